From an optimization exercise on the open Yosys and OpenROAD flow, aimed at small area; shortcuts taken in it are not production practice. At most, simulation tests tie the RTL to the original design; equivalence was not proved. Runs are listed by start time; runs that overlapped did not see each other's results, and the first one shown may already differ from the original design. Some runs may be left out. An edit can pass the tests and still lose a function that they never use. Only the layout flow was run in runs 13 and 15; the RTL was not checked for function there. No driver is modelled on the clock port, so clocking that relies on it looks cheaper here than on a real chip. No activity file was given, so power comes from the tool's default toggle rates.

<file path="flow/design.v">
module ula (
    input signed [15:0] A, B,
    input [2:0] param,
    output reg signed [15:0] S
);
    always @(*) begin
        case (param)
				3'b000: S = B;
            3'b001: S = A + B;  
            3'b010: S = A + B;  
            3'b011: S = A - B;  
            3'b100: S = A - B;  
            3'b101: S = A * B;  
				3'b110: S = 16'b0;
				3'b111: S = A;
            default: S = 16'b0;
        endcase
    end
endmodule
module memoria(input clk, input enable, input ativar_clear,
	input [3:0] endereco_reg1, input [3:0] endereco_reg2, 
	input [3:0] endereco_escrita, input [15:0] conteudo_escrita, 
	output [15:0] conteudo_reg1, output [15:0] conteudo_reg2);
	reg [15:0] banco_mem [15:0];
	integer i;  
	assign conteudo_reg1 = banco_mem[endereco_reg1];
	assign conteudo_reg2 = banco_mem[endereco_reg2];
	always@(posedge clk) begin  
		 if(ativar_clear) begin  
			 for (i = 0; i < 16; i = i + 1) begin
					banco_mem[i] <= 16'd0;
			 end
		 end
		 else if (enable) begin
			 banco_mem[endereco_escrita] <= conteudo_escrita; 
		 end
	end
endmodule
module binarioParaBCD (
    input [15:0] binario,
    output reg [3:0] dezenaDeMilhar, milhar, centena, dezena, unidade
);
    integer i;
    reg [19:0] bcd; 
    always @(binario) begin
        bcd = 20'b0;
        for (i = 15; i >= 0; i = i - 1) begin
            if (bcd[3:0] >= 5) bcd[3:0] = bcd[3:0] + 3;
            if (bcd[7:4] >= 5) bcd[7:4] = bcd[7:4] + 3;
            if (bcd[11:8] >= 5) bcd[11:8] = bcd[11:8] + 3;
            if (bcd[15:12] >= 5) bcd[15:12] = bcd[15:12] + 3;
            if (bcd[19:16] >= 5) bcd[19:16] = bcd[19:16] + 3;
            bcd = bcd << 1;
            bcd[0] = binario[i];
        end
        unidade = bcd[3:0];
        dezena = bcd[7:4];
        centena = bcd[11:8];
        milhar = bcd[15:12];
        dezenaDeMilhar = bcd[19:16];
    end
endmodule
module debounce_Botao(
    input clk, rst, botaoAgora,
    output reg botaoPressionado
);
    reg [19:0] contador;
    reg botaoAnterior;
    reg botaoEstavel;
    always @(posedge clk) begin
    if (rst) begin
        contador <= 20'b0;
        botaoAnterior <= 1'b0;
        botaoEstavel <= 1'b0;
        botaoPressionado <= 1'b0;
    end else begin
        if (botaoAgora != botaoAnterior) begin
            if (contador < 20'd50) begin
                contador <= contador + 1;
            end else begin
                botaoEstavel <= botaoAgora;
                contador <= 20'b0;
            end
        end else begin
            contador <= 20'b0;
    end
    botaoAnterior <= botaoEstavel;
    if (botaoEstavel && !botaoAnterior) begin
        botaoPressionado <= 1'b1;
    end else begin
        botaoPressionado <= 1'b0;
    end
    end
    end
endmodule
module lcd(
    input wire clk,
    input wire reset,       
    input wire sinal_start,
    input wire [2:0] entrada_op,
    input wire [3:0] entrada_end,  
    input wire signed [15:0] entrada_valor,
    output reg [7:0] saida_dados,  
    output reg lcd_rs,        
    output reg lcd_rw,  
    output reg lcd_e  
);
    reg [2:0] op_salva;
    reg [3:0] end_salvo;
    reg signed [15:0] val_salvo;  
    localparam [7:0] CMD_SET_FUNC = 8'h38;  
    localparam [7:0] CMD_LIGAR    = 8'h0C;  
    localparam [7:0] CMD_LIMPAR   = 8'h01;  
    localparam [7:0] CMD_MODO     = 8'h06;  
    localparam [31:0] T_INI_LONGO  = 32'd1_000;  
    localparam [31:0] T_CMD_CURTO  = 32'd20;  
    localparam [31:0] T_CMD_LENTO  = 32'd200;  
    localparam [31:0] T_PULSO      = 32'd6;  
    function [7:0] lista_cmds;
        input [1:0] i;
        case (i)
            2'd0: lista_cmds = CMD_SET_FUNC;
            2'd1: lista_cmds = CMD_LIGAR;
            2'd2: lista_cmds = CMD_LIMPAR;
            default: lista_cmds = CMD_MODO;
        endcase
    endfunction
    wire [15:0] val_absoluto = (val_salvo < 0) ? -val_salvo : val_salvo;  
    wire [3:0] dig_4, dig_3, dig_2, dig_1, dig_0;
    binarioParaBCD conversor (  
        .binario(val_absoluto),
        .dezenaDeMilhar(dig_4), .milhar(dig_3), .centena(dig_2), .dezena(dig_1), .unidade(dig_0)
    );
    reg [7:0] texto_tela [0:31];
    integer k;
    always @(*) begin  
        for(k=0; k<32; k=k+1) texto_tela[k] = " ";  
        case (op_salva)  
            3'b000: begin texto_tela[0]="L"; texto_tela[1]="O"; texto_tela[2]="A"; texto_tela[3]="D"; end
            3'b001: begin texto_tela[0]="A"; texto_tela[1]="D"; texto_tela[2]="D"; texto_tela[3]=" "; end
            3'b010: begin texto_tela[0]="A"; texto_tela[1]="D"; texto_tela[2]="D"; texto_tela[3]="I"; end
            3'b011: begin texto_tela[0]="S"; texto_tela[1]="U"; texto_tela[2]="B"; texto_tela[3]=" "; end
            3'b100: begin texto_tela[0]="S"; texto_tela[1]="U"; texto_tela[2]="B"; texto_tela[3]="I"; end
            3'b101: begin texto_tela[0]="M"; texto_tela[1]="U"; texto_tela[2]="L"; texto_tela[3]="T"; end
            3'b110: begin texto_tela[0]="C"; texto_tela[1]="L"; texto_tela[2]="R"; texto_tela[3]=" "; end
            3'b111: begin texto_tela[0]="D"; texto_tela[1]="P"; texto_tela[2]="L"; texto_tela[3]=" "; end
            default:begin texto_tela[0]="E"; texto_tela[1]="R"; texto_tela[2]="R"; texto_tela[3]="O"; end
        endcase
        texto_tela[10] = "[";
        texto_tela[11] = (end_salvo[3]) ? "1" : "0";  
        texto_tela[12] = (end_salvo[2]) ? "1" : "0";
        texto_tela[13] = (end_salvo[1]) ? "1" : "0";
        texto_tela[14] = (end_salvo[0]) ? "1" : "0";
        texto_tela[15] = "]";
        texto_tela[26] = (val_salvo < 0) ? "-" : "+";  
        texto_tela[27] = 8'h30 + dig_4;  
        texto_tela[28] = 8'h30 + dig_3;
        texto_tela[29] = 8'h30 + dig_2;
        texto_tela[30] = 8'h30 + dig_1;
        texto_tela[31] = 8'h30 + dig_0;
    end
    localparam [3:0]
		 EST_RESET        = 4'b0000, 
		 EST_AGUARDA_BOOT = 4'b0001, 
		 EST_OCIOSO       = 4'b0010,  
		 EST_SYNC_CPU     = 4'b0011,  
		 EST_PREPARA_BYTE = 4'b0100,  
		 EST_PULSO_E      = 4'b0101,  
		 EST_DELAY_GEN    = 4'b0110,  
		 EST_PROXIMO      = 4'b0111,  
		 EST_TRAVA_FIM    = 4'b1000;  
    localparam FASE_INIT = 1'b0;  
    localparam FASE_MSG  = 1'b1;
    reg [3:0] est_atual, est_prox;  
    reg [31:0] cnt, prox_cnt;
    reg fase_atual, prox_fase;       
    reg [5:0] index, prox_index;     
    reg [31:0] delay_alvo, prox_delay_alvo;  
    reg travar_entradas;
    reg [7:0] temp_dados, prox_temp_dados;  
    reg temp_rs, prox_temp_rs; 
    always @(posedge clk) begin  
        if(reset) begin
            est_atual  <= EST_RESET;
            cnt        <= 0;
            fase_atual <= FASE_INIT;
            index      <= 0;
            op_salva   <= 0;
            end_salvo  <= 0;
            val_salvo  <= 0;
            delay_alvo <= 0;
            temp_dados <= 0;
            temp_rs    <= 0;
        end
        else begin
            est_atual       <= est_prox;
            cnt             <= prox_cnt;
            fase_atual      <= prox_fase;
            index           <= prox_index;
            delay_alvo      <= prox_delay_alvo;
            temp_dados      <= prox_temp_dados;
            temp_rs         <= prox_temp_rs;
            if (travar_entradas) begin
                op_salva  <= entrada_op;
                end_salvo <= entrada_end;
                val_salvo <= entrada_valor;
            end
        end
    end
    always @(*) begin
        est_prox        = est_atual;
        prox_cnt        = cnt;
        prox_fase       = fase_atual;
        prox_index      = index;
        prox_delay_alvo = delay_alvo;
        prox_temp_dados = temp_dados;
        prox_temp_rs    = temp_rs;
        travar_entradas = 0;
        case(est_atual)
            EST_RESET: begin
                prox_cnt = 0;
                est_prox = EST_AGUARDA_BOOT;
            end
            EST_AGUARDA_BOOT: begin
                if (cnt < T_INI_LONGO)
                    prox_cnt = cnt + 1;
                else begin
                    prox_cnt   = 0;
                    prox_fase  = FASE_INIT;
                    prox_index = 0; 
                    est_prox   = EST_PREPARA_BYTE;  
                end
            end
            EST_OCIOSO: begin
                if (sinal_start) begin
                    prox_cnt = 0;
                    est_prox = EST_SYNC_CPU;
                end
            end
            EST_SYNC_CPU: begin
                if (cnt < 32'd40)
                    prox_cnt = cnt + 1;
                else begin
                    travar_entradas = 1;  
                    prox_fase       = FASE_MSG;
                    prox_index      = 0;
                    est_prox        = EST_PREPARA_BYTE;
                end
            end
            EST_PREPARA_BYTE: begin
                prox_cnt = 0;  
                if (fase_atual == FASE_INIT) begin
                    prox_temp_rs    = 0;
                    prox_temp_dados = lista_cmds(index[1:0]);
                    prox_delay_alvo = (index == 2) ? T_CMD_LENTO : T_CMD_CURTO;
                    est_prox        = EST_PULSO_E;
                end
                else begin
                    if (index == 0) begin  
                        prox_temp_rs = 0; 
                        prox_temp_dados = 8'h80; 
                        prox_delay_alvo = T_CMD_CURTO;
                        est_prox = EST_PULSO_E;
                    end
                    else if (index == 17) begin  
                        prox_temp_rs = 0; 
                        prox_temp_dados = 8'hC0;
                        prox_delay_alvo = T_CMD_CURTO;
                        est_prox = EST_PULSO_E;
                    end
                    else begin  
                        prox_temp_rs = 1;
                        if (index < 17)
                            prox_temp_dados = texto_tela[index - 1];
                        else
                            prox_temp_dados = texto_tela[index - 2];
                        prox_delay_alvo = T_CMD_CURTO;
                        est_prox = EST_PULSO_E;
                    end
                end
            end
            EST_PULSO_E: begin
                if (cnt < T_PULSO)
                    prox_cnt = cnt + 1;
                else begin
                    prox_cnt = 0;
                    est_prox = EST_DELAY_GEN;
                end
            end
            EST_DELAY_GEN: begin
                if (cnt < delay_alvo)
                    prox_cnt = cnt + 1;
                else
                    est_prox = EST_PROXIMO;
            end
            EST_PROXIMO: begin
                if (fase_atual == FASE_INIT) begin
                    if (index < 3) begin
                        prox_index = index + 1;
                        est_prox   = EST_PREPARA_BYTE;
                    end else begin
                        est_prox   = EST_OCIOSO;
                    end
                end
                else begin  
                    if (index < 33) begin
                        prox_index = index + 1;
                        est_prox   = EST_PREPARA_BYTE;
                    end else begin
                        est_prox   = EST_TRAVA_FIM;  
                    end
                end
            end
            EST_TRAVA_FIM: begin
                if (!sinal_start)
                    est_prox = EST_OCIOSO;
            end
            default: est_prox = EST_RESET;
        endcase
    end
    always @(*) begin  
        lcd_e       = 0;
        lcd_rw      = 0;
        lcd_rs      = temp_rs;      
        saida_dados = temp_dados;  
        if (est_atual == EST_PULSO_E)  
            lcd_e = 1;
    end
endmodule
module CPU (
    input clk,
    input rst,
    input botao_ligar_agora,
    input botao_enviar_agora,
    input [17:0] instrucao_completa,
    output reg flag_clear_memoria,  
    output reg flag_escrever,  
    output [7:0] lcd_data,
    output lcd_rs,
    output lcd_rw,
    output lcd_e,
    output lcd_on,
    output lcd_blon
);
    assign lcd_on = 1'b1;
    assign lcd_blon = 1'b1;
    localparam OP_LOAD = 3'b000;
    localparam OP_ADD = 3'b001;
    localparam OP_ADDI = 3'b010;
    localparam OP_SUB = 3'b011;
    localparam OP_SUBI = 3'b100;
    localparam OP_MUL = 3'b101;
    localparam OP_CLEAR = 3'b110;
    localparam OP_DISPLAY = 3'b111;
    localparam S_DESLIGADO = 2'd0,
               S_AGUARDANDO = 2'd1,
               S_EXECUTANDO = 2'd2;
    reg [1:0] estado;
    reg sistema_ligado;
    wire flag_ligar, flag_enviar;
    reg [2:0] lcd_opcode_latched;
    reg [3:0] lcd_logger_latched;
    reg [15:0] lcd_result_latched;
    reg [3:0] reg_1_endereco, reg_2_endereco, escrita_endereco;
    wire [15:0] reg_1_conteudo, reg_2_conteudo;
    reg [15:0] operador_1, operador_2;
    wire [15:0] conteudo_resultado;
    wire [2:0] opcode_chaves = instrucao_completa[17:15];
    wire sinal = instrucao_completa[6];
    wire [5:0] modulo_imediato_curto = instrucao_completa[5:0];
    wire [15:0] imediato_estendido;
    assign imediato_estendido =
        (sinal) ? -{10'd0, modulo_imediato_curto} :
                  {10'd0, modulo_imediato_curto};
		 memoria banco_memoria (
		 .clk(clk),
		 .enable(flag_escrever),
		 .ativar_clear(flag_clear_memoria || ~sistema_ligado),  
		 .endereco_reg1(reg_1_endereco),
		 .endereco_reg2(reg_2_endereco),
		 .endereco_escrita(escrita_endereco),
		 .conteudo_escrita(conteudo_resultado),
		 .conteudo_reg1   (reg_1_conteudo),
		 .conteudo_reg2   (reg_2_conteudo)
	);
    ula ula(
        .A(operador_1),
        .B(operador_2),
        .param(opcode_chaves),
        .S(conteudo_resultado)
    );
    lcd displayLCD(
			 .clk(clk),
			 .reset(~sistema_ligado),            
			 .sinal_start(flag_enviar),                
			 .entrada_op(lcd_opcode_latched),         
			 .entrada_end(lcd_logger_latched),         
			 .entrada_valor(lcd_result_latched),         
			 .saida_dados(lcd_data),                   
			 .lcd_rs(lcd_rs),
			 .lcd_rw(lcd_rw),
			 .lcd_e(lcd_e)
		);
    debounce_Botao detector_ligar (
        .clk(clk),
        .rst(rst),
        .botaoAgora(botao_ligar_agora),
        .botaoPressionado(flag_ligar)
    );
    debounce_Botao detector_enviar(
        .clk(clk),
        .rst(rst),
        .botaoAgora(botao_enviar_agora),
        .botaoPressionado(flag_enviar)
    );
    always@(posedge clk) begin
        if(rst)
            sistema_ligado <= 1'b0;
        else if(flag_ligar)
            sistema_ligado <= ~sistema_ligado;
    end
    always@(posedge clk) begin
        if(~sistema_ligado) begin
            estado <= S_DESLIGADO;
            lcd_opcode_latched <= 0;
            lcd_logger_latched <= 0;
            lcd_result_latched <= 0;
        end
        else begin
            case(estado)
                S_DESLIGADO: begin
                    estado <= S_AGUARDANDO;
                end
                S_AGUARDANDO: begin
                    if (flag_enviar) begin
                        lcd_opcode_latched <= opcode_chaves;
                        lcd_logger_latched <= escrita_endereco;  
                        if (opcode_chaves == OP_DISPLAY)
                            lcd_result_latched <= operador_1;  
                        else
                            lcd_result_latched <= conteudo_resultado;  
                        estado <= S_EXECUTANDO;
                    end
                end
                S_EXECUTANDO: begin
                    estado <= S_AGUARDANDO;
                end
            endcase
        end
    end
    always@(*) begin
        flag_escrever = 0;
        flag_clear_memoria = 0;
        reg_1_endereco = 0;
        reg_2_endereco = 0;
        escrita_endereco = 0;
        operador_1 = 0;
        operador_2 = 0;
        if (estado == S_AGUARDANDO || estado == S_EXECUTANDO) begin
            if (estado == S_EXECUTANDO) begin
                if (opcode_chaves == OP_CLEAR)
                    flag_clear_memoria = 1;
                else if (opcode_chaves != OP_DISPLAY)
                    flag_escrever = 1;
            end
            case (opcode_chaves)
                OP_LOAD: begin
                    escrita_endereco = instrucao_completa[14:11];
                    operador_1 = 16'd0;
                    operador_2 = imediato_estendido;
                end
                OP_ADD,
                OP_SUB: begin
                    escrita_endereco = instrucao_completa[14:11];
                    reg_1_endereco = instrucao_completa[10:7];
                    reg_2_endereco = instrucao_completa[3:0];
                    operador_1 = reg_1_conteudo;
                    operador_2 = reg_2_conteudo;
                end
                OP_ADDI,
                OP_SUBI,
                OP_MUL: begin
                    escrita_endereco = instrucao_completa[14:11];
                    reg_1_endereco = instrucao_completa[10:7];
                    operador_1 = reg_1_conteudo;
                    operador_2 = imediato_estendido;
                end
                OP_DISPLAY: begin
                    reg_1_endereco = instrucao_completa[14:11];
                    escrita_endereco = instrucao_completa[14:11];  
                    operador_1 = reg_1_conteudo;
                end
                default: begin
                end
            endcase
        end
    end
endmodule
</file>
<file path="flow/run.sh">
#!/bin/bash
# synth_recipe.tcl (not shown) runs the flow's synth.tcl, then flattens the netlist and writes it again
# the make line also repeats each setting of config.mk as NAME=value (left out here)
make -C /OpenROAD-flow-scripts/flow DESIGN_CONFIG=/design/flow/config.mk WORK_HOME=/design/flow/orfs CLKGATE_MAP_FILE= SYNTH_SCRIPT=/design/flow/synth_recipe.tcl finish
</file>
<file path="flow/config.mk">
export PLATFORM = sky130hd
export DESIGN_NAME = CPU
export DESIGN_NICKNAME = CPU
export VERILOG_FILES = /design/flow/design.v
export SDC_FILE = /design/flow/constraint.sdc
export NUM_CORES = 4
export LEC_CHECK = 0
export CAP_MARGIN = 20
export CORE_MARGIN = 2
export CORE_UTILIZATION = 40
export PLACE_DENSITY = 0.6
export SLEW_MARGIN = 20
</file>
<file path="flow/constraint.sdc">
create_clock -name core_clock -period 18.0 [get_ports {clk}]
set_input_delay 3.6000 -clock core_clock [delete_from_list [all_inputs] [get_ports {clk}]]
set_output_delay 3.6000 -clock core_clock [all_outputs]
set_load 0.01 [all_outputs]
</file>
==> results of run 1 <==
-- cell families (layout without fill, tap and decap cells) --
group	count (synthesis)	after routing	synth area share (%)
simple gates	1261	1261	18.2
compound gates	740	740	16.6
flops	422	422	34.2
buf+inv	409	359	4.88
fa+ha+maj	235	235	11.0
mux	206	206	10.9
xor+xnor	145	145	4.14
other cells	2	31	0.0234
-- final cells by class --
| cell class | instances | area, sq um | share of cell area [%] |
|---|---|---|---|
| flip-flops and latches | 422 | 11000 | 31.5 |
| repair buffers | 77 | 673 | 1.92 |
| clock buffers | 56 | 1190 | 3.39 |
| clock inverters | 24 | 287 | 0.819 |
| well taps | 1050 | 1310 | 3.75 |
| inverters | 202 | 759 | 2.17 |
| multi-input cells | 2618 | 19800 | 56.5 |
-- worst register-to-register path, delay by kind of cell, from the launching register on --
family / cells / cell delay [ns]
flip-flops: 1 / 0.34
XOR/XNOR: 9 / 2.54
multiplexers: 3 / 0.54
adder cells (fa/ha/maj): 11 / 3.09
AO/OA/AOI/OAI: 18 / 4.63
buffers and inverters: 6 / 0.59
AND/OR/NAND/NOR: 20 / 4.04
-- state kept, by name (all words and copies together), names as in the netlist, 2 cells and up --
register                  flops
displayLCD.end_salvo          4
lcd_opcode_latched            3
detector_ligar.contador      20
lcd_logger_latched            4
displayLCD.op_salva           3
displayLCD.est_atual          4
lcd_result_latched           16
displayLCD.texto_tela        17
displayLCD.delay_alvo         2
banco_memoria.banco_mem     256
displayLCD.index              6
detector_enviar.contador     20
displayLCD.temp_dados         8
displayLCD.val_salvo         16
displayLCD.cnt               32
estado                        2
-- synth_stat cells (35+ instances only) --
cell,n
a21boi_0,41
a21o_1,37
a21oi_1,140
a221oi_1,46
a22oi_1,53
a31oi_1,35
and2_1,43
and3_1,37
clkbuf_1,178
dfxtp_1,166
edfxtp_1,256
fa_1,80
ha_1,151
inv_1,192
mux2i_1,70
mux4_2,112
nand2_1,364
nand3_1,67
nor2_1,465
nor2b_1,87
nor3_1,43
o21ai_0,114
xnor2_1,91
xor2_1,47
-- through the flow --
stage	worst slack (ns)	power, mW
after global placement	2.75	1.46
after CTS	2.22	2.40
after detailed placement	2.25	1.46
final	2.15	2.40
after floorplan	4.23	1.33
after global routing	0.445	2.47
-- layer usage --
metal | global-route usage, % | share of wire (%) | vias to the layer above
met1 | 30.3 | 43 | 12700
met5 | 0 | 0.055 | -
met4 | 6.52 | 2.5 | 8
met2 | 35.8 | 46 | 1023
met3 | 3.88 | 8.6 | 175
li1 | - | - | 12200
-- power breakdown --
| group | leakage, nW | total, mW | switching [mW] | internal [mW] |
|---|---|---|---|---|
| Clock | 0.707 | 0.947 | 0.404 | 0.542 |
| Sequential | 4.37 | 1.09 | 0.0225 | 1.07 |
| Combinational | 8.46 | 0.355 | 0.227 | 0.128 |
| Total | 13.5 | 2.40 | 0.654 | 1.74 |
-- worst min-delay path by stage --
stage / start / to / slack, ns / cells after the start
6_report: detector_ligar.contador[0] / detector_ligar.contador[0] / 0.44 / 1
5_1_grt: detector_ligar.contador[0] / detector_ligar.contador[0] / 0.46 / 1
4_1_cts: detector_ligar.contador[0] / detector_ligar.contador[0] / 0.44 / 1
3_5_place_dp: detector_ligar.contador[0] / detector_ligar.contador[0] / 0.43 / 1
3_3_place_gp: detector_ligar.contador[0] / detector_ligar.contador[0] / 0.43 / 1
2_1_floorplan: detector_enviar.contador[0] / detector_enviar.contador[0] / 0.41 / 1
==> metrics.md, run 1 <==
| Metric | Value |
|---|---|
| DRT Pass-1 Iters | `8` |
| Via count | `26100` |
| Share of cells above drive strength 1 | `approximately a tenth` |
| Synth unique cells | `126` |
| Placed inst area | `33500 sq um` |
| Clock sink count | `422` |
| Core box area | `79300 sq um` |
| Min-delay worst type | `register to register` |
| Global-route wire length before repair | `145000 microns` |
| Antenna Cells | `0` |
| WL/cell | `20.7 microns` |
| Setup TNS | `0 ns` |
| Clock skew | `0.0383 ns` |
| Leak | `13.5 nW` |
| Top post-synthesis cells by area | `edfxtp_1 (24%), dfxtp_1 (10%), mux4_2 (7.8%)` |
| Clock Tree Buf Depth | `3` |
| Worst hold slack | `between 0.4 and 0.5 ns` |
| RSZ-0062 raised after global routing | `false` |
| Async SR Flop Fraction | `0%` |
| R2r endpoint | `displayLCD.temp_dados[1]` |
| Post-layout instance area | `~35000 sq um` |
| Worst reg2reg setup slack | `2.15 ns` |
| Die X | `approximately 290 microns` |
| Critical Path Sink | `displayLCD.temp_dados[1]` |
| Max cap viols | `0` |
| H-Tree Depth | `2` |
| Worst rel slew slack | `24.1%` |
| Post-synth EDFFs | `approximately 260` |
| GR Util All Layers | `22.1%` |
| Clk Latency, worst-skew pair | `0.58 ns` |
| Synthesis warning total | `7` |
| Cell taking the most area after synthesis | `edfxtp_1` |
| Initial Utilization | `between 40 and 50%` |
| Post-synthesis cell area | `32200 sq um` |
| Die height | `288 microns` |
| Slew Viols, Final | `0` |
| Crit path max fanout | `12` |
| Commonest non-fill, non-tap cell in the layout | `nor2_1` |
| Synth Register Bits | `422` |
| Util after Layout | `44.1%` |
| Ratio of final minimum period to clock period | `88.1%` |
| Port Buffer Count | `33` |
| # fillers | `7584` |
| Placed insts | `4369` |
| Setup crit end kind | `register` |
| DIE AREA | `82700 sq um` |
| Vias per cell | `~6` |
| Pin count of the biggest net entering global routing | `77` |
| Crit start category | `register` |
| Worst setup startpoint | `displayLCD.val_salvo[0]` |
| Initial antenna violation count | `4` |
| Hold buffer count at CTS | `0` |
| Layout net count | `3618` |
| P&R area growth vs syn | `8.80%` |
| Min cycle time layout | `roughly 16 ns` |
| Gpl congestion | `0.887` |
| Cells after Synth | `3420` |
| Status | `no timing/DRC/antenna violations` |
| Clock Pin Slew Worst Setup and Hold Paths | `about 0.07 ns` |
| Most frequent CP cell | `ha_1` |
| Crit-path slowest cell | `or3b_2` |
| Worst path arrival time | `16.31 ns` |
| Final Hold Fails | `0` |
| Total Wirelength | `92200 microns` |
| Pwr dens | `a little under 70 nW/um^2` |
| Setup CP Type | `register to register` |
| Reg-to-Reg Start | `displayLCD.val_salvo[0]` |
| Max Clock Freq | `63.1 MHz` |
| Num ports | `37` |
| Post-route ant nets | `0` |
| Number of global-route vias before repair | `25400` |
| Total congestion overflow | `0` |
| Root Driver | `clkbuf_16` |
| CTS tree | `yes` |
| WP buf/inv | `6` |
| Slew @ Worst Pin | `1.14 ns` |
| Most frequent cells in the layout | `nor2_1 (465), nand2_1 (363), edfxtp_1 (256)` |
| DRC violations left | `0` |
| Synth Area per Inst | `9.40 sq um` |
| CTS Buf Count | `44` |
| Ys flop type | `edfxtp_1` |
| Setup Viol. Count Final | `0` |
| Post-CTS resize count | `0` |
| Highest cell delay on the worst timing path | `0.53 ns` |
| Critical Path Stages | `67` |
| Synth top area share | `23.9%` |
| HPWL Detailed | `63900 microns` |
| Initial DRC Count | `2508` |
| Part of the Yosys area used for sequential elements | `34.2%` |
| Setup bufs post-CTS | `0` |
| Post-Layout Cell Count | `4449` |
| FP Rows | `103` |
| Delay-heaviest family, CP | `compound AO/OA/AOI/OAI gates` |
| Worst path required time | `18.46 ns` |
| Peak VDD IR | `0.0000688 V` |
| Reg2reg path depth | `67` |
==> inputs of run 2 (changes only) <==
==> flow/design.v (replaced) <==
module ula (
    input clk,
    input ativo,           
    input carga_carry,     
    input x,               
    input y,               
    input inv,             
    input [5:0] mag,       
    input a_mul,           
    output s,              
    output p               
);
    reg c;
    reg [4:0] atraso;      
    reg [2:0] c_mul;
    wire yi = y ^ inv;
    assign s = x ^ yi ^ c;
    wire [3:0] soma = (mag[0] & a_mul) + (mag[1] & atraso[0]) + (mag[2] & atraso[1]) +
                      (mag[3] & atraso[2]) + (mag[4] & atraso[3]) + (mag[5] & atraso[4]) +
                      c_mul;
    assign p = soma[0];
    always @(posedge clk) begin
        if (ativo) begin
            c <= (x & yi) | (x & c) | (yi & c);
            atraso <= {atraso[3:0], a_mul};
            c_mul <= soma[3:1];
        end else begin
            c <= carga_carry;
            atraso <= 5'd0;
            c_mul <= 3'd0;
        end
    end
endmodule
module memoria(
    input clk,
    input clear,               
    input escreve,             
    input [3:0] endereco_escrita,
    input bit_escrita,
    input [3:0] endereco_a,
    input [3:0] endereco_b,
    output bit_a,
    output bit_b
);
    reg [15:0] banco [0:15];
    wire [15:0] pos0;
    genvar r;
    generate
        for (r = 0; r < 16; r = r + 1) begin : g_reg
            assign pos0[r] = banco[r][0];
            always @(posedge clk)
                banco[r] <= {clear ? 1'b0 :
                             (escreve && endereco_escrita == r) ? bit_escrita :
                             banco[r][0], banco[r][15:1]};
        end
    endgenerate
    assign bit_a = pos0[endereco_a];
    assign bit_b = pos0[endereco_b];
endmodule
module binarioParaBCD (
    input [15:0] valor,
    input [1:0] sel,           
    output maior_igual,
    output [15:0] diferenca
);
    reg [15:0] k;
    always @(*) begin
        case (sel)
            2'd0: k = 16'd10000;
            2'd1: k = 16'd1000;
            2'd2: k = 16'd100;
            default: k = 16'd10;
        endcase
    end
    wire [16:0] d = {1'b0, valor} - {1'b0, k};
    assign maior_igual = ~d[16];
    assign diferenca = d[15:0];
endmodule
module debounce_Botao(
    input clk, rst, botaoAgora,
    output reg botaoPressionado
);
    reg [5:0] contador;
    reg botaoAnterior;
    reg botaoEstavel;
    always @(posedge clk) begin
        if (rst) begin
            contador <= 6'd0;
            botaoAnterior <= 1'b0;
            botaoEstavel <= 1'b0;
            botaoPressionado <= 1'b0;
        end else begin
            if (botaoAgora != botaoAnterior) begin
                if (contador < 6'd50)
                    contador <= contador + 6'd1;
                else begin
                    botaoEstavel <= botaoAgora;
                    contador <= 6'd0;
                end
            end else
                contador <= 6'd0;
            botaoAnterior <= botaoEstavel;
            botaoPressionado <= botaoEstavel & ~botaoAnterior;
        end
    end
endmodule
module lcd(
    input wire clk,
    input wire reset,
    input wire sinal_start,
    input wire [2:0] entrada_op,
    input wire [3:0] entrada_end,
    input wire captura,           
    input wire bit_valor,         
    input wire le_sinal,          
    input wire bit_sinal,
    output wire quer_captura,     
    output wire [3:0] end_atual,
    output reg [7:0] saida_dados,
    output reg lcd_rs,
    output wire lcd_rw,
    output wire lcd_e
);
    localparam [3:0]
        EST_RESET        = 4'd0,
        EST_AGUARDA_BOOT = 4'd1,
        EST_OCIOSO       = 4'd2,
        EST_SYNC_CPU     = 4'd3,
        EST_PREPARA_BYTE = 4'd4,
        EST_PULSO_E      = 4'd5,
        EST_DELAY_GEN    = 4'd6,
        EST_PROXIMO      = 4'd7,
        EST_TRAVA_FIM    = 4'd8;
    localparam FASE_INIT = 1'b0;
    localparam FASE_MSG  = 1'b1;
    reg [3:0] est;
    reg [9:0] cnt;
    reg fase;
    reg [5:0] index;
    reg [2:0] op_salva;
    reg [3:0] end_salvo;
    reg sinal;
    reg [15:0] val;               
    reg [3:0] digito;             
    wire em_char = (est == EST_PULSO_E) || (est == EST_DELAY_GEN) || (est == EST_PROXIMO);
    wire extrai_janela = (fase == FASE_MSG) && em_char && (index >= 6'd28) && (index <= 6'd31);
    wire ge;
    wire [15:0] dif;
    binarioParaBCD conversor (.valor(val), .sel(index[1:0]), .maior_igual(ge), .diferenca(dif));
    assign quer_captura = (fase == FASE_MSG) && (index == 6'd0) &&
                          (em_char || est == EST_PREPARA_BYTE);
    always @(posedge clk) begin
        if (captura)
            val <= {bit_valor, val[15:1]};
        else if (extrai_janela && ge)
            val <= dif;
        if (le_sinal)
            sinal <= bit_sinal;
        if (est == EST_PREPARA_BYTE)
            digito <= 4'd0;
        else if (extrai_janela && ge)
            digito <= digito + 4'd1;
    end
    function [7:0] nome_op;
        input [2:0] op;
        input [1:0] i;
        reg [31:0] s;
        begin
            case (op)
                3'b000: s = "LOAD";
                3'b001: s = "ADD ";
                3'b010: s = "ADDI";
                3'b011: s = "SUB ";
                3'b100: s = "SUBI";
                3'b101: s = "MULT";
                3'b110: s = "CLR ";
                default: s = "DPL ";
            endcase
            case (i)
                2'd0: nome_op = s[31:24];
                2'd1: nome_op = s[23:16];
                2'd2: nome_op = s[15:8];
                default: nome_op = s[7:0];
            endcase
        end
    endfunction
    reg [7:0] prox_dados;
    reg prox_rs;
    always @(*) begin
        prox_rs = 1'b1;
        prox_dados = " ";
        if (fase == FASE_INIT) begin
            prox_rs = 1'b0;
            case (index[1:0])
                2'd0: prox_dados = 8'h38;
                2'd1: prox_dados = 8'h0C;
                2'd2: prox_dados = 8'h01;
                default: prox_dados = 8'h06;
            endcase
        end else begin
            case (index)
                6'd0: begin prox_rs = 1'b0; prox_dados = 8'h80; end
                6'd17: begin prox_rs = 1'b0; prox_dados = 8'hC0; end
                6'd1, 6'd2, 6'd3, 6'd4: prox_dados = nome_op(op_salva, index[1:0] - 2'd1);
                6'd11: prox_dados = "[";
                6'd12: prox_dados = end_salvo[3] ? "1" : "0";
                6'd13: prox_dados = end_salvo[2] ? "1" : "0";
                6'd14: prox_dados = end_salvo[1] ? "1" : "0";
                6'd15: prox_dados = end_salvo[0] ? "1" : "0";
                6'd16: prox_dados = "]";
                6'd28: prox_dados = sinal ? "-" : "+";
                6'd29, 6'd30, 6'd31, 6'd32: prox_dados = {4'h3, digito};
                6'd33: prox_dados = {4'h3, val[3:0]};
                default: prox_dados = " ";
            endcase
        end
    end
    wire [7:0] alvo = (fase == FASE_INIT && index[1:0] == 2'd2) ? 8'd200 : 8'd20;
    always @(posedge clk) begin
        if (reset) begin
            est <= EST_RESET;
            saida_dados <= 8'd0;
            lcd_rs <= 1'b0;
        end else begin
            case (est)
                EST_RESET: begin
                    cnt <= 10'd0;
                    est <= EST_AGUARDA_BOOT;
                end
                EST_AGUARDA_BOOT: begin
                    if (cnt < 10'd1000)
                        cnt <= cnt + 10'd1;
                    else begin
                        cnt <= 10'd0;
                        fase <= FASE_INIT;
                        index <= 6'd0;
                        est <= EST_PREPARA_BYTE;
                    end
                end
                EST_OCIOSO: begin
                    if (sinal_start) begin
                        cnt <= 10'd0;
                        est <= EST_SYNC_CPU;
                    end
                end
                EST_SYNC_CPU: begin
                    if (cnt < 10'd40)
                        cnt <= cnt + 10'd1;
                    else begin
                        op_salva <= entrada_op;
                        end_salvo <= entrada_end;
                        fase <= FASE_MSG;
                        index <= 6'd0;
                        est <= EST_PREPARA_BYTE;
                    end
                end
                EST_PREPARA_BYTE: begin
                    cnt <= 10'd0;
                    saida_dados <= prox_dados;
                    lcd_rs <= prox_rs;
                    est <= EST_PULSO_E;
                end
                EST_PULSO_E: begin
                    if (cnt < 10'd6)
                        cnt <= cnt + 10'd1;
                    else begin
                        cnt <= 10'd0;
                        est <= EST_DELAY_GEN;
                    end
                end
                EST_DELAY_GEN: begin
                    if (cnt < {2'b00, alvo})
                        cnt <= cnt + 10'd1;
                    else
                        est <= EST_PROXIMO;
                end
                EST_PROXIMO: begin
                    if (fase == FASE_INIT) begin
                        if (index < 6'd3) begin
                            index <= index + 6'd1;
                            est <= EST_PREPARA_BYTE;
                        end else
                            est <= EST_OCIOSO;
                    end else begin
                        if (index < 6'd33) begin
                            index <= index + 6'd1;
                            est <= EST_PREPARA_BYTE;
                        end else
                            est <= EST_TRAVA_FIM;
                    end
                end
                EST_TRAVA_FIM: begin
                    if (!sinal_start)
                        est <= EST_OCIOSO;
                end
                default: est <= EST_RESET;
            endcase
        end
    end
    assign end_atual = end_salvo;
    assign lcd_rw = 1'b0;
    assign lcd_e = (est == EST_PULSO_E);
endmodule
module CPU (
    input clk,
    input rst,
    input botao_ligar_agora,
    input botao_enviar_agora,
    input [17:0] instrucao_completa,
    output reg flag_clear_memoria,
    output reg flag_escrever,
    output [7:0] lcd_data,
    output lcd_rs,
    output lcd_rw,
    output lcd_e,
    output lcd_on,
    output lcd_blon
);
    assign lcd_on = 1'b1;
    assign lcd_blon = 1'b1;
    localparam OP_LOAD = 3'b000;
    localparam OP_ADD = 3'b001;
    localparam OP_ADDI = 3'b010;
    localparam OP_SUB = 3'b011;
    localparam OP_SUBI = 3'b100;
    localparam OP_MUL = 3'b101;
    localparam OP_CLEAR = 3'b110;
    localparam OP_DISPLAY = 3'b111;
    localparam S_DESLIGADO = 2'd0,
               S_AGUARDANDO = 2'd1,
               S_EXECUTANDO = 2'd2;
    reg [1:0] estado;
    reg sistema_ligado;
    wire flag_ligar, flag_enviar;
    debounce_Botao detector_ligar (
        .clk(clk), .rst(rst),
        .botaoAgora(botao_ligar_agora), .botaoPressionado(flag_ligar)
    );
    debounce_Botao detector_enviar (
        .clk(clk), .rst(rst),
        .botaoAgora(botao_enviar_agora), .botaoPressionado(flag_enviar)
    );
    always @(posedge clk) begin
        if (rst)
            sistema_ligado <= 1'b0;
        else if (flag_ligar)
            sistema_ligado <= ~sistema_ligado;
    end
    always @(posedge clk) begin
        if (~sistema_ligado)
            estado <= S_DESLIGADO;
        else begin
            case (estado)
                S_DESLIGADO: estado <= S_AGUARDANDO;
                S_AGUARDANDO: if (flag_enviar) estado <= S_EXECUTANDO;
                S_EXECUTANDO: estado <= S_AGUARDANDO;
                default: estado <= estado;
            endcase
        end
    end
    wire [2:0] opcode_chaves = instrucao_completa[17:15];
    always @(*) begin
        flag_clear_memoria = (estado == S_EXECUTANDO) && (opcode_chaves == OP_CLEAR);
        flag_escrever = (estado == S_EXECUTANDO) && !(opcode_chaves[2] && opcode_chaves[1]);
    end
    wire inicia = sistema_ligado && (estado == S_AGUARDANDO) && flag_enviar;
    reg [17:0] ir;
    always @(posedge clk)
        if (inicia) ir <= instrucao_completa;
    wire [2:0] op = ir[17:15];
    wire [3:0] rd = ir[14:11];
    wire [3:0] ra = ir[10:7];
    wire [3:0] rb = ir[3:0];
    wire sgn = ir[6];
    wire [5:0] mag = ir[5:0];
    reg [3:0] fase;         
    reg pendente, rodando;
    always @(posedge clk) begin
        if (~sistema_ligado) begin
            fase <= 4'd0;
            pendente <= 1'b0;
            rodando <= 1'b0;
        end else begin
            fase <= fase + 4'd1;
            if (fase == 4'd15) begin
                rodando <= pendente;
                pendente <= inicia;
            end else if (inicia)
                pendente <= 1'b1;
        end
    end
    wire quer_captura;
    reg captura;
    wire le_sinal = quer_captura && (fase == 4'd15) && !captura;
    always @(posedge clk) begin
        if (~sistema_ligado)
            captura <= 1'b0;
        else if (fase == 4'd15)
            captura <= le_sinal;
    end
    wire [3:0] end_lcd;
    wire bit_a, bit_b;
    wire soma, prod;
    wire leitura_lcd = quer_captura | captura;
    wire limpa = ~sistema_ligado | (rodando && op == OP_CLEAR);
    wire escreve = rodando && (op[2] == 1'b0 || op[1] == 1'b0);
    wire m_k = (fase < 4'd6) ? mag[fase[2:0]] : 1'b0;
    reg x, y, inv;
    reg sinal_lcd;
    always @(*) begin
        x = bit_a; y = m_k; inv = sgn;
        case (op)
            OP_LOAD: begin x = 1'b0; y = m_k; inv = sgn; end
            OP_ADD:  begin x = bit_a; y = bit_b; inv = 1'b0; end
            OP_ADDI: begin x = bit_a; y = m_k; inv = sgn; end
            OP_SUB:  begin x = bit_a; y = bit_b; inv = 1'b1; end
            OP_SUBI: begin x = bit_a; y = m_k; inv = ~sgn; end
            default: begin x = 1'b0; y = prod; inv = sgn; end
        endcase
        if (captura) begin
            x = 1'b0; y = bit_a; inv = sinal_lcd;
        end
    end
    always @(posedge clk)
        if (le_sinal) sinal_lcd <= bit_a;
    ula ula (
        .clk(clk),
        .ativo(rodando | captura),
        .carga_carry(le_sinal ? bit_a : inv),
        .x(x), .y(y), .inv(inv),
        .mag(mag), .a_mul(bit_a),
        .s(soma), .p(prod)
    );
    memoria banco_memoria (
        .clk(clk),
        .clear(limpa),
        .escreve(escreve),
        .endereco_escrita(rd),
        .bit_escrita(soma),
        .endereco_a(leitura_lcd ? end_lcd : ra),
        .endereco_b(rb),
        .bit_a(bit_a),
        .bit_b(bit_b)
    );
    lcd displayLCD (
        .clk(clk),
        .reset(~sistema_ligado),
        .sinal_start(flag_enviar),
        .entrada_op(op),
        .entrada_end(op == OP_CLEAR ? 4'd0 : rd),
        .captura(captura),
        .bit_valor(soma),
        .le_sinal(le_sinal),
        .bit_sinal(bit_a),
        .quer_captura(quer_captura),
        .end_atual(end_lcd),
        .saida_dados(lcd_data),
        .lcd_rs(lcd_rs),
        .lcd_rw(lcd_rw),
        .lcd_e(lcd_e)
    );
endmodule
==> run 2 against run 1 <==
Net effect: worst hold slack lost 0.12 ns; die area shrank 62%; utilization grew 2.8 points; sequential cell count shrank 53; non-clock buffer count shrank 40; synthesized cell count shrank 70%; global-route usage shrank 8.4 points; sequential share of layout area grew 26 points.
==> metrics.md, run 2 <==
| Metric | Value |
|---|---|
| Synth top cells by count | `dfxtp_1 (310), nor2_1 (85), nand2_1 (67), edfxtp_1 (59), o21ai_0 (45)` |
| CTS tree | `yes` |
| Die height | `178 microns` |
| Synth unique cells | `65` |
| Post-route ant nets | `0` |
| RSZ-0062 raised after global routing | `false` |
| Total congestion overflow | `0` |
| Setup Viol. Count Final | `0` |
| Num ports | `37` |
| DRT Pass-1 Iters | `5` |
| Post-synthesis cell area | `around 12000 sq um` |
| Clock sink count | `369` |
| Via count | `7191` |
| H-Tree Depth | `2` |
| Crit path max fanout | `3` |
| Cell taking the most area after synthesis | `dfxtp_1` |
| Hold Crit Start | `banco_memoria.banco[1][4]` |
| Top post-synthesis cells by area | `dfxtp_1 (51%), edfxtp_1 (15%), ha_1 (3.0%)` |
| Reg with most FFs | `banco_memoria.banco` |
| Antenna Cells | `0` |
| Vias per cell | `4.90` |
| Regs by FF count | `banco_memoria.banco x256, ir x18, displayLCD.val x16` |
| DIE AREA | `~32000 sq um` |
| Setup crit end kind | `primary output` |
| Min-delay worst type | `register to register` |
| Max reg flops | `around 260` |
| Part of the Yosys area used for sequential elements | `66.0%` |
| Port Buffer Count | `33` |
| GR Util All Layers | `a little over an eighth` |
| Min cycle time layout | `8.44 ns` |
| Reg-to-Reg Start | `displayLCD.index[0]` |
| Synth Register Bits | `369` |
| Setup bufs post-CTS | `0` |
| Crit start category | `input port` |
| Reg2reg path depth | `18` |
| Final Hold Fails | `0` |
| Synthesis warning total | `7` |
| Pin count of the biggest net entering global routing | `36` |
| Status | `no timing/DRC/antenna violations` |
| Synth Area per Inst | `11.9 sq um` |
| Worst path arrival time | `4.84 ns` |
| HPWL Detailed | `14100 microns` |
| Slew Viols, Final | `0` |
| Max Clock Freq | `118 MHz` |
| P&R area growth vs syn | `15.4%` |
| Setup CP Type | `input port to primary output` |
| Initial Utilization | `40.7%` |
| Util after Layout | `46.9%` |
| Core box area | `29700 sq um` |
| Synth top area share | `51.3%` |
| Commonest non-fill, non-tap cell in the layout | `dfxtp_1` |
| Clock skew | `0.0171 ns` |
| CTS Buf Count | `36` |
| Most frequent cells in the layout | `dfxtp_1 (310), nor2_1 (84), nand2_1 (67)` |
| Ys flop type | `dfxtp_1` |
| Hold path cells | `0` |
| Initial antenna violation count | `0` |
| Gpl congestion | `0.853` |
| Share of cells above drive strength 1 | `7.43%` |
| Worst hold path endpoint | `banco_memoria.banco[1][3]` |
| Clock Pin Slew Worst Setup and Hold Paths | `0.06 ns` |
| Root Driver | `clkbuf_16` |
| Die X | `around 180 microns` |
| Layout net count | `1107` |
| Setup TNS | `0 ns` |
| FP Rows | `63` |
| Clk Latency, worst-skew pair | `~0.53 ns` |
| DRC violations left | `0` |
| Number of global-route vias before repair | `6738` |
| R2r endpoint | `displayLCD.val[15]` |
| Async SR Flop Fraction | `0%` |
| Most numerous cell in the Yosys netlist | `dfxtp_1` |
| Post-synth EDFFs | `59` |
| Post-CTS resize count | `0` |
| Cells after Synth | `slightly above 1000` |
| Hold buffer count at CTS | `0` |
| Worst path required time | `14.40 ns` |
| Ratio of final minimum period to clock period | `46.9%` |
| Slew @ Worst Pin | `0.941 ns` |
| Total Wirelength | `21200 microns` |
| Max cap viols | `0` |
| Worst reg2reg setup slack | `approximately 12 ns` |
| Worst rel slew slack | `36.8%` |
| WL/cell | `14.4 microns` |
| Global-route wire length before repair | `34600 microns` |
| Clock Tree Buf Depth | `3` |
| Initial DRC Count | `404` |
## run 2: worst max path at each step
stage | from | endpoint | slack [ns]
floorplan | instrucao_completa[15] | flag_clear_memoria | 10.50
global placement | instrucao_completa[17] | flag_clear_memoria | 9.54
detailed placement | instrucao_completa[17] | flag_clear_memoria | 9.55
CTS | instrucao_completa[17] | flag_clear_memoria | 9.55
global route | instrucao_completa[16] | flag_clear_memoria | 9.50
finish | instrucao_completa[17] | flag_clear_memoria | 9.56
## run 2: layout make-up
class / instances / area [sq um]
repair buffers: 37 / 360
inverters: 32 / 120
well taps: 390 / 488
flip-flops and latches: 369 / 7980
clock inverters: 15 / 128
multi-input cells: 574 / 3850
clock buffers: 50 / 1020
fillers: 2660 / 15800
## run 2: routing by layer
layer  global-route usage (%)  part of all wire (%)  up-vias
met2                     19.8                    40      164
met4                     4.71                   2.3        0
met3                     3.36                   6.0       36
met5                        0                     0        -
li1                         -                     -     3623
met1                     20.0                    51     3368
## run 2: through the flow
step                hold WS (ns)  std cells  setup slack (ns)  area (sq um)
floorplan                  0.310       1014             10.50         12100
global placement           0.310       1401              9.54         12800
detailed placement         0.312       1401              9.55         12800
CTS                        0.320       1466              9.55         13900
global route               0.325       1467              9.50         14000
finish                     0.321       1467              9.56         14000
## run 2: kinds of logic after synthesis
group	share of synthesized area, %
compound gates	9.17
xor+xnor	3.04
fa+ha+maj	3.99
buf+inv	2.30
flops	66.0
mux	4.12
other cells	0.0621
simple gates	11.4
## run 2: worst max-delay path, stage by stage
cell	delay [ns]
clkdlybuf4s50_1	0.50
nand2_1	0.06
nor3_1	0.13
clkdlybuf4s50_1	0.56
Power of run 2 is not shown: the default activity estimate is doubtful for this run.
==> inputs of run 3 (changes only) <==
--- a/flow/design.v
+++ b/flow/design.v
@@ -82,2 +82,3 @@
 );
+    localparam [5:0] CONTA_50 = 6'b010011;
     reg [5:0] contador;
@@ -85,2 +86,4 @@
     reg botaoEstavel;
+    wire diferente = botaoAgora != botaoAnterior;
+    wire fim = contador == CONTA_50;
     always @(posedge clk) begin
@@ -92,11 +95,8 @@
         end else begin
-            if (botaoAgora != botaoAnterior) begin
-                if (contador < 6'd50)
-                    contador <= contador + 6'd1;
-                else begin
-                    botaoEstavel <= botaoAgora;
-                    contador <= 6'd0;
-                end
-            end else
+            if (diferente && !fim)
+                contador <= {contador[4:0], ~(contador[5] ^ contador[4])};
+            else
                 contador <= 6'd0;
+            if (diferente && fim)
+                botaoEstavel <= botaoAgora;
             botaoAnterior <= botaoEstavel;
@@ -123,18 +123,12 @@
 );
-    localparam [3:0]
-        EST_RESET        = 4'd0,
-        EST_AGUARDA_BOOT = 4'd1,
-        EST_OCIOSO       = 4'd2,
-        EST_SYNC_CPU     = 4'd3,
-        EST_PREPARA_BYTE = 4'd4,
-        EST_PULSO_E      = 4'd5,
-        EST_DELAY_GEN    = 4'd6,
-        EST_PROXIMO      = 4'd7,
-        EST_TRAVA_FIM    = 4'd8;
+    localparam [1:0]
+        EST_ESPERA = 2'd0,        
+        EST_OCIOSO = 2'd1,
+        EST_SLOT   = 2'd2;
     localparam FASE_INIT = 1'b0;
     localparam FASE_MSG  = 1'b1;
-    reg [3:0] est;
-    reg [9:0] cnt;
+    reg [1:0] est;
+    reg [9:0] c;
     reg fase;
-    reg [5:0] index;
+    reg [5:0] index;              
     reg [2:0] op_salva;
@@ -143,5 +137,7 @@
     reg [15:0] val;               
+    reg [3:0] conta;              
     reg [3:0] digito;             
-    wire em_char = (est == EST_PULSO_E) || (est == EST_DELAY_GEN) || (est == EST_PROXIMO);
-    wire extrai_janela = (fase == FASE_MSG) && em_char && (index >= 6'd28) && (index <= 6'd31);
+    wire boot = index[2];         
+    wire extrai_janela = (est == EST_SLOT) && (fase == FASE_MSG) &&
+                         (index[5:2] == 4'd7);       
     wire ge;
@@ -149,4 +145,9 @@
     binarioParaBCD conversor (.valor(val), .sel(index[1:0]), .maior_igual(ge), .diferenca(dif));
-    assign quer_captura = (fase == FASE_MSG) && (index == 6'd0) &&
-                          (em_char || est == EST_PREPARA_BYTE);
+    wire extrai = extrai_janela && ge;
+    assign quer_captura = (est == EST_SLOT) && (fase == FASE_MSG) && (index == 6'd0);
+    wire longo = (fase == FASE_INIT) && (index[1:0] == 2'd2);
+    wire fim_init = (fase == FASE_INIT) && (index[1:0] == 2'd3) && (c[7:0] == 8'd28);
+    wire fim_slot = longo ? (c[7:0] == 8'd209) : (c[7:0] == 8'd29);
+    wire fim_msg = (fase == FASE_MSG) && (index == 6'd33);
+    wire fim_espera = boot ? (c == 10'd1002) : (c == 10'd41);
     always @(posedge clk) begin
@@ -154,3 +155,3 @@
             val <= {bit_valor, val[15:1]};
-        else if (extrai_janela && ge)
+        else if (extrai)
             val <= dif;
@@ -158,6 +159,52 @@
             sinal <= bit_sinal;
-        if (est == EST_PREPARA_BYTE)
-            digito <= 4'd0;
-        else if (extrai_janela && ge)
-            digito <= digito + 4'd1;
+    end
+    always @(posedge clk) begin
+        if (reset) begin
+            est <= EST_ESPERA;
+            c <= 10'd0;
+            fase <= FASE_INIT;
+            index <= 6'd4;
+        end else begin
+            c <= c + 10'd1;
+            case (est)
+                EST_ESPERA: begin
+                    if (fim_espera) begin
+                        c <= 10'd0;
+                        index <= 6'd0;
+                        est <= EST_SLOT;
+                        if (!boot) begin
+                            fase <= FASE_MSG;
+                            op_salva <= entrada_op;
+                            end_salvo <= entrada_end;
+                        end else
+                            fase <= FASE_INIT;
+                    end
+                end
+                EST_OCIOSO: begin
+                    if (sinal_start) begin
+                        c <= 10'd0;
+                        est <= EST_ESPERA;
+                    end
+                end
+                default: begin  
+                    if (fim_init)
+                        est <= EST_OCIOSO;
+                    else if (fim_slot) begin
+                        if (fim_msg)
+                            est <= EST_OCIOSO;
+                        else begin
+                            c <= 10'd0;
+                            index <= index + 6'd1;
+                        end
+                    end
+                end
+            endcase
+        end
+    end
+    always @(posedge clk) begin
+        if (est == EST_SLOT && fim_slot) begin
+            conta <= 4'd0;
+            digito <= conta;
+        end else if (extrai)
+            conta <= conta + 4'd1;
     end
@@ -186,14 +233,13 @@
     endfunction
-    reg [7:0] prox_dados;
-    reg prox_rs;
     always @(*) begin
-        prox_rs = 1'b1;
-        prox_dados = " ";
+        lcd_rs = 1'b1;
+        saida_dados = " ";
         if (fase == FASE_INIT) begin
-            prox_rs = 1'b0;
-            case (index[1:0])
-                2'd0: prox_dados = 8'h38;
-                2'd1: prox_dados = 8'h0C;
-                2'd2: prox_dados = 8'h01;
-                default: prox_dados = 8'h06;
+            lcd_rs = 1'b0;
+            case (index[2:0])
+                3'd0: saida_dados = 8'h38;
+                3'd1: saida_dados = 8'h0C;
+                3'd2: saida_dados = 8'h01;
+                3'd3: saida_dados = 8'h06;
+                default: saida_dados = 8'h00;
             endcase
@@ -201,97 +247,15 @@
             case (index)
-                6'd0: begin prox_rs = 1'b0; prox_dados = 8'h80; end
-                6'd17: begin prox_rs = 1'b0; prox_dados = 8'hC0; end
-                6'd1, 6'd2, 6'd3, 6'd4: prox_dados = nome_op(op_salva, index[1:0] - 2'd1);
-                6'd11: prox_dados = "[";
-                6'd12: prox_dados = end_salvo[3] ? "1" : "0";
-                6'd13: prox_dados = end_salvo[2] ? "1" : "0";
-                6'd14: prox_dados = end_salvo[1] ? "1" : "0";
-                6'd15: prox_dados = end_salvo[0] ? "1" : "0";
-                6'd16: prox_dados = "]";
-                6'd28: prox_dados = sinal ? "-" : "+";
-                6'd29, 6'd30, 6'd31, 6'd32: prox_dados = {4'h3, digito};
-                6'd33: prox_dados = {4'h3, val[3:0]};
-                default: prox_dados = " ";
-            endcase
-        end
-    end
-    wire [7:0] alvo = (fase == FASE_INIT && index[1:0] == 2'd2) ? 8'd200 : 8'd20;
-    always @(posedge clk) begin
-        if (reset) begin
-            est <= EST_RESET;
-            saida_dados <= 8'd0;
-            lcd_rs <= 1'b0;
-        end else begin
-            case (est)
-                EST_RESET: begin
-                    cnt <= 10'd0;
-                    est <= EST_AGUARDA_BOOT;
-                end
-                EST_AGUARDA_BOOT: begin
-                    if (cnt < 10'd1000)
-                        cnt <= cnt + 10'd1;
-                    else begin
-                        cnt <= 10'd0;
-                        fase <= FASE_INIT;
-                        index <= 6'd0;
-                        est <= EST_PREPARA_BYTE;
-                    end
-                end
-                EST_OCIOSO: begin
-                    if (sinal_start) begin
-                        cnt <= 10'd0;
-                        est <= EST_SYNC_CPU;
-                    end
-                end
-                EST_SYNC_CPU: begin
-                    if (cnt < 10'd40)
-                        cnt <= cnt + 10'd1;
-                    else begin
-                        op_salva <= entrada_op;
-                        end_salvo <= entrada_end;
-                        fase <= FASE_MSG;
-                        index <= 6'd0;
-                        est <= EST_PREPARA_BYTE;
-                    end
-                end
-                EST_PREPARA_BYTE: begin
-                    cnt <= 10'd0;
-                    saida_dados <= prox_dados;
-                    lcd_rs <= prox_rs;
-                    est <= EST_PULSO_E;
-                end
-                EST_PULSO_E: begin
-                    if (cnt < 10'd6)
-                        cnt <= cnt + 10'd1;
-                    else begin
-                        cnt <= 10'd0;
-                        est <= EST_DELAY_GEN;
-                    end
-                end
-                EST_DELAY_GEN: begin
-                    if (cnt < {2'b00, alvo})
-                        cnt <= cnt + 10'd1;
-                    else
-                        est <= EST_PROXIMO;
-                end
-                EST_PROXIMO: begin
-                    if (fase == FASE_INIT) begin
-                        if (index < 6'd3) begin
-                            index <= index + 6'd1;
-                            est <= EST_PREPARA_BYTE;
-                        end else
-                            est <= EST_OCIOSO;
-                    end else begin
-                        if (index < 6'd33) begin
-                            index <= index + 6'd1;
-                            est <= EST_PREPARA_BYTE;
-                        end else
-                            est <= EST_TRAVA_FIM;
-                    end
-                end
-                EST_TRAVA_FIM: begin
-                    if (!sinal_start)
-                        est <= EST_OCIOSO;
-                end
-                default: est <= EST_RESET;
+                6'd0: begin lcd_rs = 1'b0; saida_dados = 8'h80; end
+                6'd17: begin lcd_rs = 1'b0; saida_dados = 8'hC0; end
+                6'd1, 6'd2, 6'd3, 6'd4: saida_dados = nome_op(op_salva, index[1:0] - 2'd1);
+                6'd11: saida_dados = "[";
+                6'd12: saida_dados = end_salvo[3] ? "1" : "0";
+                6'd13: saida_dados = end_salvo[2] ? "1" : "0";
+                6'd14: saida_dados = end_salvo[1] ? "1" : "0";
+                6'd15: saida_dados = end_salvo[0] ? "1" : "0";
+                6'd16: saida_dados = "]";
+                6'd28: saida_dados = sinal ? "-" : "+";
+                6'd29, 6'd30, 6'd31, 6'd32: saida_dados = {4'h3, digito};
+                6'd33: saida_dados = {4'h3, val[3:0]};
+                default: saida_dados = " ";
             endcase
@@ -301,3 +265,3 @@
     assign lcd_rw = 1'b0;
-    assign lcd_e = (est == EST_PULSO_E);
+    assign lcd_e = (est == EST_SLOT) && (c[9:3] == 7'd0) && (c[2:0] != 3'd7);
 endmodule
==> run 3 against run 2 <==
Net effect: still clean; cell area decreased by 3.2%; worst hold slack worse by 0.012 ns; cell count down 3.1%; critical path depth unchanged; first-iteration DRC count up 9.2%; setup slack lost 0.022 ns; global-route usage fell by 0.21 points; maximum frequency shrank 0.26%; sequential share of layout area shrank 0.14 points; count of clock-buffer cells in the layout decreased by 4; register-to-register slack worse by 0.34 ns; synthesized area is 4.2% lower; critical path type unchanged; critical endpoint unchanged.
==> metrics.md, run 3 <==
| Metric | Value |
|---|---|
| GR Util All Layers | `13.5%` |
| Clk Latency, worst-skew pair | `0.54 ns` |
| Clock skew | `0.0342 ns` |
| Num ports | `37` |
| Async SR Flop Fraction | `0%` |
| Ratio of final minimum period to clock period | `47.0%` |
| Crit path max fanout | `3` |
| Slew @ Worst Pin | `0.766 ns` |
| Post-CTS resize count | `0` |
| Clock sink count | `362` |
| Share of cells above drive strength 1 | `8.09%` |
| Number of global-route vias before repair | `6513` |
| Min-delay worst type | `register to register` |
| Max Clock Freq | `118 MHz` |
| Global-route wire length before repair | `33400 microns` |
| FP Rows | `62` |
| Cell taking the most area after synthesis | `dfxtp_1` |
| WL/cell | `14.0 microns` |
| Setup crit end kind | `primary output` |
| Initial DRC Count | `441` |
| Worst path required time | `approximately 14 ns` |
| Largest family of logic cells by synthesized area | `simple AND/OR/NAND/NOR gates` |
| Setup slack at placement | `9.53 ns` |
| Total Wirelength | `20000 microns` |
| CTS Buf Count | `36` |
| Hold buffer count at CTS | `0` |
| Worst rel slew slack | `48.9%` |
| DRT Pass-1 Iters | `5` |
| Post-synth EDFFs | `46` |
| Commonest non-fill, non-tap cell in the layout | `dfxtp_1` |
| Synth unique cells | `67` |
| Layout net count | `1073` |
| Clock Tree Buf Depth | `3` |
| Crit start category | `input port` |
| Core box area | `28600 sq um` |
| P&R area growth vs syn | `16.6%` |
| Synthesis warning total | `7` |
| Setup Viol. Count Final | `0` |
| Antenna Cells | `0` |
| HPWL Detailed | `roughly 14000 microns` |
| Synth Area in XOR/XNOR | `under 10%` |
| Reg with most FFs | `banco_memoria.banco` |
| CTS tree | `yes` |
| Clock Pin Slew Worst Setup and Hold Paths | `~0.07 ns` |
| Part of the Yosys area used for sequential elements | `66.5%` |
| Ys flop type | `dfxtp_1` |
| Initial antenna violation count | `0` |
| WP buf/inv | `2` |
| Final Hold Fails | `0` |
| Highest cell delay on the worst timing path | `0.55 ns` |
| Delay-heaviest family, CP | `buffers and inverters` |
| DIE AREA | `30300 sq um` |
| Synth Area per Inst | `approximately 12 sq um` |
| Synth Area in Adders | `4.28%` |
| Setup CP Type | `input port to primary output` |
| Most frequent cells in the layout | `dfxtp_1 (316), nor2_1 (85), nand2_1 (67)` |
| Pin count of the biggest net entering global routing | `38` |
| Gpl congestion | `0.816` |
| H-Tree Depth | `2` |
| Synth top area share | `54.6%` |
| Multiplexer share of the synthesized area | `about 4.4%` |
| Die height | `174 microns` |
| Slew Viols, Final | `0` |
| Crit-path slowest cell | `clkdlybuf4s50_1` |
| Compound-Gate Fraction of Synth Area | `7.92%` |
| Post-synthesis cell area | `between 10000 and 15000 sq um` |
| Cells after Synth | `972` |
| Most numerous cell in the Yosys netlist | `dfxtp_1` |
| Setup TNS | `0 ns` |
| Worst-path cell chain | `clkdlybuf4s50_1 > nand2_1 > nor3_1 > clkdlybuf4s50_1` |
| Post-route ant nets | `0` |
| Min cycle time layout | `~8.5 ns` |
| Initial Utilization | `40.5%` |
| Setup WS post-layout | `9.54 ns` |
| Max reg flops | `256` |
| Total congestion overflow | `0` |
| Via count | `6726` |
| RSZ-0062 raised after global routing | `false` |
| Most frequent CP cell | `clkdlybuf4s50_1` |
| Max cap viols | `0` |
| # fillers | `2557` |
| Synth top cells by count | `dfxtp_1 (316), nor2_1 (86), nand2_1 (67), edfxtp_1 (46), a21oi_1 (44)` |
| Worst path arrival time | `4.86 ns` |
| Synth Register Bits | `362` |
| Vias per cell | `between 4 and 5` |
| DRC violations left | `0` |
| Status | `no timing/DRC/antenna violations` |
| Regs by FF count | `banco_memoria.banco x256, ir x18, displayLCD.val x16` |
| Setup bufs post-CTS | `0` |
| Port Buffer Count | `33` |
| Top post-synthesis cells by area | `dfxtp_1 (55%), edfxtp_1 (12%), ha_1 (3.2%)` |
| Root Driver | `clkbuf_16` |
| Synth Area in Simple Gates | `11.9%` |
| Die X | `174 microns` |
run 3: changes by cell type in the layout (fill, tap and decap cells not counted), moves of 4 or more:
cell,change
a311oi_1,-11
edfxtp_1,-13
inv_1,+5
nor3_1,-5
and2_1,+14
a21oi_1,+6
xnor2_1,-4
clkbuf_8,-5
xor2_1,-6
bufinv_16,+4
dfxtp_1,+6
nand3_1,-4
o21ai_0,-4
o211ai_1,-6
run 3: area by class of cell:
type / count / area, sq um / share of cell area, %
inverters: 38 / 143 / 1.06
clock buffers: 46 / 980 / 7.25
flip-flops and latches: 362 / 7710 / 57.0
repair buffers: 36 / 353 / 2.61
well taps: 384 / 480 / 3.56
multi-input cells: 541 / 3600 / 26.6
clock inverters: 15 / 248 / 1.83
run 3: worst reg2reg max path, cell delays in order (launching register included):
cell and delay (ns):
dfxtp_1 0.40, inv_1 0.21, ha_1 0.56, a31o_1 0.46, mux2i_4 0.51, mux2i_1 0.30, mux2i_1 0.12, mux2i_1 0.17
mux2_4 0.20, inv_1 0.06, and2_1 0.17, fa_1 0.46, fa_1 0.51, nor3b_1 0.20, nor2_1 0.07, a22oi_2 0.18
xor2_1 0.10, fa_1 0.83, inv_1 0.21, mux2i_1 0.19, nor2_1 0.09
run 3: worst paths after layout:
kind                                                  from                     endpoint  slack [ns]  depth (start not counted)
worst max-delay path                instrucao_completa[17]           flag_clear_memoria        9.54                          4
worst min-delay path            banco_memoria.banco[12][1]   banco_memoria.banco[12][0]        0.31                          0
worst max register to register         displayLCD.index[0]  banco_memoria.banco[13][15]       11.88                         20
worst min register to register  banco_memoria.banco[12][1]   banco_memoria.banco[12][0]        0.31                          0
run 3: per-layer routing:
layer  wire length, microns  vias up  GRT usage (%)
li1                       -     3405              -
met1                  10100     3169           19.7
met2                   8600      117           20.0
met3                    835       35           2.80
met4                    407        0           4.73
met5                      0        -              0
run 3: cell families (layout without fill, tap and decap cells):
| logic type | after synthesis | in the layout |
|---|---|---|
| buffers and inverters | 70 | 135 |
| muxes | 41 | 41 |
| xor gates and xnor gates | 32 | 32 |
| other | 2 | 3 |
| DFF | 362 | 362 |
| and+or+nand+nor | 284 | 284 |
| adders and majority gates | 36 | 36 |
| AOI/OAI and AO/OA | 145 | 145 |
run 3: stage by stage:
| step | std cells | hold WS [ns] | utilization (%) | area [sq um] |
|---|---|---|---|---|
| 2_1_floorplan | 973 | 0.310 | - | 11600 |
| 6_report | 1422 | 0.309 | 47.2 | 13500 |
| 4_1_cts | 1422 | 0.311 | 47.2 | 13500 |
| 5_1_grt | 1422 | 0.316 | 47.2 | 13500 |
| 3_3_place_gp | 1361 | 0.310 | 42.9 | 12300 |
| 3_5_place_dp | 1361 | 0.312 | 42.9 | 12300 |
Power of run 3 is not shown: the default activity estimate is doubtful for this run.
==> inputs of run 4 (changes only) <==
--- a/flow/design.v
+++ b/flow/design.v
@@ -127,8 +127,5 @@
         EST_SLOT   = 2'd2;
-    localparam FASE_INIT = 1'b0;
-    localparam FASE_MSG  = 1'b1;
     reg [1:0] est;
     reg [9:0] c;
-    reg fase;
-    reg [5:0] index;              
+    reg [5:0] index;
     reg [2:0] op_salva;
@@ -137,7 +134,6 @@
     reg [15:0] val;               
-    reg [3:0] conta;              
     reg [3:0] digito;             
+    wire init = index[5:3] == 3'b111;
     wire boot = index[2];         
-    wire extrai_janela = (est == EST_SLOT) && (fase == FASE_MSG) &&
-                         (index[5:2] == 4'd7);       
+    wire extrai_janela = (est == EST_SLOT) && (index[5:2] == 4'd7);   
     wire ge;
@@ -146,7 +142,8 @@
     wire extrai = extrai_janela && ge;
-    assign quer_captura = (est == EST_SLOT) && (fase == FASE_MSG) && (index == 6'd0);
-    wire longo = (fase == FASE_INIT) && (index[1:0] == 2'd2);
-    wire fim_init = (fase == FASE_INIT) && (index[1:0] == 2'd3) && (c[7:0] == 8'd28);
-    wire fim_slot = longo ? (c[7:0] == 8'd209) : (c[7:0] == 8'd29);
-    wire fim_msg = (fase == FASE_MSG) && (index == 6'd33);
+    assign quer_captura = (est == EST_SLOT) && (index == 6'd0);
+    wire longo = index == 6'd58;
+    wire fim_init = (index == 6'd59) && (c[7:0] == 8'd28);
+    wire fim_slot = !init ? (c[5:0] == 6'd29) :
+                    longo ? (c[7:0] == 8'd209) : (c[7:0] == 8'd29);
+    wire fim_msg = index == 6'd33;
     wire fim_espera = boot ? (c == 10'd1002) : (c == 10'd41);
@@ -164,6 +161,6 @@
             c <= 10'd0;
-            fase <= FASE_INIT;
-            index <= 6'd4;
+            index <= 6'd60;
         end else begin
-            c <= c + 10'd1;
+            c[5:0] <= c[5:0] + 6'd1;
+            c[9:6] <= c[9:6] + {3'd0, (&c[5:0]) | extrai};
             case (est)
@@ -172,6 +169,5 @@
                         c <= 10'd0;
-                        index <= 6'd0;
                         est <= EST_SLOT;
                         if (!boot) begin
-                            fase <= FASE_MSG;
+                            index <= 6'd0;
                             op_salva <= entrada_op;
@@ -179,3 +175,3 @@
                         end else
-                            fase <= FASE_INIT;
+                            index <= 6'd56;
                     end
@@ -203,9 +199,5 @@
     end
-    always @(posedge clk) begin
-        if (est == EST_SLOT && fim_slot) begin
-            conta <= 4'd0;
-            digito <= conta;
-        end else if (extrai)
-            conta <= conta + 4'd1;
-    end
+    always @(posedge clk)
+        if (est == EST_SLOT && fim_slot)
+            digito <= c[9:6];
     function [7:0] nome_op;
@@ -236,13 +228,9 @@
         saida_dados = " ";
-        if (fase == FASE_INIT) begin
-            lcd_rs = 1'b0;
-            case (index[2:0])
-                3'd0: saida_dados = 8'h38;
-                3'd1: saida_dados = 8'h0C;
-                3'd2: saida_dados = 8'h01;
-                3'd3: saida_dados = 8'h06;
-                default: saida_dados = 8'h00;
-            endcase
-        end else begin
+        begin
             case (index)
+                6'd56: begin lcd_rs = 1'b0; saida_dados = 8'h38; end
+                6'd57: begin lcd_rs = 1'b0; saida_dados = 8'h0C; end
+                6'd58: begin lcd_rs = 1'b0; saida_dados = 8'h01; end
+                6'd59: begin lcd_rs = 1'b0; saida_dados = 8'h06; end
+                6'd60: begin lcd_rs = 1'b0; saida_dados = 8'h00; end
                 6'd0: begin lcd_rs = 1'b0; saida_dados = 8'h80; end
@@ -265,3 +253,4 @@
     assign lcd_rw = 1'b0;
-    assign lcd_e = (est == EST_SLOT) && (c[9:3] == 7'd0) && (c[2:0] != 3'd7);
+    assign lcd_e = (est == EST_SLOT) && (c[5:3] == 3'd0) && (c[2:0] != 3'd7) &&
+                   (!init || c[7:6] == 2'd0);
 endmodule
--- a/flow/config.mk
+++ b/flow/config.mk
@@ -7,6 +7,8 @@
 export LEC_CHECK = 0
-export CAP_MARGIN = 20
+export CAP_MARGIN = 0
 export CORE_MARGIN = 2
 export CORE_UTILIZATION = 40
+export CTS_CLUSTER_DIAMETER = 60
+export CTS_CLUSTER_SIZE = 20
 export PLACE_DENSITY = 0.6
-export SLEW_MARGIN = 20
+export SLEW_MARGIN = 0
==> run 4 against run 3 <==
Net effect: setup slack better by 0.0033 ns; count of clock-buffer cells in the layout down 15; synthesized area down 2.9%; non-clock buffer count down 2; cell count down 6.3%; die area down 2.8%; first-iteration DRC count up 3.4%; largest cell class unchanged; global-route usage down 0.090 points; maximum frequency about the same; critical path depth unchanged; utilization down 1.3 points; routed wire length down 4.1%.
==> metrics.md, run 4 <==
| Metric | Value |
|---|---|
| Core box area | `27700 sq um` |
| Setup slack at placement | `9.54 ns` |
| Cell taking the most area after synthesis | `dfxtp_1` |
| Post-layout instance area | `approximately 13000 sq um` |
| Reg-to-Reg Start | `displayLCD.index[0]` |
| Clock Pin Slew Worst Setup and Hold Paths | `0.08 ns` |
| Worst setup startpoint | `instrucao_completa[16]` |
| DRT Pass-1 Iters | `5` |
| Crit path max fanout | `3` |
| Antenna Cells | `0` |
| Pin count of the biggest net entering global routing | `35` |
| Post-synth EDFFs | `between 40 and 50` |
| Top post-synthesis cells by area | `dfxtp_1 (55%), edfxtp_1 (12%), ha_1 (3.2%)` |
| Root Driver | `clkbuf_16` |
| Initial DRC Count | `between 400 and 500` |
| RSZ-0062 raised after global routing | `false` |
| R2r endpoint | `banco_memoria.banco[14][15]` |
| Share of cells above drive strength 1 | `6.18%` |
| Status | `no timing/DRC/antenna violations` |
| Max Clock Freq | `118 MHz` |
| Placed insts | `1293` |
| Worst path arrival time | `4.86 ns` |
| Post-route ant nets | `0` |
| Ratio of final minimum period to clock period | `47.0%` |
| H-Tree Depth | `1` |
| Number of global-route vias before repair | `~6100` |
| Synth top cells by count | `dfxtp_1 (311), nand2_1 (60), nor2_1 (55), a21oi_1 (53), edfxtp_1 (46)` |
| Clock skew | `0.0169 ns` |
| Commonest non-fill, non-tap cell in the layout | `dfxtp_1` |
| Max reg flops | `256` |
| Initial antenna violation count | `0` |
| WL/cell | `between 10 and 15 microns` |
| Gpl congestion | `0.816` |
| Setup bufs post-CTS | `0` |
| Worst path required time | `14.40 ns` |
| Synth unique cells | `68` |
| Synthesis warning total | `7` |
| Placed inst area | `around 12000 sq um` |
| Num ports | `37` |
| Slew Viols, Final | `0` |
| Clock Tree Buf Depth | `3` |
| Clk Latency, worst-skew pair | `between 0.5 and 0.6 ns` |
| Via count | `6396` |
| Reg with most FFs | `banco_memoria.banco` |
| Global-route wire length before repair | `31300 microns` |
| FP Rows | `just over 60` |
| Critical Path Sink | `flag_clear_memoria` |
| Synth Area per Inst | `about 12 sq um` |
| DIE AREA | `29500 sq um` |
| Hold buffer count at CTS | `0` |
| Max cap viols | `0` |
| Synth Register Bits | `roughly 360` |
| Vias per cell | `4.80` |
| Ys flop type | `dfxtp_1` |
| Part of the Yosys area used for sequential elements | `67.6%` |
| Clock sink count | `about 360` |
| Regs by FF count | `banco_memoria.banco x256, ir x18, displayLCD.val x16` |
| Port Buffer Count | `33` |
| Worst reg2reg setup slack | `roughly 12 ns` |
| CTS Buf Count | `25` |
| Die X | `172 microns` |
| Layout net count | `999` |
| Setup Viol. Count Final | `0` |
| Synth top area share | `55.4%` |
| DRC violations left | `0` |
| Total congestion overflow | `0` |
| P&R area growth vs syn | `13.1%` |
| CTS tree | `yes` |
| Min cycle time layout | `8.46 ns` |
| Slew @ Worst Pin | `1.23 ns` |
| Total Wirelength | `19200 microns` |
| Cells after Synth | `912` |
| Initial Utilization | `40.6%` |
| HPWL Detailed | `13500 microns` |
| Die height | `172 microns` |
| Setup crit end kind | `primary output` |
| Crit start category | `input port` |
| Post-synthesis cell area | `around 11000 sq um` |
| Most frequent cells in the layout | `dfxtp_1 (311), nand2_1 (60), nor2_1 (54)` |
| Final Hold Fails | `0` |
| Async SR Flop Fraction | `0%` |
| Worst rel slew slack | `17.1%` |
| Setup CP Type | `input port to primary output` |
| Min-delay worst type | `register to register` |
| Post-CTS resize count | `0` |
| Setup TNS | `0 ns` |
| Reg2reg path depth | `18` |
| Post-Layout Cell Count | `1333` |
| Setup WS post-layout | `about 9.5 ns` |
| Most numerous cell in the Yosys netlist | `dfxtp_1` |
| GR Util All Layers | `13.4%` |
run 4: cell types whose count changed after synthesis, sizes merged, moves of 8 or more:
cell / previous run / this run
nor2: 86 / 56
mux2i: 31 / 13
o21ai: 43 / 29
a311oi: 0 / 12
a21oi: 44 / 54
a211oi: 10 / 2
run 4: critical path, cell delays in order:
cell and delay (ns):
clkdlybuf4s50_1 0.50, nand2_1 0.06, nor3_1 0.14, clkdlybuf4s50_1 0.56
run 4: routing by layer:
metal | vias to the layer above | share of wire [%] | routed length [microns] | global-route usage, %
li1 | 3234 | - | - | -
met4 | 0 | 1.8 | 352 | 3.87
met1 | 3037 | 47 | 9100 | 18.0
met5 | - | 0 | 0 | 0
met2 | 102 | 47 | 9000 | 22.3
met3 | 23 | 3.7 | 711 | 2.28
run 4: cell type report:
class | count | area, sq um
clock inverters | 9 | 119
multi-input cells | 492 | 3390
flip-flops and latches | 357 | 7610
clock buffers | 31 | 669
well taps | 378 | 473
repair buffers | 34 | 338
fillers | 2492 | 15000
inverters | 32 | 120
run 4: how the worst min path moves through the flow:
stage                                   to                   startpoint  depth (start not counted)  slack, ns
2_1_floorplan    banco_memoria.banco[0][0]    banco_memoria.banco[0][1]                          0       0.31
3_3_place_gp     banco_memoria.banco[5][4]    banco_memoria.banco[5][5]                          0       0.31
3_5_place_dp   banco_memoria.banco[13][12]  banco_memoria.banco[13][13]                          0       0.31
4_1_cts          banco_memoria.banco[9][4]    banco_memoria.banco[9][5]                          0       0.32
5_1_grt          banco_memoria.banco[9][4]    banco_memoria.banco[9][5]                          0       0.33
6_report         banco_memoria.banco[9][4]    banco_memoria.banco[9][5]                          0       0.32
run 4: logic make-up (layout without fill, tap and decap cells):
| kind of cell | Yosys count | after routing | synth area share (%) |
|---|---|---|---|
| and+or+nand+nor | 254 | 254 | 11.6 |
| muxes | 27 | 27 | 3.63 |
| DFF | 357 | 357 | 67.6 |
| AOI/OAI and AO/OA | 151 | 151 | 8.78 |
| other | 2 | 3 | 0.0668 |
| adders and majority gates | 35 | 35 | 4.29 |
| xor gates and xnor gates | 22 | 22 | 1.71 |
| buffers and inverters | 64 | 106 | 2.28 |
run 4: stage by stage:
step / util, % / hold WS [ns]
floorplan: - / 0.310
global placement: 43.1 / 0.310
detailed placement: 43.1 / 0.312
CTS: 45.9 / 0.317
global route: 45.9 / 0.327
finish: 45.9 / 0.316
Power of run 4 is not shown: the default activity estimate is doubtful for this run.
==> inputs of run 5 (changes only) <==
--- a/flow/config.mk
+++ b/flow/config.mk
@@ -7,8 +7,8 @@
 export LEC_CHECK = 0
-export CAP_MARGIN = 0
+export CAP_MARGIN = 20
 export CORE_MARGIN = 2
 export CORE_UTILIZATION = 40
-export CTS_CLUSTER_DIAMETER = 60
-export CTS_CLUSTER_SIZE = 20
+export CTS_CLUSTER_DIAMETER = 90
+export CTS_CLUSTER_SIZE = 32
 export PLACE_DENSITY = 0.6
-export SLEW_MARGIN = 0
+export SLEW_MARGIN = 20
==> run 5 against run 4 <==
Net effect: register-to-register slack worse by 0.02 ns; via count shrank 1.1%; worst hold slack better by 0.0064 ns; utilization fell by 0.93 points; sequential cell count stayed put; clock skew is 0.00058 ns lower; synthesized cell count unchanged; routed wire length decreased by 1.3%; maximum frequency hardly changed; synthesized area did not move; cell count decreased by 1.1%; critical path type unchanged.
==> metrics.md, run 5 <==
| Metric | Value |
|---|---|
| GR Util All Layers | `13.2%` |
| Worst-path cell chain | `clkdlybuf4s50_1 > nand2_1 > nor3_1 > clkdlybuf4s50_1` |
| Highest cell delay on the worst timing path | `0.56 ns` |
| Setup Viol. Count Final | `0` |
| CTS tree | `yes` |
| Port Buffer Count | `33` |
| Vias per cell | `4.80` |
| Post-route ant nets | `0` |
| Compound-Gate Fraction of Synth Area | `between 8 and 9%` |
| Max cap viols | `0` |
| Number of global-route vias before repair | `5968` |
| Post-CTS resize count | `0` |
| Reg-to-Reg Start | `displayLCD.index[0]` |
| Worst path arrival time | `4.86 ns` |
| Cell taking the most area after synthesis | `dfxtp_1` |
| Worst reg2reg setup slack | `12.02 ns` |
| Root Driver | `clkbuf_16` |
| HPWL Detailed | `13400 microns` |
| Reg with most FFs | `banco_memoria.banco` |
| DIE AREA | `29500 sq um` |
| Commonest non-fill, non-tap cell in the layout | `dfxtp_1` |
| Die X | `172 microns` |
| Worst rel slew slack | `approximately 30%` |
| Crit start category | `input port` |
| Top post-synthesis cells by area | `dfxtp_1 (55%), edfxtp_1 (12%), ha_1 (3.2%)` |
| Most numerous cell in the Yosys netlist | `dfxtp_1` |
| Synth Area in Simple Gates | `between 10% and 20%` |
| Clk Latency, worst-skew pair | `0.51 ns` |
| Setup TNS | `0 ns` |
| Regs by FF count | `banco_memoria.banco x256, ir x18, displayLCD.val x16` |
| Slew Viols, Final | `0` |
| Clock skew | `0.0163 ns` |
| Initial Utilization | `40.6%` |
| Status | `no timing/DRC/antenna violations` |
| Worst path required time | `between 10 and 15 ns` |
| Multiplexer share of the synthesized area | `between 3 and 4%` |
| Ys flop type | `dfxtp_1` |
| Num ports | `37` |
| Largest family of logic cells by synthesized area | `simple AND/OR/NAND/NOR gates` |
| Core box area | `~28000 sq um` |
| Total Wirelength | `between 15000 and 20000 microns` |
| Min-delay worst type | `register to register` |
| Crit path max fanout | `3` |
| Hold buffer count at CTS | `0` |
| Total congestion overflow | `0` |
| Synth Area in Adders | `around 4.3%` |
| Setup WS post-layout | `9.54 ns` |
| Critical Path Sink | `flag_clear_memoria` |
| P&R area growth vs syn | `10.8%` |
| Synth unique cells | `68` |
| WL/cell | `14.3 microns` |
| Most frequent cells in the layout | `dfxtp_1 (311), nand2_1 (60), nor2_1 (54)` |
| Slew @ Worst Pin | `1.05 ns` |
| Share of cells above drive strength 1 | `between 5 and 6%` |
| Part of the Yosys area used for sequential elements | `around two thirds` |
| Synthesis warning total | `7` |
| Setup bufs post-CTS | `0` |
| DRC violations left | `0` |
| Post-synth EDFFs | `46` |
| Min cycle time layout | `8.46 ns` |
| Setup CP Type | `input port to primary output` |
| Post-synthesis cell area | `around 11000 sq um` |
| RSZ-0062 raised after global routing | `false` |
| DRT Pass-1 Iters | `8` |
| Gpl congestion | `a little over 0.8` |
| Post-Layout Cell Count | `1319` |
| Placed inst area | `around 12000 sq um` |
| Pin count of the biggest net entering global routing | `35` |
| Setup crit end kind | `primary output` |
| Layout net count | `990` |
| Synth Area in XOR/XNOR | `1.71%` |
| Global-route wire length before repair | `31000 microns` |
| Async SR Flop Fraction | `0%` |
| Die height | `172 microns` |
| Initial antenna violation count | `1` |
| Clock sink count | `about 360` |
| Synth top cells by count | `dfxtp_1 (311), nand2_1 (60), nor2_1 (55), a21oi_1 (53), edfxtp_1 (46)` |
| Placed insts | `1293` |
| Ratio of final minimum period to clock period | `47.0%` |
| Most frequent CP cell | `clkdlybuf4s50_1` |
| Final Hold Fails | `0` |
| R2r endpoint | `banco_memoria.banco[6][15]` |
| Setup slack at placement | `9.54 ns` |
| Antenna Cells | `0` |
| Cells after Synth | `912` |
| Crit-path slowest cell | `clkdlybuf4s50_1` |
| # fillers | `roughly 2500` |
| Clock Pin Slew Worst Setup and Hold Paths | `0.12 ns` |
| Synth top area share | `a little under three fifths` |
| Reg2reg path depth | `18` |
| Post-layout instance area | `roughly 12000 sq um` |
| CTS Buf Count | `16` |
| FP Rows | `61` |
| Synth Area per Inst | `about 12 sq um` |
| Max Clock Freq | `118 MHz` |
| Via count | `6328` |
| Synth Register Bits | `between 300 and 400` |
| Max reg flops | `256` |
| H-Tree Depth | `1` |
| Initial DRC Count | `357` |
| Worst setup startpoint | `instrucao_completa[16]` |
| Clock Tree Buf Depth | `3` |
run 5: cell counts after synthesis:
Identical to the previous run, type by type.
run 5: area by class of cell:
class                           count  area [sq um]  area share [%]
Sequential cell                   357          7610            61.1
Multi-Input combinational cell    492          3400            27.3
Clock buffer                       21           440            3.54
Clock inverter                      5          80.1           0.643
Tap cell                          378           473            3.80
Timing Repair Buffer               34           338            2.71
Inverter                           32           120           0.964
run 5: worst max-delay path, delay by kind of cell:
family        cells  cell delay, ns
simple gates      2            0.20
buf+inv           2            1.06
run 5: how the worst min path moves through the flow:
stage	from	to	slack [ns]	cells after the start
2_1_floorplan	banco_memoria.banco[0][1]	banco_memoria.banco[0][0]	0.31	0
3_3_place_gp	banco_memoria.banco[5][5]	banco_memoria.banco[5][4]	0.31	0
3_5_place_dp	banco_memoria.banco[13][1]	banco_memoria.banco[13][0]	0.31	0
4_1_cts	banco_memoria.banco[14][1]	banco_memoria.banco[14][0]	0.32	0
5_1_grt	banco_memoria.banco[6][5]	banco_memoria.banco[6][4]	0.32	0
6_report	banco_memoria.banco[14][1]	banco_memoria.banco[14][0]	0.32	0
run 5: routing by layer:
metal	vias to the layer above	GRT usage, %	share of wire, %
met1	2994	18.3	48
li1	3215	-	-
met3	25	2.00	4.0
met5	-	0	0
met4	0	3.17	1.7
met2	94	21.6	46
run 5: cells by family (layout without fill, tap and decap cells):
| logic type | after synthesis | count (layout) |
|---|---|---|
| buffers and inverters | 64 | 92 |
| multiplexers | 27 | 27 |
| adder cells (fa/ha/maj) | 35 | 35 |
| XOR/XNOR | 22 | 22 |
| flip-flops | 357 | 357 |
| AO/OA/AOI/OAI | 151 | 151 |
| other | 2 | 3 |
| AND/OR/NAND/NOR | 254 | 254 |
run 5: per-stage QoR:
stage	util [%]	hold WS (ns)
6_report	45.0	0.323
5_1_grt	45.0	0.325
4_1_cts	44.9	0.323
3_5_place_dp	43.1	0.312
3_3_place_gp	43.1	0.310
2_1_floorplan	-	0.310
Power of run 5 is not shown: the default activity estimate is doubtful for this run.
==> inputs of run 6 (changes only) <==
--- a/flow/config.mk
+++ b/flow/config.mk
@@ -10,4 +10,4 @@
 export CORE_UTILIZATION = 40
-export CTS_CLUSTER_DIAMETER = 90
-export CTS_CLUSTER_SIZE = 32
+export CTS_CLUSTER_DIAMETER = 80
+export CTS_CLUSTER_SIZE = 25
 export PLACE_DENSITY = 0.6
==> run 6 against run 5 <==
Net effect: sequential share of layout area down 0.21 points; critical path depth is the same; worst hold slack better by 0.0040 ns; setup slack about the same; utilization grew 0.16 points; critical path type unchanged; largest cell class unchanged.
==> metrics.md, run 6 <==
| Metric | Value |
|---|---|
| Crit path max fanout | `3` |
| Vias per cell | `4.80` |
| Max reg flops | `256` |
| Min cycle time layout | `8.46 ns` |
| Slew Viols, Final | `0` |
| Synth Register Bits | `357` |
| Worst setup startpoint | `instrucao_completa[16]` |
| CTS tree | `yes` |
| Worst rel slew slack | `approximately 30%` |
| Most frequent cells in the layout | `dfxtp_1 (311), nand2_1 (60), nor2_1 (54)` |
| Number of global-route vias before repair | `5999` |
| Initial DRC Count | `380` |
| Clock Tree Buf Depth | `3` |
| Post-synthesis cell area | `approximately 11000 sq um` |
| Cell taking the most area after synthesis | `dfxtp_1` |
| Slew @ Worst Pin | `around 1.1 ns` |
| Synth top area share | `about 55%` |
| DRT Pass-1 Iters | `5` |
| Clock skew | `0.0136 ns` |
| Pin count of the biggest net entering global routing | `35` |
| Layout net count | `993` |
| Async SR Flop Fraction | `0%` |
| Post-synth EDFFs | `between 40 and 50` |
| Worst path required time | `14.40 ns` |
| Port Buffer Count | `33` |
| Ratio of final minimum period to clock period | `approximately 47%` |
| Worst path arrival time | `a little under 5 ns` |
| Setup CP Type | `input port to primary output` |
| Ys flop type | `dfxtp_1` |
| # fillers | `2538` |
| Synth Area per Inst | `12.3 sq um` |
| Reg2reg path depth | `18` |
| Status | `no timing/DRC/antenna violations` |
| Total congestion overflow | `0` |
| Commonest non-fill, non-tap cell in the layout | `dfxtp_1` |
| Global-route wire length before repair | `31100 microns` |
| Reg-to-Reg Start | `displayLCD.index[0]` |
| R2r endpoint | `banco_memoria.banco[12][15]` |
| Reg with most FFs | `banco_memoria.banco` |
| Crit start category | `input port` |
| Hold buffer count at CTS | `0` |
| Post-route ant nets | `0` |
| DRC violations left | `0` |
| Synthesis warning total | `7` |
| Clock sink count | `357` |
| Most numerous cell in the Yosys netlist | `dfxtp_1` |
| WL/cell | `14.3 microns` |
| Top post-synthesis cells by area | `dfxtp_1 (55%), edfxtp_1 (12%), ha_1 (3.2%)` |
| Synth unique cells | `68` |
| Setup bufs post-CTS | `0` |
| Setup TNS | `0 ns` |
| Min-delay worst type | `register to register` |
| P&R area growth vs syn | `11.1%` |
| Post-layout instance area | `12500 sq um` |
| Root Driver | `clkbuf_16` |
| Max cap viols | `0` |
| Core box area | `27700 sq um` |
| FP Rows | `61` |
| H-Tree Depth | `1` |
| Clk Latency, worst-skew pair | `0.51 ns` |
| Total Wirelength | `approximately 19000 microns` |
| Regs by FF count | `banco_memoria.banco x256, ir x18, displayLCD.val x16` |
| Share of cells above drive strength 1 | `5.39%` |
| RSZ-0062 raised after global routing | `false` |
| Worst reg2reg setup slack | `11.99 ns` |
| Part of the Yosys area used for sequential elements | `67.6%` |
| Final Hold Fails | `0` |
| Initial Utilization | `40.6%` |
| Num ports | `37` |
| Die height | `172 microns` |
| Post-CTS resize count | `0` |
| Max Clock Freq | `118 MHz` |
| GR Util All Layers | `13.2%` |
| Gpl congestion | `0.816` |
| Placed inst area | `11900 sq um` |
| DIE AREA | `29500 sq um` |
| Setup Viol. Count Final | `0` |
| CTS Buf Count | `19` |
| Antenna Cells | `0` |
| Critical Path Sink | `flag_clear_memoria` |
| Util after Layout | `roughly 45%` |
| Synth top cells by count | `dfxtp_1 (311), nand2_1 (60), nor2_1 (55), a21oi_1 (53), edfxtp_1 (46)` |
| Initial antenna violation count | `0` |
| Via count | `6357` |
| Clock Pin Slew Worst Setup and Hold Paths | `0.09 ns` |
| HPWL Detailed | `13400 microns` |
| Cells after Synth | `912` |
| Die X | `172 microns` |
| Setup crit end kind | `primary output` |
run 6: cell type report:
type	instances	area, sq um	share of cell area (%)
clock buffer	25	498	3.98
multi-input combinational	492	3400	27.2
clock inverter	6	66.3	0.530
tap	378	473	3.78
inverter	32	120	0.961
timing repair buffer	34	338	2.70
sequential	357	7610	60.9
run 6: through the flow:
step           instances  setup slack, ns  hold slack (ns)
2_1_floorplan        913            10.50            0.310
3_3_place_gp        1293             9.54            0.310
3_5_place_dp        1293             9.54            0.312
4_1_cts             1324             9.53            0.324
5_1_grt             1324             9.47            0.333
6_report            1324             9.54            0.327
run 6: worst min path at each step:
stage	start	end	slack, ns	cells after the start
2_1_floorplan	banco_memoria.banco[0][1]	banco_memoria.banco[0][0]	0.31	0
3_3_place_gp	banco_memoria.banco[5][5]	banco_memoria.banco[5][4]	0.31	0
3_5_place_dp	banco_memoria.banco[13][1]	banco_memoria.banco[13][0]	0.31	0
4_1_cts	banco_memoria.banco[5][9]	banco_memoria.banco[5][8]	0.32	0
5_1_grt	banco_memoria.banco[2][10]	banco_memoria.banco[2][9]	0.33	0
6_report	banco_memoria.banco[5][9]	banco_memoria.banco[5][8]	0.33	0
run 6: worst max-delay path, cell delays in order:
cell             delay [ns]
clkdlybuf4s50_1        0.50
nand2_1                0.06
nor3_1                 0.14
clkdlybuf4s50_1        0.56
run 6: cells by family after synthesis:
family                   share of synthesized area (%)
multiplexers                                      3.63
adder cells (fa/ha/maj)                           4.29
buffers and inverters                             2.28
flip-flops                                        67.6
XOR/XNOR                                          1.71
AO/OA/AOI/OAI                                     8.78
AND/OR/NAND/NOR                                   11.6
other                                           0.0668
run 6: per-layer routing:
layer  vias up  GRT usage (%)  wire length [microns]
met5         -              0                      0
met4         0           3.21                    329
li1       3230              -                      -
met3        31           1.63                    571
met1      2996           18.5                   9340
met2       100           21.6                   8760
Power of run 6 is not shown: the default activity estimate is doubtful for this run.
==> inputs of run 7 (changes only) <==
==> flow/flow/run.sh (new file) <==
#!/bin/bash
# Standard layout, with two changes: ports are buffered with the smallest
# buffer, and clock tree synthesis adds no dummy loads.
cp standard.sh standard_sh_copy.txt
export BUFFER_PORTS_ARGS="-buffer_cell sky130_fd_sc_hd__buf_1"
export CTS_ARGS="-sink_clustering_enable -repair_clock_nets -dont_use_dummy_load -sink_clustering_size 25 -sink_clustering_max_diameter 80"
bash standard.sh > standard.log 2>&1
==> flow/standard.sh (new file) <==
#!/bin/bash
# synth_recipe.tcl (not shown) runs the flow's synth.tcl, then flattens the netlist and writes it again
# the make line also repeats each setting of config.mk as NAME=value (left out here)
make -C /OpenROAD-flow-scripts/flow DESIGN_CONFIG=/design/flow/config.mk WORK_HOME=/design/flow/orfs CLKGATE_MAP_FILE= SYNTH_SCRIPT=/design/flow/synth_recipe.tcl "${@:-finish}"
removed: flow/run.sh
==> run 7 against run 6 <==
Net effect: register-to-register slack gained 0.11 ns; synthesized cell count is the same; first-iteration DRC count grew 7.9%; die area is the same; critical path depth is the same; sequential cell count is the same.
==> metrics.md, run 7 <==
| Metric | Value |
|---|---|
| CTS Buf Count | `19` |
| Clk Latency, worst-skew pair | `between 0.5 and 0.6 ns` |
| Met3 global-route usage | `2.12%` |
| Util after Layout | `44.1%` |
| Status | `no timing/DRC/antenna violations` |
| Post-CTS resize count | `0` |
| Worst path required time | `14.40 ns` |
| Critical Path Sink | `flag_clear_memoria` |
| Worst path arrival time | `4.09 ns` |
| Commonest non-fill, non-tap cell in the layout | `dfxtp_1` |
| Area of the multi-input gates | `3400 sq um` |
| Setup crit end kind | `primary output` |
| Vias per cell | `4.85` |
| Synth top area share | `55.4%` |
| Synth Register Bits | `approximately 360` |
| Core box area | `27700 sq um` |
| Synth top cells by count | `dfxtp_1 (311), nand2_1 (60), nor2_1 (55), a21oi_1 (53), edfxtp_1 (46)` |
| Crit start category | `input port` |
| Most frequent cells in the layout | `dfxtp_1 (311), nand2_1 (60), nor2_1 (54)` |
| Die X | `between 150 and 200 microns` |
| Reg with most FFs | `banco_memoria.banco` |
| Global-route wire length before repair | `30700 microns` |
| Clock skew | `0.0224 ns` |
| Gpl congestion | `0.822` |
| R2r endpoint | `banco_memoria.banco[13][15]` |
| Num ports | `37` |
| FF/Latch Area | `about 7600 sq um` |
| DIE AREA | `29500 sq um` |
| Antenna Cells | `0` |
| Layout net count | `993` |
| WL/cell | `14.5 microns` |
| Post-route ant nets | `0` |
| Post-layout instance area | `about 12000 sq um` |
| Synthesis warning total | `7` |
| Clock Pin Slew Worst Setup and Hold Paths | `0.09 ns` |
| Min cycle time layout | `7.69 ns` |
| Reg-to-Reg Start | `displayLCD.index[0]` |
| Cells after Synth | `912` |
| Setup bufs post-CTS | `0` |
| Part of the Yosys area used for sequential elements | `67.6%` |
| Most used routing layer | `met2` |
| Post-synthesis cell area | `between 10000 and 15000 sq um` |
| GR Util All Layers | `13.1%` |
| Max cap viols | `0` |
| Worst rel slew slack | `29.8%` |
| DRT Pass-1 Iters | `5` |
| Hold path cells | `0` |
| Port Buffer Count | `33` |
| Worst setup startpoint | `instrucao_completa[17]` |
| Pin count of the biggest net entering global routing | `35` |
| Synth unique cells | `68` |
| Most numerous cell in the Yosys netlist | `dfxtp_1` |
| Worst hold slack | `0.311 ns` |
| Min-delay worst type | `register to register` |
| Clock sink count | `357` |
| Max reg flops | `256` |
| HPWL Detailed | `13300 microns` |
| Ys flop type | `dfxtp_1` |
| Top post-synthesis cells by area | `dfxtp_1 (55%), edfxtp_1 (12%), ha_1 (3.2%)` |
| Total Wirelength | `~19000 microns` |
| Clock Tree Buf Depth | `3` |
| Final Hold Fails | `0` |
| Reg2reg path depth | `18` |
| H-Tree Depth | `1` |
| RSZ-0062 raised after global routing | `false` |
| Max Clock Freq | `roughly 130 MHz` |
| Initial Utilization | `40.6%` |
| Initial DRC Count | `410` |
| Met2 Use GR | `21.8%` |
| Regs by FF count | `banco_memoria.banco x256, ir x18, displayLCD.val x16` |
| Post-synth EDFFs | `46` |
| FP Rows | `61` |
| Slew Viols, Final | `0` |
| Synth Area per Inst | `12.3 sq um` |
| Via count | `6369` |
| Initial antenna violation count | `0` |
| Ratio of final minimum period to clock period | `42.7%` |
| # fillers | `2575` |
| Hold buffer count at CTS | `0` |
| Setup CP Type | `input port to primary output` |
| DRC violations left | `0` |
| Setup Viol. Count Final | `0` |
| Die height | `~170 microns` |
| Setup TNS | `0 ns` |
| Crit path max fanout | `3` |
| Share of cells above drive strength 1 | `under 10%` |
| Number of global-route vias before repair | `5886` |
| CTS tree | `yes` |
| Met1 usage | `between 10% and 20%` |
| Async SR Flop Fraction | `0%` |
| Placed inst area | `11700 sq um` |
| Total congestion overflow | `0` |
| Slew @ Worst Pin | `1.03 ns` |
| Cell taking the most area after synthesis | `dfxtp_1` |
| P&R area growth vs syn | `8.52%` |
| Worst reg2reg setup slack | `12.10 ns` |
| Root Driver | `clkbuf_16` |
## run 7: per-stage QoR
step / std cells / setup slack, ns
finish: 1312 / 10.31
global route: 1312 / 10.25
CTS: 1312 / 10.31
floorplan: 913 / 10.50
detailed placement: 1293 / 10.32
global placement: 1293 / 10.33
## run 7: final cells by class
class                           count  area share (%)
Sequential cell                   357            62.3
Tap cell                          378            3.87
Timing Repair Buffer               34            1.08
Clock buffer                       19            3.90
Multi-Input combinational cell    492            27.8
Inverter                           32           0.984
## run 7: metal layers
layer | vias to the layer above | wire, microns | part of all wire (%)
met5 | - | 0 | 0
met4 | 0 | 376 | 2.0
met3 | 31 | 782 | 4.1
met2 | 117 | 8710 | 46
met1 | 3019 | 9180 | 48
li1 | 3202 | - | -
## run 7: worst min-delay path by stage
stage	from	end
detailed placement	banco_memoria.banco[6][12]	banco_memoria.banco[6][11]
global route	banco_memoria.banco[13][8]	banco_memoria.banco[13][7]
CTS	banco_memoria.banco[13][8]	banco_memoria.banco[13][7]
floorplan	banco_memoria.banco[0][1]	banco_memoria.banco[0][0]
global placement	banco_memoria.banco[7][6]	banco_memoria.banco[7][5]
finish	banco_memoria.banco[13][8]	banco_memoria.banco[13][7]
## run 7: kinds of logic (layout without fill, tap and decap cells)
logic type | Yosys count | count (layout) | synth area share [%]
simple gates | 254 | 254 | 11.6
fa+ha+maj | 35 | 35 | 4.29
other cells | 2 | 3 | 0.0668
buf+inv | 64 | 85 | 2.28
xor+xnor | 22 | 22 | 1.71
compound gates | 151 | 151 | 8.78
mux | 27 | 27 | 3.63
flops | 357 | 357 | 67.6
## run 7: worst max-delay path, stage by stage
cell and delay [ns]:
buf_1 0.13, nand2_1 0.07, nor3_1 0.12, buf_1 0.17
Power of run 7 is not shown: the default activity estimate is doubtful for this run.
==> inputs of run 8 (changes only) <==
==> flow/run.sh (new file) <==
#!/bin/bash
# synth_recipe.tcl (not shown) runs the flow's synth.tcl, then flattens the netlist and writes it again
# the make line also repeats each setting of config.mk as NAME=value (left out here)
make -C /OpenROAD-flow-scripts/flow DESIGN_CONFIG=/design/flow/config.mk WORK_HOME=/design/flow/orfs CLKGATE_MAP_FILE= SYNTH_SCRIPT=/design/flow/synth_recipe.tcl finish
--- a/flow/config.mk
+++ b/flow/config.mk
@@ -9,6 +9,6 @@
 export CORE_MARGIN = 2
-export CORE_UTILIZATION = 40
-export CTS_CLUSTER_DIAMETER = 80
+export CORE_UTILIZATION = 65
+export CTS_CLUSTER_DIAMETER = 60
 export CTS_CLUSTER_SIZE = 25
-export PLACE_DENSITY = 0.6
+export PLACE_DENSITY = 0.8
 export SLEW_MARGIN = 20
removed: flow/flow/run.sh
removed: flow/standard.sh
==> run 8 against run 7 <==
Net effect: register-to-register slack got worse by 0.02 ns; highest routed layer is now met5; still clean on timing, DRC and antenna; worst hold slack improved by 0.014 ns; count of clock-buffer cells in the layout rose by 10; via count is 2.1% higher; maximum frequency decreased by 8.9%; sequential cell count did not move; critical path depth did not move; first-iteration DRC count up 24%; die area down 38%.
==> metrics.md, run 8 <==
| Metric | Value |
|---|---|
| Highest cell delay on the worst timing path | `0.56 ns` |
| Post-CTS resize count | `0` |
| Ys flop type | `dfxtp_1` |
| Synth top area share | `55.4%` |
| Worst-path cell chain | `clkdlybuf4s50_1 > nand2_1 > nor3_1 > clkdlybuf4s50_1` |
| WP buf/inv | `2` |
| Worst path arrival time | `4.84 ns` |
| Clock sink count | `~360` |
| Clock Tree Buf Depth | `3` |
| Worst rel slew slack | `~34%` |
| Critical Path Stages | `4` |
| Critical Path Sink | `flag_clear_memoria` |
| Cell taking the most area after synthesis | `dfxtp_1` |
| P&R area growth vs syn | `10.2%` |
| Reg with most FFs | `banco_memoria.banco` |
| Hold Crit Start | `banco_memoria.banco[4][12]` |
| Vias per cell | `5.54` |
| Worst path required time | `14.40 ns` |
| Clock Pin Slew Worst Setup and Hold Paths | `0.09 ns` |
| Share of cells above drive strength 1 | `roughly 5.6%` |
| Max cap viols | `0` |
| Via count | `6502` |
| CTS tree | `yes` |
| Initial antenna violation count | `1` |
| Top post-synthesis cells by area | `dfxtp_1 (55%), edfxtp_1 (12%), ha_1 (3.2%)` |
| Core box area | `17100 sq um` |
| Status | `no timing/DRC/antenna violations` |
| Reg-to-Reg Start | `displayLCD.index[0]` |
| Number of global-route vias before repair | `6152` |
| Crit-path slowest cell | `clkdlybuf4s50_1` |
| Regs by FF count | `banco_memoria.banco x256, ir x18, displayLCD.val x16` |
| DRT Pass-1 Iters | `5` |
| Gpl congestion | `0.874` |
| Global-route wire length before repair | `31500 microns` |
| Clock skew | `0.0176 ns` |
| Placed inst area | `roughly 12000 sq um` |
| Max reg flops | `about 260` |
| WL/cell | `16.7 microns` |
| Clk Latency, worst-skew pair | `0.52 ns` |
| Delay-heaviest family, CP | `buffers and inverters` |
| Synth top cells by count | `dfxtp_1 (311), nand2_1 (60), nor2_1 (55), a21oi_1 (53), edfxtp_1 (46)` |
| Slew @ Worst Pin | `0.967 ns` |
| # fillers | `about 1200` |
| Worst reg2reg setup slack | `12.08 ns` |
| Crit path max fanout | `3` |
| Setup Viol. Count Final | `0` |
| Post-synthesis cell area | `11200 sq um` |
| Most frequent CP cell | `clkdlybuf4s50_1` |
| Min-delay worst type | `register to register` |
| Synth Area per Inst | `between 10 and 15 sq um` |
| Final Hold Fails | `0` |
| Min cycle time layout | `8.44 ns` |
| Hold buffer count at CTS | `0` |
| FP Rows | `48` |
| Post-layout instance area | `~12000 sq um` |
| Die height | `136 microns` |
| Max Clock Freq | `around 120 MHz` |
| Compound-Gate Fraction of Synth Area | `8.78%` |
| Post-synth EDFFs | `46` |
| Most numerous cell in the Yosys netlist | `dfxtp_1` |
| Initial DRC Count | `510` |
| Total Wirelength | `19600 microns` |
| H-Tree Depth | `1` |
| Setup CP Type | `input port to primary output` |
| Setup bufs post-CTS | `0` |
| Commonest non-fill, non-tap cell in the layout | `dfxtp_1` |
| Synth Area in Adders | `4.29%` |
| Worst setup startpoint | `instrucao_completa[16]` |
| DIE AREA | `18400 sq um` |
| HPWL Detailed | `around 13000 microns` |
| Root Driver | `clkbuf_16` |
| Multiplexer share of the synthesized area | `3.63%` |
| Synth Area in Simple Gates | `between 10% and 20%` |
| Layout net count | `between 900 and 1000` |
| Setup TNS | `0 ns` |
| Synthesis warning total | `7` |
| Crit start category | `input port` |
| Reg2reg path depth | `18` |
| Die X | `136 microns` |
| Ratio of final minimum period to clock period | `between 40% and 50%` |
| Largest family of logic cells by synthesized area | `simple AND/OR/NAND/NOR gates` |
| Synth unique cells | `68` |
| CTS Buf Count | `20` |
| Setup crit end kind | `primary output` |
| Port Buffer Count | `33` |
| RSZ-0062 raised after global routing | `false` |
| Most frequent cells in the layout | `dfxtp_1 (311), nand2_1 (60), nor2_1 (54)` |
| R2r endpoint | `banco_memoria.banco[12][15]` |
| Initial Utilization | `65.7%` |
| Pin count of the biggest net entering global routing | `35` |
| Antenna Cells | `0` |
| Synth Area in XOR/XNOR | `1.71%` |
| Part of the Yosys area used for sequential elements | `67.6%` |
| Num ports | `37` |
| Total congestion overflow | `0` |
| Cells after Synth | `between 900 and 1000` |
| Post-route ant nets | `0` |
| DRC violations left | `0` |
| GR Util All Layers | `21.7%` |
| Async SR Flop Fraction | `0%` |
| Slew Viols, Final | `0` |
| Synth Register Bits | `around 360` |
run 8: kinds of logic (layout without fill, tap and decap cells):
kind of cell / after synthesis / count (layout)
AOI/OAI and AO/OA: 151 / 151
xor gates and xnor gates: 22 / 22
adders and majority gates: 35 / 35
buffers and inverters: 64 / 100
DFF: 357 / 357
muxes: 27 / 27
other: 2 / 3
and+or+nand+nor: 254 / 254
run 8: routing by layer:
layer  vias up  GRT usage (%)  routed length (microns)
li1       3230              -                        -
met1      3049           29.8                     8820
met2       180           35.7                     9180
met3        41           3.44                      997
met4         2           7.29                      565
met5         -              0                       13
run 8: worst min path at each step:
| stage | to | slack (ns) | depth (start not counted) |
|---|---|---|---|
| detailed placement | banco_memoria.banco[14][13] | 0.31 | 0 |
| finish | banco_memoria.banco[4][11] | 0.33 | 0 |
| CTS | banco_memoria.banco[1][2] | 0.33 | 0 |
| global route | banco_memoria.banco[1][2] | 0.33 | 0 |
| floorplan | banco_memoria.banco[0][0] | 0.31 | 0 |
| global placement | banco_memoria.banco[13][0] | 0.31 | 0 |
run 8: final cells by class:
type / instances / area (sq um) / share of cell area [%]
flip-flops and latches: 357 / 7610 / 61.4
multi-input cells: 492 / 3400 / 27.5
clock buffers: 29 / 566 / 4.56
repair buffers: 34 / 338 / 2.73
well taps: 225 / 282 / 2.27
inverters: 32 / 120 / 0.969
clock inverters: 5 / 77.6 / 0.626
run 8: metrics by stage:
stage | util [%] | instances | hold slack (ns) | setup WS, ns
4_1_cts | 72.3 | 1174 | 0.327 | 9.55
6_report | 72.4 | 1174 | 0.325 | 9.56
3_3_place_gp | 68.6 | 1140 | 0.310 | 9.55
2_1_floorplan | - | 913 | 0.310 | 10.50
3_5_place_dp | 68.6 | 1140 | 0.312 | 9.57
5_1_grt | 72.4 | 1174 | 0.331 | 9.43
run 8: worst register-to-register path: stages, from the launching register on:
cell and delay [ns]:
dfxtp_1 0.45, inv_1 0.12, ha_1 0.39, a41oi_4 0.32, mux2i_1 0.49, mux4_1 0.42, mux2i_1 0.17, mux2i_1 0.19
and2_1 0.23, fa_1 0.48, inv_1 0.06, fa_1 0.49, nor3b_1 0.22, a21oi_1 0.06, a21oi_1 0.15, a21oi_2 0.06
xor2_1 0.17, fa_1 0.72, a311oi_1 0.59
Power of run 8 is not shown: the default activity estimate is doubtful for this run.
==> inputs of run 9 (changes only) <==
==> flow/flow/run.sh (new file) <==
#!/bin/bash
# Standard layout, with three changes: ports are buffered with the smallest
# buffer, clock tree synthesis adds no dummy loads, and after clock tree
# synthesis cells with slack to spare are downsized.
export BUFFER_PORTS_ARGS="-buffer_cell sky130_fd_sc_hd__buf_1"
export CTS_ARGS="-sink_clustering_enable -repair_clock_nets -dont_use_dummy_load -sink_clustering_size 25 -sink_clustering_max_diameter 80"
export POST_CTS_TCL="$(pwd)/flow/post_cts.tcl"
bash standard.sh > standard.log 2>&1
==> flow/flow/post_cts.tcl (new file) <==
# Area recovery: downsize cells on paths with slack to spare, then
# legalize the placement again.
repair_timing -recover_power 100 -verbose
detailed_placement
check_placement -verbose
==> flow/standard.sh (new file) <==
#!/bin/bash
# synth_recipe.tcl (not shown) runs the flow's synth.tcl, then flattens the netlist and writes it again
# the make line also repeats each setting of config.mk as NAME=value (left out here)
make -C /OpenROAD-flow-scripts/flow DESIGN_CONFIG=/design/flow/config.mk WORK_HOME=/design/flow/orfs CLKGATE_MAP_FILE= SYNTH_SCRIPT=/design/flow/synth_recipe.tcl "${@:-finish}"
--- a/flow/config.mk
+++ b/flow/config.mk
@@ -9,6 +9,6 @@
 export CORE_MARGIN = 2
-export CORE_UTILIZATION = 65
-export CTS_CLUSTER_DIAMETER = 60
+export CORE_UTILIZATION = 40
+export CTS_CLUSTER_DIAMETER = 80
 export CTS_CLUSTER_SIZE = 25
-export PLACE_DENSITY = 0.8
+export PLACE_DENSITY = 0.6
 export SLEW_MARGIN = 20
removed: flow/run.sh
==> run 9 against run 8 <==
Net effect: maximum frequency increased by 9.8%; register-to-register slack got worse by 0.34 ns; sequential cell count stayed put; cell count grew 12%; critical path depth is the same; synthesized cell count unchanged; setup slack improved by 0.75 ns; clock skew up 0.0047 ns; count of clock-buffer cells in the layout fell by 10; routed wire length shrank 2.7%; highest routed layer is now met4; cell area down 1.6%.
==> metrics.md, run 9 <==
| Metric | Value |
|---|---|
| Status | `no timing/DRC/antenna violations` |
| Setup TNS | `0 ns` |
| Cells after Synth | `912` |
| Highest cell delay on the worst timing path | `0.17 ns` |
| Max cap viols | `0` |
| Antenna Cells | `0` |
| WL/cell | `between 10 and 15 microns` |
| Async SR Flop Fraction | `0%` |
| Synth top area share | `55.4%` |
| Clock skew | `0.0223 ns` |
| Area of the multi-input gates | `~3400 sq um` |
| Ys flop type | `dfxtp_1` |
| Synth Area per Inst | `~12 sq um` |
| Layout net count | `994` |
| Global-route wire length before repair | `30800 microns` |
| Synth unique cells | `68` |
| Worst-path cell chain | `buf_1 > nand2_1 > nor3_1 > buf_1` |
| Post-synth EDFFs | `46` |
| Post-route ant nets | `0` |
| CTS tree | `yes` |
| Worst path arrival time | `4.09 ns` |
| Clock Pin Slew Worst Setup and Hold Paths | `0.09 ns` |
| Worst path required time | `14.40 ns` |
| Most numerous cell in the Yosys netlist | `dfxtp_1` |
| FF/Latch Area | `7610 sq um` |
| Ratio of final minimum period to clock period | `42.7%` |
| DRT Pass-1 Iters | `5` |
| Crit start category | `input port` |
| Commonest non-fill, non-tap cell in the layout | `dfxtp_1` |
| Cell taking the most area after synthesis | `dfxtp_1` |
| Max reg flops | `256` |
| Regs by FF count | `banco_memoria.banco x256, ir x18, displayLCD.val x16` |
| Min-delay worst type | `register to register` |
| Delay-heaviest family, CP | `buffers and inverters` |
| Most frequent cells in the layout | `dfxtp_1 (311), nand2_1 (60), nor2_1 (54), a21oi_1 (54), edfxtp_1 (46)` |
| Initial Utilization | `a little over 40%` |
| DIE AREA | `29500 sq um` |
| Clk Latency, worst-skew pair | `around 0.51 ns` |
| P&R area growth vs syn | `8.43%` |
| Total Wirelength | `19000 microns` |
| DRC violations left | `0` |
| Pin count of the biggest net entering global routing | `35` |
| Initial antenna violation count | `0` |
| GR Util All Layers | `13.2%` |
| RSZ-0062 raised after global routing | `false` |
| Top post-synthesis cells by area | `dfxtp_1 (55%), edfxtp_1 (12%), ha_1 (3.2%)` |
| Num ports | `37` |
| Initial DRC Count | `357` |
| Setup Viol. Count Final | `0` |
| Total congestion overflow | `0` |
| Worst rel slew slack | `30.0%` |
| Die height | `between 150 and 200 microns` |
| Vias per cell | `4.85` |
| Slew @ Worst Pin | `1.02 ns` |
| Part of the Yosys area used for sequential elements | `67.6%` |
| Min cycle time layout | `roughly 7.7 ns` |
| Number of global-route vias before repair | `between 5000 and 6000` |
| FP Rows | `a little over 60` |
| Most frequent CP cell | `buf_1` |
| Crit-path slowest cell | `buf_1` |
| Synthesis warning total | `7` |
| Synth Register Bits | `357` |
| Setup CP Type | `input port to primary output` |
| HPWL Detailed | `13300 microns` |
| Setup crit end kind | `primary output` |
| Core box area | `approximately 28000 sq um` |
| Slew Viols, Final | `0` |
| WP buf/inv | `2` |
| Gpl congestion | `just over 0.8` |
| Via count | `6368` |
| Final Hold Fails | `0` |
| Synth top cells by count | `dfxtp_1 (311), nand2_1 (60), nor2_1 (55), a21oi_1 (53), edfxtp_1 (46)` |
| Clock sink count | `357` |
| # fillers | `around 2600` |
| Crit path max fanout | `3` |
| Max Clock Freq | `130 MHz` |
| Reg with most FFs | `banco_memoria.banco` |
| Port Buffer Count | `33` |
| Die X | `approximately 170 microns` |
| Post-synthesis cell area | `11200 sq um` |
| Share of cells above drive strength 1 | `between 4 and 5%` |
run 9: metal layers:
layer,GRT usage [%],vias to the layer above,share of wire [%]
li1,-,3200,-
met1,18.0,3009,48
met2,21.8,128,46
met3,2.12,31,4.0
met4,3.24,0,2.0
met5,0,-,0
run 9: cells by family after synthesis:
| logic type | count (synthesis) | share of synthesized area [%] |
|---|---|---|
| AO/OA/AOI/OAI | 151 | 8.78 |
| XOR/XNOR | 22 | 1.71 |
| adder cells (fa/ha/maj) | 35 | 4.29 |
| buffers and inverters | 64 | 2.28 |
| flip-flops | 357 | 67.6 |
| multiplexers | 27 | 3.63 |
| other | 2 | 0.0668 |
| AND/OR/NAND/NOR | 254 | 11.6 |
run 9: final cells by class:
class	instances	share of cell area (%)
inverter	32	0.985
multi-input combinational	492	27.7
sequential	357	62.4
tap	378	3.88
timing repair buffer	35	1.18
clock buffer	19	3.90
run 9: worst paths after layout:
check	slack, ns	depth (start not counted)	to	startpoint
worst min register to register	0.31	0	banco_memoria.banco[13][7]	banco_memoria.banco[13][8]
worst max register to register	11.74	18	banco_memoria.banco[13][15]	displayLCD.index[0]
worst min-delay path	0.31	0	banco_memoria.banco[13][7]	banco_memoria.banco[13][8]
worst max-delay path	10.31	4	flag_clear_memoria	instrucao_completa[17]
run 9: worst register-to-register path: cells and delay by family (launching register included):
kind	cells	cell delay [ns]
buffers and inverters	2	0.17
AO/OA/AOI/OAI	5	1.62
XOR/XNOR	1	0.20
adder cells (fa/ha/maj)	4	2.11
AND/OR/NAND/NOR	2	0.28
flip-flops	1	0.45
multiplexers	4	1.27
run 9: metrics by stage:
step	instance area, sq um	hold WS [ns]	util (%)	cells	setup slack (ns)
final	12200	0.311	44.0	1313	10.31
after global placement	11700	0.310	42.3	1293	10.33
after global routing	12200	0.318	44.0	1313	10.25
after detailed placement	11700	0.312	42.3	1293	10.32
after floorplan	11300	0.310	-	913	10.50
Power of run 9 is not shown: the default activity estimate is doubtful for this run.
==> inputs of run 10 (changes only) <==
==> flow/flow/run.sh (replaced) <==
#!/bin/bash
# The standard layout (standard.sh), with two changes: the ports are
# buffered with the smallest buffer (buf_1) instead of the default choice,
# and clock tree synthesis inserts no dummy loads. Everything else,
# synthesis included, is the standard flow. Its output goes to
# standard.log in the work folder.
export BUFFER_PORTS_ARGS="-buffer_cell sky130_fd_sc_hd__buf_1"
export CTS_ARGS="-sink_clustering_enable -repair_clock_nets -dont_use_dummy_load -sink_clustering_size 25 -sink_clustering_max_diameter 80"
bash standard.sh > standard.log 2>&1
removed: flow/flow/post_cts.tcl
==> run 10 against run 9 <==
Net effect: critical endpoint unchanged; cell area is essentially flat; still clean on timing, DRC and antenna; synthesized cell count is the same; sequential share of layout area shrank 0.052 points; global-route usage is essentially flat; non-clock buffer count shrank 1.
==> metrics.md, run 10 <==
| Metric | Value |
|---|---|
| Hold path cells | `0` |
| Cell taking the most area after synthesis | `dfxtp_1` |
| DRC violations left | `0` |
| Setup CP Type | `input port to primary output` |
| Synth Area per Inst | `around 12 sq um` |
| Ratio of final minimum period to clock period | `42.7%` |
| CTS Buf Count | `19` |
| Clock skew | `0.0224 ns` |
| Highest cell delay on the worst timing path | `0.17 ns` |
| Gpl congestion | `0.822` |
| Crit-path slowest cell | `buf_1` |
| Num ports | `37` |
| Global-route wire length before repair | `30700 microns` |
| Crit path max fanout | `3` |
| Die height | `172 microns` |
| Pin count of the biggest net entering global routing | `35` |
| Synth unique cells | `68` |
| Reg2reg path depth | `18` |
| Placed inst area | `11700 sq um` |
| Setup Viol. Count Final | `0` |
| Min-delay worst type | `register to register` |
| Number of global-route vias before repair | `5886` |
| Most numerous cell in the Yosys netlist | `dfxtp_1` |
| Top post-synthesis cells by area | `dfxtp_1 (55%), edfxtp_1 (12%), ha_1 (3.2%)` |
| Crit start category | `input port` |
| Async SR Flop Fraction | `0%` |
| Final Hold Fails | `0` |
| Core box area | `27700 sq um` |
| Clock Tree Buf Depth | `3` |
| WL/cell | `14.5 microns` |
| Max Clock Freq | `between 100 and 150 MHz` |
| Total Wirelength | `roughly 19000 microns` |
| Synth top cells by count | `dfxtp_1 (311), nand2_1 (60), nor2_1 (55), a21oi_1 (53), edfxtp_1 (46)` |
| Initial antenna violation count | `0` |
| Post-synth EDFFs | `46` |
| Critical Path Stages | `4` |
| Slew Viols, Final | `0` |
| Worst path arrival time | `4.09 ns` |
| Reg with most FFs | `banco_memoria.banco` |
| DRT Pass-1 Iters | `5` |
| Synthesis warning total | `7` |
| Port Buffer Count | `33` |
| Clock sink count | `357` |
| Post-synthesis cell area | `between 10000 and 15000 sq um` |
| Slew @ Worst Pin | `just over 1 ns` |
| Max cap viols | `0` |
| Min cycle time layout | `7.69 ns` |
| Worst rel slew slack | `29.8%` |
| Post-layout instance area | `12200 sq um` |
| Share of cells above drive strength 1 | `under 10%` |
| RSZ-0062 raised after global routing | `false` |
| Total congestion overflow | `0` |
| Antenna Cells | `0` |
| Post-CTS resize count | `0` |
| Setup slack at placement | `10.32 ns` |
| Root Driver | `clkbuf_16` |
| Status | `no timing/DRC/antenna violations` |
| Post-route ant nets | `0` |
| Setup bufs post-CTS | `0` |
| Initial DRC Count | `410` |
| FP Rows | `61` |
| Synth top area share | `between 50% and 60%` |
| Delay-heaviest family, CP | `buffers and inverters` |
| Max reg flops | `roughly 260` |
| DIE AREA | `29500 sq um` |
| Setup WS post-layout | `10.31 ns` |
| GR Util All Layers | `13.1%` |
| WP buf/inv | `2` |
| Layout net count | `993` |
| Clk Latency, worst-skew pair | `0.51 ns` |
| Initial Utilization | `40.6%` |
| Part of the Yosys area used for sequential elements | `67.6%` |
| Worst path required time | `14.40 ns` |
| Synth Register Bits | `between 300 and 400` |
| Setup TNS | `0 ns` |
| Ys flop type | `dfxtp_1` |
| Die X | `172 microns` |
| Regs by FF count | `banco_memoria.banco x256, ir x18, displayLCD.val x16` |
| Cells after Synth | `912` |
| Via count | `between 6000 and 7000` |
| CTS tree | `yes` |
| Most frequent cells in the layout | `dfxtp_1 (311), nand2_1 (60), nor2_1 (54)` |
| Worst-path cell chain | `buf_1 > nand2_1 > nor3_1 > buf_1` |
| Most frequent CP cell | `buf_1` |
| HPWL Detailed | `13300 microns` |
| Vias per cell | `4.85` |
| Hold buffer count at CTS | `0` |
| Worst hold slack | `0.311 ns` |
| Commonest non-fill, non-tap cell in the layout | `dfxtp_1` |
| P&R area growth vs syn | `8.52%` |
| Setup crit end kind | `primary output` |
| Clock Pin Slew Worst Setup and Hold Paths | `0.09 ns` |
| H-Tree Depth | `1` |
run 10: kinds of logic after synthesis:
kind of cell / synth area share [%]
other: 0.0668
xor gates and xnor gates: 1.71
and+or+nand+nor: 11.6
adders and majority gates: 4.29
DFF: 67.6
muxes: 3.63
AOI/OAI and AO/OA: 8.78
buffers and inverters: 2.28
run 10: layout make-up:
| class | count | area (sq um) |
|---|---|---|
| clock buffer | 19 | 475 |
| fill | 2575 | 15500 |
| inverter | 32 | 120 |
| multi-input combinational | 492 | 3400 |
| sequential | 357 | 7610 |
| tap | 378 | 473 |
| timing repair buffer | 34 | 131 |
run 10: metrics by stage:
stage,util (%),std cells
floorplan,-,913
global placement,42.3,1293
detailed placement,42.3,1293
CTS,44.0,1312
global route,44.1,1312
finish,44.1,1312
run 10: routing by layer:
layer	GRT usage [%]	vias up	share of wire (%)
li1	-	3202	-
met1	18.0	3019	48
met2	21.8	117	46
met3	2.12	31	4.1
met4	3.24	0	2.0
met5	0	-	0
run 10: final timing paths:
check | to | slack (ns) | startpoint
setup reg to reg | banco_memoria.banco[13][15] | 12.10 | displayLCD.index[0]
hold / removal | banco_memoria.banco[13][7] | 0.31 | banco_memoria.banco[13][8]
hold reg to reg | banco_memoria.banco[13][7] | 0.31 | banco_memoria.banco[13][8]
setup / recovery | flag_clear_memoria | 10.31 | instrucao_completa[17]
Power of run 10 is not shown: the default activity estimate is doubtful for this run.
==> inputs of run 11 (changes only) <==
--- a/flow/flow/run.sh
+++ b/flow/flow/run.sh
@@ -7,3 +7,3 @@
 export BUFFER_PORTS_ARGS="-buffer_cell sky130_fd_sc_hd__buf_1"
-export CTS_ARGS="-sink_clustering_enable -repair_clock_nets -dont_use_dummy_load -sink_clustering_size 25 -sink_clustering_max_diameter 80"
+export CTS_ARGS="-sink_clustering_enable -repair_clock_nets -dont_use_dummy_load -sink_clustering_size 36 -sink_clustering_max_diameter 60"
 bash standard.sh > standard.log 2>&1
--- a/flow/config.mk
+++ b/flow/config.mk
@@ -9,6 +9,6 @@
 export CORE_MARGIN = 2
-export CORE_UTILIZATION = 40
+export CORE_UTILIZATION = 65
 export CTS_CLUSTER_DIAMETER = 80
 export CTS_CLUSTER_SIZE = 25
-export PLACE_DENSITY = 0.6
+export PLACE_DENSITY = 0.85
 export SLEW_MARGIN = 20
==> run 11 against run 10 <==
Net effect: non-clock buffer count grew 1; sequential share of layout area rose by 1.4 points; critical endpoint unchanged; still clean on timing, DRC and antenna; setup slack improved by 0.010 ns; critical path depth unchanged; count of clock-buffer cells in the layout down 3; maximum frequency up 0.13%; register-to-register slack improved by 0.05 ns; first-iteration DRC count rose by 22%.
==> metrics.md, run 11 <==
| Metric | Value |
|---|---|
| Synth Area in Adders | `under 10%` |
| Metal2 WL | `around 9400 microns` |
| Initial antenna violation count | `0` |
| Slew @ Worst Pin | `roughly 1 ns` |
| Top post-synthesis cells by area | `dfxtp_1 (55%), edfxtp_1 (12%), ha_1 (3.2%)` |
| CTS Buf Count | `16` |
| Max cap viols | `0` |
| Layout net count | `991` |
| Commonest non-fill, non-tap cell in the layout | `dfxtp_1` |
| Clock skew | `roughly 0.077 ns` |
| Core box area | `17100 sq um` |
| Async SR Flop Fraction | `0%` |
| Synth Area in Simple Gates | `a little under an eighth` |
| Via count | `6461` |
| Setup CP Type | `input port to primary output` |
| Crit-path slowest cell | `buf_1` |
| Highest cell delay on the worst timing path | `between 0.15 and 0.2 ns` |
| Synthesis warning total | `7` |
| Top layer in use | `met4` |
| Setup TNS | `0 ns` |
| Setup crit end kind | `primary output` |
| Die height | `136 microns` |
| Worst rel slew slack | `31.3%` |
| HPWL Detailed | `13400 microns` |
| Final Hold Fails | `0` |
| Vias per cell | `5.58` |
| FP Rows | `48` |
| Largest family of logic cells by synthesized area | `simple AND/OR/NAND/NOR gates` |
| Hold buffer count at CTS | `0` |
| CTS tree | `yes` |
| Max reg flops | `256` |
| Worst hold slack | `0.304 ns` |
| Total congestion overflow | `0` |
| Status | `no timing/DRC/antenna violations` |
| Global-route wire length before repair | `31400 microns` |
| Post-synthesis cell area | `11200 sq um` |
| Num ports | `37` |
| Gpl congestion | `0.887` |
| Reg with most FFs | `banco_memoria.banco` |
| Clock sink count | `approximately 360` |
| GR Util All Layers | `21.8%` |
| Synth Area in XOR/XNOR | `about 1.7%` |
| Root Driver | `clkbuf_16` |
| Post-route ant nets | `0` |
| Delay-heaviest family, CP | `buffers and inverters` |
| Cells after Synth | `~910` |
| Max Clock Freq | `between 100 and 150 MHz` |
| Share of cells above drive strength 1 | `4.51%` |
| Post-synth EDFFs | `46` |
| Slew Viols, Final | `0` |
| Synth top cells by count | `dfxtp_1 (311), nand2_1 (60), nor2_1 (55), a21oi_1 (53), edfxtp_1 (46)` |
| WP buf/inv | `2` |
| Min-delay worst type | `register to register` |
| Initial DRC Count | `500` |
| H-Tree Depth | `1` |
| Synth Area per Inst | `between 10 and 15 sq um` |
| Multiplexer share of the synthesized area | `3.63%` |
| Antenna Cells | `0` |
| Crit start category | `input port` |
| Clk Latency, worst-skew pair | `0.52 ns` |
| Min cycle time layout | `7.68 ns` |
| Die X | `136 microns` |
| Worst path required time | `14.40 ns` |
| Ys flop type | `dfxtp_1` |
| Pin count of the biggest net entering global routing | `37` |
| Worst path arrival time | `4.08 ns` |
| Total Wirelength | `between 15000 and 20000 microns` |
| Most numerous cell in the Yosys netlist | `dfxtp_1` |
| Regs by FF count | `banco_memoria.banco x256, ir x18, displayLCD.val x16` |
| Initial Utilization | `about two thirds` |
| Clock Pin Slew Worst Setup and Hold Paths | `0.12 ns` |
| DRT met1 WL | `8550 microns` |
| DRC violations left | `0` |
| Worst-path cell chain | `buf_1 > nand2_1 > nor3_1 > buf_1` |
| Ratio of final minimum period to clock period | `42.7%` |
| Synth Register Bits | `roughly 360` |
| Met3 WL | `918 microns` |
| Setup bufs post-CTS | `0` |
| Synth top area share | `55.4%` |
| WL/cell | `16.8 microns` |
| Cell taking the most area after synthesis | `dfxtp_1` |
| DRT Pass-1 Iters | `5` |
| Setup Viol. Count Final | `0` |
| Number of global-route vias before repair | `6182` |
| Clock Tree Buf Depth | `3` |
| Most frequent CP cell | `buf_1` |
| Part of the Yosys area used for sequential elements | `67.6%` |
| DIE AREA | `18400 sq um` |
| Port Buffer Count | `33` |
| Crit path max fanout | `3` |
| RSZ-0062 raised after global routing | `false` |
| Post-CTS resize count | `0` |
| P&R area growth vs syn | `6.19%` |
| Most frequent cells in the layout | `dfxtp_1 (311), nand2_1 (60), nor2_1 (54)` |
| Synth unique cells | `68` |
| Compound-Gate Fraction of Synth Area | `8.78%` |
## run 11: worst paths after layout
check             cells past startpoint  slack, ns                 startpoint                         to
setup / recovery                      4      10.32     instrucao_completa[17]         flag_clear_memoria
hold / removal                        0       0.30  banco_memoria.banco[0][2]  banco_memoria.banco[0][1]
setup reg to reg                     19      12.15        displayLCD.index[0]         displayLCD.val[15]
hold reg to reg                       0       0.30  banco_memoria.banco[0][2]  banco_memoria.banco[0][1]
## run 11: cell families (layout without fill, tap and decap cells)
| kind of cell | Yosys count | after routing |
|---|---|---|
| and+or+nand+nor | 254 | 254 |
| AOI/OAI and AO/OA | 151 | 151 |
| DFF | 357 | 357 |
| xor gates and xnor gates | 22 | 22 |
| adders and majority gates | 35 | 35 |
| muxes | 27 | 27 |
| other | 2 | 3 |
| buffers and inverters | 64 | 83 |
## run 11: worst reg2reg max path, cell delays in order (launching register included)
cell     delay (ns)
dfxtp_1        0.47
inv_1          0.13
ha_1           0.40
a41oi_4        0.33
mux2i_1        0.49
mux4_1         0.40
mux2i_1        0.15
mux2i_1        0.17
and2_1         0.22
fa_1           0.49
inv_1          0.06
fa_1           0.47
nor3b_1        0.21
a21oi_1        0.06
a21oi_1        0.15
a21oi_2        0.05
xor2_1         0.17
fa_1           0.91
and2_1         0.22
a31oi_1        0.04
## run 11: layer usage
layer | track usage [%] | vias up
met5 | 0 | -
met1 | 29.0 | 3071
li1 | - | 3194
met2 | 36.8 | 161
met3 | 3.14 | 35
met4 | 7.35 | 0
## run 11: per-stage QoR
| stage | std cells | area, sq um | util (%) | setup WS (ns) |
|---|---|---|---|---|
| 3_3_place_gp | 1140 | 11500 | 67.4 | 10.34 |
| 5_1_grt | 1157 | 11900 | 69.8 | 10.22 |
| 2_1_floorplan | 913 | 11300 | - | 10.50 |
| 3_5_place_dp | 1140 | 11500 | 67.4 | 10.33 |
| 6_report | 1157 | 11900 | 69.8 | 10.32 |
| 4_1_cts | 1156 | 11900 | 69.7 | 10.32 |
## run 11: final cells by class
| cell class | instances | area [sq um] |
|---|---|---|
| multi-input cells | 492 | 3390 |
| flip-flops and latches | 357 | 7610 |
| repair buffers | 35 | 139 |
| fillers | 1204 | 5170 |
| clock buffers | 16 | 400 |
| inverters | 32 | 120 |
| well taps | 225 | 282 |
Power of run 11 is not shown: the default activity estimate is doubtful for this run.
==> inputs of run 12 (changes only) <==
--- a/flow/flow/run.sh
+++ b/flow/flow/run.sh
@@ -7,3 +7,3 @@
 export BUFFER_PORTS_ARGS="-buffer_cell sky130_fd_sc_hd__buf_1"
-export CTS_ARGS="-sink_clustering_enable -repair_clock_nets -dont_use_dummy_load -sink_clustering_size 36 -sink_clustering_max_diameter 60"
+export CTS_ARGS="-sink_clustering_enable -repair_clock_nets -dont_use_dummy_load -sink_clustering_size 30 -sink_clustering_max_diameter 70"
 bash standard.sh > standard.log 2>&1
--- a/flow/config.mk
+++ b/flow/config.mk
@@ -9,6 +9,6 @@
 export CORE_MARGIN = 2
-export CORE_UTILIZATION = 65
+export CORE_UTILIZATION = 40
 export CTS_CLUSTER_DIAMETER = 80
 export CTS_CLUSTER_SIZE = 25
-export PLACE_DENSITY = 0.85
+export PLACE_DENSITY = 0.6
 export SLEW_MARGIN = 20
==> run 12 against run 11 <==
Net effect: cell count is 13% higher; largest cell class unchanged; utilization is 26 points lower; register-to-register slack got worse by 0.03 ns; worst hold slack worse by 0.012 ns; still clean on timing, DRC and antenna.
==> metrics.md, run 12 <==
| Metric | Value |
|---|---|
| Status | `no timing/DRC/antenna violations` |
| Worst-path cell chain | `buf_1 > nand2_1 > nor3_1 > buf_1` |
| Layout net count | `991` |
| Global-route wire length before repair | `30700 microns` |
| Max reg flops | `256` |
| Part of the Yosys area used for sequential elements | `67.6%` |
| Vias per cell | `4.91` |
| Via count | `6431` |
| Ratio of final minimum period to clock period | `42.7%` |
| Antenna Cells | `0` |
| Max Clock Freq | `130 MHz` |
| Ys flop type | `dfxtp_1` |
| Post-CTS resize count | `0` |
| Initial DRC Count | `358` |
| Post-synthesis cell area | `11200 sq um` |
| Most frequent cells in the layout | `dfxtp_1 (311), nand2_1 (60), nor2_1 (54)` |
| Gpl congestion | `just over 0.8` |
| GR Util All Layers | `13.2%` |
| Die height | `172 microns` |
| RSZ-0062 raised after global routing | `false` |
| DRC violations left | `0` |
| Min-delay worst type | `register to register` |
| Core box area | `27700 sq um` |
| Worst rel slew slack | `28.0%` |
| Clock Pin Slew Worst Setup and Hold Paths | `~0.1 ns` |
| DRT Pass-1 Iters | `6` |
| WP buf/inv | `2` |
| Share of cells above drive strength 1 | `4.61%` |
| Commonest non-fill, non-tap cell in the layout | `dfxtp_1` |
| Crit start category | `input port` |
| Synthesis warning total | `7` |
| DIE AREA | `29500 sq um` |
| Most numerous cell in the Yosys netlist | `dfxtp_1` |
| Root Driver | `clkbuf_16` |
| CTS Buf Count | `17` |
| Most frequent CP cell | `buf_1` |
| Highest cell delay on the worst timing path | `0.17 ns` |
| Pin count of the biggest net entering global routing | `35` |
| H-Tree Depth | `1` |
| Crit-path slowest cell | `buf_1` |
| Setup Viol. Count Final | `0` |
| Synth top cells by count | `dfxtp_1 (311), nand2_1 (60), nor2_1 (55), a21oi_1 (53), edfxtp_1 (46)` |
| Total Wirelength | `19100 microns` |
| Number of global-route vias before repair | `5859` |
| Post-route ant nets | `0` |
| Setup CP Type | `input port to primary output` |
| Clk Latency, worst-skew pair | `0.50 ns` |
| Regs by FF count | `banco_memoria.banco x256, ir x18, displayLCD.val x16` |
| Top post-synthesis cells by area | `dfxtp_1 (55%), edfxtp_1 (12%), ha_1 (3.2%)` |
| Slew @ Worst Pin | `1.05 ns` |
| Num ports | `37` |
| Initial antenna violation count | `0` |
| Die X | `172 microns` |
| Synth unique cells | `68` |
| Clock sink count | `approximately 360` |
| FP Rows | `61` |
| Port Buffer Count | `33` |
| Worst path required time | `about 14 ns` |
| Post-synth EDFFs | `46` |
| Max cap viols | `0` |
| Final Hold Fails | `0` |
| Setup bufs post-CTS | `0` |
| HPWL Detailed | `13300 microns` |
| Reg with most FFs | `banco_memoria.banco` |
| Hold buffer count at CTS | `0` |
| Crit path max fanout | `3` |
| Min cycle time layout | `7.69 ns` |
| Synth Register Bits | `357` |
| Total congestion overflow | `0` |
| Synth Area per Inst | `12.3 sq um` |
| Clock Tree Buf Depth | `3` |
| Cell taking the most area after synthesis | `dfxtp_1` |
| Initial Utilization | `40.6%` |
| Placed inst area | `11700 sq um` |
| Cells after Synth | `912` |
| Clock skew | `0.0399 ns` |
| Setup TNS | `0 ns` |
| Delay-heaviest family, CP | `buffers and inverters` |
| CTS tree | `yes` |
| Post-layout instance area | `12200 sq um` |
| Async SR Flop Fraction | `0%` |
| # fillers | `2574` |
| Synth top area share | `55.4%` |
| Slew Viols, Final | `0` |
| P&R area growth vs syn | `8.08%` |
| Worst path arrival time | `4.09 ns` |
| WL/cell | `between 10 and 15 microns` |
| Setup crit end kind | `primary output` |
-- run 12: changes by cell type in the layout (fill, tap and decap cells not counted) --
cell       before  now
buf_4           2    1
clkbuf_16      16   17
o21ai_1         1    0
o21ai_2         0    1
-- run 12: final timing paths --
check | depth (start not counted) | startpoint | end | slack [ns]
setup reg to reg | 18 | displayLCD.index[0] | banco_memoria.banco[13][15] | 12.12
setup / recovery | 4 | instrucao_completa[17] | flag_clear_memoria | 10.31
hold reg to reg | 0 | banco_memoria.banco[8][12] | banco_memoria.banco[8][11] | 0.29
hold / removal | 0 | banco_memoria.banco[8][12] | banco_memoria.banco[8][11] | 0.29
-- run 12: stage by stage --
| step | cells | worst slack (ns) | util (%) | hold WS (ns) |
|---|---|---|---|---|
| floorplan | 913 | 10.50 | - | 0.310 |
| global placement | 1293 | 10.33 | 42.3 | 0.310 |
| detailed placement | 1293 | 10.32 | 42.3 | 0.312 |
| CTS | 1310 | 10.31 | 43.9 | 0.287 |
| global route | 1310 | 10.25 | 43.9 | 0.297 |
| finish | 1310 | 10.31 | 43.9 | 0.292 |
-- run 12: cells by family after synthesis --
logic type	share of synthesized area, %
DFF	67.6
and+or+nand+nor	11.6
AOI/OAI and AO/OA	8.78
buffers and inverters	2.28
adders and majority gates	4.29
muxes	3.63
xor gates and xnor gates	1.71
other	0.0668
-- run 12: cell type report --
cell class                      count  area (sq um)  share of cell area [%]
Sequential cell                   357          7610                    62.6
Multi-Input combinational cell    492          3400                    28.0
Tap cell                          378           473                    3.89
Clock buffer                       17           425                    3.50
Timing Repair Buffer               34           131                    1.08
Inverter                           32           120                   0.988
-- run 12: layer usage --
metal | vias up | GRT usage, % | share of wire, % | routed length, microns
met5 | - | 0 | 0 | 0
met1 | 3056 | 17.9 | 48 | 9050
met3 | 29 | 2.19 | 4.2 | 796
li1 | 3205 | - | - | -
met4 | 0 | 3.54 | 2.1 | 408
met2 | 141 | 21.7 | 46 | 8800
Power of run 12 is not shown: the default activity estimate is doubtful for this run.
==> inputs of run 13 (changes only) <==
--- a/flow/design.v
+++ b/flow/design.v
@@ -135,3 +135,3 @@
     reg [3:0] digito;             
-    wire init = index[5:3] == 3'b111;
+    wire init = index[5] & index[4];
     wire boot = index[2];         
@@ -143,8 +143,10 @@
     assign quer_captura = (est == EST_SLOT) && (index == 6'd0);
-    wire longo = index == 6'd58;
-    wire fim_init = (index == 6'd59) && (c[7:0] == 8'd28);
-    wire fim_slot = !init ? (c[5:0] == 6'd29) :
-                    longo ? (c[7:0] == 8'd209) : (c[7:0] == 8'd29);
-    wire fim_msg = index == 6'd33;
-    wire fim_espera = boot ? (c == 10'd1002) : (c == 10'd41);
+    wire longo = init & index[1] & ~index[0];                  
+    wire fim_init = init & index[1] & index[0] &               
+                    c[4] & c[3] & c[2];
+    wire fim_slot = longo ? (c[7] & c[6] & c[4] & c[0])        
+                          : (c[4] & c[3] & c[2] & c[0]);       
+    wire fim_msg = index[5] & ~index[4] & index[0];            
+    wire fim_espera = boot ? (c[9] & c[8] & c[7] & c[6] & c[5] & c[3] & c[1])   
+                           : (c[5] & c[3] & c[0]);             
     always @(posedge clk) begin
@@ -359,3 +361,4 @@
     wire escreve = rodando && (op[2] == 1'b0 || op[1] == 1'b0);
-    wire m_k = (fase < 4'd6) ? mag[fase[2:0]] : 1'b0;
+    wire impulso = (fase == 4'd0);
+    wire a_mul = (op == OP_MUL) ? bit_a : impulso;
     reg x, y, inv;
@@ -363,9 +366,9 @@
     always @(*) begin
-        x = bit_a; y = m_k; inv = sgn;
+        x = bit_a; y = prod; inv = sgn;
         case (op)
-            OP_LOAD: begin x = 1'b0; y = m_k; inv = sgn; end
+            OP_LOAD: begin x = 1'b0; y = prod; inv = sgn; end
             OP_ADD:  begin x = bit_a; y = bit_b; inv = 1'b0; end
-            OP_ADDI: begin x = bit_a; y = m_k; inv = sgn; end
+            OP_ADDI: begin x = bit_a; y = prod; inv = sgn; end
             OP_SUB:  begin x = bit_a; y = bit_b; inv = 1'b1; end
-            OP_SUBI: begin x = bit_a; y = m_k; inv = ~sgn; end
+            OP_SUBI: begin x = bit_a; y = prod; inv = ~sgn; end
             default: begin x = 1'b0; y = prod; inv = sgn; end
@@ -383,3 +386,3 @@
         .x(x), .y(y), .inv(inv),
-        .mag(mag), .a_mul(bit_a),
+        .mag(mag), .a_mul(a_mul),
         .s(soma), .p(prod)
--- a/flow/flow/run.sh
+++ b/flow/flow/run.sh
@@ -7,3 +7,3 @@
 export BUFFER_PORTS_ARGS="-buffer_cell sky130_fd_sc_hd__buf_1"
-export CTS_ARGS="-sink_clustering_enable -repair_clock_nets -dont_use_dummy_load -sink_clustering_size 30 -sink_clustering_max_diameter 70"
+export CTS_ARGS="-sink_clustering_enable -repair_clock_nets -dont_use_dummy_load -sink_clustering_size 25 -sink_clustering_max_diameter 80"
 bash standard.sh > standard.log 2>&1
==> run 13 against run 12 <==
Net effect: still clean on timing, DRC and antenna; maximum frequency increased by 0.12%; count of clock-buffer cells in the layout increased by 2; synthesized cell count is 0.44% higher; critical path type unchanged; critical endpoint unchanged.
==> metrics.md, run 13 <==
| Metric | Value |
|---|---|
| Setup crit end kind | `primary output` |
| Worst path arrival time | `4.08 ns` |
| Setup TNS | `0 ns` |
| # fillers | `2640` |
| DIE AREA | `29600 sq um` |
| Max Clock Freq | `130 MHz` |
| Most numerous cell in the Yosys netlist | `dfxtp_1` |
| Most frequent cells in the layout | `dfxtp_1 (311), nand2_1 (59), nor2_1 (50)` |
| DRT Pass-1 Iters | `5` |
| Setup CP Type | `input port to primary output` |
| Initial DRC Count | `around 330` |
| Ys flop type | `dfxtp_1` |
| Post-route ant nets | `0` |
| Ratio of final minimum period to clock period | `42.7%` |
| Setup Viol. Count Final | `0` |
| Clock Pin Slew Worst Setup and Hold Paths | `0.09 ns` |
| Top post-synthesis cells by area | `dfxtp_1 (55%), edfxtp_1 (12%), ha_1 (3.2%)` |
| Total Wirelength | `19100 microns` |
| FP Rows | `61` |
| Synth Register Bits | `roughly 360` |
| Total congestion overflow | `0` |
| Synth top area share | `55.1%` |
| Layout net count | `1001` |
| Port Buffer Count | `33` |
| Crit path max fanout | `3` |
| Initial antenna violation count | `0` |
| RSZ-0062 raised after global routing | `false` |
| Post-synthesis cell area | `11300 sq um` |
| Crit start category | `input port` |
| Share of cells above drive strength 1 | `5.20%` |
| CTS Buf Count | `19` |
| Min cycle time layout | `~7.7 ns` |
| Num ports | `37` |
| WL/cell | `14.5 microns` |
| Clock skew | `0.0290 ns` |
| Slew @ Worst Pin | `0.827 ns` |
| Vias per cell | `approximately 4.9` |
| Post-CTS resize count | `0` |
| Slew Viols, Final | `0` |
| Max reg flops | `256` |
| Root Driver | `clkbuf_16` |
| Worst rel slew slack | `approximately 44%` |
| Die X | `172 microns` |
| Cell taking the most area after synthesis | `dfxtp_1` |
| Number of global-route vias before repair | `roughly 6000` |
| Gpl congestion | `0.834` |
| Clock Tree Buf Depth | `3` |
| Max cap viols | `0` |
| Commonest non-fill, non-tap cell in the layout | `dfxtp_1` |
| Die height | `172 microns` |
| DRC violations left | `0` |
| GR Util All Layers | `around an eighth` |
| Clk Latency, worst-skew pair | `0.50 ns` |
| H-Tree Depth | `1` |
| Post-synth EDFFs | `46` |
| Clock sink count | `357` |
| Synth unique cells | `72` |
| Initial Utilization | `about two fifths` |
| P&R area growth vs syn | `8.72%` |
| Async SR Flop Fraction | `0%` |
| Worst path required time | `14.40 ns` |
| Part of the Yosys area used for sequential elements | `~67%` |
| Regs by FF count | `banco_memoria.banco x256, ir x18, displayLCD.val x16` |
| Setup WS post-layout | `10.32 ns` |
| Reg with most FFs | `banco_memoria.banco` |
| Synthesis warning total | `7` |
| Via count | `6434` |
| CTS tree | `yes` |
| Cells after Synth | `916` |
| Final Hold Fails | `0` |
| Post-layout instance area | `roughly 12000 sq um` |
| Synth Area per Inst | `12.3 sq um` |
| Setup slack at placement | `10.31 ns` |
| Placed inst area | `11800 sq um` |
| Core box area | `27800 sq um` |
| Min-delay worst type | `register to register` |
| Status | `no timing/DRC/antenna violations` |
| Global-route wire length before repair | `30800 microns` |
| Antenna Cells | `0` |
| HPWL Detailed | `13400 microns` |
| Setup bufs post-CTS | `0` |
| Hold buffer count at CTS | `0` |
| Pin count of the biggest net entering global routing | `34` |
| Synth top cells by count | `dfxtp_1 (311), nand2_1 (59), nor2_1 (50), edfxtp_1 (46), a21oi_1 (42)` |
==> run 13: worst max-delay path, cell delays in order <==
cell     delay, ns
buf_1         0.12
nand2_1       0.07
nor3_1        0.13
buf_1         0.17
==> run 13: kinds of logic after synthesis <==
logic type / Yosys count / share of synthesized area [%]
AOI/OAI and AO/OA: 157 / 9.34
and+or+nand+nor: 255 / 11.5
adders and majority gates: 35 / 4.28
muxes: 25 / 3.39
buffers and inverters: 62 / 2.29
other: 2 / 0.0665
xor gates and xnor gates: 23 / 1.78
DFF: 357 / 67.4
==> run 13: layout make-up <==
class,instances,area [sq um],share of cell area (%)
timing repair buffer,36,151,1.23
multi-input combinational,498,3450,28.1
clock buffer,19,475,3.87
inverter,32,120,0.978
tap,378,473,3.85
sequential,357,7610,62.0
==> run 13: worst paths after layout <==
path,start,to,slack (ns),depth (start not counted)
max,instrucao_completa[17],flag_clear_memoria,10.32,4
min,banco_memoria.banco[8][9],banco_memoria.banco[8][8],0.29,0
max reg2reg,displayLCD.index[0],displayLCD.val[15],11.79,20
min reg2reg,banco_memoria.banco[8][9],banco_memoria.banco[8][8],0.29,0
==> run 13: layer usage <==
layer	vias up	part of all wire [%]	global-route usage [%]
met1	3048	48	17.7
met5	-	0	0
met2	120	45	21.7
met3	33	3.9	2.06
li1	3233	-	-
met4	0	2.8	4.27
==> run 13: metrics by stage <==
step	instances	util (%)	hold WS (ns)
2_1_floorplan	917	-	0.310
3_3_place_gp	1300	42.4	0.310
3_5_place_dp	1300	42.4	0.312
4_1_cts	1319	44.1	0.297
5_1_grt	1320	44.2	0.311
6_report	1320	44.2	0.292
Power of run 13 is not shown: the default activity estimate is doubtful for this run.
==> inputs of run 14 (changes only) <==
--- a/flow/design.v
+++ b/flow/design.v
@@ -361,4 +361,3 @@
     wire escreve = rodando && (op[2] == 1'b0 || op[1] == 1'b0);
-    wire impulso = (fase == 4'd0);
-    wire a_mul = (op == OP_MUL) ? bit_a : impulso;
+    wire m_k = (fase < 4'd6) ? mag[fase[2:0]] : 1'b0;
     reg x, y, inv;
@@ -366,9 +365,9 @@
     always @(*) begin
-        x = bit_a; y = prod; inv = sgn;
+        x = bit_a; y = m_k; inv = sgn;
         case (op)
-            OP_LOAD: begin x = 1'b0; y = prod; inv = sgn; end
+            OP_LOAD: begin x = 1'b0; y = m_k; inv = sgn; end
             OP_ADD:  begin x = bit_a; y = bit_b; inv = 1'b0; end
-            OP_ADDI: begin x = bit_a; y = prod; inv = sgn; end
+            OP_ADDI: begin x = bit_a; y = m_k; inv = sgn; end
             OP_SUB:  begin x = bit_a; y = bit_b; inv = 1'b1; end
-            OP_SUBI: begin x = bit_a; y = prod; inv = ~sgn; end
+            OP_SUBI: begin x = bit_a; y = m_k; inv = ~sgn; end
             default: begin x = 1'b0; y = prod; inv = sgn; end
@@ -386,3 +385,3 @@
         .x(x), .y(y), .inv(inv),
-        .mag(mag), .a_mul(a_mul),
+        .mag(mag), .a_mul(bit_a),
         .s(soma), .p(prod)
==> run 14 against run 13 <==
Net effect: worst hold slack improved by 0.0096 ns; critical path type unchanged; highest routed layer unchanged; clock skew is 0.021 ns higher; maximum frequency about the same; still clean on timing, DRC and antenna; synthesized cell count fell by 1.2%; routed wire length shrank 3.7%; critical path depth unchanged; sequential cell count unchanged; largest cell class unchanged; setup slack worse by 0.0031 ns.
==> metrics.md, run 14 <==
| Metric | Value |
|---|---|
| Status | `no timing/DRC/antenna violations` |
| DRC violations left | `0` |
| Min-delay worst type | `register to register` |
| Die height | `171 microns` |
| Most numerous cell in the Yosys netlist | `dfxtp_1` |
| Clock Pin Slew Worst Setup and Hold Paths | `0.09 ns` |
| Worst path arrival time | `4.09 ns` |
| Worst setup startpoint | `instrucao_completa[17]` |
| Crit path max fanout | `3` |
| CTS tree | `yes` |
| Core box area | `27600 sq um` |
| Setup bufs post-CTS | `0` |
| Async SR Flop Fraction | `0%` |
| Regs by FF count | `banco_memoria.banco x256, ir x18, displayLCD.val x16` |
| Port Buffer Count | `33` |
| Most frequent CP cell | `buf_1` |
| P&R area growth vs syn | `8.62%` |
| Antenna Cells | `0` |
| Commonest non-fill, non-tap cell in the layout | `dfxtp_1` |
| Clk Latency, worst-skew pair | `0.51 ns` |
| Setup crit end kind | `primary output` |
| Total Wirelength | `18400 microns` |
| Slew @ Worst Pin | `between 1 and 1.5 ns` |
| Worst path required time | `14.40 ns` |
| Number of global-route vias before repair | `roughly 6000` |
| Clock sink count | `357` |
| Setup CP Type | `input port to primary output` |
| Area of the multi-input gates | `~3300 sq um` |
| Worst-path cell chain | `buf_1 > nand2_1 > nor3_1 > buf_1` |
| Initial antenna violation count | `0` |
| Post-route ant nets | `0` |
| Setup TNS | `0 ns` |
| Worst rel slew slack | `29.5%` |
| Max cap viols | `0` |
| Critical Path Sink | `flag_clear_memoria` |
| Ys flop type | `dfxtp_1` |
| DIE AREA | `29300 sq um` |
| Part of the Yosys area used for sequential elements | `68.2%` |
| Synthesis warning total | `7` |
| Initial DRC Count | `374` |
| Vias per cell | `4.80` |
| Post-synthesis cell area | `~11000 sq um` |
| Worst reg2reg setup slack | `11.97 ns` |
| Num ports | `37` |
| DRT Pass-1 Iters | `7` |
| Share of cells above drive strength 1 | `4.75%` |
| Post-CTS resize count | `0` |
| Setup Viol. Count Final | `0` |
| Synth Register Bits | `357` |
| Top post-synthesis cells by area | `dfxtp_1 (56%), edfxtp_1 (12%), ha_1 (3.1%)` |
| Min cycle time layout | `7.69 ns` |
| FF/Latch Area | `7610 sq um` |
| # fillers | `~2600` |
| Ratio of final minimum period to clock period | `a little over two fifths` |
| Synth top area share | `a little under three fifths` |
| Synth top cells by count | `dfxtp_1 (311), nand2_1 (56), nor2_1 (53), edfxtp_1 (46)` |
| GR Util All Layers | `12.6%` |
| Clock skew | `0.0498 ns` |
| Crit start category | `input port` |
| Gpl congestion | `0.823` |
| Clock Tree Buf Depth | `3` |
| Via count | `about 6300` |
| Slew Viols, Final | `0` |
| Final Hold Fails | `0` |
| Max reg flops | `256` |
| Cells after Synth | `905` |
| Die X | `171 microns` |
| Reg2reg path depth | `19` |
| FP Rows | `61` |
| R2r endpoint | `displayLCD.val[15]` |
| Initial Utilization | `40.4%` |
| Highest cell delay on the worst timing path | `0.18 ns` |
| RSZ-0062 raised after global routing | `false` |
| Total congestion overflow | `0` |
| Root Driver | `clkbuf_16` |
| Reg-to-Reg Start | `displayLCD.index[0]` |
| Max Clock Freq | `130 MHz` |
| Global-route wire length before repair | `29900 microns` |
| HPWL Detailed | `13000 microns` |
| Pin count of the biggest net entering global routing | `31` |
| Hold buffer count at CTS | `0` |
| Synth unique cells | `64` |
| H-Tree Depth | `1` |
| Reg with most FFs | `banco_memoria.banco` |
| Synth Area per Inst | `12.3 sq um` |
| Most frequent cells in the layout | `dfxtp_1 (311), nand2_1 (56), nor2_1 (52)` |
| Cell taking the most area after synthesis | `dfxtp_1` |
| Post-synth EDFFs | `46` |
| WL/cell | `14.1 microns` |
| CTS Buf Count | `19` |
| Crit-path slowest cell | `buf_1` |
| Layout net count | `985` |
==> run 14: stage by stage <==
stage / hold WS (ns) / cell area [sq um] / utilization (%) / instances / setup WS, ns
finish: 0.302 / 12100 / 43.9 / 1305 / 10.31
global route: 0.297 / 12100 / 43.9 / 1305 / 10.28
CTS: 0.295 / 12100 / 43.9 / 1305 / 10.32
detailed placement: 0.312 / 11600 / 42.1 / 1286 / 10.32
global placement: 0.310 / 11600 / 42.1 / 1286 / 10.33
floorplan: 0.310 / 11200 / - / 906 / 10.50
==> run 14: critical path, delay by kind of cell <==
family / cells / cell delay, ns
buffers and inverters: 2 / 0.30
and+or+nand+nor: 2 / 0.19
==> run 14: cells by family after synthesis <==
| family | Yosys count | synth area share (%) |
|---|---|---|
| other cells | 2 | 0.0673 |
| flops | 357 | 68.2 |
| compound gates | 157 | 9.12 |
| buf+inv | 63 | 2.23 |
| mux | 26 | 3.41 |
| simple gates | 242 | 10.9 |
| fa+ha+maj | 34 | 4.21 |
| xor+xnor | 24 | 1.88 |
==> run 14: area by class of cell <==
cell class | instances | area share, %
repair buffers | 34 | 1.08
clock buffers | 19 | 3.92
well taps | 378 | 3.90
flip-flops and latches | 357 | 62.7
multi-input cells | 486 | 27.4
inverters | 31 | 0.960
==> run 14: worst min-delay path by stage <==
stage	from	endpoint	slack [ns]	cells past startpoint
4_1_cts	banco_memoria.banco[13][5]	banco_memoria.banco[13][4]	0.30	0
3_3_place_gp	banco_memoria.banco[3][8]	banco_memoria.banco[3][7]	0.31	0
6_report	banco_memoria.banco[13][5]	banco_memoria.banco[13][4]	0.30	0
5_1_grt	banco_memoria.banco[15][13]	banco_memoria.banco[15][12]	0.30	0
2_1_floorplan	banco_memoria.banco[0][1]	banco_memoria.banco[0][0]	0.31	0
3_5_place_dp	banco_memoria.banco[5][15]	banco_memoria.banco[5][14]	0.31	0
==> run 14: per-layer routing <==
| layer | GRT usage, % | up-vias | share of wire, % |
|---|---|---|---|
| met5 | 0 | - | 0 |
| li1 | - | 3180 | - |
| met1 | 17.7 | 2941 | 49 |
| met3 | 1.78 | 24 | 3.6 |
| met4 | 2.80 | 0 | 1.4 |
| met2 | 20.9 | 113 | 46 |
Power of run 14 is not shown: the default activity estimate is doubtful for this run.
==> inputs of run 15 (changes only) <==
--- a/flow/design.v
+++ b/flow/design.v
@@ -137,3 +137,3 @@
     wire boot = index[2];         
-    wire extrai_janela = (est == EST_SLOT) && (index[5:2] == 4'd7);   
+    wire extrai_janela = est[1] && (index[5:2] == 4'd7);   
     wire ge;
@@ -142,3 +142,3 @@
     wire extrai = extrai_janela && ge;
-    assign quer_captura = (est == EST_SLOT) && (index == 6'd0);
+    assign quer_captura = est[1] && (index == 6'd0);
     wire longo = init & index[1] & ~index[0];                  
@@ -202,3 +202,3 @@
     always @(posedge clk)
-        if (est == EST_SLOT && fim_slot)
+        if (est[1] && fim_slot)
             digito <= c[9:6];
@@ -255,3 +255,3 @@
     assign lcd_rw = 1'b0;
-    assign lcd_e = (est == EST_SLOT) && (c[5:3] == 3'd0) && (c[2:0] != 3'd7) &&
+    assign lcd_e = est[1] && (c[5:3] == 3'd0) && (c[2:0] != 3'd7) &&
                    (!init || c[7:6] == 2'd0);
@@ -303,13 +303,6 @@
     end
+    wire inicia = sistema_ligado && estado[0] && flag_enviar;
     always @(posedge clk) begin
-        if (~sistema_ligado)
-            estado <= S_DESLIGADO;
-        else begin
-            case (estado)
-                S_DESLIGADO: estado <= S_AGUARDANDO;
-                S_AGUARDANDO: if (flag_enviar) estado <= S_EXECUTANDO;
-                S_EXECUTANDO: estado <= S_AGUARDANDO;
-                default: estado <= estado;
-            endcase
-        end
+        estado[1] <= inicia;
+        estado[0] <= sistema_ligado && !inicia;
     end
@@ -317,6 +310,5 @@
     always @(*) begin
-        flag_clear_memoria = (estado == S_EXECUTANDO) && (opcode_chaves == OP_CLEAR);
-        flag_escrever = (estado == S_EXECUTANDO) && !(opcode_chaves[2] && opcode_chaves[1]);
+        flag_clear_memoria = estado[1] && (opcode_chaves == OP_CLEAR);
+        flag_escrever = estado[1] && !(opcode_chaves[2] && opcode_chaves[1]);
     end
-    wire inicia = sistema_ligado && (estado == S_AGUARDANDO) && flag_enviar;
     reg [17:0] ir;
==> run 15 against run 14 <==
Net effect: still clean; worst hold slack improved by 0.020 ns; first-iteration DRC count increased by 14%; die area is 1.2% higher; maximum frequency is 0.34% higher; utilization up 0.18 points; cell count grew 1.8%; largest cell class unchanged; highest routed layer unchanged.
==> metrics.md, run 15 <==
| Metric | Value |
|---|---|
| Most numerous cell in the Yosys netlist | `dfxtp_1` |
| Worst path arrival time | `around 4 ns` |
| Post-CTS resize count | `0` |
| Final Hold Fails | `0` |
| Status | `no timing/DRC/antenna violations` |
| Most frequent cells in the layout | `dfxtp_1 (311), nand2_1 (65), nor2_1 (61)` |
| Synth top cells by count | `dfxtp_1 (311), nand2_1 (65), nor2_1 (61), edfxtp_1 (46), a21oi_1 (41)` |
| Setup TNS | `0 ns` |
| CTS Buf Count | `19` |
| Setup Viol. Count Final | `0` |
| GR Util All Layers | `13.4%` |
| Gpl congestion | `slightly below 0.9` |
| Clk Latency, worst-skew pair | `0.51 ns` |
| Top post-synthesis cells by area | `dfxtp_1 (55%), edfxtp_1 (12%), ha_1 (3.1%)` |
| Worst path required time | `14.40 ns` |
| Clock Pin Slew Worst Setup and Hold Paths | `0.09 ns` |
| Synth Area per Inst | `12.2 sq um` |
| DRT Pass-1 Iters | `5` |
| Slew @ Worst Pin | `around 1.1 ns` |
| Root Driver | `clkbuf_16` |
| Die X | `172 microns` |
| Synth Area in Adders | `roughly 4.2%` |
| WL/cell | `14.8 microns` |
| Setup bufs post-CTS | `0` |
| Core box area | `27800 sq um` |
| Port Buffer Count | `33` |
| Min-delay worst type | `register to register` |
| Setup crit end kind | `primary output` |
| Reg with most FFs | `banco_memoria.banco` |
| CTS tree | `yes` |
| Cells after Synth | `roughly 930` |
| Initial DRC Count | `428` |
| Crit start category | `input port` |
| Async SR Flop Fraction | `0%` |
| Cell taking the most area after synthesis | `dfxtp_1` |
| FP Rows | `61` |
| Number of global-route vias before repair | `6114` |
| Pin count of the biggest net entering global routing | `33` |
| DRC violations left | `0` |
| Total congestion overflow | `0` |
| H-Tree Depth | `1` |
| Compound-Gate Fraction of Synth Area | `8.69%` |
| Layout net count | `between 1000 and 1500` |
| Global-route wire length before repair | `31500 microns` |
| Regs by FF count | `banco_memoria.banco x256, ir x18, displayLCD.val x16` |
| Crit path max fanout | `3` |
| Clock skew | `~0.045 ns` |
| Commonest non-fill, non-tap cell in the layout | `dfxtp_1` |
| Max reg flops | `256` |
| Die height | `172 microns` |
| Worst rel slew slack | `between 20% and 30%` |
| Post-route ant nets | `0` |
| Synth unique cells | `72` |
| Slew Viols, Final | `0` |
| HPWL Detailed | `13700 microns` |
| Hold buffer count at CTS | `0` |
| Min cycle time layout | `7.66 ns` |
| Initial Utilization | `40.7%` |
| Post-synthesis cell area | `roughly 11000 sq um` |
| Synth Area in Simple Gates | `12.2%` |
| Antenna Cells | `0` |
| Largest family of logic cells by synthesized area | `simple AND/OR/NAND/NOR gates` |
| Synth top area share | `55.1%` |
| Ratio of final minimum period to clock period | `42.6%` |
| Vias per cell | `between 4 and 5` |
| Reg2reg path depth | `20` |
| Max Clock Freq | `131 MHz` |
| DIE AREA | `29600 sq um` |
| Post-synth EDFFs | `46` |
| Setup CP Type | `input port to primary output` |
| Initial antenna violation count | `0` |
| Clock sink count | `about 360` |
| P&R area growth vs syn | `8.39%` |
| Max cap viols | `0` |
| Ys flop type | `dfxtp_1` |
| Clock Tree Buf Depth | `3` |
| Share of cells above drive strength 1 | `under 10%` |
| Synth Register Bits | `357` |
| Part of the Yosys area used for sequential elements | `between 60% and 70%` |
| Via count | `6552` |
| Hold path cells | `0` |
| Num ports | `37` |
| RSZ-0062 raised after global routing | `false` |
| Synth Area in XOR/XNOR | `1.47%` |
| Total Wirelength | `19600 microns` |
| Multiplexer share of the synthesized area | `3.84%` |
| Synthesis warning total | `7` |
## run 15: cell types whose count changed after synthesis, moves of 4 or more
cell / change
nor2_1: +8
and2_1: +5
nand2_1: +9
xnor2_1: -5
nand3_1: +7
a31oi_1: -4
mux2_2: +5
o21ai_0: -5
nand4_1: +6
a21boi_0: +5
a2111oi_0: -4
a211oi_1: -4
## run 15: path summary, 6_finish.rpt
check | start | to | slack, ns
worst min register to register | banco_memoria.banco[7][9] | banco_memoria.banco[7][8] | 0.32
worst max register to register | displayLCD.index[0] | displayLCD.val[15] | 11.22
worst max-delay path | instrucao_completa[16] | flag_clear_memoria | 10.34
worst min-delay path | banco_memoria.banco[7][9] | banco_memoria.banco[7][8] | 0.32
## run 15: area by class of cell
cell class                      count  area [sq um]
Sequential cell                   357          7610
Fill cell                        2656         15500
Timing Repair Buffer               35           136
Tap cell                          378           473
Inverter                           29           109
Multi-Input combinational cell    510          3440
Clock buffer                       19           475
## run 15: through the flow
step                      instance area [sq um]  worst slack [ns]  cells  utilization [%]  hold slack [ns]
after floorplan                           11300             10.51    929                -            0.310
after global placement                    11800             10.34   1308             42.3            0.310
after detailed placement                  11800             10.33   1308             42.3            0.312
after CTS                                 12200             10.33   1327             44.0            0.320
after global routing                      12200             10.28   1328             44.1            0.326
final                                     12200             10.34   1328             44.1            0.321
## run 15: metal layers
layer	share of wire [%]	track usage [%]	wire length, microns	vias to the layer above
met5	0	0	0	-
met1	48	18.4	9370	3105
met2	45	21.9	8830	153
met4	3.0	4.82	585	0
met3	4.2	1.79	823	40
li1	-	-	-	3254
## run 15: critical path, stage by stage
cell     delay, ns
buf_1         0.11
and4b_1       0.20
buf_1         0.15
## run 15: logic make-up after synthesis
group | Yosys count
buf+inv | 62
flops | 357
other cells | 2
fa+ha+maj | 34
compound gates | 150
mux | 32
simple gates | 272
xor+xnor | 19
Power of run 15 is not shown: the default activity estimate is doubtful for this run.
==> inputs of run 16 (changes only) <==
--- a/flow/design.v
+++ b/flow/design.v
@@ -137,3 +137,3 @@
     wire boot = index[2];         
-    wire extrai_janela = est[1] && (index[5:2] == 4'd7);   
+    wire extrai_janela = (est == EST_SLOT) && (index[5:2] == 4'd7);   
     wire ge;
@@ -142,3 +142,3 @@
     wire extrai = extrai_janela && ge;
-    assign quer_captura = est[1] && (index == 6'd0);
+    assign quer_captura = (est == EST_SLOT) && (index == 6'd0);
     wire longo = init & index[1] & ~index[0];                  
@@ -202,3 +202,3 @@
     always @(posedge clk)
-        if (est[1] && fim_slot)
+        if (est == EST_SLOT && fim_slot)
             digito <= c[9:6];
@@ -255,3 +255,3 @@
     assign lcd_rw = 1'b0;
-    assign lcd_e = est[1] && (c[5:3] == 3'd0) && (c[2:0] != 3'd7) &&
+    assign lcd_e = (est == EST_SLOT) && (c[5:3] == 3'd0) && (c[2:0] != 3'd7) &&
                    (!init || c[7:6] == 2'd0);
@@ -303,6 +303,13 @@
     end
-    wire inicia = sistema_ligado && estado[0] && flag_enviar;
     always @(posedge clk) begin
-        estado[1] <= inicia;
-        estado[0] <= sistema_ligado && !inicia;
+        if (~sistema_ligado)
+            estado <= S_DESLIGADO;
+        else begin
+            case (estado)
+                S_DESLIGADO: estado <= S_AGUARDANDO;
+                S_AGUARDANDO: if (flag_enviar) estado <= S_EXECUTANDO;
+                S_EXECUTANDO: estado <= S_AGUARDANDO;
+                default: estado <= estado;
+            endcase
+        end
     end
@@ -310,5 +317,6 @@
     always @(*) begin
-        flag_clear_memoria = estado[1] && (opcode_chaves == OP_CLEAR);
-        flag_escrever = estado[1] && !(opcode_chaves[2] && opcode_chaves[1]);
+        flag_clear_memoria = (estado == S_EXECUTANDO) && (opcode_chaves == OP_CLEAR);
+        flag_escrever = (estado == S_EXECUTANDO) && !(opcode_chaves[2] && opcode_chaves[1]);
     end
+    wire inicia = sistema_ligado && (estado == S_AGUARDANDO) && flag_enviar;
     reg [17:0] ir;
--- a/flow/flow/run.sh
+++ b/flow/flow/run.sh
@@ -7,3 +7,3 @@
 export BUFFER_PORTS_ARGS="-buffer_cell sky130_fd_sc_hd__buf_1"
-export CTS_ARGS="-sink_clustering_enable -repair_clock_nets -dont_use_dummy_load -sink_clustering_size 25 -sink_clustering_max_diameter 80"
+export CTS_ARGS="-sink_clustering_enable -repair_clock_nets -dont_use_dummy_load -sink_clustering_size 25 -sink_clustering_max_diameter 80 -buf_list {sky130_fd_sc_hd__clkbuf_8 sky130_fd_sc_hd__clkbuf_16}"
 bash standard.sh > standard.log 2>&1
==> run 16 against run 15 <==
Net effect: synthesized cell count is 2.5% lower; sequential share of layout area is 0.60 points higher; setup slack worse by 0.026 ns; critical path type unchanged; highest routed layer unchanged.
==> metrics.md, run 16 <==
| Metric | Value |
|---|---|
| Status | `no timing/DRC/antenna violations` |
| Initial Utilization | `40.4%` |
| Hold path cells | `0` |
| Reg2reg path depth | `19` |
| Die X | `171 microns` |
| Async SR Flop Fraction | `0%` |
| Cell taking the most area after synthesis | `dfxtp_1` |
| Port Buffer Count | `33` |
| FP Rows | `61` |
| CTS Buf Count | `19` |
| Die height | `171 microns` |
| Vias per cell | `4.80` |
| Max Clock Freq | `~130 MHz` |
| Ratio of final minimum period to clock period | `between 40% and 50%` |
| Max reg flops | `256` |
| Number of global-route vias before repair | `5950` |
| Post-route ant nets | `0` |
| RSZ-0062 raised after global routing | `false` |
| Clock sink count | `357` |
| Pin count of the biggest net entering global routing | `31` |
| Reg with most FFs | `banco_memoria.banco` |
| Worst rel slew slack | `29.5%` |
| Top post-synthesis cells by area | `dfxtp_1 (56%), edfxtp_1 (12%), ha_1 (3.1%)` |
| Hold Crit Start | `banco_memoria.banco[13][5]` |
| Synth unique cells | `64` |
| Via count | `6258` |
| Num ports | `37` |
| Ys flop type | `dfxtp_1` |
| Worst hold path endpoint | `banco_memoria.banco[13][4]` |
| Slew Viols, Final | `0` |
| R2r endpoint | `displayLCD.val[15]` |
| Worst path required time | `14.40 ns` |
| Reg-to-Reg Start | `displayLCD.index[0]` |
| WL/cell | `approximately 14 microns` |
| Min cycle time layout | `7.69 ns` |
| Most numerous cell in the Yosys netlist | `dfxtp_1` |
| Clock skew | `0.0498 ns` |
| Post-CTS resize count | `0` |
| Final Hold Fails | `0` |
| Clock Pin Slew Worst Setup and Hold Paths | `0.09 ns` |
| Post-synthesis cell area | `11200 sq um` |
| DRT Pass-1 Iters | `7` |
| Setup Viol. Count Final | `0` |
| CTS tree | `yes` |
| Worst reg2reg setup slack | `11.97 ns` |
| Initial antenna violation count | `0` |
| Min-delay worst type | `register to register` |
| Synth top area share | `55.8%` |
| Setup TNS | `0 ns` |
| Clk Latency, worst-skew pair | `0.51 ns` |
| DIE AREA | `roughly 29000 sq um` |
| Total congestion overflow | `0` |
| Total Wirelength | `around 18000 microns` |
| Setup CP Type | `input port to primary output` |
| Core box area | `27600 sq um` |
| Cells after Synth | `905` |
| Synth Area per Inst | `between 10 and 15 sq um` |
| DRC violations left | `0` |
| Commonest non-fill, non-tap cell in the layout | `dfxtp_1` |
| Part of the Yosys area used for sequential elements | `68.2%` |
| Post-synth EDFFs | `46` |
| Regs by FF count | `banco_memoria.banco x256, ir x18, displayLCD.val x16` |
| P&R area growth vs syn | `8.62%` |
| Layout net count | `around 990` |
| Hold buffer count at CTS | `0` |
| Most frequent cells in the layout | `dfxtp_1 (311), nand2_1 (56), nor2_1 (52)` |
| Synth top cells by count | `dfxtp_1 (311), nand2_1 (56), nor2_1 (53), edfxtp_1 (46)` |
| Crit start category | `input port` |
| Gpl congestion | `roughly 0.82` |
| HPWL Detailed | `around 13000 microns` |
| Root Driver | `clkbuf_16` |
| Max cap viols | `0` |
| Share of cells above drive strength 1 | `around 4.7%` |
| Crit path max fanout | `3` |
| Setup crit end kind | `primary output` |
| Synthesis warning total | `7` |
| H-Tree Depth | `1` |
| Setup bufs post-CTS | `0` |
| Clock Tree Buf Depth | `3` |
| GR Util All Layers | `12.6%` |
| Global-route wire length before repair | `29900 microns` |
| Antenna Cells | `0` |
| Worst path arrival time | `4.09 ns` |
| Initial DRC Count | `374` |
| Synth Register Bits | `between 300 and 400` |
| Slew @ Worst Pin | `1.06 ns` |
## run 16: cell types whose count changed after synthesis, sizes merged, moves of 6 or more
cell,change
nand2,-9
nand3,-7
nand4,-6
nor2,-8
## run 16: per-stage QoR
stage               std cells  hold WS [ns]  utilization (%)  setup slack [ns]  instance area (sq um)
finish                   1305         0.302             43.9             10.31                  12100
global route             1305         0.297             43.9             10.28                  12100
CTS                      1305         0.295             43.9             10.32                  12100
detailed placement       1286         0.312             42.1             10.32                  11600
global placement         1286         0.310             42.1             10.33                  11600
floorplan                 906         0.310                -             10.50                  11200
## run 16: how the worst max path moves through the flow
stage / from / to / slack (ns) / cells after the start
6_report: instrucao_completa[17] / flag_clear_memoria / 10.31 / 4
2_1_floorplan: instrucao_completa[15] / flag_clear_memoria / 10.50 / 1
3_3_place_gp: instrucao_completa[17] / flag_clear_memoria / 10.33 / 4
5_1_grt: instrucao_completa[17] / flag_clear_memoria / 10.28 / 4
4_1_cts: instrucao_completa[17] / flag_clear_memoria / 10.32 / 4
3_5_place_dp: instrucao_completa[17] / flag_clear_memoria / 10.32 / 4
## run 16: per-layer routing
layer  global-route usage (%)  part of all wire, %  up-vias
met1                     17.7                   49     2941
met4                     2.80                  1.4        0
met2                     20.9                   46      113
li1                         -                    -     3180
met5                        0                    0        -
met3                     1.78                  3.6       24
## run 16: logic make-up after synthesis
| family | count (synthesis) | share of synthesized area, % |
|---|---|---|
| buf+inv | 63 | 2.23 |
| xor+xnor | 24 | 1.88 |
| flops | 357 | 68.2 |
| other cells | 2 | 0.0673 |
| fa+ha+maj | 34 | 4.21 |
| mux | 26 | 3.41 |
| simple gates | 242 | 10.9 |
| compound gates | 157 | 9.12 |
## run 16: cell type report
type                            count  area, sq um
Clock buffer                       19          475
Fill cell                        2594        15500
Inverter                           31          116
Multi-Input combinational cell    486         3320
Sequential cell                   357         7610
Tap cell                          378          473
Timing Repair Buffer               34          131
## run 16: critical path, stage by stage
cell and delay (ns):
buf_1 0.12, nand2_1 0.07, nor3_1 0.12, buf_1 0.18
Power of run 16 is not shown: the default activity estimate is doubtful for this run.
==> inputs of run 17 (changes only) <==
--- a/flow/flow/run.sh
+++ b/flow/flow/run.sh
@@ -7,3 +7,3 @@
 export BUFFER_PORTS_ARGS="-buffer_cell sky130_fd_sc_hd__buf_1"
-export CTS_ARGS="-sink_clustering_enable -repair_clock_nets -dont_use_dummy_load -sink_clustering_size 25 -sink_clustering_max_diameter 80 -buf_list {sky130_fd_sc_hd__clkbuf_8 sky130_fd_sc_hd__clkbuf_16}"
+export CTS_ARGS="-sink_clustering_enable -repair_clock_nets -dont_use_dummy_load -sink_clustering_size 28 -sink_clustering_max_diameter 80"
 bash standard.sh > standard.log 2>&1
==> run 17 against run 16 <==
Net effect: die area stayed put; cell area decreased by 0.41%; clock skew decreased by 0.024 ns; synthesized cell count unchanged.
==> metrics.md, run 17 <==
| Metric | Value |
|---|---|
| CTS Buf Count | `17` |
| Crit path max fanout | `3` |
| Area of the multi-input gates | `3320 sq um` |
| Vias per cell | `4.81` |
| P&R area growth vs syn | `8.17%` |
| Post-route ant nets | `0` |
| Clock Tree Buf Depth | `3` |
| Die height | `171 microns` |
| Via count | `6268` |
| Post-CTS resize count | `0` |
| WP buf/inv | `2` |
| Delay-heaviest family, CP | `buffers and inverters` |
| Worst reg2reg setup slack | `11.97 ns` |
| Clock skew | `0.0256 ns` |
| Setup Viol. Count Final | `0` |
| Max cap viols | `0` |
| Slew Viols, Final | `0` |
| Most frequent CP cell | `buf_1` |
| Setup crit end kind | `primary output` |
| HPWL Detailed | `13000 microns` |
| Synth top area share | `55.8%` |
| Crit-path slowest cell | `buf_1` |
| Commonest non-fill, non-tap cell in the layout | `dfxtp_1` |
| Initial Utilization | `40.4%` |
| Max Clock Freq | `130 MHz` |
| Synthesis warning total | `7` |
| Hold buffer count at CTS | `0` |
| Gpl congestion | `a little over 0.8` |
| Reg2reg path depth | `18` |
| Die X | `171 microns` |
| Initial DRC Count | `393` |
| Reg with most FFs | `banco_memoria.banco` |
| Clock Pin Slew Worst Setup and Hold Paths | `around 0.10 ns` |
| Hold Crit Start | `banco_memoria.banco[10][6]` |
| Worst rel slew slack | `30.4%` |
| Worst-path cell chain | `buf_1 > nand2_1 > nor3_1 > buf_1` |
| Share of cells above drive strength 1 | `4.54%` |
| Post-synthesis cell area | `11200 sq um` |
| Placed inst area | `~12000 sq um` |
| Hold path cells | `0` |
| CTS tree | `yes` |
| Most frequent cells in the layout | `dfxtp_1 (311), nand2_1 (56), nor2_1 (52)` |
| DRC violations left | `0` |
| Cells after Synth | `approximately 910` |
| Top post-synthesis cells by area | `dfxtp_1 (56%), edfxtp_1 (12%), ha_1 (3.1%)` |
| Part of the Yosys area used for sequential elements | `~68%` |
| Ys flop type | `dfxtp_1` |
| RSZ-0062 raised after global routing | `false` |
| Synth Register Bits | `357` |
| Status | `no timing/DRC/antenna violations` |
| DRT Pass-1 Iters | `5` |
| Ratio of final minimum period to clock period | `42.7%` |
| Clock sink count | `357` |
| Synth Area per Inst | `12.3 sq um` |
| Post-layout instance area | `about 12000 sq um` |
| # fillers | `roughly 2600` |
| Layout net count | `983` |
| Clk Latency, worst-skew pair | `0.49 ns` |
| Max reg flops | `256` |
| Crit start category | `input port` |
| FF/Latch Area | `around 7600 sq um` |
| Antenna Cells | `0` |
| Regs by FF count | `banco_memoria.banco x256, ir x18, displayLCD.val x16` |
| Synth unique cells | `64` |
| Core box area | `27600 sq um` |
| DIE AREA | `29300 sq um` |
| Root Driver | `clkbuf_16` |
| Slew @ Worst Pin | `1.04 ns` |
| Worst path required time | `14.40 ns` |
| Initial antenna violation count | `0` |
| Most numerous cell in the Yosys netlist | `dfxtp_1` |
| Num ports | `37` |
| Synth top cells by count | `dfxtp_1 (311), nand2_1 (56), nor2_1 (53), edfxtp_1 (46)` |
| Highest cell delay on the worst timing path | `0.18 ns` |
| Cell taking the most area after synthesis | `dfxtp_1` |
| Setup CP Type | `input port to primary output` |
| WL/cell | `14.2 microns` |
| Total Wirelength | `~18000 microns` |
| Reg-to-Reg Start | `displayLCD.index[0]` |
| Worst hold path endpoint | `banco_memoria.banco[10][5]` |
| Setup bufs post-CTS | `0` |
| Min-delay worst type | `register to register` |
| Min cycle time layout | `7.69 ns` |
| Worst path arrival time | `just over 4 ns` |
| Setup TNS | `0 ns` |
| Pin count of the biggest net entering global routing | `31` |
| FP Rows | `~60` |
| Total congestion overflow | `0` |
| Final Hold Fails | `0` |
| Global-route wire length before repair | `29900 microns` |
| H-Tree Depth | `1` |
| Async SR Flop Fraction | `0%` |
| Number of global-route vias before repair | `around 5900` |
| Post-synth EDFFs | `between 40 and 50` |
| Port Buffer Count | `33` |
| GR Util All Layers | `12.7%` |
| R2r endpoint | `banco_memoria.banco[4][15]` |
## run 17: cell counts after synthesis
No cell type changed its count.
## run 17: how the worst max path moves through the flow
| stage | startpoint | endpoint | slack, ns | cells after the start |
|---|---|---|---|---|
| 6_report | instrucao_completa[17] | flag_clear_memoria | 10.31 | 4 |
| 3_5_place_dp | instrucao_completa[17] | flag_clear_memoria | 10.32 | 4 |
| 5_1_grt | instrucao_completa[17] | flag_clear_memoria | 10.28 | 4 |
| 2_1_floorplan | instrucao_completa[15] | flag_clear_memoria | 10.50 | 1 |
| 4_1_cts | instrucao_completa[17] | flag_clear_memoria | 10.32 | 4 |
| 3_3_place_gp | instrucao_completa[17] | flag_clear_memoria | 10.33 | 4 |
## run 17: logic make-up after synthesis
| family | synth area share [%] |
|---|---|
| AO/OA/AOI/OAI | 9.12 |
| adder cells (fa/ha/maj) | 4.21 |
| XOR/XNOR | 1.88 |
| AND/OR/NAND/NOR | 10.9 |
| flip-flops | 68.2 |
| other | 0.0673 |
| buffers and inverters | 2.23 |
| multiplexers | 3.41 |
## run 17: routing by layer
layer	routed length, microns	share of wire [%]	track usage (%)	up-vias
li1	-	-	-	3176
met1	9030	49	17.7	2952
met2	8490	46	21.0	116
met3	711	3.9	1.99	24
met4	228	1.2	2.47	0
met5	0	0	0	-
## run 17: through the flow
stage	instances	hold WS [ns]	utilization (%)	worst slack, ns
final	1303	0.303	43.7	10.31
after global routing	1303	0.302	43.7	10.28
after CTS	1303	0.304	43.7	10.32
after detailed placement	1286	0.312	42.1	10.32
after global placement	1286	0.310	42.1	10.33
after floorplan	906	0.310	-	10.50
## run 17: cell type report
| type | instances | share of cell area, % |
|---|---|---|
| inverters | 31 | 0.964 |
| multi-input cells | 486 | 27.5 |
| repair buffers | 34 | 1.09 |
| flip-flops and latches | 357 | 63.0 |
| clock buffers | 17 | 3.52 |
| well taps | 378 | 3.92 |
Power of run 17 is not shown: the default activity estimate is doubtful for this run.
==> inputs of run 18 (changes only) <==
--- a/flow/flow/run.sh
+++ b/flow/flow/run.sh
@@ -3,3 +3,4 @@
 # buffered with the smallest buffer (buf_1) instead of the default choice,
-# and clock tree synthesis inserts no dummy loads. Everything else,
+# and clock tree synthesis inserts no dummy loads (its sink clusters of up
+# to 28 flip-flops within 80 um, as in config.mk). Everything else,
 # synthesis included, is the standard flow. Its output goes to
--- a/flow/config.mk
+++ b/flow/config.mk
@@ -11,3 +11,3 @@
 export CTS_CLUSTER_DIAMETER = 80
-export CTS_CLUSTER_SIZE = 25
+export CTS_CLUSTER_SIZE = 28
 export PLACE_DENSITY = 0.6
==> run 18 against run 17 <==
Net effect: routed wire length unchanged; cell count is the same; first-iteration DRC count unchanged; critical path type unchanged; largest cell class unchanged.
==> metrics.md, run 18 <==
| Metric | Value |
|---|---|
| Status | `no timing/DRC/antenna violations` |
| Setup bufs post-CTS | `0` |
| Core box area | `roughly 28000 sq um` |
| Post-CTS resize count | `0` |
| Number of global-route vias before repair | `5935` |
| Hold Crit Start | `banco_memoria.banco[10][6]` |
| Die X | `between 150 and 200 microns` |
| Placed inst area | `11600 sq um` |
| Commonest non-fill, non-tap cell in the layout | `dfxtp_1` |
| Setup TNS | `0 ns` |
| Synth top area share | `55.8%` |
| Cells after Synth | `approximately 910` |
| CTS tree | `yes` |
| RSZ-0062 raised after global routing | `false` |
| Crit start category | `input port` |
| Initial Utilization | `40.4%` |
| Post-synthesis cell area | `about 11000 sq um` |
| Layout net count | `~1000` |
| Max reg flops | `256` |
| DRC violations left | `0` |
| Clock skew | `about 0.026 ns` |
| Initial antenna violation count | `0` |
| Clock Pin Slew Worst Setup and Hold Paths | `0.10 ns` |
| Worst rel slew slack | `30.4%` |
| CTS Buf Count | `17` |
| WL/cell | `14.2 microns` |
| GR Util All Layers | `12.7%` |
| Ratio of final minimum period to clock period | `42.7%` |
| Reg with most FFs | `banco_memoria.banco` |
| Ys flop type | `dfxtp_1` |
| HPWL Detailed | `13000 microns` |
| Root Driver | `clkbuf_16` |
| Clock Tree Buf Depth | `3` |
| Global-route wire length before repair | `29900 microns` |
| Vias per cell | `4.81` |
| Final Hold Fails | `0` |
| Gpl congestion | `approximately 0.82` |
| Setup crit end kind | `primary output` |
| Max cap viols | `0` |
| Worst hold path endpoint | `banco_memoria.banco[10][5]` |
| Initial DRC Count | `a little under 400` |
| Total Wirelength | `roughly 18000 microns` |
| Placed insts | `1286` |
| P&R area growth vs syn | `8.17%` |
| Clock sink count | `~360` |
| Slew Viols, Final | `0` |
| Part of the Yosys area used for sequential elements | `68.2%` |
| Synth unique cells | `64` |
| Worst path arrival time | `4.09 ns` |
| Setup Viol. Count Final | `0` |
| Antenna Cells | `0` |
| Setup CP Type | `input port to primary output` |
| Min-delay worst type | `register to register` |
| Max Clock Freq | `130 MHz` |
| Hold path cells | `0` |
| Synthesis warning total | `7` |
| Synth Register Bits | `357` |
| Worst reg2reg setup slack | `11.97 ns` |
| Hold buffer count at CTS | `0` |
| Post-route ant nets | `0` |
| Cell taking the most area after synthesis | `dfxtp_1` |
| DIE AREA | `29300 sq um` |
| Clk Latency, worst-skew pair | `0.49 ns` |
| Worst setup startpoint | `instrucao_completa[17]` |
| Share of cells above drive strength 1 | `4.54%` |
| DRT Pass-1 Iters | `5` |
| Reg-to-Reg Start | `displayLCD.index[0]` |
| Crit path max fanout | `3` |
| Top post-synthesis cells by area | `dfxtp_1 (56%), edfxtp_1 (12%), ha_1 (3.1%)` |
| H-Tree Depth | `1` |
| Synth Area per Inst | `12.3 sq um` |
| FP Rows | `61` |
| Die height | `between 150 and 200 microns` |
| Min cycle time layout | `a little under 8 ns` |
| Post-layout instance area | `12100 sq um` |
| Reg2reg path depth | `18` |
| Most frequent cells in the layout | `dfxtp_1 (311), nand2_1 (56), nor2_1 (52)` |
| Via count | `6268` |
| Post-Layout Cell Count | `1303` |
| Post-synth EDFFs | `46` |
| Port Buffer Count | `33` |
| Synth top cells by count | `dfxtp_1 (311), nand2_1 (56), nor2_1 (53), edfxtp_1 (46)` |
| Regs by FF count | `banco_memoria.banco x256, ir x18, displayLCD.val x16` |
| Worst hold slack | `between 0.3 and 0.4 ns` |
| Num ports | `37` |
| Worst path required time | `14.40 ns` |
| Total congestion overflow | `0` |
| Async SR Flop Fraction | `0%` |
| Most numerous cell in the Yosys netlist | `dfxtp_1` |
| R2r endpoint | `banco_memoria.banco[4][15]` |
| Pin count of the biggest net entering global routing | `31` |
| Slew @ Worst Pin | `1.04 ns` |
-- run 18: cell counts after synthesis --
No cell type changed its count.
-- run 18: critical path, stage by stage --
cell and delay (ns):
buf_1 0.12, nand2_1 0.07, nor3_1 0.12, buf_1 0.18
-- run 18: worst max-delay path by stage --
stage               cells after the start  slack, ns            endpoint
finish                                  4      10.31  flag_clear_memoria
global placement                        4      10.33  flag_clear_memoria
global route                            4      10.28  flag_clear_memoria
floorplan                               1      10.50  flag_clear_memoria
detailed placement                      4      10.32  flag_clear_memoria
CTS                                     4      10.32  flag_clear_memoria
-- run 18: final cells by class --
| type | instances | area [sq um] |
|---|---|---|
| fill | 2592 | 15600 |
| sequential | 357 | 7610 |
| tap | 378 | 473 |
| clock buffer | 17 | 425 |
| inverter | 31 | 116 |
| multi-input combinational | 486 | 3320 |
| timing repair buffer | 34 | 131 |
-- run 18: routing by layer --
metal	up-vias	wire length, microns	track usage (%)
met2	116	8490	21.0
met5	-	0	0
li1	3176	-	-
met1	2952	9030	17.7
met3	24	711	1.99
met4	0	228	2.47
-- run 18: logic make-up after synthesis --
group / after synthesis / share of synthesized area [%]
compound gates: 157 / 9.12
simple gates: 242 / 10.9
xor+xnor: 24 / 1.88
fa+ha+maj: 34 / 4.21
mux: 26 / 3.41
buf+inv: 63 / 2.23
other cells: 2 / 0.0673
flops: 357 / 68.2
-- run 18: metrics by stage --
stage          setup WS [ns]  utilization (%)
3_3_place_gp           10.33             42.1
6_report               10.31             43.7
3_5_place_dp           10.32             42.1
4_1_cts                10.32             43.7
5_1_grt                10.28             43.7
2_1_floorplan          10.50                -
Power of run 18 is not shown: the default activity estimate is doubtful for this run.

## re-timing with driven ports
The flow's constraints put no driver on any port. The routed layouts listed below were extracted and timed again, unchanged, in two steps.
Step 1, drivers: a clkbuf_16 drives clk and a buf_2 each remaining input, both assumed.
Step 2 moves the port delays by t, midway between the first and last clock arrival at a register: inputs arrive t later, outputs are due t later. That takes back most of the time a late clock gives input paths.
Three values: no drivers, after step 1, after step 2; two values: the first two.
run | t (ns) | slack for setup (ns) | hold slack, ns | worst register clock-pin slew, ns
run 1 | 0.619 | 2.149 / 2.149 / 2.149 | 0.438 / 0.438 / 0.438 | 0.07 / 0.07
run 2 | 0.567 | 9.559 / 9.528 / 9.528 | 0.321 / 0.321 / 0.321 | 0.07 / 0.07
run 3 | 0.566 | 9.537 / 9.497 / 9.497 | 0.309 / 0.309 / 0.309 | 0.07 / 0.07
run 4 | 0.583 | 9.540 / 9.508 / 9.508 | 0.316 / 0.316 / 0.316 | 0.08 / 0.08
run 5 | 0.548 | 9.537 / 9.505 / 9.505 | 0.323 / 0.323 / 0.323 | 0.12 / 0.12
run 6 | 0.548 | 9.537 / 9.505 / 9.505 | 0.327 / 0.327 / 0.327 | 0.10 / 0.10
run 7 | 0.539 | 10.308 / 10.283 / 10.283 | 0.311 / 0.311 / 0.311 | 0.09 / 0.09
run 8 | 0.553 | 9.557 / 9.525 / 9.525 | 0.325 / 0.325 / 0.325 | 0.10 / 0.10
run 9 | 0.542 | 10.308 / 10.283 / 10.283 | 0.311 / 0.311 / 0.311 | 0.09 / 0.09
run 10 | 0.539 | 10.308 / 10.283 / 10.283 | 0.311 / 0.311 / 0.311 | 0.09 / 0.09
run 11 | 0.524 | 10.319 / 10.293 / 10.293 | 0.304 / 0.304 / 0.304 | 0.12 / 0.12
run 12 | 0.529 | 10.306 / 10.281 / 10.281 | 0.292 / 0.292 / 0.292 | 0.11 / 0.11
run 13 | 0.534 | 10.315 / 10.294 / 10.294 | 0.292 / 0.292 / 0.292 | 0.09 / 0.09
run 14 | 0.528 | 10.312 / 10.291 / 10.291 | 0.302 / 0.302 / 0.302 | 0.09 / 0.09
run 15 | 0.531 | 10.338 / 10.317 / 10.317 | 0.321 / 0.321 / 0.321 | 0.09 / 0.09
run 16 | 0.528 | 10.312 / 10.291 / 10.291 | 0.302 / 0.302 / 0.302 | 0.09 / 0.09
run 17 | 0.522 | 10.314 / 10.292 / 10.292 | 0.303 / 0.303 / 0.303 | 0.10 / 0.10
run 18 | 0.522 | 10.314 / 10.292 / 10.292 | 0.303 / 0.303 / 0.303 | 0.10 / 0.10
After both steps setup and hold are still met in every run listed. The setup slack of run 3, which loses most, moves by -0.040 ns with the drivers and by -0.040 ns with both steps.
